Background: an optimization exercise with open tools, aiming at small area. Do not read the settings as production practice. The RTL was checked by simulation tests, not by an equivalence proof against the original design. Order is by start time. A run may have started before the one above it ended, and the first run may already hold edits. Some runs may be left out. An edit can pass the tests and still lose a function that they never use. Power figures rest on the tool's default switching activity, not on a simulated workload.

[design/flow/run.sh]
#!/bin/bash
# synth_recipe.tcl (not shown) runs the flow's synth.tcl, then flattens the netlist and writes it again
# the make line also repeats each setting of config.mk as NAME=value (left out here)
make -C /OpenROAD-flow-scripts/flow DESIGN_CONFIG=/design/flow/config.mk WORK_HOME=/design/flow/orfs CLKGATE_MAP_FILE= SYNTH_SCRIPT=/design/flow/synth_recipe.tcl finish
[design/flow/config.mk]
export PLATFORM = sky130hd
export DESIGN_NAME = Convolution3x3
export DESIGN_NICKNAME = Convolution3x3
export VERILOG_FILES = /design/flow/design.v
export SDC_FILE = /design/flow/constraint.sdc
export NUM_CORES = 4
export LEC_CHECK = 0
export CAP_MARGIN = 20
export CORE_MARGIN = 2
export CORE_UTILIZATION = 40
export SLEW_MARGIN = 20
[design/flow/constraint.sdc]
create_clock -name core_clock -period 10.0 [get_ports {clk}]
set_input_delay 2.0000 -clock core_clock [delete_from_list [all_inputs] [get_ports {clk}]]
set_output_delay 2.0000 -clock core_clock [all_outputs]
set_load 0.01 [all_outputs]
[design/flow/design.v]
module Convolution3x3 (
    input clk,               
    input rst_n,             
    input [71:0] input_patch,  
    input [71:0] kernel,       
    input [7:0] bias,        
    output reg [9:0] output_pixel   
);
    always @(posedge clk or negedge rst_n) begin
        if (!rst_n) begin
            output_pixel <= 10'b0;
        end else begin
            output_pixel[7:0] = 
                input_patch[0*8 +: 8] * kernel[0*8 +: 8] + 
                input_patch[1*8 +: 8] * kernel[1*8 +: 8] + 
                input_patch[2*8 +: 8] * kernel[2*8 +: 8] +
                input_patch[3*8 +: 8] * kernel[3*8 +: 8] + 
                input_patch[4*8 +: 8] * kernel[4*8 +: 8] + 
                input_patch[5*8 +: 8] * kernel[5*8 +: 8] +
                input_patch[6*8 +: 8] * kernel[6*8 +: 8] + 
                input_patch[7*8 +: 8] * kernel[7*8 +: 8] + 
                input_patch[8*8 +: 8] * kernel[8*8 +: 8];
            output_pixel[7:0] = output_pixel[7:0] + bias[7:0];
        end
    end
endmodule
==> impl_metrics.tcl, run 1 <==
set metrics [dict create \
    crit_fanout 7 \
    portBuffers 161 \
    cts_made_buffers 3 \
    synth_common_cells "inv_1, fa_1, and2_1" \
    post_cts_buffers 0 \
    fin_nets 1690 \
    clkTransAtPathRegs_ps 40 \
    final_layout_size_suffix_gt1_frac 0.00495 \
    coreArea_um2 23300 \
    place_congestion 0.862 \
    yosysSeqAreaShare 0.0211 \
    drtIter0Drc 206 \
    cts_tree "built" \
    drt_first_pass_iters 4 \
    cts_resized 0 \
    ys_warn_count 1 \
    syn-cell-area_um2 9480 \
    status "finished clean" \
    wl_per_cell_um 15.3 \
    cts_htree_levels 1 \
    endpoint_kind "flop" \
    grt_pass1_wl_mm 38.3 \
    rsz0062_at_grt "no" \
    grt_usage 0.199 \
    antenna_found_initial 0 \
    ys_types 13 \
    viasPerCell 4.46 \
    critPathMaxStageDelay_ps 530 \
    fillers 2231 \
    io_pins 164 \
    yosys_most_used_dff "dfrtp_1" \
    die_area_um2 24900 \
    synth_area_per_cell_um2 9.06 \
    n_antenna_cell 0 \
    drv_cap 0 \
    setup_ws_ps 502 \
    top_register "output_pixel" \
    hold_viol_final 0 \
    syn_to_final_growth_pct 22.1 \
    slew_violations 0 \
    grt_pass1_vias 7520 \
    place_ws_ps 262 \
    globalRouteOverflowTotal 0 \
    cts.root.buffer_cell "clkbuf_16" \
    clock_sinks 8 \
    dp_cells 1528 \
    routed_wl_mm 23.5 \
    synth_edf_count 0 \
    post-dp-hpwl_mm 22.0 \
    max_freq_ghz 0.105 \
    crit_arrival_ps 9590 \
    crit_type "input port to flop" \
    grt_max_degree 9 \
    synth-seq-cells 8 \
    yosys.cell_count.top_type "inv_1" \
    multi_input_area_um2 8350 \
    rows 56 \
    fp.dieH_um 158 \
    cp_slowest_cell "fa_1" \
    hold_class "input port to asynchronous set/reset pin" \
    cts-hold-fix-buffers 0 \
    num_vias 6831 \
    yosysTopAreaCellShare 0.376 \
    final_cells 1531 \
    cp_top_family "adder cells" \
    finalSetupViolations 0 \
    timing.setup.tns_ps 0 \
    path_buf_inv 9 \
    ctsLongestPathBuffers 2 \
    syn-instance-count 1046 \
    synth_largest_area_cell "fa_1" \
    cp.required_ps 10090 \
    postLayoutCoreUtil 0.496 \
    postSynth.asyncResetShare 1.00 \
    die-width_um 158 \
    drt_drc_violations_left 0 \
    register_area_um2 200 \
    largest_register_ffs 8 \
    min_period_ps 9500 \
    final_antenna_net_count 0 \
    fin_crit_sh 0.950 \
    start_kind "input port" \
    crit_top_cell "fa_1" \
    start_util 0.406 \
    synthTopCellsByArea "fa_1, ha_1, and2_1" \
    largestRegisters "output_pixel: 8 flops" \
]
-- cells by family after synthesis --
family / share of synthesized area
xor gates and xnor gates: 0.138
and+or+nand+nor: 0.173
AOI/OAI and AO/OA: 0.00264
adders and majority gates: 0.566
buffers and inverters: 0.0986
DFF: 0.0211
other: 0.000396
-- final timing paths --
| kind | start | endpoint | slack (ps) | depth (start not counted) |
|---|---|---|---|---|
| hold / removal | rst_n | output_pixel[2] | 2040 | 1 |
| max in group asynchronous | rst_n | output_pixel[4] | 7720 | 1 |
| setup / recovery | kernel[1] | output_pixel[7] | 500 | 27 |
| min in group core_clock | bias[0] | output_pixel[0] | 2800 | 5 |
-- final cells by class --
cell class              instances  area share
clock buffers                   3     0.00649
inverters                     245      0.0795
multi-input cells             792       0.721
flip-flops and latches          8      0.0173
well taps                     319      0.0345
repair buffers                164       0.141
-- metrics by stage --
step,hold slack (ps),cell area (µm²)
CTS,2040,11600
global route,2080,11600
detailed placement,2280,11500
finish,2040,11600
global placement,2290,11500
floorplan,1700,9480
-- metal layers --
metal  part of all wire  track usage  vias to the layer above  routed length [µm]
met5                  0            0                        -                   0
met4              0.021       0.0398                        0                 495
met3              0.038       0.0134                       14                 886
met2               0.47        0.344                      142               11100
met1               0.47        0.275                     3293               11000
li1                   -            -                     3382                   -
-- cells in the final DEF (no fill, tap or decap) --
cell	count
nand2_1	155
clkbuf_16	3
ha_1	144
fa_1	178
xnor3_1	6
inv_1	245
buf_4	3
xnor2_1	112
clkdlybuf4s50_1	161
conb_1	2
a21o_1	2
dfrtp_1	8
and2_1	169
a21oi_1	2
xor2_1	22
Power of run 1 is left out: the tool's default activity adds up to more than one toggle a clock period on the data nets, which glitch-free logic cannot reach.
==> run 2, diff against run 1 <==
==> design/flow/design.v (replaced) <==
module fa (input a, input b, input c, output s, output co);
  assign s = a ^ b ^ c;
  assign co = (a & b) | (a & c) | (b & c);
endmodule
module ha (input a, input b, output s, output co);
  assign s = a ^ b;
  assign co = a & b;
endmodule
module Convolution3x3 (
    input clk,
    input rst_n,
    input [71:0] input_patch,
    input [71:0] kernel,
    input [7:0] bias,
    output reg [9:0] output_pixel
);
  wire [71:0] px = input_patch;
  wire [71:0] kx = kernel;
  wire [7:0] bx = bias;
  wire pp0_0_0 = ~(px[0] & kx[0]);
  wire pp0_0_1 = ~(px[0] & kx[1]);
  wire pp0_0_2 = ~(px[0] & kx[2]);
  wire pp0_0_3 = ~(px[0] & kx[3]);
  wire pp0_0_4 = ~(px[0] & kx[4]);
  wire pp0_0_5 = ~(px[0] & kx[5]);
  wire pp0_0_6 = ~(px[0] & kx[6]);
  wire pp0_0_7 = ~(px[0] & kx[7]);
  wire pp0_1_0 = ~(px[1] & kx[0]);
  wire pp0_1_1 = ~(px[1] & kx[1]);
  wire pp0_1_2 = ~(px[1] & kx[2]);
  wire pp0_1_3 = ~(px[1] & kx[3]);
  wire pp0_1_4 = ~(px[1] & kx[4]);
  wire pp0_1_5 = ~(px[1] & kx[5]);
  wire pp0_1_6 = ~(px[1] & kx[6]);
  wire pp0_2_0 = ~(px[2] & kx[0]);
  wire pp0_2_1 = ~(px[2] & kx[1]);
  wire pp0_2_2 = ~(px[2] & kx[2]);
  wire pp0_2_3 = ~(px[2] & kx[3]);
  wire pp0_2_4 = ~(px[2] & kx[4]);
  wire pp0_2_5 = ~(px[2] & kx[5]);
  wire pp0_3_0 = ~(px[3] & kx[0]);
  wire pp0_3_1 = ~(px[3] & kx[1]);
  wire pp0_3_2 = ~(px[3] & kx[2]);
  wire pp0_3_3 = ~(px[3] & kx[3]);
  wire pp0_3_4 = ~(px[3] & kx[4]);
  wire pp0_4_0 = ~(px[4] & kx[0]);
  wire pp0_4_1 = ~(px[4] & kx[1]);
  wire pp0_4_2 = ~(px[4] & kx[2]);
  wire pp0_4_3 = ~(px[4] & kx[3]);
  wire pp0_5_0 = ~(px[5] & kx[0]);
  wire pp0_5_1 = ~(px[5] & kx[1]);
  wire pp0_5_2 = ~(px[5] & kx[2]);
  wire pp0_6_0 = ~(px[6] & kx[0]);
  wire pp0_6_1 = ~(px[6] & kx[1]);
  wire pp0_7_0 = ~(px[7] & kx[0]);
  wire pp1_0_0 = ~(px[8] & kx[8]);
  wire pp1_0_1 = ~(px[8] & kx[9]);
  wire pp1_0_2 = ~(px[8] & kx[10]);
  wire pp1_0_3 = ~(px[8] & kx[11]);
  wire pp1_0_4 = ~(px[8] & kx[12]);
  wire pp1_0_5 = ~(px[8] & kx[13]);
  wire pp1_0_6 = ~(px[8] & kx[14]);
  wire pp1_0_7 = ~(px[8] & kx[15]);
  wire pp1_1_0 = ~(px[9] & kx[8]);
  wire pp1_1_1 = ~(px[9] & kx[9]);
  wire pp1_1_2 = ~(px[9] & kx[10]);
  wire pp1_1_3 = ~(px[9] & kx[11]);
  wire pp1_1_4 = ~(px[9] & kx[12]);
  wire pp1_1_5 = ~(px[9] & kx[13]);
  wire pp1_1_6 = ~(px[9] & kx[14]);
  wire pp1_2_0 = ~(px[10] & kx[8]);
  wire pp1_2_1 = ~(px[10] & kx[9]);
  wire pp1_2_2 = ~(px[10] & kx[10]);
  wire pp1_2_3 = ~(px[10] & kx[11]);
  wire pp1_2_4 = ~(px[10] & kx[12]);
  wire pp1_2_5 = ~(px[10] & kx[13]);
  wire pp1_3_0 = ~(px[11] & kx[8]);
  wire pp1_3_1 = ~(px[11] & kx[9]);
  wire pp1_3_2 = ~(px[11] & kx[10]);
  wire pp1_3_3 = ~(px[11] & kx[11]);
  wire pp1_3_4 = ~(px[11] & kx[12]);
  wire pp1_4_0 = ~(px[12] & kx[8]);
  wire pp1_4_1 = ~(px[12] & kx[9]);
  wire pp1_4_2 = ~(px[12] & kx[10]);
  wire pp1_4_3 = ~(px[12] & kx[11]);
  wire pp1_5_0 = ~(px[13] & kx[8]);
  wire pp1_5_1 = ~(px[13] & kx[9]);
  wire pp1_5_2 = ~(px[13] & kx[10]);
  wire pp1_6_0 = ~(px[14] & kx[8]);
  wire pp1_6_1 = ~(px[14] & kx[9]);
  wire pp1_7_0 = ~(px[15] & kx[8]);
  wire pp2_0_0 = ~(px[16] & kx[16]);
  wire pp2_0_1 = ~(px[16] & kx[17]);
  wire pp2_0_2 = ~(px[16] & kx[18]);
  wire pp2_0_3 = ~(px[16] & kx[19]);
  wire pp2_0_4 = ~(px[16] & kx[20]);
  wire pp2_0_5 = ~(px[16] & kx[21]);
  wire pp2_0_6 = ~(px[16] & kx[22]);
  wire pp2_0_7 = ~(px[16] & kx[23]);
  wire pp2_1_0 = ~(px[17] & kx[16]);
  wire pp2_1_1 = ~(px[17] & kx[17]);
  wire pp2_1_2 = ~(px[17] & kx[18]);
  wire pp2_1_3 = ~(px[17] & kx[19]);
  wire pp2_1_4 = ~(px[17] & kx[20]);
  wire pp2_1_5 = ~(px[17] & kx[21]);
  wire pp2_1_6 = ~(px[17] & kx[22]);
  wire pp2_2_0 = ~(px[18] & kx[16]);
  wire pp2_2_1 = ~(px[18] & kx[17]);
  wire pp2_2_2 = ~(px[18] & kx[18]);
  wire pp2_2_3 = ~(px[18] & kx[19]);
  wire pp2_2_4 = ~(px[18] & kx[20]);
  wire pp2_2_5 = ~(px[18] & kx[21]);
  wire pp2_3_0 = ~(px[19] & kx[16]);
  wire pp2_3_1 = ~(px[19] & kx[17]);
  wire pp2_3_2 = ~(px[19] & kx[18]);
  wire pp2_3_3 = ~(px[19] & kx[19]);
  wire pp2_3_4 = ~(px[19] & kx[20]);
  wire pp2_4_0 = ~(px[20] & kx[16]);
  wire pp2_4_1 = ~(px[20] & kx[17]);
  wire pp2_4_2 = ~(px[20] & kx[18]);
  wire pp2_4_3 = ~(px[20] & kx[19]);
  wire pp2_5_0 = ~(px[21] & kx[16]);
  wire pp2_5_1 = ~(px[21] & kx[17]);
  wire pp2_5_2 = ~(px[21] & kx[18]);
  wire pp2_6_0 = ~(px[22] & kx[16]);
  wire pp2_6_1 = ~(px[22] & kx[17]);
  wire pp2_7_0 = ~(px[23] & kx[16]);
  wire pp3_0_0 = ~(px[24] & kx[24]);
  wire pp3_0_1 = ~(px[24] & kx[25]);
  wire pp3_0_2 = ~(px[24] & kx[26]);
  wire pp3_0_3 = ~(px[24] & kx[27]);
  wire pp3_0_4 = ~(px[24] & kx[28]);
  wire pp3_0_5 = ~(px[24] & kx[29]);
  wire pp3_0_6 = ~(px[24] & kx[30]);
  wire pp3_0_7 = ~(px[24] & kx[31]);
  wire pp3_1_0 = ~(px[25] & kx[24]);
  wire pp3_1_1 = ~(px[25] & kx[25]);
  wire pp3_1_2 = ~(px[25] & kx[26]);
  wire pp3_1_3 = ~(px[25] & kx[27]);
  wire pp3_1_4 = ~(px[25] & kx[28]);
  wire pp3_1_5 = ~(px[25] & kx[29]);
  wire pp3_1_6 = ~(px[25] & kx[30]);
  wire pp3_2_0 = ~(px[26] & kx[24]);
  wire pp3_2_1 = ~(px[26] & kx[25]);
  wire pp3_2_2 = ~(px[26] & kx[26]);
  wire pp3_2_3 = ~(px[26] & kx[27]);
  wire pp3_2_4 = ~(px[26] & kx[28]);
  wire pp3_2_5 = ~(px[26] & kx[29]);
  wire pp3_3_0 = ~(px[27] & kx[24]);
  wire pp3_3_1 = ~(px[27] & kx[25]);
  wire pp3_3_2 = ~(px[27] & kx[26]);
  wire pp3_3_3 = ~(px[27] & kx[27]);
  wire pp3_3_4 = ~(px[27] & kx[28]);
  wire pp3_4_0 = ~(px[28] & kx[24]);
  wire pp3_4_1 = ~(px[28] & kx[25]);
  wire pp3_4_2 = ~(px[28] & kx[26]);
  wire pp3_4_3 = ~(px[28] & kx[27]);
  wire pp3_5_0 = ~(px[29] & kx[24]);
  wire pp3_5_1 = ~(px[29] & kx[25]);
  wire pp3_5_2 = ~(px[29] & kx[26]);
  wire pp3_6_0 = ~(px[30] & kx[24]);
  wire pp3_6_1 = ~(px[30] & kx[25]);
  wire pp3_7_0 = ~(px[31] & kx[24]);
  wire pp4_0_0 = ~(px[32] & kx[32]);
  wire pp4_0_1 = ~(px[32] & kx[33]);
  wire pp4_0_2 = ~(px[32] & kx[34]);
  wire pp4_0_3 = ~(px[32] & kx[35]);
  wire pp4_0_4 = ~(px[32] & kx[36]);
  wire pp4_0_5 = ~(px[32] & kx[37]);
  wire pp4_0_6 = ~(px[32] & kx[38]);
  wire pp4_0_7 = ~(px[32] & kx[39]);
  wire pp4_1_0 = ~(px[33] & kx[32]);
  wire pp4_1_1 = ~(px[33] & kx[33]);
  wire pp4_1_2 = ~(px[33] & kx[34]);
  wire pp4_1_3 = ~(px[33] & kx[35]);
  wire pp4_1_4 = ~(px[33] & kx[36]);
  wire pp4_1_5 = ~(px[33] & kx[37]);
  wire pp4_1_6 = ~(px[33] & kx[38]);
  wire pp4_2_0 = ~(px[34] & kx[32]);
  wire pp4_2_1 = ~(px[34] & kx[33]);
  wire pp4_2_2 = ~(px[34] & kx[34]);
  wire pp4_2_3 = ~(px[34] & kx[35]);
  wire pp4_2_4 = ~(px[34] & kx[36]);
  wire pp4_2_5 = ~(px[34] & kx[37]);
  wire pp4_3_0 = ~(px[35] & kx[32]);
  wire pp4_3_1 = ~(px[35] & kx[33]);
  wire pp4_3_2 = ~(px[35] & kx[34]);
  wire pp4_3_3 = ~(px[35] & kx[35]);
  wire pp4_3_4 = ~(px[35] & kx[36]);
  wire pp4_4_0 = ~(px[36] & kx[32]);
  wire pp4_4_1 = ~(px[36] & kx[33]);
  wire pp4_4_2 = ~(px[36] & kx[34]);
  wire pp4_4_3 = ~(px[36] & kx[35]);
  wire pp4_5_0 = ~(px[37] & kx[32]);
  wire pp4_5_1 = ~(px[37] & kx[33]);
  wire pp4_5_2 = ~(px[37] & kx[34]);
  wire pp4_6_0 = ~(px[38] & kx[32]);
  wire pp4_6_1 = ~(px[38] & kx[33]);
  wire pp4_7_0 = ~(px[39] & kx[32]);
  wire pp5_0_0 = ~(px[40] & kx[40]);
  wire pp5_0_1 = ~(px[40] & kx[41]);
  wire pp5_0_2 = ~(px[40] & kx[42]);
  wire pp5_0_3 = ~(px[40] & kx[43]);
  wire pp5_0_4 = ~(px[40] & kx[44]);
  wire pp5_0_5 = ~(px[40] & kx[45]);
  wire pp5_0_6 = ~(px[40] & kx[46]);
  wire pp5_0_7 = ~(px[40] & kx[47]);
  wire pp5_1_0 = ~(px[41] & kx[40]);
  wire pp5_1_1 = ~(px[41] & kx[41]);
  wire pp5_1_2 = ~(px[41] & kx[42]);
  wire pp5_1_3 = ~(px[41] & kx[43]);
  wire pp5_1_4 = ~(px[41] & kx[44]);
  wire pp5_1_5 = ~(px[41] & kx[45]);
  wire pp5_1_6 = ~(px[41] & kx[46]);
  wire pp5_2_0 = ~(px[42] & kx[40]);
  wire pp5_2_1 = ~(px[42] & kx[41]);
  wire pp5_2_2 = ~(px[42] & kx[42]);
  wire pp5_2_3 = ~(px[42] & kx[43]);
  wire pp5_2_4 = ~(px[42] & kx[44]);
  wire pp5_2_5 = ~(px[42] & kx[45]);
  wire pp5_3_0 = ~(px[43] & kx[40]);
  wire pp5_3_1 = ~(px[43] & kx[41]);
  wire pp5_3_2 = ~(px[43] & kx[42]);
  wire pp5_3_3 = ~(px[43] & kx[43]);
  wire pp5_3_4 = ~(px[43] & kx[44]);
  wire pp5_4_0 = ~(px[44] & kx[40]);
  wire pp5_4_1 = ~(px[44] & kx[41]);
  wire pp5_4_2 = ~(px[44] & kx[42]);
  wire pp5_4_3 = ~(px[44] & kx[43]);
  wire pp5_5_0 = ~(px[45] & kx[40]);
  wire pp5_5_1 = ~(px[45] & kx[41]);
  wire pp5_5_2 = ~(px[45] & kx[42]);
  wire pp5_6_0 = ~(px[46] & kx[40]);
  wire pp5_6_1 = ~(px[46] & kx[41]);
  wire pp5_7_0 = ~(px[47] & kx[40]);
  wire pp6_0_0 = ~(px[48] & kx[48]);
  wire pp6_0_1 = ~(px[48] & kx[49]);
  wire pp6_0_2 = ~(px[48] & kx[50]);
  wire pp6_0_3 = ~(px[48] & kx[51]);
  wire pp6_0_4 = ~(px[48] & kx[52]);
  wire pp6_0_5 = ~(px[48] & kx[53]);
  wire pp6_0_6 = ~(px[48] & kx[54]);
  wire pp6_0_7 = ~(px[48] & kx[55]);
  wire pp6_1_0 = ~(px[49] & kx[48]);
  wire pp6_1_1 = ~(px[49] & kx[49]);
  wire pp6_1_2 = ~(px[49] & kx[50]);
  wire pp6_1_3 = ~(px[49] & kx[51]);
  wire pp6_1_4 = ~(px[49] & kx[52]);
  wire pp6_1_5 = ~(px[49] & kx[53]);
  wire pp6_1_6 = ~(px[49] & kx[54]);
  wire pp6_2_0 = ~(px[50] & kx[48]);
  wire pp6_2_1 = ~(px[50] & kx[49]);
  wire pp6_2_2 = ~(px[50] & kx[50]);
  wire pp6_2_3 = ~(px[50] & kx[51]);
  wire pp6_2_4 = ~(px[50] & kx[52]);
  wire pp6_2_5 = ~(px[50] & kx[53]);
  wire pp6_3_0 = ~(px[51] & kx[48]);
  wire pp6_3_1 = ~(px[51] & kx[49]);
  wire pp6_3_2 = ~(px[51] & kx[50]);
  wire pp6_3_3 = ~(px[51] & kx[51]);
  wire pp6_3_4 = ~(px[51] & kx[52]);
  wire pp6_4_0 = ~(px[52] & kx[48]);
  wire pp6_4_1 = ~(px[52] & kx[49]);
  wire pp6_4_2 = ~(px[52] & kx[50]);
  wire pp6_4_3 = ~(px[52] & kx[51]);
  wire pp6_5_0 = ~(px[53] & kx[48]);
  wire pp6_5_1 = ~(px[53] & kx[49]);
  wire pp6_5_2 = ~(px[53] & kx[50]);
  wire pp6_6_0 = ~(px[54] & kx[48]);
  wire pp6_6_1 = ~(px[54] & kx[49]);
  wire pp6_7_0 = ~(px[55] & kx[48]);
  wire pp7_0_0 = ~(px[56] & kx[56]);
  wire pp7_0_1 = ~(px[56] & kx[57]);
  wire pp7_0_2 = ~(px[56] & kx[58]);
  wire pp7_0_3 = ~(px[56] & kx[59]);
  wire pp7_0_4 = ~(px[56] & kx[60]);
  wire pp7_0_5 = ~(px[56] & kx[61]);
  wire pp7_0_6 = ~(px[56] & kx[62]);
  wire pp7_0_7 = ~(px[56] & kx[63]);
  wire pp7_1_0 = ~(px[57] & kx[56]);
  wire pp7_1_1 = ~(px[57] & kx[57]);
  wire pp7_1_2 = ~(px[57] & kx[58]);
  wire pp7_1_3 = ~(px[57] & kx[59]);
  wire pp7_1_4 = ~(px[57] & kx[60]);
  wire pp7_1_5 = ~(px[57] & kx[61]);
  wire pp7_1_6 = ~(px[57] & kx[62]);
  wire pp7_2_0 = ~(px[58] & kx[56]);
  wire pp7_2_1 = ~(px[58] & kx[57]);
  wire pp7_2_2 = ~(px[58] & kx[58]);
  wire pp7_2_3 = ~(px[58] & kx[59]);
  wire pp7_2_4 = ~(px[58] & kx[60]);
  wire pp7_2_5 = ~(px[58] & kx[61]);
  wire pp7_3_0 = ~(px[59] & kx[56]);
  wire pp7_3_1 = ~(px[59] & kx[57]);
  wire pp7_3_2 = ~(px[59] & kx[58]);
  wire pp7_3_3 = ~(px[59] & kx[59]);
  wire pp7_3_4 = ~(px[59] & kx[60]);
  wire pp7_4_0 = ~(px[60] & kx[56]);
  wire pp7_4_1 = ~(px[60] & kx[57]);
  wire pp7_4_2 = ~(px[60] & kx[58]);
  wire pp7_4_3 = ~(px[60] & kx[59]);
  wire pp7_5_0 = ~(px[61] & kx[56]);
  wire pp7_5_1 = ~(px[61] & kx[57]);
  wire pp7_5_2 = ~(px[61] & kx[58]);
  wire pp7_6_0 = ~(px[62] & kx[56]);
  wire pp7_6_1 = ~(px[62] & kx[57]);
  wire pp7_7_0 = ~(px[63] & kx[56]);
  wire pp8_0_0 = ~(px[64] & kx[64]);
  wire pp8_0_1 = ~(px[64] & kx[65]);
  wire pp8_0_2 = ~(px[64] & kx[66]);
  wire pp8_0_3 = ~(px[64] & kx[67]);
  wire pp8_0_4 = ~(px[64] & kx[68]);
  wire pp8_0_5 = ~(px[64] & kx[69]);
  wire pp8_0_6 = ~(px[64] & kx[70]);
  wire pp8_0_7 = ~(px[64] & kx[71]);
  wire pp8_1_0 = ~(px[65] & kx[64]);
  wire pp8_1_1 = ~(px[65] & kx[65]);
  wire pp8_1_2 = ~(px[65] & kx[66]);
  wire pp8_1_3 = ~(px[65] & kx[67]);
  wire pp8_1_4 = ~(px[65] & kx[68]);
  wire pp8_1_5 = ~(px[65] & kx[69]);
  wire pp8_1_6 = ~(px[65] & kx[70]);
  wire pp8_2_0 = ~(px[66] & kx[64]);
  wire pp8_2_1 = ~(px[66] & kx[65]);
  wire pp8_2_2 = ~(px[66] & kx[66]);
  wire pp8_2_3 = ~(px[66] & kx[67]);
  wire pp8_2_4 = ~(px[66] & kx[68]);
  wire pp8_2_5 = ~(px[66] & kx[69]);
  wire pp8_3_0 = ~(px[67] & kx[64]);
  wire pp8_3_1 = ~(px[67] & kx[65]);
  wire pp8_3_2 = ~(px[67] & kx[66]);
  wire pp8_3_3 = ~(px[67] & kx[67]);
  wire pp8_3_4 = ~(px[67] & kx[68]);
  wire pp8_4_0 = ~(px[68] & kx[64]);
  wire pp8_4_1 = ~(px[68] & kx[65]);
  wire pp8_4_2 = ~(px[68] & kx[66]);
  wire pp8_4_3 = ~(px[68] & kx[67]);
  wire pp8_5_0 = ~(px[69] & kx[64]);
  wire pp8_5_1 = ~(px[69] & kx[65]);
  wire pp8_5_2 = ~(px[69] & kx[66]);
  wire pp8_6_0 = ~(px[70] & kx[64]);
  wire pp8_6_1 = ~(px[70] & kx[65]);
  wire pp8_7_0 = ~(px[71] & kx[64]);
  wire bn0 = ~bx[0];
  wire bn1 = ~bx[1];
  wire bn2 = ~bx[2];
  wire bn3 = ~bx[3];
  wire bn4 = ~bx[4];
  wire bn5 = ~bx[5];
  wire bn6 = ~bx[6];
  wire bn7 = ~bx[7];
  wire s1 = ~(bn0 ^ pp0_0_0);
  wire c2 = bn0 | pp0_0_0;
  wire s3, c4;
  fa us3 (pp1_0_0, pp2_0_0, pp3_0_0, s3, c4);
  wire s5, c6;
  fa us5 (pp4_0_0, pp5_0_0, pp6_0_0, s5, c6);
  wire s7, c8;
  fa us7 (pp7_0_0, pp8_0_0, s1, s7, c8);
  wire s9, c10;
  fa us9 (s3, s5, s7, s9, c10);
  wire s11 = ~(bn1 ^ pp0_0_1);
  wire c12 = bn1 | pp0_0_1;
  wire s13, c14;
  fa us13 (pp0_1_0, pp1_0_1, pp1_1_0, s13, c14);
  wire s15, c16;
  fa us15 (pp2_0_1, pp2_1_0, pp3_0_1, s15, c16);
  wire s17, c18;
  fa us17 (pp3_1_0, pp4_0_1, pp4_1_0, s17, c18);
  wire s19, c20;
  fa us19 (pp5_0_1, pp5_1_0, pp6_0_1, s19, c20);
  wire s21, c22;
  fa us21 (pp6_1_0, pp7_0_1, pp7_1_0, s21, c22);
  wire s23, c24;
  fa us23 (pp8_0_1, pp8_1_0, c2, s23, c24);
  wire s25, c26;
  fa us25 (s11, c4, c6, s25, c26);
  wire s27, c28;
  fa us27 (s13, s15, s17, s27, c28);
  wire s29, c30;
  fa us29 (s19, s21, c8, s29, c30);
  wire s31, c32;
  fa us31 (s23, s25, s27, s31, c32);
  wire s33, c34;
  fa us33 (c10, s29, s31, s33, c34);
  wire s35 = ~(bn2 ^ pp0_0_2);
  wire c36 = bn2 | pp0_0_2;
  wire s37, c38;
  fa us37 (pp0_1_1, pp0_2_0, pp1_0_2, s37, c38);
  wire s39, c40;
  fa us39 (pp1_1_1, pp1_2_0, pp2_0_2, s39, c40);
  wire s41, c42;
  fa us41 (pp2_1_1, pp2_2_0, pp3_0_2, s41, c42);
  wire s43, c44;
  fa us43 (pp3_1_1, pp3_2_0, pp4_0_2, s43, c44);
  wire s45, c46;
  fa us45 (pp4_1_1, pp4_2_0, pp5_0_2, s45, c46);
  wire s47, c48;
  fa us47 (pp5_1_1, pp5_2_0, pp6_0_2, s47, c48);
  wire s49, c50;
  fa us49 (pp6_1_1, pp6_2_0, pp7_0_2, s49, c50);
  wire s51, c52;
  fa us51 (pp7_1_1, pp7_2_0, pp8_0_2, s51, c52);
  wire s53, c54;
  fa us53 (pp8_1_1, pp8_2_0, c12, s53, c54);
  wire s55, c56;
  fa us55 (s35, c14, c16, s55, c56);
  wire s57, c58;
  fa us57 (c18, c20, c22, s57, c58);
  wire s59, c60;
  fa us59 (s37, s39, s41, s59, c60);
  wire s61, c62;
  fa us61 (s43, s45, s47, s61, c62);
  wire s63, c64;
  fa us63 (s49, s51, c24, s63, c64);
  wire s65, c66;
  fa us65 (s53, c26, s55, s65, c66);
  wire s67, c68;
  fa us67 (s57, c28, s59, s67, c68);
  wire s69, c70;
  fa us69 (s61, c30, s63, s69, c70);
  wire s71, c72;
  fa us71 (c32, s65, s67, s71, c72);
  wire s73, c74;
  fa us73 (s69, c34, s71, s73, c74);
  wire s75, c76;
  fa us75 (bn3, pp0_0_3, pp0_1_2, s75, c76);
  wire s77, c78;
  fa us77 (pp0_2_1, pp0_3_0, pp1_0_3, s77, c78);
  wire s79, c80;
  fa us79 (pp1_1_2, pp1_2_1, pp1_3_0, s79, c80);
  wire s81, c82;
  fa us81 (pp2_0_3, pp2_1_2, pp2_2_1, s81, c82);
  wire s83, c84;
  fa us83 (pp2_3_0, pp3_0_3, pp3_1_2, s83, c84);
  wire s85, c86;
  fa us85 (pp3_2_1, pp3_3_0, pp4_0_3, s85, c86);
  wire s87, c88;
  fa us87 (pp4_1_2, pp4_2_1, pp4_3_0, s87, c88);
  wire s89, c90;
  fa us89 (pp5_0_3, pp5_1_2, pp5_2_1, s89, c90);
  wire s91, c92;
  fa us91 (pp5_3_0, pp6_0_3, pp6_1_2, s91, c92);
  wire s93, c94;
  fa us93 (pp6_2_1, pp6_3_0, pp7_0_3, s93, c94);
  wire s95, c96;
  fa us95 (pp7_1_2, pp7_2_1, pp7_3_0, s95, c96);
  wire s97, c98;
  fa us97 (pp8_0_3, pp8_1_2, pp8_2_1, s97, c98);
  wire s99, c100;
  fa us99 (pp8_3_0, c36, c38, s99, c100);
  wire s101, c102;
  fa us101 (c40, c42, c44, s101, c102);
  wire s103, c104;
  fa us103 (c46, c48, c50, s103, c104);
  wire s105, c106;
  fa us105 (c52, s75, s77, s105, c106);
  wire s107, c108;
  fa us107 (s79, s81, s83, s107, c108);
  wire s109, c110;
  fa us109 (s85, s87, s89, s109, c110);
  wire s111, c112;
  fa us111 (s91, s93, s95, s111, c112);
  wire s113, c114;
  fa us113 (s97, c54, c56, s113, c114);
  wire s115, c116;
  fa us115 (c58, s101, s103, s115, c116);
  wire s117, c118;
  fa us117 (s99, c60, c62, s117, c118);
  wire s119, c120;
  fa us119 (s105, s107, s109, s119, c120);
  wire s121, c122;
  fa us121 (s111, c64, c66, s121, c122);
  wire s123, c124;
  fa us123 (s113, c68, s115, s123, c124);
  wire s125, c126;
  fa us125 (s117, s119, c70, s125, c126);
  wire s127, c128;
  fa us127 (s121, s123, c72, s127, c128);
  wire s129, c130;
  fa us129 (s125, c74, s127, s129, c130);
  wire s131 = ~(bn4 ^ pp0_0_4);
  wire c132 = bn4 | pp0_0_4;
  wire s133, c134;
  fa us133 (pp0_1_3, pp0_2_2, pp0_3_1, s133, c134);
  wire s135, c136;
  fa us135 (pp0_4_0, pp1_0_4, pp1_1_3, s135, c136);
  wire s137, c138;
  fa us137 (pp1_2_2, pp1_3_1, pp1_4_0, s137, c138);
  wire s139, c140;
  fa us139 (pp2_0_4, pp2_1_3, pp2_2_2, s139, c140);
  wire s141, c142;
  fa us141 (pp2_3_1, pp2_4_0, pp3_0_4, s141, c142);
  wire s143, c144;
  fa us143 (pp3_1_3, pp3_2_2, pp3_3_1, s143, c144);
  wire s145, c146;
  fa us145 (pp3_4_0, pp4_0_4, pp4_1_3, s145, c146);
  wire s147, c148;
  fa us147 (pp4_2_2, pp4_3_1, pp4_4_0, s147, c148);
  wire s149, c150;
  fa us149 (pp5_0_4, pp5_1_3, pp5_2_2, s149, c150);
  wire s151, c152;
  fa us151 (pp5_3_1, pp5_4_0, pp6_0_4, s151, c152);
  wire s153, c154;
  fa us153 (pp6_1_3, pp6_2_2, pp6_3_1, s153, c154);
  wire s155, c156;
  fa us155 (pp6_4_0, pp7_0_4, pp7_1_3, s155, c156);
  wire s157, c158;
  fa us157 (pp7_2_2, pp7_3_1, pp7_4_0, s157, c158);
  wire s159, c160;
  fa us159 (pp8_0_4, pp8_1_3, pp8_2_2, s159, c160);
  wire s161, c162;
  fa us161 (pp8_3_1, pp8_4_0, s131, s161, c162);
  wire s163, c164;
  fa us163 (c76, c78, c80, s163, c164);
  wire s165, c166;
  fa us165 (c82, c84, c86, s165, c166);
  wire s167, c168;
  fa us167 (c88, c90, c92, s167, c168);
  wire s169, c170;
  fa us169 (c94, c96, c98, s169, c170);
  wire s171, c172;
  fa us171 (s133, s135, s137, s171, c172);
  wire s173, c174;
  fa us173 (s139, s141, s143, s173, c174);
  wire s175, c176;
  fa us175 (s145, s147, s149, s175, c176);
  wire s177, c178;
  fa us177 (s151, s153, s155, s177, c178);
  wire s179, c180;
  fa us179 (s157, s159, s161, s179, c180);
  wire s181, c182;
  fa us181 (c100, c102, c104, s181, c182);
  wire s183, c184;
  fa us183 (s163, s165, s167, s183, c184);
  wire s185, c186;
  fa us185 (s169, c106, c108, s185, c186);
  wire s187, c188;
  fa us187 (c110, c112, s171, s187, c188);
  wire s189, c190;
  fa us189 (s173, s175, s177, s189, c190);
  wire s191, c192;
  fa us191 (s179, c114, c116, s191, c192);
  wire s193, c194;
  fa us193 (c118, s181, c120, s193, c194);
  wire s195, c196;
  fa us195 (s183, s185, s187, s195, c196);
  wire s197, c198;
  fa us197 (s189, c122, c124, s197, c198);
  wire s199, c200;
  fa us199 (s191, s193, s195, s199, c200);
  wire s201, c202;
  fa us201 (c126, c128, s197, s201, c202);
  wire s203, c204;
  fa us203 (s199, c130, s201, s203, c204);
  wire s205 = ~(bn5 ^ pp0_0_5);
  wire c206 = bn5 | pp0_0_5;
  wire s207, c208;
  fa us207 (pp0_1_4, pp0_2_3, pp0_3_2, s207, c208);
  wire s209, c210;
  fa us209 (pp0_4_1, pp0_5_0, pp1_0_5, s209, c210);
  wire s211, c212;
  fa us211 (pp1_1_4, pp1_2_3, pp1_3_2, s211, c212);
  wire s213, c214;
  fa us213 (pp1_4_1, pp1_5_0, pp2_0_5, s213, c214);
  wire s215, c216;
  fa us215 (pp2_1_4, pp2_2_3, pp2_3_2, s215, c216);
  wire s217, c218;
  fa us217 (pp2_4_1, pp2_5_0, pp3_0_5, s217, c218);
  wire s219, c220;
  fa us219 (pp3_1_4, pp3_2_3, pp3_3_2, s219, c220);
  wire s221, c222;
  fa us221 (pp3_4_1, pp3_5_0, pp4_0_5, s221, c222);
  wire s223, c224;
  fa us223 (pp4_1_4, pp4_2_3, pp4_3_2, s223, c224);
  wire s225, c226;
  fa us225 (pp4_4_1, pp4_5_0, pp5_0_5, s225, c226);
  wire s227, c228;
  fa us227 (pp5_1_4, pp5_2_3, pp5_3_2, s227, c228);
  wire s229, c230;
  fa us229 (pp5_4_1, pp5_5_0, pp6_0_5, s229, c230);
  wire s231, c232;
  fa us231 (pp6_1_4, pp6_2_3, pp6_3_2, s231, c232);
  wire s233, c234;
  fa us233 (pp6_4_1, pp6_5_0, pp7_0_5, s233, c234);
  wire s235, c236;
  fa us235 (pp7_1_4, pp7_2_3, pp7_3_2, s235, c236);
  wire s237, c238;
  fa us237 (pp7_4_1, pp7_5_0, pp8_0_5, s237, c238);
  wire s239, c240;
  fa us239 (pp8_1_4, pp8_2_3, pp8_3_2, s239, c240);
  wire s241, c242;
  fa us241 (pp8_4_1, pp8_5_0, c132, s241, c242);
  wire s243, c244;
  fa us243 (s205, c134, c136, s243, c244);
  wire s245, c246;
  fa us245 (c138, c140, c142, s245, c246);
  wire s247, c248;
  fa us247 (c144, c146, c148, s247, c248);
  wire s249, c250;
  fa us249 (c150, c152, c154, s249, c250);
  wire s251, c252;
  fa us251 (c156, c158, c160, s251, c252);
  wire s253, c254;
  fa us253 (s207, s209, s211, s253, c254);
  wire s255, c256;
  fa us255 (s213, s215, s217, s255, c256);
  wire s257, c258;
  fa us257 (s219, s221, s223, s257, c258);
  wire s259, c260;
  fa us259 (s225, s227, s229, s259, c260);
  wire s261, c262;
  fa us261 (s231, s233, s235, s261, c262);
  wire s263, c264;
  fa us263 (s237, s239, c162, s263, c264);
  wire s265, c266;
  fa us265 (s241, c164, c166, s265, c266);
  wire s267, c268;
  fa us267 (c168, c170, s243, s267, c268);
  wire s269, c270;
  fa us269 (s245, s247, s249, s269, c270);
  wire s271, c272;
  fa us271 (s251, c172, c174, s271, c272);
  wire s273, c274;
  fa us273 (c176, c178, s253, s273, c274);
  wire s275, c276;
  fa us275 (s255, s257, s259, s275, c276);
  wire s277, c278;
  fa us277 (s261, c180, s263, s277, c278);
  wire s279, c280;
  fa us279 (c182, c184, c186, s279, c280);
  wire s281, c282;
  fa us281 (s265, c188, c190, s281, c282);
  wire s283, c284;
  fa us283 (s267, s269, s271, s283, c284);
  wire s285, c286;
  fa us285 (s273, s275, s277, s285, c286);
  wire s287, c288;
  fa us287 (c192, c194, s279, s287, c288);
  wire s289, c290;
  fa us289 (s281, c196, s283, s289, c290);
  wire s291, c292;
  fa us291 (s285, c198, s287, s291, c292);
  wire s293, c294;
  fa us293 (c200, s289, c202, s293, c294);
  wire s295, c296;
  fa us295 (s291, c204, s293, s295, c296);
  wire s297 = ~(bn6 ^ pp0_0_6);
  wire c298 = bn6 | pp0_0_6;
  wire s299, c300;
  fa us299 (pp0_1_5, pp0_2_4, pp0_3_3, s299, c300);
  wire s301, c302;
  fa us301 (pp0_4_2, pp0_5_1, pp0_6_0, s301, c302);
  wire s303, c304;
  fa us303 (pp1_0_6, pp1_1_5, pp1_2_4, s303, c304);
  wire s305, c306;
  fa us305 (pp1_3_3, pp1_4_2, pp1_5_1, s305, c306);
  wire s307, c308;
  fa us307 (pp1_6_0, pp2_0_6, pp2_1_5, s307, c308);
  wire s309, c310;
  fa us309 (pp2_2_4, pp2_3_3, pp2_4_2, s309, c310);
  wire s311, c312;
  fa us311 (pp2_5_1, pp2_6_0, pp3_0_6, s311, c312);
  wire s313, c314;
  fa us313 (pp3_1_5, pp3_2_4, pp3_3_3, s313, c314);
  wire s315, c316;
  fa us315 (pp3_4_2, pp3_5_1, pp3_6_0, s315, c316);
  wire s317, c318;
  fa us317 (pp4_0_6, pp4_1_5, pp4_2_4, s317, c318);
  wire s319, c320;
  fa us319 (pp4_3_3, pp4_4_2, pp4_5_1, s319, c320);
  wire s321, c322;
  fa us321 (pp4_6_0, pp5_0_6, pp5_1_5, s321, c322);
  wire s323, c324;
  fa us323 (pp5_2_4, pp5_3_3, pp5_4_2, s323, c324);
  wire s325, c326;
  fa us325 (pp5_5_1, pp5_6_0, pp6_0_6, s325, c326);
  wire s327, c328;
  fa us327 (pp6_1_5, pp6_2_4, pp6_3_3, s327, c328);
  wire s329, c330;
  fa us329 (pp6_4_2, pp6_5_1, pp6_6_0, s329, c330);
  wire s331, c332;
  fa us331 (pp7_0_6, pp7_1_5, pp7_2_4, s331, c332);
  wire s333, c334;
  fa us333 (pp7_3_3, pp7_4_2, pp7_5_1, s333, c334);
  wire s335, c336;
  fa us335 (pp7_6_0, pp8_0_6, pp8_1_5, s335, c336);
  wire s337, c338;
  fa us337 (pp8_2_4, pp8_3_3, pp8_4_2, s337, c338);
  wire s339, c340;
  fa us339 (pp8_5_1, pp8_6_0, c206, s339, c340);
  wire s341, c342;
  fa us341 (s297, c208, c210, s341, c342);
  wire s343, c344;
  fa us343 (c212, c214, c216, s343, c344);
  wire s345, c346;
  fa us345 (c218, c220, c222, s345, c346);
  wire s347, c348;
  fa us347 (c224, c226, c228, s347, c348);
  wire s349, c350;
  fa us349 (c230, c232, c234, s349, c350);
  wire s351, c352;
  fa us351 (c236, c238, c240, s351, c352);
  wire s353, c354;
  fa us353 (s299, s301, s303, s353, c354);
  wire s355, c356;
  fa us355 (s305, s307, s309, s355, c356);
  wire s357, c358;
  fa us357 (s311, s313, s315, s357, c358);
  wire s359, c360;
  fa us359 (s317, s319, s321, s359, c360);
  wire s361, c362;
  fa us361 (s323, s325, s327, s361, c362);
  wire s363, c364;
  fa us363 (s329, s331, s333, s363, c364);
  wire s365, c366;
  fa us365 (s335, s337, c242, s365, c366);
  wire s367, c368;
  fa us367 (s339, c244, c246, s367, c368);
  wire s369, c370;
  fa us369 (c248, c250, c252, s369, c370);
  wire s371, c372;
  fa us371 (s341, s343, s345, s371, c372);
  wire s373, c374;
  fa us373 (s347, s349, s351, s373, c374);
  wire s375, c376;
  fa us375 (c254, c256, c258, s375, c376);
  wire s377, c378;
  fa us377 (c260, c262, s353, s377, c378);
  wire s379, c380;
  fa us379 (s355, s357, s359, s379, c380);
  wire s381, c382;
  fa us381 (s361, s363, c264, s381, c382);
  wire s383, c384;
  fa us383 (s365, c266, c268, s383, c384);
  wire s385, c386;
  fa us385 (c270, c272, s367, s385, c386);
  wire s387, c388;
  fa us387 (s369, c274, c276, s387, c388);
  wire s389, c390;
  fa us389 (s371, s373, s375, s389, c390);
  wire s391, c392;
  fa us391 (s377, s379, c278, s391, c392);
  wire s393, c394;
  fa us393 (s381, c280, c282, s393, c394);
  wire s395, c396;
  fa us395 (s383, s385, c284, s395, c396);
  wire s397, c398;
  fa us397 (s387, s389, c286, s397, c398);
  wire s399, c400;
  fa us399 (s391, c288, c290, s399, c400);
  wire s401, c402;
  fa us401 (s393, s395, s397, s401, c402);
  wire s403, c404;
  fa us403 (c292, s399, s401, s403, c404);
  wire s405, c406;
  fa us405 (c294, s403, c296, s405, c406);
  wire x407 = bn7 ^ pp0_0_7;
  wire x408 = pp0_1_6 ^ pp0_2_5;
  wire x409 = pp0_3_4 ^ pp0_4_3;
  wire x410 = pp0_5_2 ^ pp0_6_1;
  wire x411 = pp0_7_0 ^ pp1_0_7;
  wire x412 = pp1_1_6 ^ pp1_2_5;
  wire x413 = pp1_3_4 ^ pp1_4_3;
  wire x414 = pp1_5_2 ^ pp1_6_1;
  wire x415 = pp1_7_0 ^ pp2_0_7;
  wire x416 = pp2_1_6 ^ pp2_2_5;
  wire x417 = pp2_3_4 ^ pp2_4_3;
  wire x418 = pp2_5_2 ^ pp2_6_1;
  wire x419 = pp2_7_0 ^ pp3_0_7;
  wire x420 = pp3_1_6 ^ pp3_2_5;
  wire x421 = pp3_3_4 ^ pp3_4_3;
  wire x422 = pp3_5_2 ^ pp3_6_1;
  wire x423 = pp3_7_0 ^ pp4_0_7;
  wire x424 = pp4_1_6 ^ pp4_2_5;
  wire x425 = pp4_3_4 ^ pp4_4_3;
  wire x426 = pp4_5_2 ^ pp4_6_1;
  wire x427 = pp4_7_0 ^ pp5_0_7;
  wire x428 = pp5_1_6 ^ pp5_2_5;
  wire x429 = pp5_3_4 ^ pp5_4_3;
  wire x430 = pp5_5_2 ^ pp5_6_1;
  wire x431 = pp5_7_0 ^ pp6_0_7;
  wire x432 = pp6_1_6 ^ pp6_2_5;
  wire x433 = pp6_3_4 ^ pp6_4_3;
  wire x434 = pp6_5_2 ^ pp6_6_1;
  wire x435 = pp6_7_0 ^ pp7_0_7;
  wire x436 = pp7_1_6 ^ pp7_2_5;
  wire x437 = pp7_3_4 ^ pp7_4_3;
  wire x438 = pp7_5_2 ^ pp7_6_1;
  wire x439 = pp7_7_0 ^ pp8_0_7;
  wire x440 = pp8_1_6 ^ pp8_2_5;
  wire x441 = pp8_3_4 ^ pp8_4_3;
  wire x442 = pp8_5_2 ^ pp8_6_1;
  wire x443 = pp8_7_0 ^ c298;
  wire x444 = x407 ^ x408;
  wire x445 = x409 ^ x410;
  wire x446 = x411 ^ x412;
  wire x447 = x413 ^ x414;
  wire x448 = x415 ^ x416;
  wire x449 = x417 ^ x418;
  wire x450 = x419 ^ x420;
  wire x451 = x421 ^ x422;
  wire x452 = x423 ^ x424;
  wire x453 = x425 ^ x426;
  wire x454 = x427 ^ x428;
  wire x455 = x429 ^ x430;
  wire x456 = x431 ^ x432;
  wire x457 = x433 ^ x434;
  wire x458 = x435 ^ x436;
  wire x459 = x437 ^ x438;
  wire x460 = x439 ^ x440;
  wire x461 = x441 ^ x442;
  wire x462 = c300 ^ c302;
  wire x463 = c304 ^ c306;
  wire x464 = c308 ^ c310;
  wire x465 = c312 ^ c314;
  wire x466 = c316 ^ c318;
  wire x467 = c320 ^ c322;
  wire x468 = c324 ^ c326;
  wire x469 = c328 ^ c330;
  wire x470 = c332 ^ c334;
  wire x471 = c336 ^ c338;
  wire x472 = x443 ^ x444;
  wire x473 = x445 ^ x446;
  wire x474 = x447 ^ x448;
  wire x475 = x449 ^ x450;
  wire x476 = x451 ^ x452;
  wire x477 = x453 ^ x454;
  wire x478 = x455 ^ x456;
  wire x479 = x457 ^ x458;
  wire x480 = x459 ^ x460;
  wire x481 = x461 ^ c340;
  wire x482 = x462 ^ x463;
  wire x483 = x464 ^ x465;
  wire x484 = x466 ^ x467;
  wire x485 = x468 ^ x469;
  wire x486 = x470 ^ x471;
  wire x487 = x472 ^ x473;
  wire x488 = x474 ^ x475;
  wire x489 = x476 ^ x477;
  wire x490 = x478 ^ x479;
  wire x491 = x480 ^ c342;
  wire x492 = c344 ^ c346;
  wire x493 = c348 ^ c350;
  wire x494 = c352 ^ x481;
  wire x495 = x482 ^ x483;
  wire x496 = x484 ^ x485;
  wire x497 = x486 ^ c354;
  wire x498 = c356 ^ c358;
  wire x499 = c360 ^ c362;
  wire x500 = c364 ^ x487;
  wire x501 = x488 ^ x489;
  wire x502 = x490 ^ c366;
  wire x503 = x491 ^ x492;
  wire x504 = x493 ^ x494;
  wire x505 = x495 ^ x496;
  wire x506 = x497 ^ x498;
  wire x507 = x499 ^ x500;
  wire x508 = x501 ^ c368;
  wire x509 = c370 ^ x502;
  wire x510 = x503 ^ c372;
  wire x511 = c374 ^ c376;
  wire x512 = x504 ^ x505;
  wire x513 = x506 ^ c378;
  wire x514 = c380 ^ x507;
  wire x515 = c382 ^ x508;
  wire x516 = x509 ^ x510;
  wire x517 = x511 ^ x512;
  wire x518 = x513 ^ x514;
  wire x519 = x515 ^ c384;
  wire x520 = c386 ^ x516;
  wire x521 = c388 ^ c390;
  wire x522 = x517 ^ x518;
  wire x523 = c392 ^ x519;
  wire x524 = x520 ^ x521;
  wire x525 = x522 ^ x523;
  wire x526 = c394 ^ c396;
  wire x527 = x524 ^ x525;
  wire x528 = c398 ^ x526;
  wire x529 = x527 ^ x528;
  wire x530 = c400 ^ x529;
  wire x531 = c402 ^ x530;
  wire x532 = x531 ^ c404;
  wire x533 = x532 ^ c406;
  wire [7:0] res;
  assign res[0] = ~s9;
  assign res[1] = ~s33;
  assign res[2] = ~s73;
  assign res[3] = ~s129;
  assign res[4] = ~s203;
  assign res[5] = ~s295;
  assign res[6] = ~s405;
  assign res[7] = x533;
  always @(posedge clk or negedge rst_n) begin
    if (!rst_n) output_pixel <= 10'b0;
    else output_pixel <= {2'b00, res};
  end
endmodule
--- a/design/flow/config.mk
+++ b/design/flow/config.mk
@@ -9,3 +9,5 @@
 export CORE_MARGIN = 2
 export CORE_UTILIZATION = 40
 export SLEW_MARGIN = 20
+export SYNTH_HIERARCHICAL = 1
+export SYNTH_MINIMUM_KEEP_SIZE = 0
==> run 2 against run 1 <==
  * Still clean on timing, DRC and antenna
  * Global-route usage grew 8.7 points
  * Routed wire length grew 5.5%
  * Non-clock buffer count down 3
  * Critical path depth down 10
  * Flip-flop and latch count stayed put
  * Synthesized cell count is 33% lower
  * Cell area is 25% lower
  * Utilization up 2.4 points
  * Die area down 28%
  * Largest cell class unchanged
==> impl_metrics.tcl, run 2 <==
set metrics [dict create \
    hold_viol_final 0 \
    yosysSeqAreaShare 0.0295 \
    die_area_um2 18000 \
    start_util 0.409 \
    min_period_ps 8240 \
    largestRegisters "output_pixel: 8 flops" \
    grt_max_degree 9 \
    final_common_cell "nand2_1" \
    io_pins 164 \
    grt_pass1_vias 6172 \
    timing.setup.tns_ps 0 \
    coreArea_um2 16600 \
    ctsLongestPathBuffers 2 \
    synth-seq-cells 8 \
    drt-met1-wl_mm 10.0 \
    cts.root.buffer_cell "clkbuf_16" \
    start_kind "input port" \
    power.density_nw_per_um2 422 \
    slew_headroom 0.530 \
    max_freq_ghz 0.121 \
    antenna_found_initial 0 \
    postSynth.asyncResetShare 1.00 \
    synth_common_cells "nand2_1, fa_1, xnor2_1" \
    whs_ps 2050 \
    register_area_um2 200 \
    ys_warn_count 7 \
    drt_drc_violations_left 0 \
    crit_fanout 8 \
    finalPower_w 0.00364 \
    yosys_most_used_dff "dfrtp_1" \
    fin_nets 1204 \
    status "finished clean" \
    portBuffers 161 \
    cts_resized 0 \
    rsz0062_at_grt "no" \
    crit_type "input port to flop" \
    worstMarginPinSlew_ps 700 \
    final_area_um2 8630 \
    crit_arrival_ps 8330 \
    drtIter0Drc 447 \
    placed_area_um2 8560 \
    clock_sinks 8 \
    cts_htree_levels 1 \
    fillers 1514 \
    endpoint_kind "flop" \
    grt_pass1_wl_mm 37.1 \
    routed_wl_mm 24.7 \
    final_layout_size_suffix_gt1_frac 0.00710 \
    ir_drop_uv 650 \
    yosys.cell_count.top_type "nand2_1" \
    clkTransAtPathRegs_ps 40 \
    synth_edf_count 0 \
    dr_wl_met2_mm 12.2 \
    syn-cell-area_um2 6780 \
    post_cts_buffers 0 \
    grt_usage 0.285 \
    n_antenna_cell 0 \
    synth_area_per_cell_um2 9.72 \
    cp.required_ps 10090 \
    globalRouteOverflowTotal 0 \
    fin_crit_sh 0.824 \
    ys_types 15 \
    leakage_nw 3.05 \
    top_register "output_pixel" \
    syn_to_final_growth_pct 27.3 \
    post-dp-hpwl_mm 22.7 \
    route.met3.wl_mm 1.77 \
    finalSetupViolations 0 \
    num_vias 5398 \
    fp.dieH_um 134 \
    viasPerCell 5.07 \
    die-width_um 134 \
    synth_largest_area_cell "fa_1" \
    slew_violations 0 \
    final_antenna_net_count 0 \
    hold_class "input port to asynchronous set/reset pin" \
    syn-instance-count 698 \
    place_congestion 0.971 \
    rows 47 \
    wl_per_cell_um 23.2 \
    multi_input_area_um2 6400 \
    cts-hold-fix-buffers 0 \
    drt_first_pass_iters 5 \
    largest_register_ffs 8 \
    cts_made_buffers 3 \
    synthTopCellsByArea "fa_1, nand2_1, xnor2_1" \
    drv_cap 0 \
    postLayoutCoreUtil 0.520 \
    final_cell_mix "nand2_1, fa_1, clkdlybuf4s50_1, xnor2_1, xor2_1" \
    cts_tree "built" \
    top_layer "met4" \
    yosysTopAreaCellShare 0.582 \
]
-- run 2: worst max path at each step --
stage	start	cells past startpoint	end	slack, ps
4_1_cts	kernel[0]	17	output_pixel[7]	1720
6_report	kernel[0]	17	output_pixel[7]	1760
2_1_floorplan	kernel[24]	17	output_pixel[7]	2560
3_3_place_gp	kernel[0]	17	output_pixel[7]	1630
3_5_place_dp	kernel[0]	17	output_pixel[7]	1490
5_1_grt	kernel[0]	17	output_pixel[7]	1480
-- run 2: area by class of cell --
| type | instances | area share |
|---|---|---|
| Multi-Input combinational cell | 654 | 0.741 |
| Timing Repair Buffer | 161 | 0.187 |
| Tap cell | 220 | 0.0319 |
| Sequential cell | 8 | 0.0232 |
| Clock buffer | 3 | 0.00870 |
| Inverter | 19 | 0.00826 |
-- run 2: cell families after synthesis --
kind of cell,after synthesis,synth area share
buffers and inverters,37,0.0277
flip-flops,8,0.0295
XOR/XNOR,125,0.168
other,1,0.000553
AND/OR/NAND/NOR,324,0.182
adder cells (fa/ha/maj),203,0.593
-- run 2: through the flow --
stage / cells / setup WS [ps]
2_1_floorplan: 699 / 2560
4_1_cts: 1065 / 1720
3_5_place_dp: 1062 / 1490
5_1_grt: 1065 / 1480
6_report: 1065 / 1760
3_3_place_gp: 1062 / 1630
-- run 2: worst max-delay path: stages --
cell	delay (ps)
clkdlybuf4s50_1	840
nand2_1	160
fa_1	480
fa_1	440
fa_1	510
fa_1	590
fa_1	440
fa_1	400
fa_1	420
fa_1	430
fa_1	390
xnor2_1	150
xnor2_1	180
xnor2_1	180
xnor2_2	150
xnor3_1	330
xnor3_1	220
-- run 2: power breakdown --
group / internal [W] / switching [W]
logic: 0.00184 / 0.00163
registers: 0.000108 / 0.00000411
clock network: 0.0000514 / 0.0000138
total: 0.00200 / 0.00164
-- run 2: Yosys stat by module (local to each module, per instance) --
module / cells / times used / area [µm²] / flip-flops and latches
Convolution3x3: 501 / 1 / 2840 / 8
fa: 1 / 197 / 20.0 / 0
-- run 2: metal layers --
metal  track usage  vias to the layer above
li1              -                     2363
met1         0.374                     2773
met2         0.486                      238
met3        0.0605                       24
met4        0.0690                        0
met5             0                        -
==> run 3, diff against run 2 <==
==> design/flow/flow/run.sh (new file) <==
#!/bin/bash
# Standard ORFS layout (standard.sh, standard synthesis unchanged), with every
# input and output port buffered by the smallest buffer, sky130_fd_sc_hd__buf_1.
set -euo pipefail
bash standard.sh "BUFFER_PORTS_ARGS=-buffer_cell sky130_fd_sc_hd__buf_1" finish > standard_sh.log 2>&1
==> design/flow/standard.sh (new file) <==
#!/bin/bash
# synth_recipe.tcl (not shown) runs the flow's synth.tcl, then flattens the netlist and writes it again
# the make line also repeats each setting of config.mk as NAME=value (left out here)
make -C /OpenROAD-flow-scripts/flow DESIGN_CONFIG=/design/flow/config.mk WORK_HOME=/design/flow/orfs CLKGATE_MAP_FILE= SYNTH_SCRIPT=/design/flow/synth_recipe.tcl "${@:-finish}"
--- a/design/flow/config.mk
+++ b/design/flow/config.mk
@@ -8,6 +8,7 @@
 export CAP_MARGIN = 20
 export CORE_MARGIN = 2
 export CORE_UTILIZATION = 40
+export CTS_BUF_LIST = sky130_fd_sc_hd__clkbuf_2
 export SLEW_MARGIN = 20
 export SYNTH_HIERARCHICAL = 1
 export SYNTH_MINIMUM_KEEP_SIZE = 0
removed: design/flow/run.sh
==> run 3 against run 2 <==
  * Setup slack improved by 530 ps
  * Cell area decreased by 12%
  * Count of clock-buffer cells in the layout unchanged
  * Flip-flop and latch count unchanged
  * Highest routed layer unchanged
  * Critical path type unchanged
==> impl_metrics.tcl, run 3 <==
set metrics [dict create \
    min_period_ps 7700 \
    cts_tree "built" \
    start_kind "input port" \
    dp_cells 1062 \
    syn-cell-area_um2 6780 \
    drt_first_pass_iters 5 \
    fp.dieH_um 134 \
    whs_ps 1670 \
    synth_fa_ha_area_frac 0.593 \
    cts_resized 0 \
    hold_class "input port to asynchronous set/reset pin" \
    synth_area_per_cell_um2 9.72 \
    grt_usage 0.260 \
    cts.root.buffer_cell "clkbuf_2" \
    status "finished clean" \
    synth_top_family_by_area "adder cells" \
    crit_arrival_ps 7840 \
    coreArea_um2 16600 \
    crit_fanout 8 \
    max_freq_ghz 0.130 \
    n_antenna_cell 0 \
    die-width_um 134 \
    ys_types 15 \
    largestRegisters "output_pixel: 8 flops" \
    portBuffers 161 \
    synth_compound_area_frac 0 \
    post-dp-hpwl_mm 20.7 \
    syn_to_final_growth_pct 11.5 \
    synth_common_cells "nand2_1, fa_1, xnor2_1" \
    fillers 1684 \
    grt_max_degree 9 \
    grt_pass1_vias 5874 \
    final_common_cell "nand2_1" \
    postSynth.asyncResetShare 1.00 \
    rows 47 \
    die_area_um2 18000 \
    viasPerCell 5.08 \
    top_register "output_pixel" \
    endpoint_kind "flop" \
    slew_headroom 0.599 \
    finalSetupViolations 0 \
    place_congestion 0.949 \
    globalRouteOverflowTotal 0 \
    antenna_found_initial 0 \
    slew_violations 0 \
    syn-instance-count 698 \
    drv_cap 0 \
    largest_register_ffs 8 \
    yosysSeqAreaShare 0.0295 \
    drt_drc_violations_left 0 \
    cp_cell_sequence "buf_1, nand2_1, fa_1, fa_1, fa_1, fa_1, fa_1, fa_1, fa_1, fa_1, fa_1, xnor2_1, xnor2_1, xnor2_1, xnor2_2, xnor3_1, xnor3_1" \
    yosys_most_used_dff "dfrtp_1" \
    muxShareOfSynthArea 0 \
    synth_simple_gate_area_frac 0.182 \
    yosysTopAreaCellShare 0.582 \
    final_cells 1065 \
    synth_largest_area_cell "fa_1" \
    clkTransAtPathRegs_ps 100 \
    path_buf_inv 1 \
    routed_wl_mm 22.7 \
    crit_type "input port to flop" \
    cts_htree_levels 1 \
    post_cts_buffers 0 \
    synth_edf_count 0 \
    final_cell_mix "nand2_1, fa_1, buf_1, xnor2_1, xor2_1" \
    cp_top_family "adder cells" \
    grt_pass1_wl_mm 34.2 \
    synthXorXnorAreaFrac 0.168 \
    worstMarginPinSlew_ps 597 \
    ys_warn_count 7 \
    rsz0062_at_grt "no" \
    timing.setup.tns_ps 0 \
    cp.required_ps 10130 \
    final_layout_size_suffix_gt1_frac 0.00710 \
    critPathMaxStageDelay_ps 650 \
    cts-hold-fix-buffers 0 \
    wl_per_cell_um 21.3 \
    yosys.cell_count.top_type "nand2_1" \
    ctsLongestPathBuffers 2 \
    clock_sinks 8 \
    synthTopCellsByArea "fa_1, nand2_1, xnor2_1" \
    cts_made_buffers 3 \
    io_pins 164 \
    final_antenna_net_count 0 \
    start_util 0.409 \
    num_vias 5411 \
    hold_viol_final 0 \
    cp_slowest_cell "fa_1" \
    drtIter0Drc 390 \
    fin_crit_sh 0.770 \
    fin_nets 1204 \
    synth-seq-cells 8 \
    crit_top_cell "fa_1" \
]
## run 3: cell counts after synthesis
Identical to the previous run, type by type.
## run 3: cells by family after synthesis
logic type	Yosys count
simple gates	324
fa+ha+maj	203
xor+xnor	125
buf+inv	37
flops	8
other cells	1
## run 3: path summary, 6_finish.rpt
path | from | endpoint | slack (ps) | cells after the start
min | rst_n | output_pixel[0] | 1670 | 1
min in group core_clock | input_patch[64] | output_pixel[0] | 2500 | 5
max | kernel[8] | output_pixel[7] | 2300 | 17
max in group asynchronous | rst_n | output_pixel[5] | 7970 | 1
## run 3: per-module statistics from Yosys, one instance, submodules excluded
module          cells inside  flip-flops and latches  area (µm²)
Convolution3x3           501                       8        2840
fa                         1                       0        20.0
## run 3: area by class of cell
class                           count  area [µm²]  area share
Clock buffer                        3        15.0     0.00199
Sequential cell                     8         200      0.0265
Timing Repair Buffer              161         604      0.0799
Tap cell                          220         275      0.0364
Inverter                           19        71.3     0.00943
Multi-Input combinational cell    654        6400       0.846
## run 3: layer usage
metal / up-vias / wire (µm) / GRT usage
met2: 280 / 10600 / 0.415
met3: 36 / 1720 / 0.0363
met5: - / 0 / 0
li1: 2357 / - / -
met1: 2738 / 9410 / 0.367
met4: 0 / 971 / 0.0883
## run 3: metrics by stage
step / instance area [µm²] / setup slack (ps) / util
floorplan: 6790 / 2560 / -
global placement: 7550 / 2040 / 0.455
detailed placement: 7550 / 2010 / 0.455
CTS: 7560 / 2280 / 0.456
global route: 7560 / 2100 / 0.456
finish: 7560 / 2300 / 0.456
Power of run 3 is not shown: the default activity estimate is doubtful for this run.
==> run 4, diff against run 3 <==
==> design/flow/design.v (replaced) <==
module fa (input a, input b, input c, output s, output co);
  assign s = a ^ b ^ c;
  assign co = (a & b) | (a & c) | (b & c);
endmodule
module ha (input a, input b, output s, output co);
  assign s = a ^ b;
  assign co = a & b;
endmodule
module nd2 (input a, input b, output y);
  assign y = ~(a & b);
endmodule
module nd3 (input a, input b, input c, output y);
  assign y = ~(a & b & c);
endmodule
module nr2 (input a, input b, output y);
  assign y = ~(a | b);
endmodule
module xo2 (input a, input b, output y);
  assign y = a ^ b;
endmodule
module xn2 (input a, input b, output y);
  assign y = ~(a ^ b);
endmodule
module inv (input a, output y);
  assign y = ~a;
endmodule
module Convolution3x3 (
    input clk,               
    input rst_n,             
    input [71:0] input_patch,  
    input [71:0] kernel,       
    input [7:0] bias,        
    output reg [9:0] output_pixel   
);
  wire [71:0] px = input_patch;
  wire [71:0] kx = kernel;
  wire [7:0] bx = bias;
  wire [7:0] u;       
  wire [7:0] d;       
  wire rst;
  wire n1, s2, c3;
  nd2 g4 (px[0], kx[0], n1);
  xo2 g5 (bx[0], n1, s2);
  nd3 g6 (bx[0], px[0], kx[0], c3);
  wire n7;
  nd2 g8 (px[8], kx[8], n7);
  wire n9;
  nd2 g10 (px[16], kx[16], n9);
  wire n11;
  nd2 g12 (px[24], kx[24], n11);
  wire n13;
  nd2 g14 (px[32], kx[32], n13);
  wire n15;
  nd2 g16 (px[40], kx[40], n15);
  wire n17;
  nd2 g18 (px[48], kx[48], n17);
  wire n19;
  nd2 g20 (px[56], kx[56], n19);
  wire n21;
  nd2 g22 (px[64], kx[64], n21);
  wire n23, s24, c25;
  nd2 g26 (px[0], kx[1], n23);
  xo2 g27 (bx[1], n23, s24);
  nd3 g28 (bx[1], px[0], kx[1], c25);
  wire n29;
  nd2 g30 (px[1], kx[0], n29);
  wire n31;
  nd2 g32 (px[8], kx[9], n31);
  wire n33;
  nd2 g34 (px[9], kx[8], n33);
  wire n35;
  nd2 g36 (px[16], kx[17], n35);
  wire n37;
  nd2 g38 (px[17], kx[16], n37);
  wire n39;
  nd2 g40 (px[24], kx[25], n39);
  wire n41;
  nd2 g42 (px[25], kx[24], n41);
  wire n43;
  nd2 g44 (px[32], kx[33], n43);
  wire n45;
  nd2 g46 (px[33], kx[32], n45);
  wire n47;
  nd2 g48 (px[40], kx[41], n47);
  wire n49;
  nd2 g50 (px[41], kx[40], n49);
  wire n51;
  nd2 g52 (px[48], kx[49], n51);
  wire n53;
  nd2 g54 (px[49], kx[48], n53);
  wire n55;
  nd2 g56 (px[56], kx[57], n55);
  wire n57;
  nd2 g58 (px[57], kx[56], n57);
  wire n59;
  nd2 g60 (px[64], kx[65], n59);
  wire n61;
  nd2 g62 (px[65], kx[64], n61);
  wire n63, s64, c65;
  nd2 g66 (px[0], kx[2], n63);
  xo2 g67 (bx[2], n63, s64);
  nd3 g68 (bx[2], px[0], kx[2], c65);
  wire n69;
  nd2 g70 (px[1], kx[1], n69);
  wire n71;
  nd2 g72 (px[2], kx[0], n71);
  wire n73;
  nd2 g74 (px[8], kx[10], n73);
  wire n75;
  nd2 g76 (px[9], kx[9], n75);
  wire n77;
  nd2 g78 (px[10], kx[8], n77);
  wire n79;
  nd2 g80 (px[16], kx[18], n79);
  wire n81;
  nd2 g82 (px[17], kx[17], n81);
  wire n83;
  nd2 g84 (px[18], kx[16], n83);
  wire n85;
  nd2 g86 (px[24], kx[26], n85);
  wire n87;
  nd2 g88 (px[25], kx[25], n87);
  wire n89;
  nd2 g90 (px[26], kx[24], n89);
  wire n91;
  nd2 g92 (px[32], kx[34], n91);
  wire n93;
  nd2 g94 (px[33], kx[33], n93);
  wire n95;
  nd2 g96 (px[34], kx[32], n95);
  wire n97;
  nd2 g98 (px[40], kx[42], n97);
  wire n99;
  nd2 g100 (px[41], kx[41], n99);
  wire n101;
  nd2 g102 (px[42], kx[40], n101);
  wire n103;
  nd2 g104 (px[48], kx[50], n103);
  wire n105;
  nd2 g106 (px[49], kx[49], n105);
  wire n107;
  nd2 g108 (px[50], kx[48], n107);
  wire n109;
  nd2 g110 (px[56], kx[58], n109);
  wire n111;
  nd2 g112 (px[57], kx[57], n111);
  wire n113;
  nd2 g114 (px[58], kx[56], n113);
  wire n115;
  nd2 g116 (px[64], kx[66], n115);
  wire n117;
  nd2 g118 (px[65], kx[65], n117);
  wire n119;
  nd2 g120 (px[66], kx[64], n119);
  wire bn121;
  inv g122 (bx[3], bn121);
  wire n123;
  nd2 g124 (px[0], kx[3], n123);
  wire n125;
  nd2 g126 (px[1], kx[2], n125);
  wire n127;
  nd2 g128 (px[2], kx[1], n127);
  wire n129;
  nd2 g130 (px[3], kx[0], n129);
  wire n131;
  nd2 g132 (px[8], kx[11], n131);
  wire n133;
  nd2 g134 (px[9], kx[10], n133);
  wire n135;
  nd2 g136 (px[10], kx[9], n135);
  wire n137;
  nd2 g138 (px[11], kx[8], n137);
  wire n139;
  nd2 g140 (px[16], kx[19], n139);
  wire n141;
  nd2 g142 (px[17], kx[18], n141);
  wire n143;
  nd2 g144 (px[18], kx[17], n143);
  wire n145;
  nd2 g146 (px[19], kx[16], n145);
  wire n147;
  nd2 g148 (px[24], kx[27], n147);
  wire n149;
  nd2 g150 (px[25], kx[26], n149);
  wire n151;
  nd2 g152 (px[26], kx[25], n151);
  wire n153;
  nd2 g154 (px[27], kx[24], n153);
  wire n155;
  nd2 g156 (px[32], kx[35], n155);
  wire n157;
  nd2 g158 (px[33], kx[34], n157);
  wire n159;
  nd2 g160 (px[34], kx[33], n159);
  wire n161;
  nd2 g162 (px[35], kx[32], n161);
  wire n163;
  nd2 g164 (px[40], kx[43], n163);
  wire n165;
  nd2 g166 (px[41], kx[42], n165);
  wire n167;
  nd2 g168 (px[42], kx[41], n167);
  wire n169;
  nd2 g170 (px[43], kx[40], n169);
  wire n171;
  nd2 g172 (px[48], kx[51], n171);
  wire n173;
  nd2 g174 (px[49], kx[50], n173);
  wire n175;
  nd2 g176 (px[50], kx[49], n175);
  wire n177;
  nd2 g178 (px[51], kx[48], n177);
  wire n179;
  nd2 g180 (px[56], kx[59], n179);
  wire n181;
  nd2 g182 (px[57], kx[58], n181);
  wire n183;
  nd2 g184 (px[58], kx[57], n183);
  wire n185;
  nd2 g186 (px[59], kx[56], n185);
  wire n187;
  nd2 g188 (px[64], kx[67], n187);
  wire n189;
  nd2 g190 (px[65], kx[66], n189);
  wire n191;
  nd2 g192 (px[66], kx[65], n191);
  wire n193;
  nd2 g194 (px[67], kx[64], n193);
  wire n195, s196, c197;
  nd2 g198 (px[0], kx[4], n195);
  xo2 g199 (bx[4], n195, s196);
  nd3 g200 (bx[4], px[0], kx[4], c197);
  wire n201;
  nd2 g202 (px[1], kx[3], n201);
  wire n203;
  nd2 g204 (px[2], kx[2], n203);
  wire n205;
  nd2 g206 (px[3], kx[1], n205);
  wire n207;
  nd2 g208 (px[4], kx[0], n207);
  wire n209;
  nd2 g210 (px[8], kx[12], n209);
  wire n211;
  nd2 g212 (px[9], kx[11], n211);
  wire n213;
  nd2 g214 (px[10], kx[10], n213);
  wire n215;
  nd2 g216 (px[11], kx[9], n215);
  wire n217;
  nd2 g218 (px[12], kx[8], n217);
  wire n219;
  nd2 g220 (px[16], kx[20], n219);
  wire n221;
  nd2 g222 (px[17], kx[19], n221);
  wire n223;
  nd2 g224 (px[18], kx[18], n223);
  wire n225;
  nd2 g226 (px[19], kx[17], n225);
  wire n227;
  nd2 g228 (px[20], kx[16], n227);
  wire n229;
  nd2 g230 (px[24], kx[28], n229);
  wire n231;
  nd2 g232 (px[25], kx[27], n231);
  wire n233;
  nd2 g234 (px[26], kx[26], n233);
  wire n235;
  nd2 g236 (px[27], kx[25], n235);
  wire n237;
  nd2 g238 (px[28], kx[24], n237);
  wire n239;
  nd2 g240 (px[32], kx[36], n239);
  wire n241;
  nd2 g242 (px[33], kx[35], n241);
  wire n243;
  nd2 g244 (px[34], kx[34], n243);
  wire n245;
  nd2 g246 (px[35], kx[33], n245);
  wire n247;
  nd2 g248 (px[36], kx[32], n247);
  wire n249;
  nd2 g250 (px[40], kx[44], n249);
  wire n251;
  nd2 g252 (px[41], kx[43], n251);
  wire n253;
  nd2 g254 (px[42], kx[42], n253);
  wire n255;
  nd2 g256 (px[43], kx[41], n255);
  wire n257;
  nd2 g258 (px[44], kx[40], n257);
  wire n259;
  nd2 g260 (px[48], kx[52], n259);
  wire n261;
  nd2 g262 (px[49], kx[51], n261);
  wire n263;
  nd2 g264 (px[50], kx[50], n263);
  wire n265;
  nd2 g266 (px[51], kx[49], n265);
  wire n267;
  nd2 g268 (px[52], kx[48], n267);
  wire n269;
  nd2 g270 (px[56], kx[60], n269);
  wire n271;
  nd2 g272 (px[57], kx[59], n271);
  wire n273;
  nd2 g274 (px[58], kx[58], n273);
  wire n275;
  nd2 g276 (px[59], kx[57], n275);
  wire n277;
  nd2 g278 (px[60], kx[56], n277);
  wire n279;
  nd2 g280 (px[64], kx[68], n279);
  wire n281;
  nd2 g282 (px[65], kx[67], n281);
  wire n283;
  nd2 g284 (px[66], kx[66], n283);
  wire n285;
  nd2 g286 (px[67], kx[65], n285);
  wire n287;
  nd2 g288 (px[68], kx[64], n287);
  wire n289, s290, c291;
  nd2 g292 (px[0], kx[5], n289);
  xo2 g293 (bx[5], n289, s290);
  nd3 g294 (bx[5], px[0], kx[5], c291);
  wire n295;
  nd2 g296 (px[1], kx[4], n295);
  wire n297;
  nd2 g298 (px[2], kx[3], n297);
  wire n299;
  nd2 g300 (px[3], kx[2], n299);
  wire n301;
  nd2 g302 (px[4], kx[1], n301);
  wire n303;
  nd2 g304 (px[5], kx[0], n303);
  wire n305;
  nd2 g306 (px[8], kx[13], n305);
  wire n307;
  nd2 g308 (px[9], kx[12], n307);
  wire n309;
  nd2 g310 (px[10], kx[11], n309);
  wire n311;
  nd2 g312 (px[11], kx[10], n311);
  wire n313;
  nd2 g314 (px[12], kx[9], n313);
  wire n315;
  nd2 g316 (px[13], kx[8], n315);
  wire n317;
  nd2 g318 (px[16], kx[21], n317);
  wire n319;
  nd2 g320 (px[17], kx[20], n319);
  wire n321;
  nd2 g322 (px[18], kx[19], n321);
  wire n323;
  nd2 g324 (px[19], kx[18], n323);
  wire n325;
  nd2 g326 (px[20], kx[17], n325);
  wire n327;
  nd2 g328 (px[21], kx[16], n327);
  wire n329;
  nd2 g330 (px[24], kx[29], n329);
  wire n331;
  nd2 g332 (px[25], kx[28], n331);
  wire n333;
  nd2 g334 (px[26], kx[27], n333);
  wire n335;
  nd2 g336 (px[27], kx[26], n335);
  wire n337;
  nd2 g338 (px[28], kx[25], n337);
  wire n339;
  nd2 g340 (px[29], kx[24], n339);
  wire n341;
  nd2 g342 (px[32], kx[37], n341);
  wire n343;
  nd2 g344 (px[33], kx[36], n343);
  wire n345;
  nd2 g346 (px[34], kx[35], n345);
  wire n347;
  nd2 g348 (px[35], kx[34], n347);
  wire n349;
  nd2 g350 (px[36], kx[33], n349);
  wire n351;
  nd2 g352 (px[37], kx[32], n351);
  wire n353;
  nd2 g354 (px[40], kx[45], n353);
  wire n355;
  nd2 g356 (px[41], kx[44], n355);
  wire n357;
  nd2 g358 (px[42], kx[43], n357);
  wire n359;
  nd2 g360 (px[43], kx[42], n359);
  wire n361;
  nd2 g362 (px[44], kx[41], n361);
  wire n363;
  nd2 g364 (px[45], kx[40], n363);
  wire n365;
  nd2 g366 (px[48], kx[53], n365);
  wire n367;
  nd2 g368 (px[49], kx[52], n367);
  wire n369;
  nd2 g370 (px[50], kx[51], n369);
  wire n371;
  nd2 g372 (px[51], kx[50], n371);
  wire n373;
  nd2 g374 (px[52], kx[49], n373);
  wire n375;
  nd2 g376 (px[53], kx[48], n375);
  wire n377;
  nd2 g378 (px[56], kx[61], n377);
  wire n379;
  nd2 g380 (px[57], kx[60], n379);
  wire n381;
  nd2 g382 (px[58], kx[59], n381);
  wire n383;
  nd2 g384 (px[59], kx[58], n383);
  wire n385;
  nd2 g386 (px[60], kx[57], n385);
  wire n387;
  nd2 g388 (px[61], kx[56], n387);
  wire n389;
  nd2 g390 (px[64], kx[69], n389);
  wire n391;
  nd2 g392 (px[65], kx[68], n391);
  wire n393;
  nd2 g394 (px[66], kx[67], n393);
  wire n395;
  nd2 g396 (px[67], kx[66], n395);
  wire n397;
  nd2 g398 (px[68], kx[65], n397);
  wire n399;
  nd2 g400 (px[69], kx[64], n399);
  wire n401, s402, c403;
  nd2 g404 (px[0], kx[6], n401);
  xo2 g405 (bx[6], n401, s402);
  nd3 g406 (bx[6], px[0], kx[6], c403);
  wire n407;
  nd2 g408 (px[1], kx[5], n407);
  wire n409;
  nd2 g410 (px[2], kx[4], n409);
  wire n411;
  nd2 g412 (px[3], kx[3], n411);
  wire n413;
  nd2 g414 (px[4], kx[2], n413);
  wire n415;
  nd2 g416 (px[5], kx[1], n415);
  wire n417;
  nd2 g418 (px[6], kx[0], n417);
  wire n419;
  nd2 g420 (px[8], kx[14], n419);
  wire n421;
  nd2 g422 (px[9], kx[13], n421);
  wire n423;
  nd2 g424 (px[10], kx[12], n423);
  wire n425;
  nd2 g426 (px[11], kx[11], n425);
  wire n427;
  nd2 g428 (px[12], kx[10], n427);
  wire n429;
  nd2 g430 (px[13], kx[9], n429);
  wire n431;
  nd2 g432 (px[14], kx[8], n431);
  wire n433;
  nd2 g434 (px[16], kx[22], n433);
  wire n435;
  nd2 g436 (px[17], kx[21], n435);
  wire n437;
  nd2 g438 (px[18], kx[20], n437);
  wire n439;
  nd2 g440 (px[19], kx[19], n439);
  wire n441;
  nd2 g442 (px[20], kx[18], n441);
  wire n443;
  nd2 g444 (px[21], kx[17], n443);
  wire n445;
  nd2 g446 (px[22], kx[16], n445);
  wire n447;
  nd2 g448 (px[24], kx[30], n447);
  wire n449;
  nd2 g450 (px[25], kx[29], n449);
  wire n451;
  nd2 g452 (px[26], kx[28], n451);
  wire n453;
  nd2 g454 (px[27], kx[27], n453);
  wire n455;
  nd2 g456 (px[28], kx[26], n455);
  wire n457;
  nd2 g458 (px[29], kx[25], n457);
  wire n459;
  nd2 g460 (px[30], kx[24], n459);
  wire n461;
  nd2 g462 (px[32], kx[38], n461);
  wire n463;
  nd2 g464 (px[33], kx[37], n463);
  wire n465;
  nd2 g466 (px[34], kx[36], n465);
  wire n467;
  nd2 g468 (px[35], kx[35], n467);
  wire n469;
  nd2 g470 (px[36], kx[34], n469);
  wire n471;
  nd2 g472 (px[37], kx[33], n471);
  wire n473;
  nd2 g474 (px[38], kx[32], n473);
  wire n475;
  nd2 g476 (px[40], kx[46], n475);
  wire n477;
  nd2 g478 (px[41], kx[45], n477);
  wire n479;
  nd2 g480 (px[42], kx[44], n479);
  wire n481;
  nd2 g482 (px[43], kx[43], n481);
  wire n483;
  nd2 g484 (px[44], kx[42], n483);
  wire n485;
  nd2 g486 (px[45], kx[41], n485);
  wire n487;
  nd2 g488 (px[46], kx[40], n487);
  wire n489;
  nd2 g490 (px[48], kx[54], n489);
  wire n491;
  nd2 g492 (px[49], kx[53], n491);
  wire n493;
  nd2 g494 (px[50], kx[52], n493);
  wire n495;
  nd2 g496 (px[51], kx[51], n495);
  wire n497;
  nd2 g498 (px[52], kx[50], n497);
  wire n499;
  nd2 g500 (px[53], kx[49], n499);
  wire n501;
  nd2 g502 (px[54], kx[48], n501);
  wire n503;
  nd2 g504 (px[56], kx[62], n503);
  wire n505;
  nd2 g506 (px[57], kx[61], n505);
  wire n507;
  nd2 g508 (px[58], kx[60], n507);
  wire n509;
  nd2 g510 (px[59], kx[59], n509);
  wire n511;
  nd2 g512 (px[60], kx[58], n511);
  wire n513;
  nd2 g514 (px[61], kx[57], n513);
  wire n515;
  nd2 g516 (px[62], kx[56], n515);
  wire n517;
  nd2 g518 (px[64], kx[70], n517);
  wire n519;
  nd2 g520 (px[65], kx[69], n519);
  wire n521;
  nd2 g522 (px[66], kx[68], n521);
  wire n523;
  nd2 g524 (px[67], kx[67], n523);
  wire n525;
  nd2 g526 (px[68], kx[66], n525);
  wire n527;
  nd2 g528 (px[69], kx[65], n527);
  wire n529;
  nd2 g530 (px[70], kx[64], n529);
  wire n531;
  nd2 g532 (px[0], kx[7], n531);
  wire n533;
  nd2 g534 (px[1], kx[6], n533);
  wire n535;
  nd2 g536 (px[2], kx[5], n535);
  wire n537;
  nd2 g538 (px[3], kx[4], n537);
  wire n539;
  nd2 g540 (px[4], kx[3], n539);
  wire n541;
  nd2 g542 (px[5], kx[2], n541);
  wire n543;
  nd2 g544 (px[6], kx[1], n543);
  wire n545;
  nd2 g546 (px[7], kx[0], n545);
  wire n547;
  nd2 g548 (px[8], kx[15], n547);
  wire n549;
  nd2 g550 (px[9], kx[14], n549);
  wire n551;
  nd2 g552 (px[10], kx[13], n551);
  wire n553;
  nd2 g554 (px[11], kx[12], n553);
  wire n555;
  nd2 g556 (px[12], kx[11], n555);
  wire n557;
  nd2 g558 (px[13], kx[10], n557);
  wire n559;
  nd2 g560 (px[14], kx[9], n559);
  wire n561;
  nd2 g562 (px[15], kx[8], n561);
  wire n563;
  nd2 g564 (px[16], kx[23], n563);
  wire n565;
  nd2 g566 (px[17], kx[22], n565);
  wire n567;
  nd2 g568 (px[18], kx[21], n567);
  wire n569;
  nd2 g570 (px[19], kx[20], n569);
  wire n571;
  nd2 g572 (px[20], kx[19], n571);
  wire n573;
  nd2 g574 (px[21], kx[18], n573);
  wire n575;
  nd2 g576 (px[22], kx[17], n575);
  wire n577;
  nd2 g578 (px[23], kx[16], n577);
  wire n579;
  nd2 g580 (px[24], kx[31], n579);
  wire n581;
  nd2 g582 (px[25], kx[30], n581);
  wire n583;
  nd2 g584 (px[26], kx[29], n583);
  wire n585;
  nd2 g586 (px[27], kx[28], n585);
  wire n587;
  nd2 g588 (px[28], kx[27], n587);
  wire n589;
  nd2 g590 (px[29], kx[26], n589);
  wire n591;
  nd2 g592 (px[30], kx[25], n591);
  wire n593;
  nd2 g594 (px[31], kx[24], n593);
  wire n595;
  nd2 g596 (px[32], kx[39], n595);
  wire n597;
  nd2 g598 (px[33], kx[38], n597);
  wire n599;
  nd2 g600 (px[34], kx[37], n599);
  wire n601;
  nd2 g602 (px[35], kx[36], n601);
  wire n603;
  nd2 g604 (px[36], kx[35], n603);
  wire n605;
  nd2 g606 (px[37], kx[34], n605);
  wire n607;
  nd2 g608 (px[38], kx[33], n607);
  wire n609;
  nd2 g610 (px[39], kx[32], n609);
  wire n611;
  nd2 g612 (px[40], kx[47], n611);
  wire n613;
  nd2 g614 (px[41], kx[46], n613);
  wire n615;
  nd2 g616 (px[42], kx[45], n615);
  wire n617;
  nd2 g618 (px[43], kx[44], n617);
  wire n619;
  nd2 g620 (px[44], kx[43], n619);
  wire n621;
  nd2 g622 (px[45], kx[42], n621);
  wire n623;
  nd2 g624 (px[46], kx[41], n623);
  wire n625;
  nd2 g626 (px[47], kx[40], n625);
  wire n627;
  nd2 g628 (px[48], kx[55], n627);
  wire n629;
  nd2 g630 (px[49], kx[54], n629);
  wire n631;
  nd2 g632 (px[50], kx[53], n631);
  wire n633;
  nd2 g634 (px[51], kx[52], n633);
  wire n635;
  nd2 g636 (px[52], kx[51], n635);
  wire n637;
  nd2 g638 (px[53], kx[50], n637);
  wire n639;
  nd2 g640 (px[54], kx[49], n639);
  wire n641;
  nd2 g642 (px[55], kx[48], n641);
  wire n643;
  nd2 g644 (px[56], kx[63], n643);
  wire n645;
  nd2 g646 (px[57], kx[62], n645);
  wire n647;
  nd2 g648 (px[58], kx[61], n647);
  wire n649;
  nd2 g650 (px[59], kx[60], n649);
  wire n651;
  nd2 g652 (px[60], kx[59], n651);
  wire n653;
  nd2 g654 (px[61], kx[58], n653);
  wire n655;
  nd2 g656 (px[62], kx[57], n655);
  wire n657;
  nd2 g658 (px[63], kx[56], n657);
  wire n659;
  nd2 g660 (px[64], kx[71], n659);
  wire n661;
  nd2 g662 (px[65], kx[70], n661);
  wire n663;
  nd2 g664 (px[66], kx[69], n663);
  wire n665;
  nd2 g666 (px[67], kx[68], n665);
  wire n667;
  nd2 g668 (px[68], kx[67], n667);
  wire n669;
  nd2 g670 (px[69], kx[66], n669);
  wire n671;
  nd2 g672 (px[70], kx[65], n671);
  wire n673;
  nd2 g674 (px[71], kx[64], n673);
  wire s675, c676;
  fa g677 (n11, n13, n15, s675, c676);
  wire s678, c679;
  fa g680 (n17, n19, n21, s678, c679);
  wire s681, c682;
  fa g683 (n7, n9, s2, s681, c682);
  wire s684, c685;
  fa g686 (s675, s678, s681, s684, c685);
  wire s687, c688;
  fa g689 (n29, n31, n33, s687, c688);
  wire s690, c691;
  fa g692 (n35, n37, n39, s690, c691);
  wire s693, c694;
  fa g695 (n41, n43, n45, s693, c694);
  wire s696, c697;
  fa g698 (n47, n49, n51, s696, c697);
  wire s699, c700;
  fa g701 (n53, n55, n57, s699, c700);
  wire s702, c703;
  fa g704 (n59, n61, c3, s702, c703);
  wire s705, c706;
  fa g707 (s24, c676, c679, s705, c706);
  wire s708, c709;
  fa g710 (s687, s690, s693, s708, c709);
  wire s711, c712;
  fa g713 (s696, s699, s702, s711, c712);
  wire s714, c715;
  fa g716 (c682, s705, s708, s714, c715);
  wire s717, c718;
  fa g719 (s711, c685, s714, s717, c718);
  wire s720, c721;
  fa g722 (n101, n103, n105, s720, c721);
  wire s723, c724;
  fa g725 (n107, n109, n111, s723, c724);
  wire s726, c727;
  fa g728 (n113, n115, n117, s726, c727);
  wire s729, c730;
  fa g731 (n119, n69, n71, s729, c730);
  wire s732, c733;
  fa g734 (n73, n75, n77, s732, c733);
  wire s735, c736;
  fa g737 (n79, n81, n83, s735, c736);
  wire s738, c739;
  fa g740 (n85, n87, n89, s738, c739);
  wire s741, c742;
  fa g743 (n91, n93, n95, s741, c742);
  wire s744, c745;
  fa g746 (n97, n99, c25, s744, c745);
  wire s747, c748;
  fa g749 (s64, c688, c691, s747, c748);
  wire s750, c751;
  fa g752 (c694, c697, c700, s750, c751);
  wire s753, c754;
  fa g755 (c703, s720, s723, s753, c754);
  wire s756, c757;
  fa g758 (s726, s729, s732, s756, c757);
  wire s759, c760;
  fa g761 (s735, s738, s741, s759, c760);
  wire s762, c763;
  fa g764 (s744, c706, s747, s762, c763);
  wire s765, c766;
  fa g767 (s750, c709, c712, s765, c766);
  wire s768, c769;
  fa g770 (s753, s756, s759, s768, c769);
  wire s771, c772;
  fa g773 (c715, s762, s765, s771, c772);
  wire s774, c775;
  fa g776 (s768, c718, s771, s774, c775);
  wire s777, c778;
  fa g779 (bn121, n123, n125, s777, c778);
  wire s780, c781;
  fa g782 (n127, n129, n131, s780, c781);
  wire s783, c784;
  fa g785 (n133, n135, n137, s783, c784);
  wire s786, c787;
  fa g788 (n139, n141, n143, s786, c787);
  wire s789, c790;
  fa g791 (n145, n147, n149, s789, c790);
  wire s792, c793;
  fa g794 (n151, n153, n155, s792, c793);
  wire s795, c796;
  fa g797 (n157, n159, n161, s795, c796);
  wire s798, c799;
  fa g800 (n163, n165, n167, s798, c799);
  wire s801, c802;
  fa g803 (n169, n171, n173, s801, c802);
  wire s804, c805;
  fa g806 (n175, n177, n179, s804, c805);
  wire s807, c808;
  fa g809 (n181, n183, n185, s807, c808);
  wire s810, c811;
  fa g812 (n187, n189, n191, s810, c811);
  wire s813, c814;
  fa g815 (n193, c65, c721, s813, c814);
  wire s816, c817;
  fa g818 (c724, c727, c730, s816, c817);
  wire s819, c820;
  fa g821 (c733, c736, c739, s819, c820);
  wire s822, c823;
  fa g824 (c742, c745, s777, s822, c823);
  wire s825, c826;
  fa g827 (s780, s783, s786, s825, c826);
  wire s828, c829;
  fa g830 (s789, s792, s795, s828, c829);
  wire s831, c832;
  fa g833 (s798, s801, s804, s831, c832);
  wire s834, c835;
  fa g836 (s807, s810, c748, s834, c835);
  wire s837, c838;
  fa g839 (c751, s813, s816, s837, c838);
  wire s840, c841;
  fa g842 (s819, c754, c757, s840, c841);
  wire s843, c844;
  fa g845 (c760, s822, s825, s843, c844);
  wire s846, c847;
  fa g848 (s828, s831, c763, s846, c847);
  wire s849, c850;
  fa g851 (s834, c766, c769, s849, c850);
  wire s852, c853;
  fa g854 (s837, s840, s843, s852, c853);
  wire s855, c856;
  fa g857 (s846, c772, s849, s855, c856);
  wire s858, c859;
  fa g860 (s852, c775, s855, s858, c859);
  wire s861, c862;
  fa g863 (n201, n203, n205, s861, c862);
  wire s864, c865;
  fa g866 (n207, n209, n211, s864, c865);
  wire s867, c868;
  fa g869 (n213, n215, n217, s867, c868);
  wire s870, c871;
  fa g872 (n219, n221, n223, s870, c871);
  wire s873, c874;
  fa g875 (n225, n227, n229, s873, c874);
  wire s876, c877;
  fa g878 (n231, n233, n235, s876, c877);
  wire s879, c880;
  fa g881 (n237, n239, n241, s879, c880);
  wire s882, c883;
  fa g884 (n243, n245, n247, s882, c883);
  wire s885, c886;
  fa g887 (n249, n251, n253, s885, c886);
  wire s888, c889;
  fa g890 (n255, n257, n259, s888, c889);
  wire s891, c892;
  fa g893 (n261, n263, n265, s891, c892);
  wire s894, c895;
  fa g896 (n267, n269, n271, s894, c895);
  wire s897, c898;
  fa g899 (n273, n275, n277, s897, c898);
  wire s900, c901;
  fa g902 (n279, n281, n283, s900, c901);
  wire s903, c904;
  fa g905 (n285, n287, s196, s903, c904);
  wire s906, c907;
  fa g908 (c778, c781, c784, s906, c907);
  wire s909, c910;
  fa g911 (c787, c790, c793, s909, c910);
  wire s912, c913;
  fa g914 (c796, c799, c802, s912, c913);
  wire s915, c916;
  fa g917 (c805, c808, c811, s915, c916);
  wire s918, c919;
  fa g920 (s861, s864, s867, s918, c919);
  wire s921, c922;
  fa g923 (s870, s873, s876, s921, c922);
  wire s924, c925;
  fa g926 (s879, s882, s885, s924, c925);
  wire s927, c928;
  fa g929 (s888, s891, s894, s927, c928);
  wire s930, c931;
  fa g932 (s897, s900, s903, s930, c931);
  wire s933, c934;
  fa g935 (c814, c817, c820, s933, c934);
  wire s936, c937;
  fa g938 (s906, s909, s912, s936, c937);
  wire s939, c940;
  fa g941 (s915, c823, c826, s939, c940);
  wire s942, c943;
  fa g944 (c829, c832, s918, s942, c943);
  wire s945, c946;
  fa g947 (s921, s924, s927, s945, c946);
  wire s948, c949;
  fa g950 (s930, c835, c838, s948, c949);
  wire s951, c952;
  fa g953 (c841, s933, c844, s951, c952);
  wire s954, c955;
  fa g956 (s936, s939, s942, s954, c955);
  wire s957, c958;
  fa g959 (s945, c847, c850, s957, c958);
  wire s960, c961;
  fa g962 (s948, s951, c853, s960, c961);
  wire s963, c964;
  fa g965 (s954, c856, s957, s963, c964);
  wire s966, c967;
  fa g968 (s960, c859, s963, s966, c967);
  wire s969, c970;
  fa g971 (n295, n297, n299, s969, c970);
  wire s972, c973;
  fa g974 (n301, n303, n305, s972, c973);
  wire s975, c976;
  fa g977 (n307, n309, n311, s975, c976);
  wire s978, c979;
  fa g980 (n313, n315, n317, s978, c979);
  wire s981, c982;
  fa g983 (n319, n321, n323, s981, c982);
  wire s984, c985;
  fa g986 (n325, n327, n329, s984, c985);
  wire s987, c988;
  fa g989 (n331, n333, n335, s987, c988);
  wire s990, c991;
  fa g992 (n337, n339, n341, s990, c991);
  wire s993, c994;
  fa g995 (n343, n345, n347, s993, c994);
  wire s996, c997;
  fa g998 (n349, n351, n353, s996, c997);
  wire s999, c1000;
  fa g1001 (n355, n357, n359, s999, c1000);
  wire s1002, c1003;
  fa g1004 (n361, n363, n365, s1002, c1003);
  wire s1005, c1006;
  fa g1007 (n367, n369, n371, s1005, c1006);
  wire s1008, c1009;
  fa g1010 (n373, n375, n377, s1008, c1009);
  wire s1011, c1012;
  fa g1013 (n379, n381, n383, s1011, c1012);
  wire s1014, c1015;
  fa g1016 (n385, n387, n389, s1014, c1015);
  wire s1017, c1018;
  fa g1019 (n391, n393, n395, s1017, c1018);
  wire s1020, c1021;
  fa g1022 (n397, n399, c197, s1020, c1021);
  wire s1023, c1024;
  fa g1025 (s290, c862, c865, s1023, c1024);
  wire s1026, c1027;
  fa g1028 (c868, c871, c874, s1026, c1027);
  wire s1029, c1030;
  fa g1031 (c877, c880, c883, s1029, c1030);
  wire s1032, c1033;
  fa g1034 (c886, c889, c892, s1032, c1033);
  wire s1035, c1036;
  fa g1037 (c895, c898, c901, s1035, c1036);
  wire s1038, c1039;
  fa g1040 (s1002, s1005, s1008, s1038, c1039);
  wire s1041, c1042;
  fa g1043 (s1011, s1014, s1017, s1041, c1042);
  wire s1044, c1045;
  fa g1046 (s969, s972, s975, s1044, c1045);
  wire s1047, c1048;
  fa g1049 (s978, s981, s984, s1047, c1048);
  wire s1050, c1051;
  fa g1052 (s987, s990, s993, s1050, c1051);
  wire s1053, c1054;
  fa g1055 (s996, s999, s1020, s1053, c1054);
  wire s1056, c1057;
  fa g1058 (c904, c907, c910, s1056, c1057);
  wire s1059, c1060;
  fa g1061 (c913, c916, s1023, s1059, c1060);
  wire s1062, c1063;
  fa g1064 (s1026, s1029, s1032, s1062, c1063);
  wire s1065, c1066;
  fa g1067 (s1035, c919, c922, s1065, c1066);
  wire s1068, c1069;
  fa g1070 (c925, c928, s1038, s1068, c1069);
  wire s1071, c1072;
  fa g1073 (s1041, s1044, s1047, s1071, c1072);
  wire s1074, c1075;
  fa g1076 (s1050, s1053, c931, s1074, c1075);
  wire s1077, c1078;
  fa g1079 (c934, c937, c940, s1077, c1078);
  wire s1080, c1081;
  fa g1082 (s1056, c943, c946, s1080, c1081);
  wire s1083, c1084;
  fa g1085 (s1059, s1062, s1065, s1083, c1084);
  wire s1086, c1087;
  fa g1088 (s1068, s1071, s1074, s1086, c1087);
  wire s1089, c1090;
  fa g1091 (c949, c952, s1077, s1089, c1090);
  wire s1092, c1093;
  fa g1094 (s1080, c955, s1083, s1092, c1093);
  wire s1095, c1096;
  fa g1097 (s1086, c958, c961, s1095, c1096);
  wire s1098, c1099;
  fa g1100 (s1089, s1092, c964, s1098, c1099);
  wire s1101, c1102;
  fa g1103 (s1095, c967, s1098, s1101, c1102);
  wire s1104, c1105;
  fa g1106 (n407, n409, n411, s1104, c1105);
  wire s1107, c1108;
  fa g1109 (n413, n415, n417, s1107, c1108);
  wire s1110, c1111;
  fa g1112 (n419, n421, n423, s1110, c1111);
  wire s1113, c1114;
  fa g1115 (n425, n427, n429, s1113, c1114);
  wire s1116, c1117;
  fa g1118 (n431, n433, n435, s1116, c1117);
  wire s1119, c1120;
  fa g1121 (n437, n439, n441, s1119, c1120);
  wire s1122, c1123;
  fa g1124 (n443, n445, n447, s1122, c1123);
  wire s1125, c1126;
  fa g1127 (n449, n451, n453, s1125, c1126);
  wire s1128, c1129;
  fa g1130 (n455, n457, n459, s1128, c1129);
  wire s1131, c1132;
  fa g1133 (n461, n463, n465, s1131, c1132);
  wire s1134, c1135;
  fa g1136 (n467, n469, n471, s1134, c1135);
  wire s1137, c1138;
  fa g1139 (n473, n475, n477, s1137, c1138);
  wire s1140, c1141;
  fa g1142 (n479, n481, n483, s1140, c1141);
  wire s1143, c1144;
  fa g1145 (n485, n487, n489, s1143, c1144);
  wire s1146, c1147;
  fa g1148 (n491, n493, n495, s1146, c1147);
  wire s1149, c1150;
  fa g1151 (n497, n499, n501, s1149, c1150);
  wire s1152, c1153;
  fa g1154 (n503, n505, n507, s1152, c1153);
  wire s1155, c1156;
  fa g1157 (n509, n511, n513, s1155, c1156);
  wire s1158, c1159;
  fa g1160 (n515, n517, n519, s1158, c1159);
  wire s1161, c1162;
  fa g1163 (n521, n523, n525, s1161, c1162);
  wire s1164, c1165;
  fa g1166 (n527, n529, c291, s1164, c1165);
  wire s1167, c1168;
  fa g1169 (s402, c1000, c1003, s1167, c1168);
  wire s1170, c1171;
  fa g1172 (c1006, c1009, c1012, s1170, c1171);
  wire s1173, c1174;
  fa g1175 (c1015, c1018, c970, s1173, c1174);
  wire s1176, c1177;
  fa g1178 (c973, c976, c979, s1176, c1177);
  wire s1179, c1180;
  fa g1181 (c982, c985, c988, s1179, c1180);
  wire s1182, c1183;
  fa g1184 (c991, c994, c997, s1182, c1183);
  wire s1185, c1186;
  fa g1187 (c1021, s1104, s1107, s1185, c1186);
  wire s1188, c1189;
  fa g1190 (s1110, s1113, s1116, s1188, c1189);
  wire s1191, c1192;
  fa g1193 (s1119, s1122, s1125, s1191, c1192);
  wire s1194, c1195;
  fa g1196 (s1128, s1131, s1134, s1194, c1195);
  wire s1197, c1198;
  fa g1199 (s1137, s1140, s1143, s1197, c1198);
  wire s1200, c1201;
  fa g1202 (s1146, s1149, s1152, s1200, c1201);
  wire s1203, c1204;
  fa g1205 (s1155, s1158, s1161, s1203, c1204);
  wire s1206, c1207;
  fa g1208 (s1164, c1024, c1027, s1206, c1207);
  wire s1209, c1210;
  fa g1211 (c1030, c1033, c1036, s1209, c1210);
  wire s1212, c1213;
  fa g1214 (s1167, s1170, s1173, s1212, c1213);
  wire s1215, c1216;
  fa g1217 (s1176, s1179, s1182, s1215, c1216);
  wire s1218, c1219;
  fa g1220 (c1039, c1042, c1045, s1218, c1219);
  wire s1221, c1222;
  fa g1223 (c1048, c1051, c1054, s1221, c1222);
  wire s1224, c1225;
  fa g1226 (s1185, s1188, s1191, s1224, c1225);
  wire s1227, c1228;
  fa g1229 (s1194, s1197, s1200, s1227, c1228);
  wire s1230, c1231;
  fa g1232 (s1203, c1057, c1060, s1230, c1231);
  wire s1233, c1234;
  fa g1235 (c1063, c1066, s1206, s1233, c1234);
  wire s1236, c1237;
  fa g1238 (s1209, c1069, c1072, s1236, c1237);
  wire s1239, c1240;
  fa g1241 (s1212, s1215, s1218, s1239, c1240);
  wire s1242, c1243;
  fa g1244 (s1221, s1224, s1227, s1242, c1243);
  wire s1245, c1246;
  fa g1247 (c1075, c1078, c1081, s1245, c1246);
  wire s1248, c1249;
  fa g1250 (s1230, s1233, c1084, s1248, c1249);
  wire s1251, c1252;
  fa g1253 (s1236, s1239, s1242, s1251, c1252);
  wire s1254, c1255;
  fa g1256 (c1087, c1090, c1093, s1254, c1255);
  wire s1257, c1258;
  fa g1259 (s1245, s1248, s1251, s1257, c1258);
  wire s1260, c1261;
  fa g1262 (c1096, s1254, s1257, s1260, c1261);
  wire s1263, c1264;
  fa g1265 (c1099, s1260, c1102, s1263, c1264);
  wire x1266;
  xo2 g1267 (bx[7], n531, x1266);
  wire x1268;
  xo2 g1269 (n533, n535, x1268);
  wire x1270;
  xo2 g1271 (n537, n539, x1270);
  wire x1272;
  xo2 g1273 (n541, n543, x1272);
  wire x1274;
  xo2 g1275 (n545, n547, x1274);
  wire x1276;
  xo2 g1277 (n549, n551, x1276);
  wire x1278;
  xo2 g1279 (n553, n555, x1278);
  wire x1280;
  xo2 g1281 (n557, n559, x1280);
  wire x1282;
  xo2 g1283 (n561, n563, x1282);
  wire x1284;
  xo2 g1285 (n565, n567, x1284);
  wire x1286;
  xo2 g1287 (n569, n571, x1286);
  wire x1288;
  xo2 g1289 (n573, n575, x1288);
  wire x1290;
  xo2 g1291 (n577, n579, x1290);
  wire x1292;
  xo2 g1293 (n581, n583, x1292);
  wire x1294;
  xo2 g1295 (n585, n587, x1294);
  wire x1296;
  xo2 g1297 (n589, n591, x1296);
  wire x1298;
  xo2 g1299 (n593, n595, x1298);
  wire x1300;
  xo2 g1301 (n597, n599, x1300);
  wire x1302;
  xo2 g1303 (n601, n603, x1302);
  wire x1304;
  xo2 g1305 (n605, n607, x1304);
  wire x1306;
  xo2 g1307 (n609, n611, x1306);
  wire x1308;
  xo2 g1309 (n613, n615, x1308);
  wire x1310;
  xo2 g1311 (n617, n619, x1310);
  wire x1312;
  xo2 g1313 (n621, n623, x1312);
  wire x1314;
  xo2 g1315 (n625, n627, x1314);
  wire x1316;
  xo2 g1317 (n629, n631, x1316);
  wire x1318;
  xo2 g1319 (n633, n635, x1318);
  wire x1320;
  xo2 g1321 (n637, n639, x1320);
  wire x1322;
  xo2 g1323 (n641, n643, x1322);
  wire x1324;
  xo2 g1325 (n645, n647, x1324);
  wire x1326;
  xo2 g1327 (n649, n651, x1326);
  wire x1328;
  xo2 g1329 (n653, n655, x1328);
  wire x1330;
  xo2 g1331 (n657, n659, x1330);
  wire x1332;
  xo2 g1333 (n661, n663, x1332);
  wire x1334;
  xo2 g1335 (n665, n667, x1334);
  wire x1336;
  xo2 g1337 (n669, n671, x1336);
  wire x1338;
  xo2 g1339 (n673, c403, x1338);
  wire x1340;
  xo2 g1341 (x1266, x1268, x1340);
  wire x1342;
  xo2 g1343 (x1270, x1272, x1342);
  wire x1344;
  xo2 g1345 (x1274, x1276, x1344);
  wire x1346;
  xo2 g1347 (x1278, x1280, x1346);
  wire x1348;
  xo2 g1349 (x1282, x1284, x1348);
  wire x1350;
  xo2 g1351 (x1286, x1288, x1350);
  wire x1352;
  xo2 g1353 (x1290, x1292, x1352);
  wire x1354;
  xo2 g1355 (x1294, x1296, x1354);
  wire x1356;
  xo2 g1357 (x1298, x1300, x1356);
  wire x1358;
  xo2 g1359 (x1302, x1304, x1358);
  wire x1360;
  xo2 g1361 (x1306, x1308, x1360);
  wire x1362;
  xo2 g1363 (x1310, x1312, x1362);
  wire x1364;
  xo2 g1365 (x1314, x1316, x1364);
  wire x1366;
  xo2 g1367 (x1318, x1320, x1366);
  wire x1368;
  xo2 g1369 (x1322, x1324, x1368);
  wire x1370;
  xo2 g1371 (x1326, x1328, x1370);
  wire x1372;
  xo2 g1373 (x1330, x1332, x1372);
  wire x1374;
  xo2 g1375 (x1334, x1336, x1374);
  wire x1376;
  xo2 g1377 (x1338, c1105, x1376);
  wire x1378;
  xo2 g1379 (c1108, c1111, x1378);
  wire x1380;
  xo2 g1381 (c1114, c1117, x1380);
  wire x1382;
  xo2 g1383 (c1120, c1123, x1382);
  wire x1384;
  xo2 g1385 (c1126, c1129, x1384);
  wire x1386;
  xo2 g1387 (c1132, c1135, x1386);
  wire x1388;
  xo2 g1389 (c1138, c1141, x1388);
  wire x1390;
  xo2 g1391 (c1144, c1147, x1390);
  wire x1392;
  xo2 g1393 (c1150, c1153, x1392);
  wire x1394;
  xo2 g1395 (c1156, c1159, x1394);
  wire x1396;
  xo2 g1397 (c1162, c1165, x1396);
  wire x1398;
  xo2 g1399 (x1340, x1342, x1398);
  wire x1400;
  xo2 g1401 (x1344, x1346, x1400);
  wire x1402;
  xo2 g1403 (x1348, x1350, x1402);
  wire x1404;
  xo2 g1405 (x1352, x1354, x1404);
  wire x1406;
  xo2 g1407 (x1356, x1358, x1406);
  wire x1408;
  xo2 g1409 (x1360, x1362, x1408);
  wire x1410;
  xo2 g1411 (x1364, x1366, x1410);
  wire x1412;
  xo2 g1413 (x1368, x1370, x1412);
  wire x1414;
  xo2 g1415 (x1372, x1374, x1414);
  wire x1416;
  xo2 g1417 (x1376, x1378, x1416);
  wire x1418;
  xo2 g1419 (x1380, x1382, x1418);
  wire x1420;
  xo2 g1421 (x1384, x1386, x1420);
  wire x1422;
  xo2 g1423 (x1388, x1390, x1422);
  wire x1424;
  xo2 g1425 (x1392, x1394, x1424);
  wire x1426;
  xo2 g1427 (x1396, x1398, x1426);
  wire x1428;
  xo2 g1429 (x1400, x1402, x1428);
  wire x1430;
  xo2 g1431 (x1404, x1406, x1430);
  wire x1432;
  xo2 g1433 (x1408, x1410, x1432);
  wire x1434;
  xo2 g1435 (x1412, x1414, x1434);
  wire x1436;
  xo2 g1437 (c1168, c1171, x1436);
  wire x1438;
  xo2 g1439 (c1174, c1177, x1438);
  wire x1440;
  xo2 g1441 (c1180, c1183, x1440);
  wire x1442;
  xo2 g1443 (x1416, x1418, x1442);
  wire x1444;
  xo2 g1445 (x1420, x1422, x1444);
  wire x1446;
  xo2 g1447 (x1424, c1186, x1446);
  wire x1448;
  xo2 g1449 (c1189, c1192, x1448);
  wire x1450;
  xo2 g1451 (c1195, c1198, x1450);
  wire x1452;
  xo2 g1453 (c1201, c1204, x1452);
  wire x1454;
  xo2 g1455 (x1426, x1428, x1454);
  wire x1456;
  xo2 g1457 (x1430, x1432, x1456);
  wire x1458;
  xo2 g1459 (x1434, x1436, x1458);
  wire x1460;
  xo2 g1461 (x1438, x1440, x1460);
  wire x1462;
  xo2 g1463 (x1442, x1444, x1462);
  wire x1464;
  xo2 g1465 (x1446, x1448, x1464);
  wire x1466;
  xo2 g1467 (x1450, x1452, x1466);
  wire x1468;
  xo2 g1469 (x1454, x1456, x1468);
  wire x1470;
  xo2 g1471 (c1207, c1210, x1470);
  wire x1472;
  xo2 g1473 (x1458, x1460, x1472);
  wire x1474;
  xo2 g1475 (c1213, c1216, x1474);
  wire x1476;
  xo2 g1477 (c1219, c1222, x1476);
  wire x1478;
  xo2 g1479 (x1462, x1464, x1478);
  wire x1480;
  xo2 g1481 (x1466, c1225, x1480);
  wire x1482;
  xo2 g1483 (c1228, x1468, x1482);
  wire x1484;
  xo2 g1485 (x1470, x1472, x1484);
  wire x1486;
  xo2 g1487 (x1474, x1476, x1486);
  wire x1488;
  xo2 g1489 (x1478, x1480, x1488);
  wire x1490;
  xo2 g1491 (x1482, c1231, x1490);
  wire x1492;
  xo2 g1493 (c1234, x1484, x1492);
  wire x1494;
  xo2 g1495 (c1237, c1240, x1494);
  wire x1496;
  xo2 g1497 (x1486, x1488, x1496);
  wire x1498;
  xo2 g1499 (c1243, x1490, x1498);
  wire x1500;
  xo2 g1501 (x1492, x1494, x1500);
  wire x1502;
  xo2 g1503 (x1496, x1498, x1502);
  wire x1504;
  xo2 g1505 (c1246, c1249, x1504);
  wire x1506;
  xo2 g1507 (x1500, c1252, x1506);
  wire x1508;
  xo2 g1509 (x1502, x1504, x1508);
  wire x1510;
  xo2 g1511 (x1506, x1508, x1510);
  wire x1512;
  xo2 g1513 (c1255, c1258, x1512);
  wire x1514;
  xo2 g1515 (x1510, x1512, x1514);
  wire x1516;
  xo2 g1517 (x1514, c1261, x1516);
  wire x1518;
  xo2 g1519 (c1264, x1516, x1518);
  assign u[0] = s684;
  assign u[1] = s717;
  assign u[2] = s774;
  assign u[3] = s858;
  assign u[4] = s966;
  assign u[5] = s1101;
  assign u[6] = s1263;
  assign u[7] = x1518;
  inv grst (rst_n, rst);
  nr2 gd0 (u[0], rst, d[0]);
  nr2 gd1 (u[1], rst, d[1]);
  nr2 gd2 (u[2], rst, d[2]);
  nr2 gd3 (u[3], rst, d[3]);
  nr2 gd4 (u[4], rst, d[4]);
  nr2 gd5 (u[5], rst, d[5]);
  nr2 gd6 (u[6], rst, d[6]);
  nr2 gd7 (u[7], rst, d[7]);
  always @(posedge clk) begin
    output_pixel <= {2'b00, d};
  end
endmodule
==> run 4 against run 3 <==
  * Hold slack better by 440 ps
  * Count of clock-buffer cells in the layout stayed put
  * Utilization grew 1.1 points
  * Flip-flop and latch count unchanged
  * Critical endpoint is now output_pixel[7]
==> impl_metrics.tcl, run 4 <==
set metrics [dict create \
    status "finished clean" \
    worstMarginPinSlew_ps 624 \
    top_register "output_pixel" \
    drv_cap 0 \
    coreArea_um2 15900 \
    syn-instance-count 681 \
    largestRegisters "output_pixel: 8 flops" \
    leakage_nw 2.63 \
    viasPerCell 4.82 \
    top_layer "met4" \
    clock_sinks 8 \
    fin_nets 1197 \
    syn_to_final_growth_pct 13.4 \
    postLayoutCoreUtil 0.467 \
    fin_crit_sh 0.682 \
    synthTopCellsByArea "fa_1, nand2_1, xor2_1" \
    routed_wl_mm 17.9 \
    final_antenna_net_count 0 \
    crit_type "input port to flop" \
    final_layout_size_suffix_gt1_frac 0.00355 \
    final_cell_mix "nand2_1, fa_1, buf_1, xor2_1" \
    n_antenna_cell 0 \
    io_pins 164 \
    cts_resized 0 \
    globalRouteOverflowTotal 0 \
    place_congestion 0.939 \
    num_vias 5108 \
    yosys.cell_count.top_type "nand2_1" \
    synth_area_per_cell_um2 9.65 \
    start_kind "input port" \
    cts_tree "built" \
    grt_usage 0.214 \
    hold_class "input port to flop" \
    cts_htree_levels 1 \
    slew_violations 0 \
    route.met3.wl_um 904 \
    dr_wl_met2_mm 8.82 \
    ctsLongestPathBuffers 2 \
    crit_fanout 14 \
    postSynth.asyncResetShare 0 \
    die-width_um 132 \
    start_util 0.412 \
    max_freq_ghz 0.147 \
    die_area_um2 17500 \
    rows 46 \
    drt-met1-wl_mm 7.98 \
    yosysSeqAreaShare 0.0244 \
    endpoint_kind "flop" \
    min_period_ps 6820 \
    final_common_cell "nand2_1" \
    syn-cell-area_um2 6570 \
    fillers 1621 \
    grt_pass1_vias 5618 \
    hold_viol_final 0 \
    synth_largest_area_cell "fa_1" \
    finalSetupViolations 0 \
    drtIter0Drc 346 \
    cts.root.buffer_cell "clkbuf_2" \
    portBuffers 161 \
    post-dp-hpwl_mm 16.8 \
    ys_types 9 \
    largest_register_ffs 8 \
    synth_common_cells "nand2_1, fa_1, xor2_1" \
    grt_pass1_wl_mm 29.3 \
    slew_headroom 0.584 \
    timing.setup.tns_ps 0 \
    clkTransAtPathRegs_ps 70 \
    ys_warn_count 7 \
    drt_first_pass_iters 5 \
    min_path_cells 3 \
    ir_drop_uv 674 \
    yosys_most_used_dff "dfxtp_1" \
    grt_max_degree 15 \
    cts-hold-fix-buffers 0 \
    wl_per_cell_um 16.9 \
    fp.dieH_um 132 \
    rsz0062_at_grt "no" \
    power.density_nw_per_um2 325 \
    cp.required_ps 10110 \
    post_cts_buffers 0 \
    crit_arrival_ps 6940 \
    synth_edf_count 0 \
    antenna_found_initial 0 \
    cts_made_buffers 3 \
    synth-seq-cells 8 \
    yosysTopAreaCellShare 0.600 \
    drt_drc_violations_left 0 \
]
-- run 4: cell count changes after synthesis, sizes merged, moves of 8 or more --
cell / change
inv: -17
nor2: +8
dfxtp: +8
buf: -16
dfrtp: -8
xnor2: -100
xor2: +110
-- run 4: worst max-delay path, stage by stage --
cell	delay [ps]
buf_1	470
nand3_1	240
fa_1	470
fa_1	520
fa_1	460
fa_1	510
fa_1	430
fa_1	400
fa_1	420
fa_1	420
fa_1	390
xor2_1	140
nor2_1	50
-- run 4: per-stage QoR --
step	setup WS, ps	power, W	instance area, µm²	instances	hold slack, ps
final	3180	0.00242	7450	1060	2110
after floorplan	3700	0.00187	6580	682	2210
after CTS	3240	0.00243	7450	1060	2100
after detailed placement	2990	0.00241	7430	1057	2350
after global routing	2980	0.00277	7450	1060	2150
after global placement	3030	0.00238	7430	1057	2330
-- run 4: kinds of logic after synthesis --
kind of cell | count (synthesis) | share of synthesized area
simple gates | 338 | 0.194
xor+xnor | 133 | 0.177
other cells | 1 | 0.000571
fa+ha+maj | 197 | 0.600
flops | 8 | 0.0244
buf+inv | 4 | 0.00343
-- run 4: modules after synthesis, one instance, submodules excluded --
module,cells,flops+latches
nd3,1,0
nr2,1,0
nd2,1,0
inv,1,0
Convolution3x3,11,8
xo2,1,0
fa,1,0
-- run 4: path summary, 6_finish.rpt --
check           start              end  slack (ps)
max    input_patch[0]  output_pixel[7]        3180
min             rst_n  output_pixel[5]        2110
-- run 4: area by class of cell --
type	instances	area, µm²	area share
Clock buffer	3	15.0	0.00202
Multi-Input combinational cell	670	6390	0.858
Timing Repair Buffer	161	604	0.0811
Sequential cell	8	160	0.0215
Tap cell	216	270	0.0363
Inverter	2	7.51	0.00101
-- run 4: report_power, final --
group / leakage [nW] / internal, W / switching, W
registers: 0.0667 / 0.0000713 / 0.00000278
logic: 2.55 / 0.00106 / 0.00126
clock network: 0.0125 / 0.00000818 / 0.00000996
-- run 4: layer usage --
metal | track usage | vias up
met5 | 0 | -
li1 | - | 2374
met1 | 0.309 | 2555
met4 | 0.0191 | 0
met2 | 0.369 | 171
met3 | 0.0169 | 8
==> run 5, diff against run 4 <==
--- a/design/flow/config.mk
+++ b/design/flow/config.mk
@@ -8,7 +8,7 @@
 export CAP_MARGIN = 20
 export CORE_MARGIN = 2
 export CORE_UTILIZATION = 40
-export CTS_BUF_LIST = sky130_fd_sc_hd__clkbuf_2
+export CTS_BUF_LIST = sky130_fd_sc_hd__clkbuf_4
 export SLEW_MARGIN = 20
 export SYNTH_HIERARCHICAL = 1
 export SYNTH_MINIMUM_KEEP_SIZE = 0
==> run 5 against run 4 <==
  * Utilization barely moved
  * Still clean on timing, DRC and antenna
  * Die area did not move
  * Largest cell class unchanged
  * Hold slack got worse by 17 ps
  * Highest routed layer unchanged
==> impl_metrics.tcl, run 5 <==
set metrics [dict create \
    crit_fanout 14 \
    drt_drc_violations_left 0 \
    synthTopCellsByArea "fa_1, nand2_1, xor2_1" \
    fin_nets 1197 \
    finalSetupViolations 0 \
    ctsLongestPathBuffers 2 \
    dp_cells 1057 \
    routed_wl_mm 17.9 \
    max_freq_ghz 0.147 \
    drtIter0Drc 346 \
    drv_cap 0 \
    crit_arrival_ps 6940 \
    rsz0062_at_grt "no" \
    postSynth.asyncResetShare 0 \
    grt_pass1_wl_mm 29.3 \
    yosys_most_used_dff "dfxtp_1" \
    largestRegisters "output_pixel: 8 flops" \
    grt_usage 0.214 \
    fp.dieH_um 132 \
    clock_sinks 8 \
    drt_first_pass_iters 5 \
    timing.setup.tns_ps 0 \
    cp.required_ps 10130 \
    yosys.cell_count.top_type "nand2_1" \
    syn-instance-count 681 \
    clkTransAtPathRegs_ps 50 \
    cts-hold-fix-buffers 0 \
    cts_htree_levels 1 \
    final_antenna_net_count 0 \
    globalRouteOverflowTotal 0 \
    yosysTopAreaCellShare 0.600 \
    status "finished clean" \
    hold_viol_final 0 \
    crit_type "input port to flop" \
    ir_drop_uv 698 \
    synth_common_cells "nand2_1, fa_1, xor2_1" \
    die-width_um 132 \
    post_cts_buffers 0 \
    min_path_cells 3 \
    endpoint_kind "flop" \
    cts.root.buffer_cell "clkbuf_4" \
    final_cell_mix "nand2_1, fa_1, buf_1, xor2_1" \
    synth_area_per_cell_um2 9.65 \
    final_cells 1060 \
    grt_pass1_vias 5618 \
    rows 46 \
    final_layout_size_suffix_gt1_frac 0.00355 \
    final_area_um2 7460 \
    coreArea_um2 15900 \
    place_congestion 0.939 \
    yosysSeqAreaShare 0.0244 \
    synth-seq-cells 8 \
    wl_per_cell_um 16.9 \
    final_common_cell "nand2_1" \
    antenna_found_initial 0 \
    viasPerCell 4.82 \
    grt_max_degree 15 \
    start_util 0.412 \
    cts_made_buffers 3 \
    syn-cell-area_um2 6570 \
    finalPower_w 0.00242 \
    ys_warn_count 7 \
    top_register "output_pixel" \
    power.density_nw_per_um2 325 \
    worstMarginPinSlew_ps 626 \
    hold_class "input port to flop" \
    num_vias 5108 \
    portBuffers 161 \
    cts_resized 0 \
    io_pins 164 \
    slew_headroom 0.583 \
    post-dp-hpwl_mm 16.8 \
    die_area_um2 17500 \
    min_period_ps 6810 \
    n_antenna_cell 0 \
    synth_largest_area_cell "fa_1" \
    leakage_nw 2.63 \
    largest_register_ffs 8 \
    syn_to_final_growth_pct 13.5 \
    cts_tree "built" \
    fillers 1619 \
    ys_types 9 \
    start_kind "input port" \
    placed_area_um2 7430 \
    slew_violations 0 \
    fin_crit_sh 0.681 \
    synth_edf_count 0 \
]
## run 5: cell count changes in the layout (fill, tap and decap cells not counted)
cell	change
clkbuf_4	+3
clkbuf_2	-3
## run 5: per-module statistics from Yosys (local to each module, per instance)
module	cells	flip-flops and latches	times used	cell area (µm²)
inv	1	0	2	3.75
fa	1	0	197	20.0
xo2	1	0	133	8.76
nd3	1	0	6	5.00
nr2	1	0	8	3.75
Convolution3x3	11	8	1	179
nd2	1	0	324	3.75
## run 5: logic make-up (layout without fill, tap and decap cells)
logic type / count (synthesis) / after routing / synth area share
adder cells (fa/ha/maj): 197 / 197 / 0.600
flip-flops: 8 / 8 / 0.0244
other: 1 / 2 / 0.000571
AND/OR/NAND/NOR: 338 / 338 / 0.194
XOR/XNOR: 133 / 133 / 0.177
buffers and inverters: 4 / 166 / 0.00343
## run 5: critical path, stage by stage
cell	delay [ps]
buf_1	470
nand3_1	240
fa_1	470
fa_1	520
fa_1	460
fa_1	510
fa_1	430
fa_1	400
fa_1	420
fa_1	420
fa_1	390
xor2_1	140
nor2_1	50
## run 5: path summary, 6_finish.rpt
| path | startpoint | endpoint | slack (ps) |
|---|---|---|---|
| worst min-delay path | rst_n | output_pixel[5] | 2090 |
| worst max-delay path | input_patch[0] | output_pixel[7] | 3190 |
## run 5: layout make-up
class                      count  area (µm²)  area share
clock buffer                   3        22.5     0.00302
timing repair buffer         161         604      0.0810
tap                          216         270      0.0362
multi-input combinational    670        6390       0.857
inverter                       2        7.51     0.00101
sequential                     8         160      0.0215
## run 5: routing by layer
| layer | GRT usage | part of all wire | vias to the layer above |
|---|---|---|---|
| met3 | 0.0169 | 0.050 | 8 |
| met2 | 0.369 | 0.49 | 171 |
| met5 | 0 | 0 | - |
| met1 | 0.309 | 0.45 | 2555 |
| met4 | 0.0191 | 0.0091 | 0 |
| li1 | - | - | 2374 |
## run 5: report_power, final
group          total [W]  internal [W]  switching (W)
sequential     0.0000741     0.0000714     0.00000275
combinational    0.00233       0.00106        0.00126
clock          0.0000236     0.0000137     0.00000997
total            0.00242       0.00115        0.00127
## run 5: stage by stage
stage,hold WS [ps],utilization,worst slack [ps]
final,2090,0.468,3190
after global routing,2140,0.468,2990
after CTS,2090,0.468,3250
after detailed placement,2350,0.466,2990
after global placement,2330,0.466,3030
after floorplan,2210,-,3700
==> run 6, diff against run 5 <==
--- a/design/flow/config.mk
+++ b/design/flow/config.mk
@@ -8,7 +8,7 @@
 export CAP_MARGIN = 20
 export CORE_MARGIN = 2
 export CORE_UTILIZATION = 40
-export CTS_BUF_LIST = sky130_fd_sc_hd__clkbuf_4
+export CTS_BUF_LIST = sky130_fd_sc_hd__clkbuf_8
 export SLEW_MARGIN = 20
 export SYNTH_HIERARCHICAL = 1
 export SYNTH_MINIMUM_KEEP_SIZE = 0
==> run 6 against run 5 <==
  * Still clean on timing, DRC and antenna
  * Utilization is 0.12 points higher
  * Total power is 0.57% higher
  * Via count hardly changed
  * Setup slack worse by 11 ps
  * Cell area is 0.25% higher
  * Combinational power hardly changed
  * Flip-flop and latch count stayed put
  * Sequential share of layout area hardly changed
  * Cell count stayed put
  * Area after synthesis stayed put
  * Global-route usage is 0.083 points higher
  * Largest power group unchanged
  * Highest routed layer unchanged
==> impl_metrics.tcl, run 6 <==
set metrics [dict create \
    status "finished clean" \
    clock_sinks 8 \
    yosysSeqAreaShare 0.0244 \
    final_common_cell "nand2_1" \
    rsz0062_at_grt "no" \
    pwr-share-comb 0.954 \
    finalSetupViolations 0 \
    cts-hold-fix-buffers 0 \
    synth_common_cells "nand2_1, fa_1, xor2_1" \
    place_congestion 0.939 \
    syn-cell-area_um2 6570 \
    min_period_ps 6820 \
    die_area_um2 17500 \
    crit_fanout 14 \
    largestRegisters "output_pixel: 8 flops" \
    crit_type "input port to flop" \
    p_clk_frac 0.016 \
    grt_pass1_vias 5620 \
    portBuffers 161 \
    rows 46 \
    yosys_most_used_dff "dfxtp_1" \
    swShare 0.524 \
    synth_fa_ha_area_frac 0.600 \
    power.switching_w 0.00128 \
    synth_top_family_by_area "adder cells" \
    cts_made_buffers 3 \
    routed_wl_mm 17.9 \
    n_antenna_cell 0 \
    start_kind "input port" \
    post_cts_buffers 0 \
    p_seq_frac 0.031 \
    fin_crit_sh 0.682 \
    crit_arrival_ps 6930 \
    leakage_nw 2.64 \
    ctsLongestPathBuffers 2 \
    cts_resized 0 \
    post-dp-hpwl_mm 16.8 \
    final_layout_size_suffix_gt1_frac 0.00355 \
    cts_tree "built" \
    yosys.cell_count.top_type "nand2_1" \
    die-width_um 132 \
    io_pins 164 \
    muxShareOfSynthArea 0 \
    slew_violations 0 \
    synth_simple_gate_area_frac 0.194 \
    postSynth.asyncResetShare 0 \
    ys_warn_count 7 \
    min_path_cells 3 \
    antenna_found_initial 0 \
    coreArea_um2 15900 \
    hold_viol_final 0 \
    final_antenna_net_count 0 \
    largest_register_ffs 8 \
    wl_per_cell_um 16.9 \
    worstMarginPinSlew_ps 649 \
    synth_edf_count 0 \
    syn_to_final_growth_pct 13.8 \
    start_util 0.412 \
    synth_area_per_cell_um2 9.65 \
    fp.dieH_um 132 \
    ir_drop_uv 673 \
    power.internal_w 0.00116 \
    synth_compound_area_frac 0 \
    hold_class "input port to flop" \
    drt_drc_violations_left 0 \
    top_register "output_pixel" \
    ys_types 9 \
    viasPerCell 4.82 \
    yosysTopAreaCellShare 0.600 \
    endpoint_kind "flop" \
    cp.required_ps 10110 \
    cts_htree_levels 1 \
    num_vias 5107 \
    max_freq_ghz 0.147 \
    drtIter0Drc 369 \
    hp-start "rst_n" \
    drt_first_pass_iters 5 \
    fin_nets 1197 \
    placed_area_um2 7430 \
    final_area_um2 7480 \
    grt_max_degree 15 \
    final_cell_mix "nand2_1, fa_1, buf_1, xor2_1" \
    cts.root.buffer_cell "clkbuf_8" \
    synth-seq-cells 8 \
    grt_pass1_wl_mm 29.4 \
    slew_headroom 0.567 \
    synthTopCellsByArea "fa_1, nand2_1, xor2_1" \
    syn-instance-count 681 \
    fillers 1614 \
    globalRouteOverflowTotal 0 \
    whs_endpoint "output_pixel[5]" \
    timing.setup.tns_ps 0 \
    synthXorXnorAreaFrac 0.177 \
    drv_cap 0 \
    synth_largest_area_cell "fa_1" \
    grt_usage 0.215 \
    clkTransAtPathRegs_ps 40 \
    power.density_nw_per_um2 326 \
]
[run 6: cell count changes in the layout (fill, tap and decap cells not counted)]
| cell | previous run | this run |
|---|---|---|
| clkbuf_4 | 3 | 0 |
| clkbuf_8 | 0 | 3 |
[run 6: critical path, cell delays in order]
cell and delay [ps]:
buf_1 480, nand3_1 230, fa_1 470, fa_1 520, fa_1 460, fa_1 510, fa_1 430, fa_1 400
fa_1 420, fa_1 420, fa_1 390, xor2_1 140, nor2_1 50
[run 6: stage by stage]
step                hold WS [ps]  instances   util  power (W)  setup slack (ps)
finish                      2110       1060  0.469    0.00244              3180
detailed placement          2350       1057  0.466    0.00241              2990
CTS                         2110       1060  0.469    0.00246              3230
global route                2160       1060  0.469    0.00279              2960
floorplan                   2210        682      -    0.00187              3700
global placement            2330       1057  0.466    0.00238              3030
[run 6: routing by layer]
| layer | GRT usage | vias up | part of all wire |
|---|---|---|---|
| li1 | - | 2373 | - |
| met1 | 0.310 | 2562 | 0.45 |
| met2 | 0.370 | 162 | 0.49 |
| met3 | 0.0169 | 10 | 0.051 |
| met4 | 0.0227 | 0 | 0.010 |
| met5 | 0 | - | 0 |
[run 6: cells by family (layout without fill, tap and decap cells)]
| group | after synthesis | in the layout |
|---|---|---|
| simple gates | 338 | 338 |
| xor+xnor | 133 | 133 |
| flops | 8 | 8 |
| fa+ha+maj | 197 | 197 |
| other cells | 1 | 2 |
| buf+inv | 4 | 166 |
[run 6: how the worst max path moves through the flow]
stage / startpoint / endpoint / slack [ps] / cells after the start
2_1_floorplan: input_patch[42] / output_pixel[7] / 3700 / 12
3_3_place_gp: input_patch[0] / output_pixel[7] / 3030 / 13
6_report: input_patch[0] / output_pixel[7] / 3180 / 13
5_1_grt: input_patch[0] / output_pixel[7] / 2960 / 13
3_5_place_dp: input_patch[0] / output_pixel[7] / 2990 / 13
4_1_cts: input_patch[0] / output_pixel[7] / 3230 / 13
[run 6: final cells by class]
| type | instances | area [µm²] | area share |
|---|---|---|---|
| Multi-Input combinational cell | 670 | 6390 | 0.855 |
| Timing Repair Buffer | 161 | 604 | 0.0808 |
| Tap cell | 216 | 270 | 0.0362 |
| Sequential cell | 8 | 160 | 0.0214 |
| Clock buffer | 3 | 41.3 | 0.00552 |
| Inverter | 2 | 7.51 | 0.00100 |
[run 6: power by group through the flow]
stage          sequential [W]  combinational (W)  clock [W]
6_report            0.0000743            0.00232  0.0000387
2_1_floorplan       0.0000820            0.00179          0
5_1_grt             0.0000762            0.00267  0.0000424
4_1_cts             0.0000744            0.00234  0.0000400
3_3_place_gp        0.0000752            0.00231          0
3_5_place_dp        0.0000750            0.00234          0
[run 6: modules after synthesis (local to each module, per instance), a selection]
module          area (µm²)  flops+latches  copies in the design
Convolution3x3         179              8                     1
fa                    20.0              0                   197
nd3                   5.00              0                     6
nd2                   3.75              0                   324
inv                   3.75              0                     2
nr2                   3.75              0                     8
==> run 7, diff against run 6 <==
==> design/flow/run.sh (new file) <==
#!/bin/bash
# synth_recipe.tcl (not shown) runs the flow's synth.tcl, then flattens the netlist and writes it again
# the make line also repeats each setting of config.mk as NAME=value (left out here)
make -C /OpenROAD-flow-scripts/flow DESIGN_CONFIG=/design/flow/config.mk WORK_HOME=/design/flow/orfs CLKGATE_MAP_FILE= SYNTH_SCRIPT=/design/flow/synth_recipe.tcl finish
--- a/design/flow/config.mk
+++ b/design/flow/config.mk
@@ -8,7 +8,7 @@
 export CAP_MARGIN = 20
 export CORE_MARGIN = 2
 export CORE_UTILIZATION = 40
-export CTS_BUF_LIST = sky130_fd_sc_hd__clkbuf_8
+export CTS_BUF_LIST = sky130_fd_sc_hd__clkbuf_2
 export SLEW_MARGIN = 20
 export SYNTH_HIERARCHICAL = 1
 export SYNTH_MINIMUM_KEEP_SIZE = 0
removed: design/flow/flow/run.sh
removed: design/flow/standard.sh
==> run 7 against run 6 <==
  * Routed wire length up 17%
  * Global-route usage rose by 3.8 points
  * Hold slack better by 380 ps
  * Area after synthesis is the same
  * Non-clock buffer count stayed put
  * Critical endpoint unchanged
==> impl_metrics.tcl, run 7 <==
set metrics [dict create \
    num_vias 5144 \
    finalSetupViolations 0 \
    critPathMaxStageDelay_ps 740 \
    power.density_nw_per_um2 294 \
    cts-hold-fix-buffers 0 \
    drtIter0Drc 248 \
    endpoint_kind "flop" \
    cts_resized 0 \
    ir_drop_uv 619 \
    grt_max_degree 15 \
    globalRouteOverflowTotal 0 \
    yosysSeqAreaShare 0.0244 \
    yosys.cell_count.top_type "nand2_1" \
    cts_made_buffers 3 \
    place_congestion 0.895 \
    fin_crit_sh 0.709 \
    synth-seq-cells 8 \
    clock_sinks 8 \
    grt_usage 0.253 \
    die_area_um2 17500 \
    postSynth.asyncResetShare 0 \
    wl_per_cell_um 19.6 \
    cts_htree_levels 1 \
    rsz0062_at_grt "no" \
    start_util 0.412 \
    n_antenna_cell 0 \
    crit_fanout 14 \
    min_period_ps 7090 \
    antenna_found_initial 0 \
    pwr-share-comb 0.963 \
    drt_drc_violations_left 0 \
    synth_area_per_cell_um2 9.65 \
    cts.root.buffer_cell "clkbuf_2" \
    cp_cell_sequence "clkdlybuf4s50_1, nand3_1, fa_1, fa_1, fa_1, fa_1, fa_1, fa_1, fa_1, fa_1, fa_1, xor2_1, nor2_1" \
    largest_register_ffs 8 \
    final_cell_mix "nand2_1, fa_1, clkdlybuf4s50_1, xor2_1" \
    hold_viol_final 0 \
    timing.setup.tns_ps 0 \
    grt_pass1_wl_mm 33.5 \
    p_seq_frac 0.030 \
    postLayoutCoreUtil 0.530 \
    synthTopCellsByArea "fa_1, nand2_1, xor2_1" \
    top_register "output_pixel" \
    grt_pass1_vias 5882 \
    die-width_um 132 \
    synth_largest_area_cell "fa_1" \
    drt_first_pass_iters 5 \
    drv_cap 0 \
    viasPerCell 4.85 \
    coreArea_um2 15900 \
    slew_violations 0 \
    status "finished clean" \
    clkTransAtPathRegs_ps 70 \
    hold_class "input port to flop" \
    post_cts_buffers 0 \
    cts_tree "built" \
    post-dp-hpwl_mm 19.3 \
    fin_nets 1197 \
    ys_warn_count 7 \
    power.internal_w 0.00120 \
    ctsLongestPathBuffers 2 \
    synth_edf_count 0 \
    final_antenna_net_count 0 \
    io_pins 164 \
    p_clk_frac 0.007 \
    leakage_nw 3.07 \
    crit_arrival_ps 7200 \
    fp.dieH_um 132 \
    rows 46 \
    cp_slowest_cell "clkdlybuf4s50_1" \
    ys_types 9 \
    synth_common_cells "nand2_1, fa_1, xor2_1" \
    syn_to_final_growth_pct 28.7 \
    start_kind "input port" \
    swShare 0.516 \
    routed_wl_mm 20.8 \
    final_common_cell "nand2_1" \
    largestRegisters "output_pixel: 8 flops" \
    yosysTopAreaCellShare 0.600 \
    power.switching_w 0.00128 \
    yosys_most_used_dff "dfxtp_1" \
    syn-instance-count 681 \
    max_freq_ghz 0.141 \
    crit_top_cell "fa_1" \
    final_layout_size_suffix_gt1_frac 0.00355 \
    cp.required_ps 10120 \
    portBuffers 161 \
    syn-cell-area_um2 6570 \
    crit_type "input port to flop" \
]
-- run 7: worst max-delay path: cells and delay by family --
kind / cells / cell delay, ps
adder cells (fa/ha/maj): 9 / 4050
AND/OR/NAND/NOR: 2 / 250
XOR/XNOR: 1 / 160
buffers and inverters: 1 / 740
-- run 7: per-module statistics from Yosys, one instance, submodules excluded --
module | flops+latches | times used | cells
nd2 | 0 | 324 | 1
nd3 | 0 | 6 | 1
inv | 0 | 2 | 1
fa | 0 | 197 | 1
xo2 | 0 | 133 | 1
Convolution3x3 | 8 | 1 | 11
nr2 | 0 | 8 | 1
-- run 7: power by group through the flow --
stage | Sequential [W] | Combinational, W | Clock, W
after global routing | 0.0000760 | 0.00275 | 0.0000211
after detailed placement | 0.0000753 | 0.00243 | 0
after global placement | 0.0000751 | 0.00238 | 0
after floorplan | 0.0000820 | 0.00179 | 0
after CTS | 0.0000746 | 0.00243 | 0.0000188
final | 0.0000744 | 0.00239 | 0.0000178
-- run 7: path summary, 6_finish.rpt --
| check | startpoint | endpoint | slack [ps] | cells past startpoint |
|---|---|---|---|---|
| hold / removal | rst_n | output_pixel[6] | 2480 | 3 |
| setup / recovery | input_patch[0] | output_pixel[7] | 2910 | 13 |
-- run 7: kinds of logic after synthesis --
kind of cell / Yosys count / synth area share
AND/OR/NAND/NOR: 338 / 0.194
buffers and inverters: 4 / 0.00343
flip-flops: 8 / 0.0244
XOR/XNOR: 133 / 0.177
other: 1 / 0.000571
adder cells (fa/ha/maj): 197 / 0.600
-- run 7: layout make-up --
class,instances,area (µm²)
clock buffers,3,15.0
multi-input cells,670,6390
inverters,2,7.51
flip-flops and latches,8,160
fillers,1490,7490
repair buffers,161,1610
well taps,216,270
-- run 7: layer usage --
| layer | vias up | track usage | routed length (µm) |
|---|---|---|---|
| li1 | 2375 | - | - |
| met4 | 0 | 0.0155 | 108 |
| met1 | 2602 | 0.358 | 9130 |
| met5 | - | 0 | 0 |
| met3 | 4 | 0.0269 | 1050 |
| met2 | 163 | 0.443 | 10500 |
-- run 7: through the flow --
step	hold slack [ps]	setup slack [ps]	area [µm²]	cells	power, W
4_1_cts	2470	2920	8460	1060	0.00253
6_report	2480	2910	8460	1060	0.00248
2_1_floorplan	2210	3700	6580	682	0.00187
3_5_place_dp	2730	2670	8440	1057	0.00250
5_1_grt	2510	2710	8460	1060	0.00285
3_3_place_gp	2720	2760	8440	1057	0.00246
==> run 8, diff against run 7 <==
==> design/flow/flow/run.sh (new file) <==
#!/bin/bash
set -euo pipefail
bash standard.sh "BUFFER_PORTS_ARGS=-buffer_cell sky130_fd_sc_hd__buf_1" "CTS_ARGS=-sink_clustering_enable -sink_clustering_size 50 -sink_clustering_max_diameter 500 -buf_list sky130_fd_sc_hd__clkbuf_4 -repair_clock_nets" finish > standard_sh.log 2>&1
==> design/flow/standard.sh (new file) <==
#!/bin/bash
# synth_recipe.tcl (not shown) runs the flow's synth.tcl, then flattens the netlist and writes it again
# the make line also repeats each setting of config.mk as NAME=value (left out here)
make -C /OpenROAD-flow-scripts/flow DESIGN_CONFIG=/design/flow/config.mk WORK_HOME=/design/flow/orfs CLKGATE_MAP_FILE= SYNTH_SCRIPT=/design/flow/synth_recipe.tcl "${@:-finish}"
removed: design/flow/run.sh
==> run 8 against run 7 <==
  * Cell area fell by 12%
  * Flip-flop and latch count did not move
  * Total power fell by 2.4%
  * Critical path depth did not move
  * Maximum frequency rose by 4.1%
  * Utilization fell by 6.3 points
  * Via count fell by 0.70%
  * Die area did not move
  * Routed wire length fell by 14%
  * Area after synthesis did not move
  * Combinational power fell by 3%
  * Setup slack improved by 280 ps
  * Critical endpoint unchanged
==> impl_metrics.tcl, run 8 <==
set metrics [dict create \
    cts_htree_levels 1 \
    die-width_um 132 \
    synth_fa_ha_area_frac 0.600 \
    final_area_um2 7460 \
    cp_top_family "adder cells" \
    ctsLongestPathBuffers 2 \
    yosysSeqAreaShare 0.0244 \
    synth_top_family_by_area "adder cells" \
    post-dp-hpwl_mm 16.8 \
    n_antenna_cell 0 \
    clkTransAtPathRegs_ps 50 \
    synth_simple_gate_area_frac 0.194 \
    cts_made_buffers 3 \
    cp-startpoint "input_patch[0]" \
    rsz0062_at_grt "no" \
    fillers 1619 \
    p_clk_frac 0.010 \
    cts_resized 0 \
    io_pins 164 \
    routed_wl_mm 17.9 \
    top_register "output_pixel" \
    die_area_um2 17500 \
    path_buf_inv 1 \
    crit_arrival_ps 6940 \
    worstMarginPinSlew_ps 626 \
    cp.required_ps 10130 \
    num_vias 5108 \
    synthTopCellsByArea "fa_1, nand2_1, xor2_1" \
    antenna_found_initial 0 \
    drt_first_pass_iters 5 \
    drv_cap 0 \
    fp.dieH_um 132 \
    cts_tree "built" \
    largestRegisters "output_pixel: 8 flops" \
    placed_area_um2 7430 \
    syn_to_final_growth_pct 13.5 \
    fin_crit_sh 0.681 \
    synth_compound_area_frac 0 \
    finalSetupViolations 0 \
    ir_drop_uv 698 \
    final_layout_size_suffix_gt1_frac 0.00355 \
    hold_class "input port to flop" \
    power.switching_w 0.00127 \
    final_common_cell "nand2_1" \
    pwr-share-comb 0.960 \
    synthXorXnorAreaFrac 0.177 \
    cts-hold-fix-buffers 0 \
    postSynth.asyncResetShare 0 \
    place_congestion 0.939 \
    critPathMaxStageDelay_ps 520 \
    swShare 0.526 \
    rows 46 \
    ys_warn_count 7 \
    slew_violations 0 \
    final_antenna_net_count 0 \
    p_seq_frac 0.031 \
    ys_types 9 \
    grt_usage 0.214 \
    hp-start "rst_n" \
    grt_pass1_vias 5618 \
    slew_headroom 0.583 \
    crit_top_cell "fa_1" \
    hold_viol_final 0 \
    multi_input_area_um2 6390 \
    fin_nets 1197 \
    wl_per_cell_um 16.9 \
    max_freq_ghz 0.147 \
    globalRouteOverflowTotal 0 \
    status "finished clean" \
    cp_cell_sequence "buf_1, nand3_1, fa_1, fa_1, fa_1, fa_1, fa_1, fa_1, fa_1, fa_1, fa_1, xor2_1, nor2_1" \
    drtIter0Drc 346 \
    post_cts_buffers 0 \
    viasPerCell 4.82 \
    syn-cell-area_um2 6570 \
    start_kind "input port" \
    yosysTopAreaCellShare 0.600 \
    drt_drc_violations_left 0 \
    portBuffers 161 \
    yosys_most_used_dff "dfxtp_1" \
    syn-instance-count 681 \
    cp_slowest_cell "fa_1" \
    crit_fanout 14 \
    final_cells 1060 \
    synth_largest_area_cell "fa_1" \
    dp_cells 1057 \
    leakage_nw 2.63 \
    start_util 0.412 \
    synth-seq-cells 8 \
    grt_max_degree 15 \
    muxShareOfSynthArea 0 \
    synth_edf_count 0 \
    power.internal_w 0.00115 \
    grt_pass1_wl_mm 29.3 \
    cts.root.buffer_cell "clkbuf_4" \
    yosys.cell_count.top_type "nand2_1" \
    crit_type "input port to flop" \
    synth_area_per_cell_um2 9.65 \
    min_period_ps 6810 \
    final_cell_mix "nand2_1, fa_1, buf_1, xor2_1" \
    coreArea_um2 15900 \
    clock_sinks 8 \
    largest_register_ffs 8 \
    power.density_nw_per_um2 325 \
    register_area_um2 160 \
    timing.setup.tns_ps 0 \
    synth_common_cells "nand2_1, fa_1, xor2_1" \
    endpoint_kind "flop" \
]
run 8: per-stage QoR:
stage | hold WS, ps | utilization | worst slack (ps) | power (W)
final | 2090 | 0.468 | 3190 | 0.00242
after global routing | 2140 | 0.468 | 2990 | 0.00278
after CTS | 2090 | 0.468 | 3250 | 0.00244
after detailed placement | 2350 | 0.466 | 2990 | 0.00241
after global placement | 2330 | 0.466 | 3030 | 0.00238
after floorplan | 2210 | - | 3700 | 0.00187
run 8: layout make-up:
class	count	share of cell area
Multi-Input combinational cell	670	0.857
Sequential cell	8	0.0215
Inverter	2	0.00101
Clock buffer	3	0.00302
Timing Repair Buffer	161	0.0810
Tap cell	216	0.0362
run 8: cell families after synthesis:
kind of cell / after synthesis
adders and majority gates: 197
other: 1
xor gates and xnor gates: 133
and+or+nand+nor: 338
buffers and inverters: 4
DFF: 8
run 8: metal layers:
layer | GRT usage | wire, µm | vias to the layer above
met5 | 0 | 0 | -
met4 | 0.0191 | 162 | 0
met3 | 0.0169 | 900 | 8
met2 | 0.369 | 8820 | 171
met1 | 0.309 | 7990 | 2555
li1 | - | - | 2374
run 8: power groups by stage:
stage                     clock [W]  combinational, W  sequential (W)
after floorplan                   0           0.00179       0.0000820
after global placement            0           0.00231       0.0000752
after detailed placement          0           0.00234       0.0000750
after CTS                 0.0000246           0.00234       0.0000743
after global routing      0.0000266           0.00267       0.0000761
final                     0.0000236           0.00233       0.0000741
run 8: path summary, 6_finish.rpt:
check	slack, ps	endpoint	cells after the start
worst max-delay path	3190	output_pixel[7]	13
worst min-delay path	2090	output_pixel[5]	3
run 8: modules after synthesis (local to each module, per instance):
module | flops+latches | cells | area (µm²) | times used
Convolution3x3 | 8 | 11 | 179 | 1
fa | 0 | 1 | 20.0 | 197
xo2 | 0 | 1 | 8.76 | 133
nd3 | 0 | 1 | 5.00 | 6
inv | 0 | 1 | 3.75 | 2
nd2 | 0 | 1 | 3.75 | 324
nr2 | 0 | 1 | 3.75 | 8
==> run 9, diff against run 8 <==
==> design/flow/flow/run.sh (replaced) <==
#!/bin/bash
set -euo pipefail
bash standard.sh "BUFFER_PORTS_ARGS=-buffer_cell sky130_fd_sc_hd__buf_1" "CTS_ARGS=-buf_list sky130_fd_sc_hd__clkbuf_4 -repair_clock_nets" finish > standard_sh.log 2>&1
==> run 9 against run 8 <==
  * Total power unchanged
  * Count of clock-buffer cells in the layout stayed put
  * Sequential share of layout area stayed put
  * Hold slack did not move
  * Critical path type unchanged
  * Largest power group unchanged
  * Via count did not move
  * Cell area is the same
  * Non-clock buffer count did not move
  * Utilization did not move
  * Largest cell class unchanged
==> impl_metrics.tcl, run 9 <==
set metrics [dict create \
    fin_crit_sh 0.681 \
    critPathMaxStageDelay_ps 520 \
    fp.dieH_um 132 \
    rsz0062_at_grt "no" \
    worstMarginPinSlew_ps 626 \
    crit_fanout 14 \
    yosys_most_used_dff "dfxtp_1" \
    crit_top_cell "fa_1" \
    routed_wl_mm 17.9 \
    cts_resized 0 \
    num_vias 5108 \
    cts_htree_levels 1 \
    syn-instance-count 681 \
    ir_drop_uv 698 \
    cp_cell_sequence "buf_1, nand3_1, fa_1, fa_1, fa_1, fa_1, fa_1, fa_1, fa_1, fa_1, fa_1, xor2_1, nor2_1" \
    cp.required_ps 10130 \
    timing.setup.tns_ps 0 \
    postSynth.asyncResetShare 0 \
    yosys.cell_count.top_type "nand2_1" \
    endpoint_kind "flop" \
    crit_type "input port to flop" \
    post_cts_buffers 0 \
    route.met3.wl_um 900 \
    wl_per_cell_um 16.9 \
    grt_usage 0.214 \
    power.density_nw_per_um2 325 \
    path_buf_inv 1 \
    final_layout_size_suffix_gt1_frac 0.00355 \
    min_period_ps 6810 \
    slew_headroom 0.583 \
    dr_wl_met2_mm 8.82 \
    synthTopCellsByArea "fa_1, nand2_1, xor2_1" \
    grt_pass1_wl_mm 29.3 \
    start_kind "input port" \
    cp_top_family "adder cells" \
    synth_area_per_cell_um2 9.65 \
    start_util 0.412 \
    drt_first_pass_iters 5 \
    top_register "output_pixel" \
    globalRouteOverflowTotal 0 \
    yosysTopAreaCellShare 0.600 \
    top_layer "met4" \
    final_cell_mix "nand2_1, fa_1, buf_1, xor2_1" \
    ys_types 9 \
    coreArea_um2 15900 \
    clock_sinks 8 \
    cts_made_buffers 3 \
    die_area_um2 17500 \
    syn-cell-area_um2 6570 \
    hold_viol_final 0 \
    drt-met1-wl_mm 7.99 \
    final_antenna_net_count 0 \
    grt_max_degree 15 \
    antenna_found_initial 0 \
    finalSetupViolations 0 \
    largest_register_ffs 8 \
    drtIter0Drc 346 \
    final_common_cell "nand2_1" \
    ctsLongestPathBuffers 2 \
    cp_slowest_cell "fa_1" \
    clkTransAtPathRegs_ps 50 \
    largestRegisters "output_pixel: 8 flops" \
    die-width_um 132 \
    leakage_nw 2.63 \
    drt_drc_violations_left 0 \
    post-dp-hpwl_mm 16.8 \
    max_freq_ghz 0.147 \
    finalPower_w 0.00242 \
    io_pins 164 \
    portBuffers 161 \
    yosysSeqAreaShare 0.0244 \
    hold_class "input port to flop" \
    cts_tree "built" \
    viasPerCell 4.82 \
    syn_to_final_growth_pct 13.5 \
    synth_common_cells "nand2_1, fa_1, xor2_1" \
    grt_pass1_vias 5618 \
    synth-seq-cells 8 \
    synth_largest_area_cell "fa_1" \
    drv_cap 0 \
    n_antenna_cell 0 \
    ys_warn_count 7 \
    cts.root.buffer_cell "clkbuf_4" \
    synth_edf_count 0 \
    crit_arrival_ps 6940 \
    fin_nets 1197 \
    status "finished clean" \
    cts-hold-fix-buffers 0 \
    slew_violations 0 \
    place_congestion 0.939 \
    rows 46 \
]
[run 9: final timing paths]
path | endpoint | start | cells after the start
worst max-delay path | output_pixel[7] | input_patch[0] | 13
worst min-delay path | output_pixel[5] | rst_n | 3
[run 9: cells by family after synthesis]
logic type / share of synthesized area
and+or+nand+nor: 0.194
adders and majority gates: 0.600
xor gates and xnor gates: 0.177
DFF: 0.0244
buffers and inverters: 0.00343
other: 0.000571
[run 9: area by class of cell]
class                           instances  area [µm²]
Tap cell                              216         270
Sequential cell                         8         160
Multi-Input combinational cell        670        6390
Clock buffer                            3        22.5
Fill cell                            1619        8490
Inverter                                2        7.51
Timing Repair Buffer                  161         604
[run 9: per-layer routing]
layer / up-vias / global-route usage
met1: 2555 / 0.309
li1: 2374 / -
met5: - / 0
met3: 8 / 0.0169
met4: 0 / 0.0191
met2: 171 / 0.369
[run 9: Yosys stat by module, one instance, submodules excluded]
module / copies in the design / flip-flops and latches
nd3: 6 / 0
xo2: 133 / 0
nr2: 8 / 0
inv: 2 / 0
fa: 197 / 0
nd2: 324 / 0
Convolution3x3: 1 / 8
[run 9: power breakdown]
part / switching, W / internal [W]
registers: 0.00000275 / 0.0000714
clock network: 0.00000997 / 0.0000137
logic: 0.00126 / 0.00106
total: 0.00127 / 0.00115
[run 9: per-stage QoR]
stage / hold WS, ps / utilization / setup slack, ps / instance area [µm²] / cells
floorplan: 2210 / - / 3700 / 6580 / 682
global placement: 2330 / 0.466 / 3030 / 7430 / 1057
detailed placement: 2350 / 0.466 / 2990 / 7430 / 1057
CTS: 2090 / 0.468 / 3250 / 7460 / 1060
global route: 2140 / 0.468 / 2990 / 7460 / 1060
finish: 2090 / 0.468 / 3190 / 7460 / 1060

-- afterwards: timing with drivers on the ports --
No port has a modelled driver above. Below, the same layouts with a new extraction and two added sets of constraints.
Step 1 (the two cells are an assumption about what drives the block):
set clk [get_ports {clk}]
set_driving_cell -lib_cell sky130_fd_sc_hd__clkbuf_16 $clk
set_driving_cell -lib_cell sky130_fd_sc_hd__buf_2 [delete_from_list [all_inputs] $clk]
Step 2, shift: input delay + t, output delay - t, t = (earliest + latest rising clock arrival at the registers) / 2. This alone moves slack from input paths to output paths.
Slacks: no drivers / after step 1 / after step 2; pairs: no drivers / after step 1.
run	t (ns)	slack for setup (ns)	latest minus earliest clock arrival (ns)	worst register clock-pin slew, ns	pins driven straight from the clock port
run 1	0.251	0.502 / 0.503 / 0.253	0.001 / 0.001	0.04 / 0.04	1
run 2	0.251	1.763 / 1.766 / 1.515	0.000 / 0.000	0.04 / 0.04	1
run 3	0.256	2.295 / 2.291 / 2.035	0.022 / 0.022	0.10 / 0.10	1
run 4	0.238	3.178 / 3.172 / 2.934	0.004 / 0.004	0.07 / 0.07	1
run 5	0.262	3.193 / 3.187 / 2.926	0.001 / 0.001	0.05 / 0.05	1
run 6	0.247	3.182 / 3.179 / 2.931	0.005 / 0.005	0.04 / 0.04	1
run 7	0.241	2.913 / 2.905 / 2.664	0.003 / 0.002	0.07 / 0.07	1
run 8	0.262	3.193 / 3.187 / 2.926	0.001 / 0.001	0.05 / 0.05	1
run 9	0.262	3.193 / 3.187 / 2.926	0.001 / 0.001	0.05 / 0.05	1
After both steps setup and hold are still met in every run listed.
